Context: an optimization exercise on an open-source flow, tuned for small area and a short achievable clock period. The choices shown serve that exercise and are no tape-out recipe. RTL that was checked went through simulation tests only; none was proved equivalent to the original. The runs stand in the order in which they began. Some may have run side by side, so a run need not build on the results above it, and the first need not be the original design. The series may have gaps, and a smaller design here may also do less where the tests do not look. The RTL of runs 1 to 8, 11 and 13 to 19 was laid out without a check of its function.

--- run.sh ---
#!/bin/bash
# synth_recipe.tcl (not shown) runs the flow's synth.tcl, then flattens the netlist and writes it again
# the make line also repeats each setting of config.mk as NAME=value (left out here)
make -C /OpenROAD-flow-scripts/flow DESIGN_CONFIG=/design/flow/config.mk WORK_HOME=/design/flow/orfs CLKGATE_MAP_FILE= SYNTH_SCRIPT=/design/flow/synth_recipe.tcl finish
--- config.mk ---
export PLATFORM = sky130hd
export DESIGN_NAME = DCT
export DESIGN_NICKNAME = DCT
export VERILOG_FILES = /design/flow/design.v
export SDC_FILE = /design/flow/constraint.sdc
export NUM_CORES = 4
export LEC_CHECK = 0
export CAP_MARGIN = 20
export CORE_MARGIN = 2
export CORE_UTILIZATION = 40
export PLACE_DENSITY = 0.6
export SLEW_MARGIN = 20
--- constraint.sdc ---
create_clock -name core_clock -period 8.0 [get_ports {CLK}]
set_input_delay 1.6000 -clock core_clock [delete_from_list [all_inputs] [get_ports {CLK}]]
set_output_delay 1.6000 -clock core_clock [all_outputs]
set_load 0.01 [all_outputs]
--- design.v ---
module DCT
#(
  parameter horizontal = 1		  
)
(
	input wire        CLK,  
	input wire        RST,  
	input wire i_stb,	
	input wire  [7:0] i_D0,
	input wire  [7:0] i_D1,
	input wire  [7:0] i_D2,
	input wire  [7:0] i_D3,
	input wire  [7:0] i_D4,
	input wire  [7:0] i_D5,
	input wire  [7:0] i_D6,
	input wire  [7:0] i_D7,
  	output wire o_stb, 
	output wire signed [15:0] o_D0,
	output wire signed [15:0] o_D1,
	output wire signed [15:0] o_D2,
	output wire signed [15:0] o_D3,
	output wire signed [15:0] o_D4,
	output wire signed [15:0] o_D5,
	output wire signed [15:0] o_D6,
	output wire signed [15:0] o_D7
  ); 
  	assign o_D0=s3_DST0;
	assign o_D1=s3_DST1;
	assign o_D2=s3_DST2;
	assign o_D3=s3_DST3;
	assign o_D4=s3_DST4;
	assign o_D5=s3_DST5;
	assign o_D6=s3_DST6;
	assign o_D7=s3_DST7;	
localparam  TRANSFORM_JPEG_IPREC_CONST_BITS   =     13																   ;
localparam  TRANSFORM_JPEG_IPREC_CONST_MULTIPLIER = (1<<TRANSFORM_JPEG_IPREC_CONST_BITS)							   ;
localparam  TRANSFORM_JPEG_IFAST_CONST_BITS       = 8																   ;
localparam  TRANSFORM_JPEG_IFAST_CONST_MULTIPLIER = (1<<TRANSFORM_JPEG_IFAST_CONST_BITS)							   ;
localparam  PASS1_BITS = 2																								;
localparam  Shift1st  = TRANSFORM_JPEG_IPREC_CONST_BITS - PASS1_BITS;												   ;
localparam  Add1st    = 1<<(Shift1st-1); 																			   ;
localparam  Shift2nd  = TRANSFORM_JPEG_IPREC_CONST_BITS + PASS1_BITS -1;										  ;
localparam  Add2nd    = 1<<(Shift2nd-1); 	
localparam Add = horizontal ? Add1st : Add2nd;
localparam Shift = horizontal ? Shift1st : Shift2nd;
localparam integer m_P_0o298631336 = 2446;  
localparam integer m_P_0o390180644 = 3196;  
localparam integer m_P_0o541196100 = 4433;  
localparam integer m_P_0o765366865 = 6270;  
localparam integer m_P_0o899976223 = 7373;  
localparam integer m_P_1o175875602 = 9633;  
localparam integer m_P_1o501321110 = 12299;  
localparam integer m_P_1o847759065 = 15137;  
localparam integer m_P_1o961570560 = 16069;  
localparam integer m_P_2o053119869 = 16819;  
localparam integer m_P_2o562915447 = 20995;  
localparam integer m_P_3o072711026 = 25172;  
  reg s1_stb;
  reg signed [31:0]  s1_D0;
  reg signed [31:0] s1_D1;
  reg signed [31:0] s1_D2;
  reg signed [31:0] s1_D3;
  reg signed [31:0] s1_D4;
  reg signed [31:0] s1_D5;
  reg signed [31:0] s1_D6;
  reg signed [31:0] s1_D7;	 
  reg signed [31:0] s1_E0;
  reg signed [31:0] s1_E1;
  reg signed [31:0] s1_E2;
  reg signed [31:0] s1_E3;
  reg signed [31:0] s1_O3;
  reg signed [31:0] s1_O2;
  reg signed [31:0] s1_O1;
  reg signed [31:0] s1_O0;	  
  always@(posedge CLK)
	  if(RST) s1_stb <= 1'b0;
	  else    s1_stb <= i_stb;
  always@(posedge CLK)begin   
	  s1_D0 <=  i_D0 ;
	  s1_D1	<=  i_D1 ;
	  s1_D2	<=  i_D2 ;
	  s1_D3	<=  i_D3 ;
	  s1_D4	<=  i_D4 ;
	  s1_D5	<=  i_D5 ;
	  s1_D6	<=  i_D6 ;
	  s1_D7	<=  i_D7 ;
	  s1_E0	<=  i_D0 + i_D7;
	  s1_E1	<=  i_D1 + i_D6;
	  s1_E2 <=  i_D2 + i_D5;
	  s1_E3	<=  i_D3 + i_D4;
	  s1_O3	<=  i_D3 - i_D4;
	  s1_O2	<=  i_D2 - i_D5;
	  s1_O1	<=  i_D1 - i_D6;
	  s1_O0	<=  i_D0 - i_D7;	  
	  end
  reg s2_stb;
  reg signed [31:0] s2_D0;
  reg signed [31:0] s2_D1;
  reg signed [31:0] s2_D2;
  reg signed [31:0] s2_D3;
  reg signed [31:0] s2_D4;
  reg signed [31:0] s2_D5;
  reg signed [31:0] s2_D6;
  reg signed [31:0] s2_D7;	 
  reg signed [31:0] s2_E0;
  reg signed [31:0] s2_E1;
  reg signed [31:0] s2_E2;
  reg signed [31:0] s2_E3;
  reg signed [31:0] s2_O3;
  reg signed [31:0] s2_O2;
  reg signed [31:0] s2_O1;
  reg signed [31:0] s2_O0;	 
  reg signed [31:0] s2_EE0;
  reg signed [31:0] s2_EO0;
  reg signed [31:0] s2_EE1;
  reg signed [31:0] s2_EO1;
  reg signed [31:0] s2_B;
  reg signed [31:0] s2_B1;
  reg signed [31:0] s2_B2;
  reg signed [31:0] s2_B3;
  reg signed [31:0] s2_B4;
  reg signed [31:0] s2_A;
  always@(posedge CLK)begin  
	  s2_D0 <=  s1_D0 ;
	  s2_D1	<=  s1_D1 ;
	  s2_D2	<=  s1_D2 ;
	  s2_D3	<=  s1_D3 ;
	  s2_D4	<=  s1_D4 ;
	  s2_D5	<=  s1_D5 ;
	  s2_D6	<=  s1_D6 ;
	  s2_D7	<=  s1_D7 ;
	  s2_E0	<=  s1_E0;
	  s2_E1	<=  s1_E1;
	  s2_E2 <=  s1_E2;
	  s2_E3	<=  s1_E3;
	  s2_O3	<=  s1_O3;
	  s2_O2	<=  s1_O2;
	  s2_O1	<=  s1_O1;
	  s2_O0	<=  s1_O0;
	  s2_EE0 <=  s1_E0 + s1_E3;
	  s2_EO0 <=  s1_E0 - s1_E3;
	  s2_EE1 <=  s1_E1 + s1_E2;
	  s2_EO1 <=  s1_E1 - s1_E2;	
	s2_B  	<=  (s1_O0 + s1_O1 + s1_O2 + s1_O3)* m_P_1o175875602;
	s2_B1	<=(s1_O3+s1_O0)*(-m_P_0o899976223);
	s2_B2	<=(s1_O2+s1_O1)*(-m_P_2o562915447);
  end
  reg s2_stb_tmp;
  reg signed [31:0] s2b_EE0;
  reg signed [31:0] s2b_EE1;
  reg signed [31:0] s2b_EO0;
  reg signed [31:0] s2b_EO1;
  reg signed [31:0] s2b_O0;
  reg signed [31:0] s2b_O1;
  reg signed [31:0] s2b_O2;
  reg signed [31:0] s2b_O3;
  reg signed [31:0] s2b_B1;
  reg signed [31:0] s2b_B2;
  always@(posedge CLK)begin  
	s2_B3<=(s2_O3+s2_O1)*(-m_P_1o961570560)+s2_B;
	s2_B4<=(s2_O2+s2_O0)*(-m_P_0o390180644)+s2_B;
	s2_A <=(s2_EO1+s2_EO0)*m_P_0o541196100;
	s2b_EE0 <= s2_EE0;
	s2b_EE1 <= s2_EE1;
	s2b_EO0 <= s2_EO0;
	s2b_EO1 <= s2_EO1;
	s2b_O0  <= s2_O0;
	s2b_O1  <= s2_O1;
	s2b_O2  <= s2_O2;
	s2b_O3  <= s2_O3;
	s2b_B1  <= s2_B1;
	s2b_B2  <= s2_B2;
  end
  reg signed [15:0] s3_DST0;
  reg signed [15:0] s3_DST1;
  reg signed [15:0] s3_DST2;
  reg signed [15:0] s3_DST3;
  reg signed [15:0] s3_DST4;
  reg signed [15:0] s3_DST5;
  reg signed [15:0] s3_DST6;
  reg signed [15:0] s3_DST7;
  reg s3_stb;  
  always@(posedge CLK)
 begin  	 
	  s3_DST0 <=  (s2b_EE0 + s2b_EE1)<< PASS1_BITS;
	  s3_DST4 <=  (s2b_EE0 - s2b_EE1)<< PASS1_BITS;
	  s3_DST2 <=  (s2_A+ (s2b_EO0 * m_P_0o765366865) + Add) >> Shift;
	  s3_DST6 <=  (s2_A +(s2b_EO1 * (-m_P_1o847759065)) + Add) >> Shift;
	  s3_DST1 <=  (((s2b_O0 * (m_P_1o501321110))+s2b_B1 + s2_B4 + Add) >> Shift);	 
	  s3_DST3 <=  (((s2b_O1 * (m_P_3o072711026))+s2b_B2 + s2_B3 + Add) >> Shift);
	  s3_DST5 <=  (((s2b_O2 * (m_P_2o053119869))+s2b_B2 + s2_B4 + Add) >> Shift);
	  s3_DST7 <=  (((s2b_O3 * (m_P_0o298631336))+s2b_B1 + s2_B3 + Add) >> Shift);		
 end	 
  reg signed [15:0] s4_DST0;
  reg signed [15:0] s4_DST1;
  reg signed [15:0] s4_DST2;
  reg signed [15:0] s4_DST3;
  reg signed [15:0] s4_DST4;
  reg signed [15:0] s4_DST5;
  reg signed [15:0] s4_DST6;
  reg signed [15:0] s4_DST7;
  always@(posedge CLK)
	  if(RST) begin
	    s2_stb     <= 1'b0;
	    s2_stb_tmp <= 1'b0;
	    s3_stb     <= 1'b0;
	  end else begin
	    s2_stb     <= s1_stb;
	    s2_stb_tmp <= s2_stb;
	    s3_stb     <= s2_stb_tmp;
	  end
  assign o_stb=s3_stb;
endmodule	
==> summary.txt, run 1 <==
status no timing/DRC/antenna violations; post-synth cell types 90; width of the die between 300 and 400 microns; Placer Congestion between 0.9 and 1; Crit path max-delay family adder cells; fin. max-slew vios 0; Max Fanout on Critical Path 6; # DRC 0; CP startpoint kind register; number of buffers created by CTS 66; list of most frequent post-synthesis cells inv_1, ha_1, fa_1; CP dominant cell by count fa_1; Worst Path Arrival 8.16 ns; fin nets 8547; RSZ-0062 raised after global routing true; antenna viol nets, final 0; area delta synth->final 11.6%; antenna violations before repair 26; fmax 131 MHz; Pre-Repair DR Iteration Count 5; Area contributors post-synth ha_1, fa_1, dfxtp_1; critical path required time 8.54 ns; wire per inst 17.3 microns; Initial Utilization 40.3%; largest net degree at the start of global routing 38; Max stage delay on crit path 0.53 ns; Hold Crit Class reg2reg; cell taking the most area after synthesis ha_1; final-report setup violation count 0; most frequent cell after synthesis inv_1; final setup margin ~0.38 ns; drt total wl 147000 microns; share of Yosys cell area claimed by the top area cell type 28.4%; clock latency on the worst-skew pair 0.66 ns; H-Tree Depth 3; Worst setup EP type register; DRT iter0 DRCs 1650; # rows 142; final hold viol count 0; Post-Syn Area per Cell 9.82 sq um; Longest Clk Path Bufs 3; # hold bufs at CTS 0; YS warnings 1; Core Box Area 150000 sq um; routed vias/inst 4.80; Place WS 0.204 ns; EDFF count, synth 0; DIE HEIGHT 393 microns; Num Clock Sinks between 500 and 600; Cell Area, Synth 60500 sq um; vias in the first global route about 42k; first-pass GRT wire length 229000 microns; fraction of layout instances using a drive strength above 1 3.59%; CTS tree built; IO Port Bufs approximately 190; vias 40.9k; Final Skew 0.0337 ns; clock-pin slew on the worst setup and hold paths 0.06 ns; fill count 14.4k; #FFs+latches synth 541; asr flop ratio synth 0%; fin crit period 7.62 ns; die area 154000 sq um; worst path bufs/invs 5; Post-DP HPWL 131000 microns; Seq/Total Area, Yosys 17.9%; Main synth FF type dfxtp_1; I/O Pins 196; overall routing resource usage between 10% and 20%; clock root buffer clkbuf_16; synthesized instance count 6160; Overflow after GRT 0; Final Cycle Share 95.3%; Worst path slowest cell fa_1; Max-cap violations 0; WS Path Type reg2reg; Max-slew headroom a little over a quarter; Slew @ Worst Pin ~1.1 ns
-- worst register-to-register path: cells and delay by family (launching register included) --
kind            cells  cell delay, ns
compound gates     12            2.73
fa+ha+maj           8            3.38
xor+xnor            2            0.22
flops               1            0.36
simple gates        3            0.37
buf+inv             5            0.43
-- layout by cell type, fill, tap and decap left out, drive strengths merged, types with 10 or more instances in the layout --
master	n
nand2b	56
clkbuf	84
a21o	97
a211oi	31
a21boi	13
o21ai	144
a31oi	19
clkdlybuf4s50	188
dfxtp	541
o31ai	10
mux2i	11
xor2	142
o211ai	12
or2	23
and3	50
a2111oi	13
or3	17
nor3	57
o21bai	81
inv	1456
fa	669
ha	1371
nand2	125
a21oi	312
o21a	44
nand3	44
xnor2	322
buf	42
nor2b	54
nor2	285
and2	15
clkinv	13
-- what timing repair did --
| action | in CTS | in global routing |
|---|---|---|
| buffers inserted | 0 | 5 |
| endpoints found under the setup margin | 0 | 18 |
| resized for setup | 0 | 34 |
-- state kept, by name, indices dropped and copies added (netlist names), 10 cells and up --
name	count
s2_A	27
s2_B	27
s2_B1	24
s2_B2	26
s2_B3	27
s2_B4	27
s2b_B1	24
s2b_B2	26
s3_DST0	10
s3_DST1	16
s3_DST2	16
s3_DST3	16
s3_DST4	11
s3_DST5	16
s3_DST6	16
s3_DST7	16
-- cell families (layout without fill, tap and decap cells) --
group | Yosys count | count (layout) | share of synthesized area, %
adder cells (fa/ha/maj) | 2040 | 2040 | 50.5
multiplexers | 15 | 15 | 0.257
buffers and inverters | 1477 | 1801 | 9.23
other | 1 | 12 | 0.00620
flip-flops | 541 | 541 | 17.9
AND/OR/NAND/NOR | 758 | 758 | 6.01
XOR/XNOR | 466 | 466 | 6.80
AO/OA/AOI/OAI | 862 | 862 | 9.29
-- final timing paths --
| path | startpoint | endpoint | slack [ns] | cells after the start |
|---|---|---|---|---|
| min | s2_B1[14] | s2b_B1[14] | 0.31 | 0 |
| max reg2reg | s1_O2[0] | s2_B2[25] | 0.38 | 30 |
| max | s1_O2[0] | s2_B2[25] | 0.38 | 30 |
| min reg2reg | s2_B1[14] | s2b_B1[14] | 0.31 | 0 |
-- per-stage QoR --
stage	instance area, sq um	setup TNS, ns	cells	hold WS [ns]	util (%)
floorplan	60500	0	6166	0.310	-
global placement	65100	0	8383	0.312	43.4
detailed placement	65100	0	8383	0.312	43.4
CTS	67400	0	8501	0.303	44.9
global route	67500	-0.00270	8506	0.323	45.0
finish	67500	0	8511	0.313	45.0
-- area by class of cell --
cell class	instances	area [sq um]	share of cell area (%)
inverters	1453	5450	8.08
well taps	2016	2520	3.74
clock inverters	34	488	0.723
flip-flops and latches	541	10800	16.1
multi-input cells	4148	44200	65.5
clock buffers	84	1810	2.68
diodes	5	12.5	0.0185
repair buffers	230	2200	3.25
-- metal layers --
metal  vias to the layer above  global-route usage (%)  routed length [microns]
met5                         -                       0                      119
met4                        22                    5.29                     3560
met3                       179                    2.80                     7290
met2                       596                    32.1                    67700
met1                     19700                    26.3                    68300
li1                      20300                       -                        -
Power of run 1 is left out: the tool's default activity adds up to more than one toggle a clock period on the data nets, which glitch-free logic cannot reach.
--- run 2: outline of the changes from run 1 ---
design.v: 213 -> 3748 lines; modules unchanged: 0
  DCT: edited, 213 -> 3748 lines, shown in part
==> module DCT as of run 2, first 110 of 3748 lines <==
module DCT #(parameter horizontal = 1) (
  input wire CLK, input wire RST, input wire i_stb,
  input wire [7:0] i_D0, i_D1, i_D2, i_D3, i_D4, i_D5, i_D6, i_D7,
  output wire o_stb,
  output wire signed [15:0] o_D0, o_D1, o_D2, o_D3, o_D4, o_D5, o_D6, o_D7
);
  wire [8:0] sum1;
  wire n_2;
  wire n_3;
  wire n_4;
  wire n_5;
  wire n_6;
  wire n_7;
  wire n_8;
  wire n_9;
  wire [8:0] sum10;
  wire [8:0] sum11;
  wire n_12;
  wire n_13;
  wire n_14;
  wire n_15;
  wire n_16;
  wire n_17;
  wire n_18;
  wire n_19;
  wire [8:0] sum20;
  wire [8:0] sum21;
  wire n_22;
  wire n_23;
  wire n_24;
  wire n_25;
  wire n_26;
  wire n_27;
  wire n_28;
  wire n_29;
  wire [8:0] sum30;
  wire [8:0] sum31;
  wire n_32;
  wire n_33;
  wire n_34;
  wire n_35;
  wire n_36;
  wire n_37;
  wire n_38;
  wire n_39;
  wire [8:0] sum40;
  wire [9:0] sum59;
  wire n_60;
  wire n_61;
  wire n_62;
  wire n_63;
  wire n_64;
  wire n_65;
  wire n_66;
  wire n_67;
  wire n_68;
  wire [9:0] sum69;
  wire [9:0] sum88;
  wire n_89;
  wire n_90;
  wire n_91;
  wire n_92;
  wire n_93;
  wire n_94;
  wire n_95;
  wire n_96;
  wire n_97;
  wire [9:0] sum98;
  wire [10:0] sum139;
  wire n_140;
  wire n_141;
  wire n_142;
  wire n_143;
  wire n_144;
  wire n_145;
  wire n_146;
  wire n_147;
  wire n_148;
  wire n_149;
  wire [10:0] sum150;
  wire [9:0] sum169;
  wire [9:0] sum179;
  wire [9:0] sum189;
  wire [10:0] sum190;
  wire n_191;
  wire n_192;
  wire n_193;
  wire n_194;
  wire n_195;
  wire n_196;
  wire n_197;
  wire n_198;
  wire n_199;
  wire [11:0] sum200;
  wire n_201;
  wire n_202;
  wire n_203;
  wire n_204;
  wire n_205;
  wire n_206;
  wire n_207;
  wire n_208;
  wire n_209;
  wire [9:0] sum210;
  wire n_220;
  wire n_231;
  wire n_242;
  wire n_244;
  wire n_246;
  wire n_248;
==> run 2 against run 1 <==
Compared with the run above:
- routed wire length shrank 43%
- critical endpoint is now r3_1357
- sequential share of layout area grew 6.8 points
- die area shrank 44%
- highest routed layer unchanged
==> summary.txt, run 2 <==
antenna viol nets, final 0; clock-pin slew on the worst setup and hold paths approximately 0.06 ns; H-Tree Depth 2; Overflow after GRT 0; # hold bufs at CTS 0; clock latency on the worst-skew pair 0.61 ns; number of buffers created by CTS 49; postcts setup bufs 0; Hold Crit Class reg2reg; width of the die slightly below 300 microns; synthesized instance count about 3.1k; fin crit period 4.55 ns; IO Port Bufs 188; EDFF count, synth 0; I/O Pins 196; area delta synth->final 11.9%; Pre-Repair DR Iteration Count 5; final hold viol count 0; Longest Clk Path Bufs 3; final std cells w/o fill 4360; worst path cell trace inv_1 > fa_1 > inv_1 > fa_1 > inv_1 > fa_1 > inv_1 > fa_1 > inv_1 > fa_1 > fa_1 > fa_1 > fa_1; Post-DP HPWL 70100 microns; WS Path Type reg2reg; Cell Area, Synth 33500 sq um; YS warnings 1; vias 20.2k; CP dominant cell by count fa_1; # DRC 0; # diodes 0; die area ~86000 sq um; routed vias/inst around 4.6; most frequent cell after synthesis inv_1; worst path bufs/invs 5; list of most frequent post-synthesis cells inv_1, fa_1, dfxtp_1; RSZ-0062 raised after global routing false; max FFs per register 4; Area contributors post-synth fa_1, dfxtp_1, ha_1; cell taking the most area after synthesis fa_1; most frequent cells in the layout inv_1, fa_1, dfxtp_1; final-report setup violation count 0; Worst path slowest cell dfxtp_1; Worst setup EP type register; DIE HEIGHT 293 microns; Core Box Area 83300 sq um; critical path required time 8.48 ns; wire per inst 19.1 microns; overall routing resource usage between 20% and 30%; fraction of layout instances using a drive strength above 1 3.38%; Worst Path Arrival 5.03 ns; most common cell after layout, fill and taps aside inv_1; first-pass GRT wire length 129000 microns; Largest Register stb; clock root buffer clkbuf_16; largest net degree at the start of global routing 15; # rows 106; fmax 220 MHz; Num Clock Sinks approximately 430; Final Skew 0.0301 ns; fin nets 4192; status no timing/DRC/antenna violations; Crit path max-delay family adder cells; post-cts repair resize count 0; Final Cycle Share 56.9%; fin. max-slew vios 0; Post-Syn Area per Cell 10.7 sq um; Initial Utilization 40.2%; setup_tns 0 ns; drt total wl roughly 83000 microns; Max Fanout on Critical Path 6; Max-slew headroom a little under a third; CP startpoint kind register; Slew @ Worst Pin 1.03 ns; DRT iter0 DRCs about 1.2k; CTS tree built; share of Yosys cell area claimed by the top area cell type 35.0%; Main synth FF type dfxtp_1; antenna violations before repair 4; post-synth cell types 69; Placer Congestion ~1.0; DP Cell Count around 4.3k; #FFs+latches synth about 430; Max-cap violations 0; Max stage delay on crit path ~0.57 ns; vias in the first global route ~22k; Seq/Total Area, Yosys between 20% and 30%; asr flop ratio synth 0%
[run 2: worst paths after layout]
kind	startpoint	to	slack (ns)	depth (start not counted)
setup reg to reg	r2_222	r3_1357	3.45	13
hold reg to reg	r2_121	r3_122	0.32	0
setup / recovery	r2_222	r3_1357	3.45	13
hold / removal	r2_121	r3_122	0.32	0
[run 2: cell type report]
type                    instances  area [sq um]
fillers                      7847         45800
inverters                     878          3300
multi-input cells            1693         20700
flip-flops and latches        427          8550
repair buffers                194          1930
well taps                    1080          1350
clock inverters                23           305
clock buffers                  65          1380
[run 2: metal layers]
metal	wire length [microns]	vias to the layer above	track usage, %
met1	36400	10100	27.0
met4	2350	2	5.41
met3	5620	134	3.99
met2	39100	569	33.0
li1	-	9452	-
met5	7	-	0
[run 2: per-stage QoR]
stage | hold slack, ns | util, % | setup slack (ns) | instance area, sq um
after detailed placement | 0.312 | 43.0 | 3.44 | 35800
after CTS | 0.323 | 45.0 | 3.44 | 37500
after global routing | 0.332 | 45.0 | 3.23 | 37500
final | 0.325 | 45.0 | 3.45 | 37500
after floorplan | 0.310 | - | 3.61 | 33500
after global placement | 0.310 | 43.0 | 3.56 | 35800
[run 2: cells by family after synthesis]
logic type	share of synthesized area (%)
and+or+nand+nor	4.87
muxes	0.0598
adders and majority gates	46.2
other	0.0112
DFF	25.5
AOI/OAI and AO/OA	6.06
xor gates and xnor gates	4.47
buffers and inverters	12.8
Power of run 2 is left out for the same reason.
--- run 3: outline of the changes from run 2 ---
design.v: 3748 -> 3671 lines; modules unchanged: 0
  DCT: edited, 3748 -> 3663 lines, shown in part
  DCT_fa: new, 4 lines
  DCT_ha: new, 4 lines
==> module DCT, changes in run 3, first 118 of 5981 lines <==
@@ -102,61 +102,61 @@
   wire n_208;
   wire n_209;
   wire [9:0] sum210;
-  wire n_220;
-  wire n_231;
-  wire n_242;
-  wire n_244;
-  wire n_246;
-  wire n_248;
-  wire n_250;
-  wire n_252;
-  wire n_254;
-  wire n_256;
-  wire n_258;
-  wire n_261;
-  wire n_263;
-  wire n_265;
-  wire n_267;
-  wire n_269;
-  wire n_271;
-  wire n_273;
-  wire n_275;
-  wire n_277;
-  wire n_279;
-  wire n_282;
-  wire n_284;
-  wire n_286;
-  wire n_288;
+  wire s_288;
+  wire c_289;
   wire n_290;
-  wire n_292;
-  wire n_294;
-  wire n_296;
-  wire n_307;
-  wire n_318;
-  wire n_319;
-  wire n_320;
+  wire s_291;
+  wire c_292;
+  wire s_293;
+  wire c_294;
+  wire s_295;
+  wire c_296;
+  wire n_297;
+  wire s_298;
+  wire c_299;
+  wire s_300;
+  wire c_301;
+  wire s_302;
+  wire c_303;
+  wire n_304;
+  wire s_305;
+  wire c_306;
+  wire s_307;
+  wire c_308;
+  wire s_309;
+  wire c_310;
+  wire n_311;
+  wire s_312;
+  wire c_313;
+  wire n_314;
+  wire s_315;
+  wire c_316;
+  wire s_317;
+  wire c_318;
+  wire s_319;
+  wire c_320;
   wire s_321;
   wire c_322;
-  wire s_323;
-  wire c_324;
-  wire s_325;
-  wire c_326;
+  wire n_323;
+  wire s_324;
+  wire c_325;
+  wire n_326;
   wire s_327;
   wire c_328;
   wire s_329;
   wire c_330;
   wire s_331;
   wire c_332;
-  wire s_333;
-  wire c_334;
-  wire s_335;
-  wire c_336;
+  wire n_333;
+  wire s_334;
+  wire c_335;
+  wire n_336;
   wire s_337;
   wire c_338;
-  wire s_339;
-  wire c_340;
-  wire s_341;
-  wire c_342;
+  wire n_339;
+  wire s_340;
+  wire c_341;
+  wire n_342;
   wire s_343;
   wire c_344;
   wire s_345;
@@ -165,16 +165,16 @@
   wire c_348;
   wire s_349;
   wire c_350;
-  wire s_351;
-  wire c_352;
-  wire s_353;
-  wire c_354;
+  wire n_351;
+  wire s_352;
+  wire c_353;
+  wire n_354;
==> module DCT_fa as of run 3 <==
module DCT_fa (input wire a, input wire b, input wire c, output wire s, output wire co);
  assign s = a ^ b ^ c;
  assign co = (a & b) | (a & c) | (b & c);
endmodule
==> module DCT_ha as of run 3 <==
module DCT_ha (input wire a, input wire b, output wire s, output wire co);
  assign s = a ^ b;
  assign co = a & b;
endmodule
--- a/config.mk
+++ b/config.mk
@@ -5,8 +5,12 @@
 export SDC_FILE = /design/flow/constraint.sdc
 export NUM_CORES = 4
 export LEC_CHECK = 0
+export ABC_CLOCK_PERIOD_IN_PS = 3500
 export CAP_MARGIN = 20
 export CORE_MARGIN = 2
 export CORE_UTILIZATION = 40
 export PLACE_DENSITY = 0.6
+export SETUP_SLACK_MARGIN = 4.5
 export SLEW_MARGIN = 20
+export SYNTH_HIERARCHICAL = 1
+export SYNTH_MINIMUM_KEEP_SIZE = 0
==> run 3 against run 2 <==
Compared with the run above:
- worst setup slack worse by 0.47 ns
- die area down 2.5%
- cell count decreased by 4.9%
- register-to-register slack worse by 0.47 ns
- first-iteration DRC count shrank 4.3%
- cell area grew 1.9%
- critical path depth grew 1
- worst hold slack got worse by 0.0013 ns
- fmax down 9.3%
- synthesized cell count is 8.9% lower
- area after synthesis down 2.5%
- sequential share of layout area is 0.27 points higher
- highest routed layer unchanged
==> summary.txt, run 3 <==
status no timing/DRC/antenna violations; die area 83900 sq um; synthesized instance count around 2.9k; WS Path Type reg2reg; post-synth cell types 65; list of most frequent post-synthesis cells fa_1, inv_1, dfxtp_1; Largest Register stb; final-report setup violation count 0; R2R setup slack 2.98 ns; clock root buffer clkbuf_16; overall routing resource usage 19.9%; final hold viol count 0; Pre-Repair DR Iteration Count 5; vias in the first global route 20.9k; antenna viol nets, final 0; CP startpoint kind register; width of the die 290 microns; most frequent cell after synthesis fa_1; asr flop ratio synth 0%; hold endpoint r3_134; Post-Syn Area per Cell around 11 sq um; largest net degree at the start of global routing 15; wire per inst 19.8 microns; fraction of layout instances using a drive strength above 1 a little over an eighth; Post-DP HPWL 64800 microns; Area contributors post-synth fa_1, dfxtp_1, ha_1; Initial Utilization approximately 40%; final hold slack 0.323 ns; fin nets 3996; Reg2Reg Depth 14; antenna violations before repair 7; share of Yosys cell area claimed by the top area cell type 36.7%; DIE HEIGHT 290 microns; Main synth FF type dfxtp_1; DP Cell Count 3953; Max-cap violations 0; Max Fanout on Critical Path 2; Slew @ Worst Pin approximately 0.63 ns; final instance area 38200 sq um; Multi-input gate area about 21000 sq um; clock-pin slew on the worst setup and hold paths 0.06 ns; fill count around 7.4k; Final Cycle Share 62.7%; I/O Pins roughly 200; Seq/Total Area, Yosys between 20% and 30%; # DRC 0; #FFs+latches synth 427; min-delay src r2_133; fin crit period 5.02 ns; area delta synth->final 17.0%; first-pass GRT wire length 124000 microns; Final Skew approximately 0.046 ns; Hold Crit Class reg2reg; EDFF count, synth 0; area post-placement about 35000 sq um; Longest Clk Path Bufs 3; vias around 20k; Worst Path Arrival ~5.6 ns; # hold bufs at CTS 0; DRT iter0 DRCs 1188; CTS tree built; Cell Area, Synth between 30000 and 40000 sq um; reg2reg end r3_593; RSZ-0062 raised after global routing true; Core Box Area 80700 sq um; Reg area a little under 9000 sq um; Num Clock Sinks approximately 430; final std cells w/o fill 4148; fmax 199 MHz; IO Port Bufs 188; max FFs per register 4; routed vias/inst between 4 and 5; Overflow after GRT 0; cell taking the most area after synthesis fa_1; fin. max-slew vios 0; Worst Hold Path Cells 0; YS warnings 7; clock latency on the worst-skew pair 0.62 ns; H-Tree Depth 2; Reg2Reg Launch Point r2_274; Placer Congestion 0.975; critical path startpoint r2_274; # rows 104; most frequent cells in the layout inv_1, fa_1, dfxtp_1; critical path required time 8.56 ns; Max-slew headroom a little under three fifths; number of buffers created by CTS 49; drt total wl ~82000 microns; Worst setup EP type register; setup_tns 0 ns; most common cell after layout, fill and taps aside inv_1
run 3: changes by cell type after synthesis, moves of 17 or more:
cell	delta
buf_2	+17
inv_1	-316
nand3_1	+24
nor3_1	+18
o21ai_0	-41
nor2_1	+27
run 3: modules after synthesis, one instance, submodules excluded:
module / cells inside / flops+latches
DCT_fa: 1 / 0
DCT: 2238 / 427
DCT_ha: 1 / 0
run 3: kinds of logic after synthesis:
family,count (synthesis),synth area share [%]
buf+inv,719,9.85
simple gates,344,5.12
mux,2,0.0651
compound gates,297,6.40
xor+xnor,177,4.75
flops,427,26.2
fa+ha+maj,883,47.6
other cells,2,0.0230
run 3: metrics by stage:
step | worst slack [ns] | utilization (%)
finish | 2.98 | 47.3
global route | 2.89 | 47.3
CTS | 2.97 | 46.5
detailed placement | 2.54 | 43.5
global placement | 2.57 | 43.5
floorplan | 3.96 | -
run 3: worst max-delay path by stage:
stage,end,slack (ns),depth (start not counted)
4_1_cts,r3_593,2.97,14
3_3_place_gp,r3_593,2.57,17
2_1_floorplan,r3_589,3.96,11
3_5_place_dp,r3_593,2.54,17
5_1_grt,r3_593,2.89,14
6_report,r3_593,2.98,14
run 3: critical path, stage by stage (launching register included):
cell and delay [ns]:
dfxtp_4 0.36, fa_1 0.50, fa_2 0.56, fa_2 0.44
fa_2 0.36, fa_2 0.36, fa_1 0.45, inv_2 0.08
ha_4 0.13, ha_4 0.12, inv_2 0.03, fa_2 0.33
fa_2 0.35, fa_2 0.37, fa_2 0.53
run 3: area by class of cell:
type / count / share of cell area [%]
Inverter: 562 / 5.53
Multi-Input combinational cell: 1713 / 55.8
Tap cell: 1060 / 3.47
Sequential cell: 427 / 23.1
Clock buffer: 62 / 3.55
Antenna cell: 1 / 0.00655
Timing Repair Buffer: 293 / 7.52
Clock inverter: 30 / 1.06
run 3: metal layers:
layer / track usage [%] / wire, microns
met5: 0 / 41
met4: 6.31 / 2650
met3: 5.53 / 6460
met2: 31.5 / 37500
met1: 26.5 / 35300
run 3: repair_timing:
item | in CTS | in global routing
buffers inserted | 37 | 65
gates resized for setup | 150 | 54
setup endpoints to repair | 48 | 43
gates cloned | 0 | 0
pin swaps | 20 | 40
Power of run 3 is left out for the same reason.
==> inputs of run 4 (changes only) <==
==> config.mk (replaced) <==
export PLATFORM = sky130hd
export DESIGN_NAME = DCT
export DESIGN_NICKNAME = DCT
export VERILOG_FILES = /design/flow/design.v
export SDC_FILE = /design/flow/constraint.sdc
export NUM_CORES = 4
export LEC_CHECK = 0
export ABC_CLOCK_PERIOD_IN_PS = 3000
export CAP_MARGIN = 20
export CORE_MARGIN = 2
export CORE_UTILIZATION = 40
export PLACE_DENSITY = 0.6
export SETUP_SLACK_MARGIN = 5
export SLEW_MARGIN = 20
export SYNTH_HIERARCHICAL = 1
export SYNTH_MINIMUM_KEEP_SIZE = 0
==> run 4 against run 3 <==
Compared with the run above:
- flip-flop and latch count unchanged
- core utilization up 1.0 points
- fmax up 0.75%
- sequential share of layout area down 0.32 points
- clock-buffer cell count up 5
- first-iteration DRC count up 6.1%
- cell count up 0.77%
- synthesized cell count unchanged
- clock skew down 0.0037 ns
- non-clock buffer count up 31
- critical path depth unchanged
- routed wire length up 2.2%
- largest cell class unchanged
==> summary.txt, run 4 <==
status no timing/DRC/antenna violations; Final Util 48.3%; fill count 7242; Placer Congestion approximately 0.9; Post-DP HPWL about 65000 microns; Pre-Repair DR Iteration Count 5; clock-pin slew on the worst setup and hold paths roughly 0.060 ns; Simple-Gate Fraction of Synth Area 5.12%; Final Cycle Share 62.3%; # DRC 0; Top Metal Used met4; DRT iter0 DRCs 1261; I/O Pins ~200; clock latency on the worst-skew pair 0.62 ns; Max stage delay on crit path around 0.55 ns; first-pass GRT wire length 129000 microns; critical path required time 8.49 ns; max FFs per register 4; drt total wl about 84000 microns; antenna viol nets, final 0; final hold viol count 0; clock root buffer clkbuf_16; Core Box Area 80700 sq um; YS warnings 7; CTS tree built; Post-Syn Area per Cell 11.5 sq um; most frequent cell after synthesis fa_1; RSZ-0062 raised after global routing true; synthesized instance count about 2.9k; width of the die 290 microns; Largest Register stb; Final Skew 0.0425 ns; Num Clock Sinks ~430; post-synthesis mux area share 0.0651%; list of most frequent post-synthesis cells fa_1, inv_1, dfxtp_1; EDFF count, synth 0; Place WS 2.82 ns; worst path cell trace fa_1 > fa_2 > fa_2 > fa_2 > fa_2 > fa_1 > inv_2 > ha_4 > ha_4 > inv_2 > fa_2 > fa_2 > fa_2 > fa_1; Main synth FF type dfxtp_1; most common cell after layout, fill and taps aside inv_1; CP dominant cell by count fa_2; Worst setup EP type register; antenna violations before repair 0; share of Yosys cell area claimed by the top area cell type 36.7%; post-synth cell types 65; xor/xnor share of the synthesized area 4.75%; Worst Path Arrival 5.47 ns; main combinational cell family by area after synthesis adder cells; #FFs+latches synth 427; IO Port Bufs approximately 190; WS Path Type reg2reg; fraction of layout instances using a drive strength above 1 between 10% and 20%; Max Fanout on Critical Path 2; Worst path slowest cell fa_2; wire length on met2 roughly 38000 microns; post-synthesis compound-gate area fraction 6.40%; Max-slew headroom 55.7%; Max-cap violations 0; fmax 201 MHz; die area 83900 sq um; most frequent cells in the layout inv_1, fa_1, dfxtp_1; routed vias/inst 4.80; DR WL met3 5240 microns; area delta synth->final 19.4%; DIE HEIGHT 290 microns; Hold Crit Class reg2reg; H-Tree Depth 2; # rows ~100; overall routing resource usage 20.6%; Crit path max-delay family adder cells; Area contributors post-synth fa_1, dfxtp_1, ha_1; final instance area a little under 40000 sq um; number of buffers created by CTS 50; cell taking the most area after synthesis fa_1; vias 20.1k; fin. max-slew vios 0; Initial Utilization 40.5%; fin nets 4028; final-report setup violation count 0; worst path bufs/invs 2; Seq/Total Area, Yosys 26.2%; setup_tns 0 ns; asr flop ratio synth 0%; Cell Area, Synth 32700 sq um; Longest Clk Path Bufs 3; area post-placement ~35000 sq um; vias in the first global route 21.3k; fin crit period roughly 5 ns; Overflow after GRT 0; final setup margin 3.02 ns; # hold bufs at CTS 0; Routed met1 length around 37000 microns; adder-cell share of the synthesized area 47.6%; wire per inst about 20 microns; Slew @ Worst Pin 0.656 ns; largest net degree at the start of global routing 15; CP startpoint kind register
[run 4: cell counts after synthesis]
No cell type changed its count.
[run 4: per-module statistics from Yosys (local to each module, per instance)]
| module | copies in the design | area (sq um) | flip-flops and latches | cells |
|---|---|---|---|---|
| DCT | 1 | 20800 | 427 | 2238 |
| DCT_fa | 557 | 20.0 | 0 | 1 |
| DCT_ha | 56 | 12.5 | 0 | 1 |
[run 4: repair_timing]
item,4_1_cts,5_1_grt
gates cloned,0,0
resized for setup,333,109
setup endpoints to repair,211,89
endpoints found under the hold margin,0,0
pin swaps,88,81
buffers inserted,108,27
[run 4: kinds of logic (layout without fill, tap and decap cells)]
| kind of cell | after synthesis | count (layout) |
|---|---|---|
| xor+xnor | 177 | 177 |
| mux | 2 | 2 |
| other cells | 2 | 12 |
| simple gates | 344 | 344 |
| fa+ha+maj | 883 | 883 |
| buf+inv | 719 | 978 |
| flops | 427 | 427 |
| compound gates | 297 | 297 |
[run 4: cell type report]
type / count / area [sq um] / share of cell area [%]
multi-input combinational: 1713 / 21800 / 56.0
tap: 1060 / 1330 / 3.40
inverter: 562 / 2120 / 5.44
clock inverter: 25 / 322 / 0.825
antenna: 2 / 5.00 / 0.0128
sequential: 427 / 8870 / 22.8
clock buffer: 67 / 1440 / 3.69
timing repair buffer: 324 / 3060 / 7.85
[run 4: final timing paths]
| path | startpoint | end | slack, ns | cells after the start |
|---|---|---|---|---|
| setup / recovery | r2_259 | r3_593 | 3.02 | 14 |
| setup reg to reg | r2_259 | r3_593 | 3.02 | 14 |
| hold / removal | r2_101 | r3_102 | 0.33 | 0 |
| hold reg to reg | r2_101 | r3_102 | 0.33 | 0 |
[run 4: stage by stage]
stage / hold WS (ns) / instances
final: 0.326 / 4180
after global routing: 0.328 / 4178
after CTS: 0.327 / 4151
after detailed placement: 0.312 / 3951
after global placement: 0.314 / 3951
after floorplan: 0.310 / 2859
[run 4: worst register-to-register path: stages, from the launching register on]
cell     delay [ns]
dfxtp_4        0.36
fa_1           0.49
fa_2           0.55
fa_2           0.44
fa_2           0.36
fa_2           0.36
fa_1           0.45
inv_2          0.08
ha_4           0.13
ha_4           0.12
inv_2          0.03
fa_2           0.33
fa_2           0.36
fa_2           0.34
fa_1           0.45
[run 4: metal layers]
layer / vias up / global-route usage, %
met5: - / 0
met4: 0 / 7.46
met3: 178 / 4.14
met2: 641 / 32.0
met1: 10100 / 28.5
li1: 9179 / -
Power of run 4 is left out for the same reason.
## Run 5: large edit since run 4, in outline
design.v: 3671 -> 7799 lines; modules unchanged: 2
  DCT: edited, 3663 -> 7791 lines, shown in part
==> module DCT, changes in run 5, first 119 of 11241 lines <==
@@ -4,439 +4,610 @@
   output wire o_stb,
   output wire signed [15:0] o_D0, o_D1, o_D2, o_D3, o_D4, o_D5, o_D6, o_D7
 );
-  wire [8:0] sum1;
-  wire n_2;
-  wire n_3;
-  wire n_4;
-  wire n_5;
-  wire n_6;
-  wire n_7;
-  wire n_8;
-  wire n_9;
-  wire [8:0] sum10;
-  wire [8:0] sum11;
-  wire n_12;
-  wire n_13;
-  wire n_14;
-  wire n_15;
-  wire n_16;
-  wire n_17;
-  wire n_18;
-  wire n_19;
-  wire [8:0] sum20;
-  wire [8:0] sum21;
-  wire n_22;
-  wire n_23;
-  wire n_24;
-  wire n_25;
-  wire n_26;
-  wire n_27;
-  wire n_28;
-  wire n_29;
-  wire [8:0] sum30;
-  wire [8:0] sum31;
-  wire n_32;
-  wire n_33;
-  wire n_34;
-  wire n_35;
-  wire n_36;
-  wire n_37;
-  wire n_38;
-  wire n_39;
-  wire [8:0] sum40;
-  wire [9:0] sum59;
+  wire s_1;
+  wire c_2;
+  wire s_3;
+  wire c_4;
+  wire s_5;
+  wire c_6;
+  wire s_7;
+  wire c_8;
+  wire s_9;
+  wire c_10;
+  wire s_11;
+  wire c_12;
+  wire s_13;
+  wire c_14;
+  wire s_15;
+  wire c_16;
+  wire w_17;
+  wire w_18;
+  wire w_19;
+  wire w_20;
+  wire w_21;
+  wire w_22;
+  wire w_23;
+  wire w_24;
+  wire w_25;
+  wire w_26;
+  wire w_27;
+  wire w_28;
+  wire w_29;
+  wire w_30;
+  wire w_31;
+  wire w_32;
+  wire w_33;
+  wire w_34;
+  wire w_35;
+  wire w_36;
+  wire w_37;
+  wire w_38;
+  wire w_39;
+  wire w_40;
+  wire w_41;
+  wire w_42;
+  wire w_43;
+  wire w_44;
+  wire w_45;
+  wire w_46;
+  wire w_47;
+  wire w_48;
+  wire w_49;
+  wire w_50;
+  wire w_51;
+  wire w_52;
+  wire n_53;
+  wire n_54;
+  wire n_55;
+  wire n_56;
+  wire n_57;
+  wire n_58;
+  wire n_59;
   wire n_60;
-  wire n_61;
-  wire n_62;
-  wire n_63;
-  wire n_64;
-  wire n_65;
-  wire n_66;
-  wire n_67;
-  wire n_68;
-  wire [9:0] sum69;
-  wire [9:0] sum88;
-  wire n_89;
-  wire n_90;
-  wire n_91;
-  wire n_92;
==> config.mk (replaced) <==
export PLATFORM = sky130hd
export DESIGN_NAME = DCT
export DESIGN_NICKNAME = DCT
export VERILOG_FILES = /design/flow/design.v
export SDC_FILE = /design/flow/constraint.sdc
export NUM_CORES = 4
export LEC_CHECK = 0
export CAP_MARGIN = 20
export CORE_MARGIN = 2
export CORE_UTILIZATION = 40
export PLACE_DENSITY = 0.6
export SLEW_MARGIN = 20
export SYNTH_HIERARCHICAL = 1
export SYNTH_MINIMUM_KEEP_SIZE = 0
==> run 5 against run 4 <==
Compared with the run above:
- register-to-register slack got worse by 0.91 ns
- critical path type unchanged
- sequential share of layout area up 4.4 points
- clock-buffer cell count grew 11
- critical path depth unchanged
- worst setup slack worse by 0.91 ns
- via count decreased by 7.2%
==> summary.txt, run 5 <==
Worst Hold Path Cells 0; postcts setup bufs 0; # DRC 0; CTS tree built; Seq/Total Area, Yosys 30.8%; fill count 7384; Post-DP HPWL about 71000 microns; critical path required time about 8.5 ns; I/O Pins just under 200; Slew @ Worst Pin 0.995 ns; Pre-Repair DR Iteration Count 5; #FFs+latches synth 506; Num Clock Sinks 506; post-synthesis compound-gate area fraction 4.70%; Post-Syn Area per Cell ~12 sq um; area delta synth->final 13.5%; # hold bufs at CTS 0; max FFs per register 4; Reg2Reg Depth 14; clock-pin slew on the worst setup and hold paths 0.06 ns; routed vias/inst 4.73; clock latency on the worst-skew pair 0.64 ns; Core Box Area 81700 sq um; Final Cycle Share approximately three quarters; H-Tree Depth 2; YS warnings 7; Final Skew 0.0507 ns; xor/xnor share of the synthesized area 4.11%; Max-cap violations 0; Placer Congestion 0.893; Largest Register stb; cell taking the most area after synthesis fa_1; setup_tns 0 ns; Hold Crit Class reg2reg; Overflow after GRT 0; # rows around 110; final hold slack 0.322 ns; drt total wl 86600 microns; number of buffers created by CTS 56; largest net degree at the start of global routing 17; IO Port Bufs 188; synthesized instance count roughly 2.7k; Worst setup EP type register; Worst Path Arrival 6.41 ns; clock root buffer clkbuf_16; DRT iter0 DRCs slightly below 900; antenna viol nets, final 0; adder-cell share of the synthesized area 48.2%; vias ~19k; vias in the first global route about 21k; Cell Area, Synth 32800 sq um; DIE HEIGHT 291 microns; post-synthesis mux area share 0%; Simple-Gate Fraction of Synth Area 4.25%; status no timing/DRC/antenna violations; EDFF count, synth 0; die area 84400 sq um; list of most frequent post-synthesis cells fa_1, dfxtp_1, inv_1; most frequent cells in the layout fa_1, dfxtp_1, inv_1; fmax 170 MHz; main combinational cell family by area after synthesis adder cells; most common cell after layout, fill and taps aside fa_1; final hold viol count 0; Initial Utilization about two fifths; Max-slew headroom 33.6%; asr flop ratio synth 0%; first-pass GRT wire length 131000 microns; final-report setup violation count 0; fin crit period a little under 6 ns; RSZ-0062 raised after global routing false; share of Yosys cell area claimed by the top area cell type between 30% and 40%; antenna violations before repair 5; fin nets approximately 3.8k; Area contributors post-synth fa_1, dfxtp_1, ha_1; overall routing resource usage 21.3%; CP startpoint kind register; fraction of layout instances using a drive strength above 1 5.06%; WS Path Type reg2reg; width of the die between 200 and 300 microns; most frequent cell after synthesis fa_1; Longest Clk Path Bufs 3; Main synth FF type dfxtp_1; Max Fanout on Critical Path 8; fin. max-slew vios 0; wire per inst 22.0 microns; R2R setup slack 2.11 ns; post-cts repair resize count 0; post-synth cell types 59
==> run 5: cell count changes in the layout (fill, tap and decap cells not counted), moves of 120 or more <==
| cell | change |
|---|---|
| dfxtp_1 | +183 |
| fa_1 | +148 |
| fa_2 | -190 |
| clkdlybuf4s50_1 | +137 |
| dlygate4sd2_1 | -131 |
| ha_1 | +120 |
==> run 5: final cells by class <==
class                   count  area [sq um]  share of cell area, %
multi-input cells        1608         20200                   54.1
well taps                1070          1340                   3.59
inverters                 434          1630                   4.37
flip-flops and latches    506         10100                   27.2
clock buffers              78          1590                   4.25
diodes                      1          2.50                0.00671
clock inverters            26           384                   1.03
repair buffers            211          2050                   5.51
==> run 5: kinds of logic after synthesis <==
family,after synthesis
AO/OA/AOI/OAI,233
AND/OR/NAND/NOR,280
flip-flops,506
adder cells (fa/ha/maj),931
other,2
XOR/XNOR,154
buffers and inverters,562
==> run 5: path summary, 6_finish.rpt <==
check / from / to
max reg2reg: r2_1511 / r3_1865
min: r2_777 / r3_778
max: r2_1511 / r3_1865
min reg2reg: r2_777 / r3_778
==> run 5: per-layer routing <==
layer  vias to the layer above  routed length [microns]  global-route usage, %
met5                         -                        0                      0
met4                         0                     2490                   5.93
met3                       137                     4940                   4.24
met2                       432                    41400                   35.9
met1                      9494                    37700                   27.8
li1                       8544                        -                      -
==> run 5: worst max-delay path, cell delays in order (launching register included) <==
cell	delay [ns]
dfxtp_1	0.82
fa_1	0.54
fa_1	0.48
fa_1	0.41
fa_1	0.50
fa_1	0.45
fa_1	0.47
inv_1	0.07
ha_1	0.14
ha_1	0.14
inv_1	0.05
fa_1	0.39
fa_1	0.43
fa_1	0.42
fa_1	0.45
==> run 5: per-module statistics from Yosys (local to each module, per instance) <==
module | times used | cells
DCT_ha | 307 | 1
DCT | 1 | 1804
DCT_fa | 557 | 1
==> run 5: through the flow <==
| stage | std cells | util, % | cell area (sq um) | setup slack [ns] |
|---|---|---|---|---|
| global route | 3933 | 45.6 | 37300 | 1.88 |
| global placement | 3829 | 43.2 | 35300 | 2.08 |
| CTS | 3933 | 45.6 | 37300 | 2.06 |
| detailed placement | 3829 | 43.2 | 35300 | 2.10 |
| floorplan | 2676 | - | 32900 | 2.63 |
| finish | 3934 | 45.6 | 37300 | 2.11 |
Power of run 5 is left out for the same reason.
==> inputs of run 6 (changes only) <==
--- a/config.mk
+++ b/config.mk
@@ -5,10 +5,12 @@
 export SDC_FILE = /design/flow/constraint.sdc
 export NUM_CORES = 4
 export LEC_CHECK = 0
+export ABC_CLOCK_PERIOD_IN_PS = 3500
 export CAP_MARGIN = 20
 export CORE_MARGIN = 2
 export CORE_UTILIZATION = 40
 export PLACE_DENSITY = 0.6
+export SETUP_SLACK_MARGIN = 4.5
 export SLEW_MARGIN = 20
 export SYNTH_HIERARCHICAL = 1
 export SYNTH_MINIMUM_KEEP_SIZE = 0
==> run 6 against run 5 <==
Compared with the run above:
- highest routed layer unchanged
- routed wire length up 4.0%
- first-iteration DRC count decreased by 3.3%
- sequential share of layout area fell by 0.43 points
- critical path depth is the same
==> summary.txt, run 6 <==
status no timing/DRC/antenna violations; fin nets approximately 3.9k; number of buffers created by CTS 58; Max stage delay on crit path 0.56 ns; list of most frequent post-synthesis cells fa_1, dfxtp_1, inv_1; Pre-Repair DR Iteration Count 5; Main synth FF type dfxtp_1; CP startpoint kind register; I/O Pins between 150 and 200; Overflow after GRT 0; # rows about 110; RSZ-0062 raised after global routing true; most frequent cell after synthesis fa_1; fmax 198 MHz; synthesized instance count 2668; most common cell after layout, fill and taps aside fa_1; overall routing resource usage 22.0%; fin. max-slew vios 0; # diodes 0; area delta synth->final 18.3%; R2R setup slack 2.95 ns; Max Fanout on Critical Path 2; YS warnings 7; asr flop ratio synth 0%; final-report setup violation count 0; Area contributors post-synth fa_1, dfxtp_1, ha_1; # DRC 0; die area 84400 sq um; worst path cell trace fa_1 > fa_2 > fa_2 > fa_1 > fa_2 > fa_1 > inv_2 > ha_4 > ha_4 > inv_2 > fa_2 > fa_2 > fa_2 > fa_2; Top Metal Used met4; #FFs+latches synth 506; DRT iter0 DRCs 863; largest net degree at the start of global routing 17; share of Yosys cell area claimed by the top area cell type 33.9%; setup_tns 0 ns; Worst Hold Path Cells 0; Reg2Reg Depth 14; Longest Clk Path Bufs 3; post-synth cell types 59; final hold viol count 0; DIE HEIGHT 291 microns; Initial Utilization 40.2%; H-Tree Depth 2; CTS tree built; CP dominant cell by count fa_2; fraction of layout instances using a drive strength above 1 between 10% and 20%; drt total wl 90000 microns; Cell Area, Synth 32800 sq um; Routed met1 length 39700 microns; Largest Register stb; wire per inst roughly 22 microns; antenna violations before repair 2; most frequent cells in the layout fa_1, inv_1, dfxtp_1; first-pass GRT wire length 136000 microns; Levels on crit path 14; Max-cap violations 0; Max-slew headroom 56.0%; clock root buffer clkbuf_16; critical path required time 8.59 ns; Final Cycle Share a little over three fifths; max FFs per register 4; Post-Syn Area per Cell 12.3 sq um; vias ~19k; WS Path Type reg2reg; width of the die 291 microns; clock latency on the worst-skew pair 0.65 ns; Worst setup EP type register; routed vias/inst 4.69; fin crit period 5.05 ns; Placer Congestion 0.913; Core Box Area 81700 sq um; IO Port Bufs 188; Worst path slowest cell fa_1; vias in the first global route 21.4k; Slew @ Worst Pin ~0.65 ns; worst path bufs/invs 2; antenna viol nets, final 0; Post-DP HPWL 70100 microns; Seq/Total Area, Yosys between 30 and 40%; clock-pin slew on the worst setup and hold paths around 0.06 ns; fill count 7282; Crit path max-delay family adder cells; Worst Path Arrival 5.64 ns; Final Skew 0.0482 ns; # hold bufs at CTS 0; Num Clock Sinks 506; cell taking the most area after synthesis fa_1; EDFF count, synth 0; Hold Crit Class reg2reg; DR WL met3 3600 microns; wire length on met2 44600 microns
[run 6: cell counts after synthesis]
Identical to the previous run, type by type.
[run 6: routing by layer]
metal  global-route usage [%]  up-vias
met5                        0        -
met1                     28.9     9661
met3                     3.29      115
met4                     5.18        0
met2                     38.3      331
li1                         -     8729
[run 6: what timing repair did]
item                                    4_1_cts  5_1_grt
buffers inserted                             73       27
gates resized for setup                     175       58
endpoints found under the setup margin       50       53
pin swaps                                    41       38
[run 6: kinds of logic after synthesis]
family                     Yosys count  share of synthesized area (%)
AOI/OAI and AO/OA                  233                           4.70
and+or+nand+nor                    280                           4.25
other                                2                         0.0229
buffers and inverters              562                           7.89
xor gates and xnor gates           154                           4.11
DFF                                506                           30.8
adders and majority gates          931                           48.2
[run 6: Yosys stat by module, one instance, submodules excluded]
module	cell area, sq um	cells inside	times used
DCT	17900	1804	1
DCT_fa	20.0	1	557
DCT_ha	12.5	1	307
[run 6: worst paths after layout]
| check | start | end |
|---|---|---|
| max reg2reg | r2_1526 | r3_1865 |
| min | r2_793 | r3_794 |
| min reg2reg | r2_793 | r3_794 |
| max | r2_1526 | r3_1865 |
[run 6: metrics by stage]
step | cells | cell area (sq um) | utilization (%) | worst slack (ns) | hold slack, ns
floorplan | 2676 | 33200 | - | 3.96 | 0.310
global placement | 3809 | 35400 | 43.4 | 2.51 | 0.315
detailed placement | 3809 | 35400 | 43.4 | 2.51 | 0.312
CTS | 3986 | 38500 | 47.1 | 2.86 | 0.326
global route | 4013 | 38900 | 47.6 | 2.83 | 0.332
finish | 4013 | 38900 | 47.6 | 2.95 | 0.320
[run 6: layout make-up]
cell class                      instances  area (sq um)  area share (%)
Tap cell                             1070          1340            3.45
Sequential cell                       506         10400            26.7
Clock inverter                         36           475            1.22
Inverter                              434          1630            4.19
Clock buffer                           68          1550            3.99
Multi-Input combinational cell       1608         20600            53.1
Timing Repair Buffer                  291          2860            7.36
[run 6: worst register-to-register path, cell delays in order (launching register included)]
cell and delay, ns:
dfxtp_4 0.35, fa_1 0.56, fa_2 0.45, fa_2 0.42
fa_1 0.49, fa_2 0.35, fa_1 0.47, inv_2 0.08
ha_4 0.13, ha_4 0.12, inv_2 0.03, fa_2 0.33
fa_2 0.34, fa_2 0.34, fa_2 0.52
Power of run 6 is left out for the same reason.
## Run 7: large edit since run 6, in outline
design.v: 7799 -> 8102 lines; modules unchanged: 2
  DCT: edited, 7791 -> 8094 lines, shown in part
==> module DCT, changes in run 7, first 111 of 10070 lines <==
@@ -1046,80 +1046,80 @@
   wire c_1152;
   wire s_1153;
   wire c_1154;
-  wire s_1155;
-  wire c_1156;
+  wire n_1155;
+  wire n_1156;
   wire s_1157;
   wire c_1158;
-  wire w_1159;
-  wire w_1160;
-  wire w_1161;
-  wire w_1162;
-  wire w_1163;
-  wire w_1164;
-  wire w_1165;
-  wire w_1166;
-  wire w_1167;
-  wire w_1168;
-  wire w_1169;
-  wire w_1170;
-  wire w_1171;
-  wire w_1172;
-  wire w_1173;
-  wire w_1174;
-  wire w_1175;
-  wire w_1176;
-  wire w_1177;
-  wire w_1178;
-  wire w_1179;
-  wire w_1180;
-  wire w_1181;
-  wire w_1182;
-  wire w_1183;
-  wire w_1184;
-  wire w_1185;
-  wire w_1186;
-  wire w_1187;
-  wire w_1188;
-  wire w_1189;
-  wire w_1190;
-  wire w_1191;
-  wire w_1192;
-  wire w_1193;
-  wire w_1194;
-  wire w_1195;
-  wire w_1196;
-  wire w_1197;
-  wire w_1198;
-  wire w_1199;
-  wire w_1200;
-  wire w_1201;
-  wire w_1202;
-  wire w_1203;
-  wire w_1204;
-  wire w_1205;
-  wire w_1206;
-  wire s_1207;
-  wire c_1208;
-  wire s_1209;
-  wire c_1210;
-  wire s_1211;
-  wire c_1212;
-  wire s_1213;
-  wire c_1214;
-  wire s_1215;
-  wire c_1216;
-  wire s_1217;
-  wire c_1218;
-  wire s_1219;
-  wire c_1220;
-  wire s_1221;
-  wire c_1222;
-  wire s_1223;
-  wire c_1224;
-  wire s_1225;
-  wire c_1226;
-  wire s_1227;
-  wire c_1228;
+  wire n_1159;
+  wire s_1160;
+  wire c_1161;
+  wire s_1162;
+  wire c_1163;
+  wire s_1164;
+  wire c_1165;
+  wire s_1166;
+  wire c_1167;
+  wire s_1168;
+  wire c_1169;
+  wire s_1170;
+  wire c_1171;
+  wire s_1172;
+  wire c_1173;
+  wire s_1174;
+  wire c_1175;
+  wire s_1176;
+  wire c_1177;
+  wire s_1178;
+  wire c_1179;
+  wire n_1180;
+  wire s_1181;
+  wire c_1182;
+  wire n_1183;
+  wire s_1184;
+  wire c_1185;
+  wire n_1186;
+  wire s_1187;
+  wire c_1188;
+  wire n_1189;
==> config.mk (replaced) <==
export PLATFORM = sky130hd
export DESIGN_NAME = DCT
export DESIGN_NICKNAME = DCT
export VERILOG_FILES = /design/flow/design.v
export SDC_FILE = /design/flow/constraint.sdc
export NUM_CORES = 4
export LEC_CHECK = 0
export ABC_CLOCK_PERIOD_IN_PS = 3000
export CAP_MARGIN = 20
export CORE_MARGIN = 2
export CORE_UTILIZATION = 40
export PLACE_DENSITY = 0.6
export SETUP_SLACK_MARGIN = 5
export SLEW_MARGIN = 20
export SYNTH_HIERARCHICAL = 1
export SYNTH_MINIMUM_KEEP_SIZE = 0
==> run 7 against run 6 <==
Compared with the run above:
- critical endpoint is now r2_1408
- cell area is 3.2% higher
- die area increased by 6.0%
- flip-flop and latch count is 23 higher
- critical path type unchanged
- worst hold slack better by 0.0054 ns
- clock skew is 0.017 ns higher
- clock-buffer cell count is 19 higher
- worst setup slack better by 1.7 ns
- highest routed layer unchanged
==> summary.txt, run 7 <==
status no timing/DRC/antenna violations; Main synth FF type dfxtp_1; fraction of layout instances using a drive strength above 1 9.08%; Core Box Area 86600 sq um; EDFF count, synth 0; Pre-Repair DR Iteration Count 5; Worst Path Arrival 3.88 ns; drt total wl 81200 microns; DRT iter0 DRCs 1063; YS warnings 7; WS Path Type reg2reg; Worst setup EP type register; area delta synth->final 15.1%; min-delay src r2_801; most frequent cells in the layout inv_1, fa_1, dfxtp_1; CP startpoint kind register; # hold bufs at CTS 0; antenna viol nets, final 0; Initial Utilization just over 40%; first-pass GRT wire length 127000 microns; H-Tree Depth 2; Area contributors post-synth fa_1, dfxtp_1, ha_1; wire per inst 18.8 microns; post-synthesis compound-gate area fraction 5.66%; Reg2Reg Launch Point r1_1131; largest net degree at the start of global routing 20; CTS tree built; asr flop ratio synth 0%; # DRC 0; routed vias/inst 4.59; Hold Crit Class reg2reg; antenna violations before repair 4; adder-cell share of the synthesized area 48.1%; vias in the first global route 21.7k; fmax slightly above 300 MHz; Placer Congestion 0.890; Final Util 46.3%; main combinational cell family by area after synthesis adder cells; clock latency on the worst-skew pair 0.66 ns; list of most frequent post-synthesis cells inv_1, fa_1, dfxtp_1; # rows 108; #FFs+latches synth 529; Cell Area, Synth 34900 sq um; Longest Clk Path Bufs 3; cell taking the most area after synthesis fa_1; DIE HEIGHT 299 microns; critical path startpoint r1_1131; width of the die about 300 microns; critical path required time roughly 8.6 ns; Max-slew headroom 51.4%; share of Yosys cell area claimed by the top area cell type 30.7%; most frequent cell after synthesis inv_1; final hold viol count 0; Max Fanout on Critical Path 3; overall routing resource usage 18.9%; clock root buffer clkbuf_16; Post-Syn Area per Cell between 10 and 15 sq um; clock-pin slew on the worst setup and hold paths ~0.060 ns; Final Skew roughly 0.066 ns; Max-cap violations 0; Num Clock Sinks 529; I/O Pins 196; vias 19.9k; max FFs per register 4; post-synthesis mux area share 0.0287%; xor/xnor share of the synthesized area 3.47%; Seq/Total Area, Yosys 30.4%; Post-DP HPWL between 60000 and 70000 microns; Largest Register stb; Final Cycle Share 41.4%; IO Port Bufs around 190; fin nets 4212; synthesized instance count 2918; post-synth cell types 61; R2R setup slack 4.69 ns; fin. max-slew vios 0; fill count roughly 7.9k; fin crit period 3.31 ns; final-report setup violation count 0; die area between 80000 and 90000 sq um; number of buffers created by CTS 60; Overflow after GRT 0; Slew @ Worst Pin 0.728 ns; setup_tns 0 ns; RSZ-0062 raised after global routing true; Simple-Gate Fraction of Synth Area under 10%
==> run 7: cell count changes after synthesis, sizes merged, moves of 6 or more <==
cell | previous run | this run
ha | 374 | 485
inv | 434 | 539
a21o | 50 | 75
dfxtp | 506 | 529
fa | 557 | 535
o21a | 15 | 25
xnor2 | 117 | 108
nand2 | 40 | 33
nor2 | 111 | 118
xor2 | 37 | 30
a31oi | 10 | 4
==> run 7: modules after synthesis, one instance, submodules excluded <==
module  copies in the design  flops+latches  area, sq um  cells inside
DCT                        1            529        18900          1964
DCT_fa                   535              0         20.0             1
DCT_ha                   419              0         12.5             1
==> run 7: final cells by class <==
class	count	area (sq um)	area share, %
multi-input combinational	1759	21700	54.2
sequential	529	10700	26.7
timing repair buffer	236	2160	5.37
inverter	539	2040	5.08
clock buffer	87	1720	4.30
tap	1155	1450	3.60
clock inverter	22	294	0.733
antenna	1	2.50	0.00624
==> run 7: layer usage <==
layer / track usage, % / vias up / share of wire, %
met4: 6.17 / 0 / 3.2
met3: 3.02 / 135 / 5.1
li1: - / 9479 / -
met1: 25.6 / 9787 / 45
met5: 0 / - / 0
met2: 31.0 / 468 / 47
==> run 7: critical path, cell delays in order, from the launching register on <==
cell and delay, ns:
dfxtp_4 0.36, ha_4 0.23, fa_1 0.49, fa_1 0.42, ha_1 0.30, a21o_1 0.18
a21o_1 0.20, a21o_1 0.20, a31o_4 0.26, a21o_1 0.21, ha_4 0.17, nor2_4 0.09
xnor2_2 0.11
==> run 7: cells by family (layout without fill, tap and decap cells) <==
logic type      Yosys count  in the layout
simple gates            273            273
flops                   529            529
mux                       1              1
compound gates          288            288
other cells               2             40
buf+inv                 667            884
xor+xnor                138            138
fa+ha+maj              1020           1020
==> run 7: final timing paths <==
path,to,cells past startpoint
worst max-delay path,r2_1408,12
worst min-delay path,r3_802,0
worst max register to register,r2_1408,12
worst min register to register,r3_802,0
==> run 7: metrics by stage <==
step / setup WS, ns / instances / hold WS, ns / instance area [sq um]
floorplan: 4.82 / 2955 / 0.310 / 35200
global placement: 4.11 / 4179 / 0.312 / 37700
detailed placement: 4.12 / 4179 / 0.314 / 37700
CTS: 4.65 / 4320 / 0.328 / 39900
global route: 4.59 / 4328 / 0.331 / 40100
finish: 4.69 / 4328 / 0.325 / 40100
==> run 7: what timing repair did <==
action,4_1_cts,5_1_grt
buffers inserted,32,7
pin swaps,15,16
setup endpoints to repair,257,75
gates resized for setup,212,39
cloned,0,0
Power of run 7 is left out for the same reason.
==> inputs of run 8 (changes only) <==
==> config.mk (replaced) <==
export PLATFORM = sky130hd
export DESIGN_NAME = DCT
export DESIGN_NICKNAME = DCT
export VERILOG_FILES = /design/flow/design.v
export SDC_FILE = /design/flow/constraint.sdc
export NUM_CORES = 4
export LEC_CHECK = 0
export ABC_CLOCK_PERIOD_IN_PS = 3500
export CAP_MARGIN = 20
export CORE_MARGIN = 2
export CORE_UTILIZATION = 40
export PLACE_DENSITY = 0.6
export SETUP_SLACK_MARGIN = 4.5
export SLEW_MARGIN = 20
export SYNTH_HIERARCHICAL = 1
export SYNTH_MINIMUM_KEEP_SIZE = 0
==> run 8 against run 7 <==
Compared with the run above:
- area after synthesis stayed put
- routed wire length is 1.1% lower
- worst hold slack hardly changed
- critical path depth is 6 lower
- worst setup slack worse by 0.13 ns
- synthesized cell count stayed put
- cell area is 0.92% lower
- critical endpoint is now r3_2294
==> summary.txt, run 8 <==
status no timing/DRC/antenna violations; fin. max-slew vios 0; antenna viol nets, final 0; Max-slew headroom between 30% and 40%; Longest Clk Path Bufs 3; clock root buffer clkbuf_16; wire per inst approximately 19 microns; Slew @ Worst Pin 0.996 ns; post-synth cell types 61; #FFs+latches synth 529; min-delay src r2_777; final-report setup violation count 0; IO Port Bufs 188; Post-DP HPWL approximately 64000 microns; EDFF count, synth 0; antenna violations before repair 5; width of the die 299 microns; Post-Syn Area per Cell 11.9 sq um; Largest Register stb; Main synth FF type dfxtp_1; Pre-Repair DR Iteration Count 4; critical path required time between 8 and 9 ns; fin crit period 3.44 ns; list of most frequent post-synthesis cells inv_1, fa_1, dfxtp_1; I/O Pins 196; overall routing resource usage 18.6%; number of buffers created by CTS 58; first-pass GRT wire length 125000 microns; setup_tns 0 ns; Num Clock Sinks 529; # rows between 100 and 150; fill count 7859; vias in the first global route 21.6k; CP startpoint kind register; Hold Crit Class reg2reg; fraction of layout instances using a drive strength above 1 5.16%; Final Cycle Share 43.0%; Reg2Reg Launch Point r2_1419; clock-pin slew on the worst setup and hold paths 0.06 ns; # DRC 0; vias 19.7k; routed vias/inst 4.59; Core Box Area 86600 sq um; Final Skew 0.0543 ns; Worst Path Arrival 3.97 ns; Worst setup EP type register; hold endpoint r3_778; DRT iter0 DRCs 932; synthesized instance count 2918; most frequent cells in the layout inv_1, fa_1, dfxtp_1; Area contributors post-synth fa_1, dfxtp_1, ha_1; WS Path Type reg2reg; clock latency on the worst-skew pair 0.67 ns; reg2reg end r3_2294; max FFs per register 4; final hold viol count 0; Max Fanout on Critical Path 9; cell taking the most area after synthesis fa_1; Max-cap violations 0; most frequent cell after synthesis inv_1; asr flop ratio synth 0%; drt total wl 80300 microns; area delta synth->final 14.0%; die area 89500 sq um; fin nets 4182; Initial Utilization 40.2%; RSZ-0062 raised after global routing false; fmax 291 MHz; CTS tree built; H-Tree Depth 2; Cell Area, Synth 34900 sq um; YS warnings 7; Reg area 10600 sq um; R2R setup slack 4.56 ns; Multi-input gate area 21500 sq um; DIE HEIGHT between 200 and 300 microns; Placer Congestion slightly below 0.9; Worst Hold Path Cells 0; largest net degree at the start of global routing 19; Reg2Reg Depth 6; # hold bufs at CTS 0; most common cell after layout, fill and taps aside inv_1; share of Yosys cell area claimed by the top area cell type 30.7%; Overflow after GRT 0; Seq/Total Area, Yosys 30.4%
## run 8: cell counts after synthesis
Identical to the previous run, type by type.
## run 8: per-layer routing
metal / up-vias / part of all wire, % / GRT usage, %
li1: 9419 / - / -
met3: 150 / 5.5 / 3.57
met4: 6 / 3.3 / 6.00
met1: 9691 / 45 / 24.6
met2: 460 / 47 / 30.9
met5: - / 0.050 / 0
## run 8: cell type report
| class | instances | area share (%) |
|---|---|---|
| diodes | 2 | 0.0126 |
| repair buffers | 208 | 5.11 |
| flip-flops and latches | 529 | 26.7 |
| multi-input cells | 1759 | 54.0 |
| clock buffers | 80 | 4.19 |
| clock inverters | 26 | 1.24 |
| well taps | 1155 | 3.64 |
| inverters | 539 | 5.09 |
## run 8: timing repair
item | CTS | global route
endpoints found under the hold margin | 0 | 0
setup buffers | 0 | 1
gates resized for setup | 1 | 18
setup endpoints to repair | 1 | 24
pin swaps | 1 | 7
## run 8: how the worst max path moves through the flow
stage | startpoint | end | depth (start not counted)
final | r2_1419 | r3_2294 | 6
after global routing | r1_1131 | r2_1409 | 11
after CTS | r2_1376 | r3_2306 | 5
after detailed placement | i_D6[0] | r1_1137 | 11
after global placement | i_D6[0] | r1_1137 | 11
after floorplan | i_D0[1] | r1_477 | 10
## run 8: critical path: stages, from the launching register on
cell and delay (ns):
dfxtp_1 0.94, fa_1 0.57, fa_1 0.50, fa_1 0.38
inv_1 0.08, fa_1 0.42, fa_1 0.45
## run 8: logic make-up (layout without fill, tap and decap cells)
kind of cell,count (synthesis),in the layout,synth area share [%]
AND/OR/NAND/NOR,273,273,3.75
multiplexers,1,1,0.0287
adder cells (fa/ha/maj),1020,1020,48.1
AO/OA/AOI/OAI,288,288,5.66
buffers and inverters,667,853,8.56
other,2,41,0.0215
flip-flops,529,529,30.4
XOR/XNOR,138,138,3.47
## run 8: modules after synthesis (local to each module, per instance)
| module | cells inside | area, sq um |
|---|---|---|
| DCT_fa | 1 | 20.0 |
| DCT_ha | 1 | 12.5 |
| DCT | 1964 | 18900 |
## run 8: through the flow
step	util [%]	instances	hold slack, ns	instance area (sq um)	setup slack (ns)
detailed placement	43.3	4189	0.312	37500	3.81
global placement	43.3	4189	0.312	37500	3.85
global route	45.9	4297	0.333	39700	4.49
finish	45.9	4298	0.325	39700	4.56
floorplan	-	2955	0.310	35000	4.59
CTS	45.8	4295	0.327	39700	4.50
Power of run 8 is left out for the same reason.
## Run 9: large edit since run 8, in outline
design.v: 8102 -> 8068 lines; modules unchanged: 2
  DCT: edited, 8094 -> 8060 lines, shown in part
==> module DCT, changes in run 9, first 111 of 9346 lines <==
@@ -1046,78 +1046,78 @@
   wire c_1152;
   wire s_1153;
   wire c_1154;
-  wire n_1155;
-  wire n_1156;
+  wire s_1155;
+  wire c_1156;
   wire s_1157;
   wire c_1158;
   wire n_1159;
   wire s_1160;
   wire c_1161;
-  wire s_1162;
-  wire c_1163;
-  wire s_1164;
-  wire c_1165;
+  wire n_1162;
+  wire s_1163;
+  wire c_1164;
+  wire n_1165;
   wire s_1166;
   wire c_1167;
-  wire s_1168;
-  wire c_1169;
-  wire s_1170;
-  wire c_1171;
+  wire n_1168;
+  wire s_1169;
+  wire c_1170;
+  wire n_1171;
   wire s_1172;
   wire c_1173;
-  wire s_1174;
-  wire c_1175;
-  wire s_1176;
-  wire c_1177;
+  wire n_1174;
+  wire s_1175;
+  wire c_1176;
+  wire n_1177;
   wire s_1178;
   wire c_1179;
   wire n_1180;
   wire s_1181;
   wire c_1182;
   wire n_1183;
-  wire s_1184;
-  wire c_1185;
-  wire n_1186;
+  wire n_1184;
+  wire s_1185;
+  wire c_1186;
   wire s_1187;
   wire c_1188;
-  wire n_1189;
-  wire s_1190;
-  wire c_1191;
-  wire n_1192;
+  wire s_1189;
+  wire c_1190;
+  wire s_1191;
+  wire c_1192;
   wire s_1193;
   wire c_1194;
-  wire n_1195;
-  wire s_1196;
-  wire c_1197;
-  wire n_1198;
+  wire s_1195;
+  wire c_1196;
+  wire s_1197;
+  wire c_1198;
   wire s_1199;
   wire c_1200;
-  wire n_1201;
-  wire s_1202;
-  wire c_1203;
-  wire s_1204;
-  wire c_1205;
-  wire s_1206;
-  wire c_1207;
-  wire s_1208;
-  wire c_1209;
-  wire s_1210;
-  wire c_1211;
-  wire s_1212;
-  wire c_1213;
-  wire s_1214;
-  wire c_1215;
-  wire s_1216;
-  wire c_1217;
-  wire s_1218;
-  wire c_1219;
-  wire s_1220;
-  wire c_1221;
-  wire s_1222;
-  wire c_1223;
-  wire s_1224;
-  wire c_1225;
-  wire n_1226;
+  wire s_1201;
+  wire c_1202;
+  wire s_1203;
+  wire c_1204;
+  wire w_1205;
+  wire w_1206;
+  wire w_1207;
+  wire w_1208;
+  wire w_1209;
+  wire w_1210;
==> config.mk (replaced) <==
export PLATFORM = sky130hd
export DESIGN_NAME = DCT
export DESIGN_NICKNAME = DCT
export VERILOG_FILES = /design/flow/design.v
export SDC_FILE = /design/flow/constraint.sdc
export NUM_CORES = 4
export LEC_CHECK = 0
export ABC_CLOCK_PERIOD_IN_PS = 3000
export CAP_MARGIN = 20
export CORE_MARGIN = 2
export CORE_UTILIZATION = 40
export PLACE_DENSITY = 0.6
export SETUP_SLACK_MARGIN = 5
export SLEW_MARGIN = 20
export SYNTH_HIERARCHICAL = 1
export SYNTH_MINIMUM_KEEP_SIZE = 0
==> run 9 against run 8 <==
Compared with the run above:
- critical path depth down 1
- core utilization increased by 1.4 points
- die area decreased by 0.68%
- clock-buffer cell count decreased by 9
- cell count is 0.81% higher
- worst hold slack worse by 0.0012 ns
- sequential share of layout area increased by 0.090 points
- fmax is 10% higher
- critical path type unchanged
==> summary.txt, run 9 <==
Cell Area, Synth about 35000 sq um; Worst setup EP type register; Overflow after GRT 0; area delta synth->final 16.5%; setup_tns 0 ns; Seq/Total Area, Yosys 30.7%; Longest Clk Path Bufs 3; #FFs+latches synth 531; WS Path Type reg2reg; # hold bufs at CTS 0; final-report setup violation count 0; vias 20.2k; YS warnings 7; Max-slew headroom 48.0%; overall routing resource usage 19.2%; fraction of layout instances using a drive strength above 1 10.9%; Max Fanout on Critical Path 5; Reg2Reg Launch Point r2_1376; H-Tree Depth 2; final hold viol count 0; most frequent cell after synthesis inv_1; Area contributors post-synth fa_1, dfxtp_1, ha_1; most common cell after layout, fill and taps aside fa_1; most frequent cells in the layout fa_1, inv_1, dfxtp_1; EDFF count, synth 0; Hold Crit Class reg2reg; Worst Path Arrival 3.61 ns; Worst path slowest cell fa_1; Initial Utilization about two fifths; fmax 320 MHz; RSZ-0062 raised after global routing true; width of the die between 200 and 300 microns; critical path required time 8.49 ns; clock latency on the worst-skew pair 0.66 ns; critical path startpoint r2_1376; clock root buffer clkbuf_16; # rows around 110; DRT iter0 DRCs 1048; Max stage delay on crit path 0.55 ns; status no timing/DRC/antenna violations; die area roughly 89000 sq um; I/O Pins around 200; Placer Congestion 0.882; largest net degree at the start of global routing 19; max FFs per register 4; CP startpoint kind register; wire per inst 19.0 microns; synthesized instance count ~2.9k; clock-pin slew on the worst setup and hold paths 0.06 ns; DIE HEIGHT 298 microns; vias in the first global route 22.2k; R2R setup slack 4.88 ns; Core Box Area about 85000 sq um; drt total wl 82300 microns; Final Skew around 0.054 ns; Largest Register stb; Pre-Repair DR Iteration Count 5; Main synth FF type dfxtp_1; fin nets ~4.2k; post-synth cell types 56; asr flop ratio synth 0%; number of buffers created by CTS 61; min-delay src r2_781; Num Clock Sinks 531; Post-Syn Area per Cell 12.0 sq um; Max-cap violations 0; final setup margin 4.88 ns; CTS tree built; fin crit period 3.12 ns; # DRC 0; list of most frequent post-synthesis cells inv_1, fa_1, dfxtp_1; antenna violations before repair 9; CP dominant cell by count fa_2; share of Yosys cell area claimed by the top area cell type about 31%; Place WS just over 4 ns; fin. max-slew vios 0; Slew @ Worst Pin between 0.7 and 0.8 ns; Final Cycle Share between 30 and 40%; worst path cell trace fa_1 > fa_1 > fa_2 > fa_2 > fa_2; first-pass GRT wire length 129000 microns; routed vias/inst ~4.7; IO Port Bufs 188; Post-DP HPWL between 60000 and 70000 microns; antenna viol nets, final 0; fill count ~7.9k; cell taking the most area after synthesis fa_1; # diodes 0
[run 9: layer usage]
| metal | global-route usage, % | share of wire, % |
|---|---|---|
| met1 | 25.4 | 43 |
| met2 | 32.0 | 47 |
| met3 | 3.41 | 6.5 |
| met4 | 6.16 | 3.6 |
| met5 | 0 | 0 |
[run 9: through the flow]
stage	utilization, %	std cells	hold WS, ns	instance area [sq um]
finish	47.2	4333	0.324	40300
global route	47.2	4333	0.330	40300
CTS	46.7	4291	0.323	39900
detailed placement	43.7	4144	0.313	37400
global placement	43.7	4144	0.311	37400
floorplan	-	2934	0.310	35000
[run 9: kinds of logic after synthesis]
logic type,count (synthesis),synth area share (%)
xor+xnor,140,3.54
compound gates,281,5.35
buf+inv,667,8.62
fa+ha+maj,1006,48.0
flops,531,30.7
other cells,2,0.0217
simple gates,270,3.77
[run 9: modules after synthesis (local to each module, per instance)]
module / cells inside / cell area, sq um / flip-flops and latches / copies in the design
DCT_fa: 1 / 20.0 / 0 / 537
DCT: 1957 / 18800 / 531 / 1
DCT_ha: 1 / 12.5 / 0 / 403
[run 9: worst max-delay path: cells and delay by family, from the launching register on]
family	cells	cell delay (ns)
adder cells (fa/ha/maj)	5	2.48
flip-flops	1	0.46
[run 9: final timing paths]
kind | depth (start not counted) | endpoint
setup / recovery | 5 | r3_1717
hold / removal | 0 | r3_782
setup reg to reg | 5 | r3_1717
hold reg to reg | 0 | r3_782
[run 9: timing repair]
action / CTS / global route
gates resized for setup: 231 / 53
setup endpoints to repair: 249 / 73
buffers inserted: 40 / 42
pin swaps: 10 / 20
hold endpoints to repair: 0 / 0
[run 9: cell type report]
type / count / area, sq um / share of cell area (%)
Sequential cell: 531 / 10800 / 26.8
Clock buffer: 71 / 1650 / 4.10
Timing Repair Buffer: 276 / 2460 / 6.09
Tap cell: 1144 / 1430 / 3.55
Multi-Input combinational cell: 1736 / 21400 / 53.2
Inverter: 539 / 2050 / 5.07
Clock inverter: 36 / 509 / 1.26
Power of run 9 is left out for the same reason.
==> inputs of run 10 (changes only) <==
--- a/config.mk
+++ b/config.mk
@@ -8,8 +8,8 @@
 export ABC_CLOCK_PERIOD_IN_PS = 3000
 export CAP_MARGIN = 20
 export CORE_MARGIN = 2
-export CORE_UTILIZATION = 40
-export PLACE_DENSITY = 0.6
+export CORE_UTILIZATION = 55
+export PLACE_DENSITY = 0.75
 export SETUP_SLACK_MARGIN = 5
 export SLEW_MARGIN = 20
 export SYNTH_HIERARCHICAL = 1
==> run 10 against run 9 <==
Compared with the run above:
- cell count decreased by 6.6%
- area after synthesis unchanged
- flip-flop and latch count unchanged
- critical endpoint is now r3_2813
==> summary.txt, run 10 <==
status no timing/DRC/antenna violations; fmax approximately 320 MHz; Worst Path Arrival roughly 3.7 ns; Max Fanout on Critical Path 6; EDFF count, synth 0; RSZ-0062 raised after global routing true; Final Cycle Share 39.4%; drt total wl 86200 microns; most frequent cell after synthesis inv_1; antenna violations before repair 5; Hold Crit Class reg2reg; worst path bufs/invs 1; overall routing resource usage 27.3%; # DRC 0; largest net degree at the start of global routing 19; vias 21.2k; Final Skew about 0.068 ns; vias in the first global route 23.6k; Cell Area, Synth 34600 sq um; WS Path Type reg2reg; worst path cell trace buf_6 > fa_2 > fa_2 > fa_2 > fa_2 > fa_2; CTS tree built; fraction of layout instances using a drive strength above 1 12.2%; fill count 4652; # rows 91; Slew @ Worst Pin 0.785 ns; synthesized instance count 2897; Max-slew headroom a little under half; most common cell after layout, fill and taps aside inv_1; fin crit period 3.16 ns; critical path required time 8.53 ns; H-Tree Depth 2; DIE HEIGHT 255 microns; fin nets 4232; most frequent cells in the layout inv_1, fa_1, dfxtp_1; fin. max-slew vios 0; Overflow after GRT 0; Main synth FF type dfxtp_1; area delta synth->final 16.0%; routed vias/inst 5.25; final hold viol count 0; CP dominant cell by count fa_2; clock root buffer clkbuf_16; asr flop ratio synth 0%; IO Port Bufs 188; cell taking the most area after synthesis fa_1; # hold bufs at CTS 0; YS warnings 7; Longest Clk Path Bufs 3; setup_tns 0 ns; antenna viol nets, final 0; #FFs+latches synth between 500 and 600; final-report setup violation count 0; Crit path max-delay family adder cells; Initial Utilization 55.9%; Area contributors post-synth fa_1, dfxtp_1, ha_1; post-synth cell types 56; Seq/Total Area, Yosys 30.7%; die area around 65000 sq um; Largest Register stb; Core Box Area 61900 sq um; clock-pin slew on the worst setup and hold paths roughly 0.06 ns; Num Clock Sinks 531; list of most frequent post-synthesis cells inv_1, fa_1, dfxtp_1; width of the die 255 microns; Pre-Repair DR Iteration Count 5; Max stage delay on crit path 0.58 ns; number of buffers created by CTS 57; share of Yosys cell area claimed by the top area cell type 31.1%; Max-cap violations 0; CP startpoint kind register; max FFs per register 4; Post-DP HPWL 64200 microns; Worst path slowest cell fa_2; I/O Pins 196; clock latency on the worst-skew pair roughly 0.66 ns; Post-Syn Area per Cell 12.0 sq um; wire per inst 21.3 microns; Worst setup EP type register; DRT iter0 DRCs roughly 1.3k; Placer Congestion 0.925; first-pass GRT wire length 132000 microns
-- run 10: cell counts after synthesis --
Identical to the previous run, type by type.
-- run 10: per-layer routing --
layer | track usage, % | part of all wire (%)
met1 | 34.8 | 40
met2 | 45.2 | 48
met3 | 5.84 | 7.2
met4 | 11.9 | 4.9
met5 | 0 | 0
-- run 10: area by class of cell --
| class | instances | area, sq um | share of cell area [%] |
|---|---|---|---|
| inverters | 539 | 2050 | 5.09 |
| well taps | 837 | 1050 | 2.61 |
| flip-flops and latches | 531 | 10800 | 26.9 |
| multi-input cells | 1736 | 21500 | 53.7 |
| repair buffers | 294 | 2550 | 6.35 |
| diodes | 2 | 5.00 | 0.0125 |
| clock inverters | 37 | 594 | 1.48 |
| clock buffers | 70 | 1560 | 3.87 |
-- run 10: timing repair --
item	CTS	global route
endpoints found under the setup margin	249	81
resized for setup	251	81
buffers inserted	57	46
pin swaps	23	35
-- run 10: through the flow --
stage | hold WS, ns | cells | worst slack [ns] | instance area, sq um | utilization (%)
2_1_floorplan | 0.310 | 2934 | 4.82 | 35000 | -
3_5_place_dp | 0.312 | 3834 | 3.93 | 36900 | 59.6
4_1_cts | 0.322 | 3998 | 4.89 | 39600 | 64.0
5_1_grt | 0.333 | 4045 | 4.81 | 40100 | 64.8
3_3_place_gp | 0.312 | 3834 | 3.96 | 36900 | 59.6
6_report | 0.324 | 4046 | 4.84 | 40200 | 64.8
-- run 10: cell families (layout without fill, tap and decap cells) --
logic type | after synthesis | count (layout) | synth area share, %
and+or+nand+nor | 270 | 270 | 3.77
other | 2 | 41 | 0.0217
buffers and inverters | 667 | 940 | 8.62
xor gates and xnor gates | 140 | 140 | 3.54
DFF | 531 | 531 | 30.7
adders and majority gates | 1006 | 1006 | 48.0
AOI/OAI and AO/OA | 281 | 281 | 5.35
-- run 10: worst paths after layout --
path | startpoint | end | slack, ns | depth (start not counted)
setup / recovery | r2_1376 | r3_2813 | 4.84 | 6
hold / removal | r2_783 | r3_784 | 0.32 | 0
setup reg to reg | r2_1376 | r3_2813 | 4.84 | 6
hold reg to reg | r2_783 | r3_784 | 0.32 | 0
-- run 10: per-module statistics from Yosys, one instance, submodules excluded --
module	area, sq um	flip-flops and latches	times used
DCT	18800	531	1
DCT_fa	20.0	0	537
DCT_ha	12.5	0	403
Power of run 10 is left out for the same reason.
==> run 11: too many edits to list; what changed since run 10 <==
design.v: 8068 -> 8202 lines; modules unchanged: 2
  DCT: edited, 8060 -> 8194 lines, shown in part
==> module DCT, changes in run 11, first 111 of 8559 lines <==
@@ -1480,85 +1480,72 @@
   wire s_1663;
   wire c_1664;
   wire n_1665;
-  wire s_1666;
-  wire c_1667;
-  wire n_1668;
   wire s_1669;
   wire c_1670;
   wire n_1671;
-  wire s_1672;
-  wire c_1673;
-  wire n_1674;
   wire s_1675;
   wire c_1676;
   wire n_1677;
-  wire s_1678;
-  wire c_1679;
-  wire n_1680;
   wire s_1681;
   wire c_1682;
   wire n_1683;
-  wire s_1684;
-  wire c_1685;
-  wire n_1686;
   wire s_1687;
   wire c_1688;
   wire n_1689;
-  wire s_1690;
-  wire c_1691;
-  wire n_1692;
   wire s_1693;
   wire c_1694;
   wire n_1695;
-  wire s_1696;
-  wire c_1697;
-  wire s_1698;
-  wire c_1699;
-  wire s_1700;
-  wire c_1701;
-  wire s_1702;
-  wire c_1703;
-  wire n_1710;
-  wire n_1712;
-  wire n_1714;
-  wire n_1716;
-  wire n_1718;
-  wire n_1720;
+  wire s_1699;
+  wire c_1700;
+  wire n_1701;
+  wire s_1705;
+  wire c_1706;
+  wire n_1707;
+  wire s_1711;
+  wire c_1712;
+  wire n_1713;
+  wire s_1717;
+  wire c_1718;
+  wire n_1719;
+  wire s_1720;
+  wire c_1721;
   wire n_1722;
-  wire n_1724;
-  wire n_1726;
-  wire n_1728;
-  wire n_1730;
-  wire n_1732;
-  wire n_1734;
-  wire n_1736;
-  wire n_1738;
-  wire n_1740;
-  wire n_1742;
-  wire n_1744;
-  wire n_1746;
+  wire s_1723;
+  wire c_1724;
+  wire s_1725;
+  wire c_1726;
+  wire s_1727;
+  wire c_1728;
+  wire s_1729;
+  wire c_1730;
+  wire n_1741;
+  wire n_1743;
+  wire n_1745;
+  wire n_1747;
   wire n_1748;
+  wire n_1749;
   wire n_1750;
+  wire n_1751;
   wire n_1752;
-  wire s_1764;
-  wire c_1765;
-  wire s_1766;
-  wire c_1767;
-  wire s_1768;
-  wire c_1769;
-  wire s_1770;
-  wire c_1771;
-  wire s_1772;
-  wire c_1773;
-  wire w_1774;
-  wire w_1775;
-  wire w_1776;
-  wire w_1777;
-  wire w_1778;
-  wire w_1779;
-  wire w_1780;
-  wire w_1781;
-  wire w_1782;
--- a/config.mk
+++ b/config.mk
@@ -8,8 +8,8 @@
 export ABC_CLOCK_PERIOD_IN_PS = 3000
 export CAP_MARGIN = 20
 export CORE_MARGIN = 2
-export CORE_UTILIZATION = 55
-export PLACE_DENSITY = 0.75
+export CORE_UTILIZATION = 40
+export PLACE_DENSITY = 0.6
 export SETUP_SLACK_MARGIN = 5
 export SLEW_MARGIN = 20
 export SYNTH_HIERARCHICAL = 1
==> run 11 against run 10 <==
Compared with the run above:
- core utilization down 18 points
- non-clock buffer count down 62
- cell count up 8.2%
- register-to-register slack better by 0.16 ns
- area after synthesis up 3.1%
- clock skew down 0.046 ns
==> summary.txt, run 11 <==
status no timing/DRC/antenna violations; Placer Congestion 0.878; IO Port Bufs roughly 190; vias in the first global route between 20k and 25k; Longest Clk Path Bufs 3; DRT iter0 DRCs 928; Multi-input gate area roughly 21000 sq um; antenna viol nets, final 0; Post-DP HPWL approximately 66000 microns; Core Box Area 88400 sq um; YS warnings 7; post-synth cell types 56; Hold Crit Class reg2reg; Overflow after GRT 0; fill count 8127; most frequent cell after synthesis dfxtp_1; CTS tree built; most frequent cells in the layout dfxtp_1, inv_1, fa_1; die area 91600 sq um; clock-pin slew on the worst setup and hold paths approximately 0.060 ns; first-pass GRT wire length 129000 microns; #FFs+latches synth 589; antenna violations before repair 2; drt total wl 83200 microns; Slew @ Worst Pin approximately 0.9 ns; Seq/Total Area, Yosys roughly a third; fin nets 4228; # DRC 0; number of buffers created by CTS 71; Max stage delay on crit path approximately 0.56 ns; H-Tree Depth 3; critical path required time around 8.6 ns; largest net degree at the start of global routing 15; cell taking the most area after synthesis dfxtp_1; final hold viol count 0; vias between 20k and 25k; asr flop ratio synth 0%; routed vias/inst ~4.6; EDFF count, synth 0; # rows 109; worst path bufs/invs 0; wire per inst between 15 and 20 microns; I/O Pins a little under 200; fmax 334 MHz; Area contributors post-synth dfxtp_1, fa_1, ha_1; Final Skew between 0.02 and 0.025 ns; setup_tns 0 ns; list of most frequent post-synthesis cells dfxtp_1, inv_1, fa_1; Post-Syn Area per Cell 12.1 sq um; synthesized instance count 2942; fin. max-slew vios 0; # hold bufs at CTS 0; final-report setup violation count 0; Worst setup EP type register; CP startpoint kind register; Pre-Repair DR Iteration Count 5; Largest Register stb; Max-cap violations 0; Worst path slowest cell fa_1; DIE HEIGHT 303 microns; Reg area between 10000 and 15000 sq um; Cell Area, Synth approximately 36000 sq um; area delta synth->final 16.0%; share of Yosys cell area claimed by the top area cell type 33.0%; Crit path max-delay family adder cells; WS Path Type reg2reg; clock latency on the worst-skew pair 0.63 ns; Initial Utilization 40.4%; overall routing resource usage 19.2%; Max-slew headroom 40.7%; Worst Path Arrival 3.55 ns; RSZ-0062 raised after global routing true; worst path cell trace fa_1 > fa_1 > ha_1 > o21a_1 > o21ai_2 > a21boi_1 > o21ai_1 > a21boi_2 > o21ai_2 > nand2b_1 > ha_1 > nor2_2 > xnor2_1; fin crit period 2.99 ns; width of the die 303 microns; clock root buffer clkbuf_16; max FFs per register 4; Max Fanout on Critical Path 2; most common cell after layout, fill and taps aside dfxtp_1; fraction of layout instances using a drive strength above 1 9.63%; Main synth FF type dfxtp_1; Num Clock Sinks 589; Final Cycle Share 37.4%
==> run 11: cell types whose count changed after synthesis, moves of 6 or more <==
| cell | previous run | this run |
|---|---|---|
| a21oi_1 | 70 | 77 |
| o21a_1 | 22 | 16 |
| o21ai_0 | 55 | 45 |
| xnor2_1 | 115 | 109 |
| or3_1 | 3 | 9 |
| dfxtp_1 | 531 | 589 |
| nor3_1 | 16 | 10 |
| o21bai_1 | 6 | 12 |
| nand2b_1 | 30 | 19 |
==> run 11: final timing paths <==
kind                start  endpoint  slack [ns]  cells past startpoint
hold reg to reg    r2_793    r3_794        0.33                      0
setup reg to reg  r1_1054   r2_1386        5.01                     13
hold / removal     r2_793    r3_794        0.33                      0
setup / recovery  r1_1054   r2_1386        5.01                     13
==> run 11: through the flow <==
step                hold slack (ns)  cell area (sq um)  cells  setup slack, ns  util [%]
global route                  0.328              41400   4375             4.85      46.8
floorplan                     0.310              36000   2979             4.82         -
detailed placement            0.312              38600   4223             3.79      43.6
finish                        0.325              41400   4376             5.01      46.8
global placement              0.310              38600   4223             3.79      43.6
CTS                           0.326              41200   4366             4.93      46.6
==> run 11: per-layer routing <==
layer	GRT usage [%]	up-vias	wire [microns]
met1	25.0	9915	36100
met4	5.86	2	2130
met5	0	-	11
li1	-	9538	-
met2	32.1	509	39800
met3	4.00	126	5160
==> run 11: layout make-up <==
class                           instances  area share, %
Inverter                              542           5.04
Clock buffer                           86           4.58
Sequential cell                       589           28.6
Tap cell                             1165           3.52
Clock inverter                         41           1.57
Timing Repair Buffer                  232           4.80
Multi-Input combinational cell       1720           51.9
Antenna cell                            1        0.00605
==> run 11: logic make-up after synthesis <==
kind of cell	synth area share [%]
buf+inv	8.40
xor+xnor	3.34
other cells	0.0210
compound gates	5.09
flops	33.0
fa+ha+maj	46.5
simple gates	3.56
==> run 11: timing repair <==
| item | 4_1_cts | 5_1_grt |
|---|---|---|
| pin swaps | 23 | 36 |
| resized for setup | 212 | 71 |
| endpoints found under the setup margin | 209 | 49 |
| buffers inserted | 16 | 9 |
==> run 11: modules after synthesis (local to each module, per instance) <==
| module | cell area (sq um) | flip-flops and latches | cells |
|---|---|---|---|
| DCT | 19900 | 589 | 2002 |
| DCT_ha | 12.5 | 0 | 1 |
| DCT_fa | 20.0 | 0 | 1 |
Power of run 11 is left out for the same reason.
==> inputs of run 12 (changes only) <==
==> design.v: back to that of run 9 <==
==> flow/run.sh (new file) <==
#!/bin/bash
# Own layout flow: the standard layout (standard.sh, standard synthesis unchanged),
# with a tighter setup-repair target and plain buffers on the ports.
# Knobs are set in flow/knobs.txt (one make assignment per line).
set -euo pipefail
here=$(pwd)
python3 - "$here" <<'PY'
import sys, shlex
here = sys.argv[1]
s = open(here + '/standard.sh').read()
knobs = [l.strip() for l in open(here + '/flow/knobs.txt') if l.strip() and not l.startswith('#')]
extra = ' '.join(shlex.quote(k) for k in knobs)
s = s.replace('"${@:-finish}"', extra + ' "${@:-finish}"')
open(here + '/standard_own.sh', 'w').write(s)
PY
bash standard_own.sh > "$here/flow_make.log" 2>&1
==> flow/knobs.txt (new file) <==
SETUP_SLACK_MARGIN=5.3
BUFFER_PORTS_ARGS=-buffer_cell sky130_fd_sc_hd__buf_2
==> standard.sh (new file) <==
#!/bin/bash
# synth_recipe.tcl (not shown) runs the flow's synth.tcl, then flattens the netlist and writes it again
# the make line also repeats each setting of config.mk as NAME=value (left out here)
make -C /OpenROAD-flow-scripts/flow DESIGN_CONFIG=/design/flow/config.mk WORK_HOME=/design/flow/orfs CLKGATE_MAP_FILE= SYNTH_SCRIPT=/design/flow/synth_recipe.tcl "${@:-finish}"
removed: run.sh
==> run 12 against run 11 <==
Compared with the run above:
- first-iteration DRC count is 17% higher
- synthesized cell count is 1.5% lower
- critical path depth is 8 lower
- worst hold slack hardly changed
- critical endpoint is now r3_2813
- cell area is 0.59% higher
- routed wire length is 1.9% higher
- clock-buffer cell count is 10 lower
==> summary.txt, run 12 <==
CP startpoint kind register; #FFs+latches synth 531; status no timing/DRC/antenna violations; worst path cell trace fa_1 > fa_1 > fa_1 > fa_1 > fa_2; area post-placement roughly 37000 sq um; Seq/Total Area, Yosys 30.7%; main combinational cell family by area after synthesis adder cells; clock latency on the worst-skew pair 0.67 ns; Max-cap violations 0; most frequent cell after synthesis inv_1; # hold bufs at CTS 0; Area contributors post-synth fa_1, dfxtp_1, ha_1; final-report setup violation count 0; DP Cell Count 4143; overall routing resource usage 19.5%; fin. max-slew vios 0; list of most frequent post-synthesis cells inv_1, fa_1, dfxtp_1; largest net degree at the start of global routing 20; clock-pin slew on the worst setup and hold paths about 0.060 ns; # rows 107; synthesized instance count 2897; final instance area 41600 sq um; worst path bufs/invs 0; DR WL met3 5520 microns; fmax 323 MHz; Pre-Repair DR Iteration Count 5; Max-slew headroom 58.0%; clock root buffer clkbuf_16; I/O Pins 196; YS warnings 7; adder-cell share of the synthesized area between 40% and 50%; fin nets 4291; Final Skew 0.0700 ns; vias in the first global route 22.4k; asr flop ratio synth 0%; # DRC 0; post-synthesis compound-gate area fraction under 10%; Initial Utilization 40.5%; Max stage delay on crit path 0.57 ns; Crit path max-delay family adder cells; wire per inst 19.2 microns; width of the die 298 microns; Reg area 11000 sq um; IO Port Bufs 188; share of Yosys cell area claimed by the top area cell type 31.1%; Post-DP HPWL between 60000 and 70000 microns; Placer Congestion 0.877; RSZ-0062 raised after global routing true; Cell Area, Synth 34600 sq um; Overflow after GRT 0; die area 88900 sq um; CTS tree built; Main synth FF type dfxtp_1; Largest Register stb; most frequent cells in the layout inv_1, ha_1, fa_1; antenna violations before repair 4; fill count 7625; CP dominant cell by count fa_1; Slew @ Worst Pin 0.626 ns; Top Metal Used met5; critical path required time 8.51 ns; most common cell after layout, fill and taps aside inv_1; final hold viol count 0; EDFF count, synth 0; vias 20.5k; wire length on met2 40200 microns; WS Path Type reg2reg; Final Cycle Share 38.7%; fraction of layout instances using a drive strength above 1 about a quarter; post-synth cell types 56; cell taking the most area after synthesis fa_1; area delta synth->final 20.2%; Simple-Gate Fraction of Synth Area ~3.8%; number of buffers created by CTS 59; DIE HEIGHT about 300 microns; Post-Syn Area per Cell between 10 and 15 sq um; Routed met1 length 35600 microns; Worst setup EP type register; post-synthesis mux area share 0%; Hold Crit Class reg2reg; xor/xnor share of the synthesized area 3.54%; Worst Path Arrival 3.61 ns; max FFs per register 4; DRT iter0 DRCs 1082; Core Box Area ~85000 sq um; Longest Clk Path Bufs 3; Num Clock Sinks 531; Max Fanout on Critical Path 6; Multi-input gate area between 20000 and 25000 sq um; final std cells w/o fill between 4k and 5k; drt total wl about 85000 microns; setup_tns 0 ns; Worst path slowest cell fa_1; fin crit period 3.10 ns; first-pass GRT wire length between 100000 and 150000 microns; H-Tree Depth 2; antenna viol nets, final 0; routed vias/inst between 4 and 5; final hold slack 0.325 ns
==> run 12: cell count changes in the layout (fill, tap and decap cells not counted), moves of 82 or more <==
cell and delta:
fa_2 +120, buf_2 +99, dlygate4sd2_1 -132, dfxtp_1 -170
buf_4 +82, fa_1 -120, buf_6 +99
==> run 12: area by class of cell <==
cell class	instances	share of cell area [%]
clock inverter	30	0.824
clock buffer	76	3.97
sequential	531	26.4
timing repair buffer	351	7.10
tap	1144	3.44
inverter	539	4.96
multi-input combinational	1736	53.3
antenna	1	0.00601
==> run 12: worst register-to-register path: cells and delay by family (launching register included) <==
| kind | cells | cell delay, ns |
|---|---|---|
| flip-flops | 1 | 0.46 |
| adder cells (fa/ha/maj) | 5 | 2.47 |
==> run 12: repair_timing <==
item	CTS	global route
pin swaps	91	110
hold endpoints to repair	0	0
endpoints found under the setup margin	256	231
setup buffers	114	44
cloned	0	0
resized for setup	342	174
==> run 12: worst paths after layout <==
check / startpoint / to / slack (ns) / cells past startpoint
worst max-delay path: r2_1376 / r3_2813 / 4.90 / 5
worst min-delay path: r2_801 / r3_802 / 0.33 / 0
worst max register to register: r2_1376 / r3_2813 / 4.90 / 5
worst min register to register: r2_801 / r3_802 / 0.33 / 0
==> run 12: routing by layer <==
metal,vias to the layer above,global-route usage (%)
met5,-,0
met4,2,7.14
met3,188,3.54
met2,555,32.7
met1,10200,25.3
li1,9610,-
==> run 12: cell families after synthesis <==
kind of cell | Yosys count
AOI/OAI and AO/OA | 281
xor gates and xnor gates | 140
adders and majority gates | 1006
buffers and inverters | 667
DFF | 531
other | 2
and+or+nand+nor | 270
==> run 12: stage by stage <==
step                setup WS (ns)  utilization, %
floorplan                    4.82               -
detailed placement           4.47            42.8
CTS                          4.92            47.5
global route                 4.87            48.7
global placement             4.49            42.8
finish                       4.90            48.7
==> run 12: modules after synthesis (local to each module, per instance) <==
| module | cells | times used | area, sq um | flip-flops and latches |
|---|---|---|---|---|
| DCT_fa | 1 | 537 | 20.0 | 0 |
| DCT | 1957 | 1 | 18800 | 531 |
| DCT_ha | 1 | 403 | 12.5 | 0 |
Power of run 12 is left out for the same reason.
==> inputs of run 13 (changes only) <==
==> design.v: back to that of run 11 <==
==> flow/knobs.txt (replaced) <==
SETUP_SLACK_MARGIN=5.2
BUFFER_PORTS_ARGS=-buffer_cell sky130_fd_sc_hd__buf_2
==> run 13 against run 12 <==
Compared with the run above:
- cell area down 1.1%
- worst setup slack better by 0.10 ns
- sequential share of layout area grew 2.5 points
- synthesized cell count grew 1.6%
- worst hold slack got worse by 0.0053 ns
- first-iteration DRC count fell by 8.6%
- register-to-register slack improved by 0.10 ns
- clock-buffer cell count up 13
- critical path type unchanged
- largest cell class unchanged
==> summary.txt, run 13 <==
status no timing/DRC/antenna violations; Max-cap violations 0; list of most frequent post-synthesis cells dfxtp_1, inv_1, fa_1; DIE HEIGHT 303 microns; critical path startpoint r1_1054; Longest Clk Path Bufs 3; Worst Setup EP r2_1387; Reg2Reg Depth 13; Largest Register stb; fin nets 4239; RSZ-0062 raised after global routing true; #FFs+latches synth just under 600; Post-Syn Area per Cell approximately 12 sq um; Post-DP HPWL 65300 microns; most frequent cell after synthesis dfxtp_1; R2R setup slack about 5.0 ns; Pre-Repair DR Iteration Count 7; vias in the first global route 21.8k; Worst Path Arrival ~3.5 ns; Worst setup EP type register; width of the die 303 microns; YS warnings 7; routed vias/inst 4.63; fraction of layout instances using a drive strength above 1 ~17%; number of buffers created by CTS 68; wire per inst approximately 19 microns; clock root buffer clkbuf_16; Area contributors post-synth dfxtp_1, fa_1, ha_1; max FFs per register 4; overall routing resource usage a little under a fifth; clock latency on the worst-skew pair 0.61 ns; setup_tns 0 ns; cell taking the most area after synthesis dfxtp_1; # rows ~110; # DRC 0; Initial Utilization 40.4%; critical path required time approximately 8.5 ns; final hold viol count 0; first-pass GRT wire length between 100000 and 150000 microns; vias 20.3k; reg2reg end r2_1387; Max-slew headroom 45.3%; most common cell after layout, fill and taps aside fa_1; fmax 334 MHz; asr flop ratio synth 0%; post-synth cell types 56; Final Skew ~0.021 ns; # hold bufs at CTS 0; antenna viol nets, final 0; Slew @ Worst Pin 0.820 ns; drt total wl 83500 microns; EDFF count, synth 0; fin. max-slew vios 0; WS Path Type reg2reg; CP startpoint kind register; largest net degree at the start of global routing 15; Max Fanout on Critical Path 2; area delta synth->final 15.3%; final-report setup violation count 0; Overflow after GRT 0; share of Yosys cell area claimed by the top area cell type about a third; clock-pin slew on the worst setup and hold paths roughly 0.06 ns; Num Clock Sinks around 590; DRT iter0 DRCs 989; Cell Area, Synth 35700 sq um; IO Port Bufs 188; Core Box Area 88400 sq um; Final Cycle Share between 30 and 40%; Main synth FF type dfxtp_1; Placer Congestion 0.880; Hold Crit Class reg2reg; die area 91600 sq um; CTS tree built; antenna violations before repair 9; synthesized instance count 2942; Seq/Total Area, Yosys 33.0%; fin crit period 2.99 ns; I/O Pins 196; most frequent cells in the layout fa_1, inv_1, dfxtp_1; H-Tree Depth 3; Reg2Reg Launch Point r1_1054
[run 13: changes by cell type in the layout (fill, tap and decap cells not counted), moves of 12 or more]
cell,change
buf_2,+67
buf_4,-69
buf_6,-88
dfxtp_1,+139
dfxtp_2,-21
dfxtp_4,-60
fa_1,+120
fa_2,-120
ha_4,-12
inv_1,+30
inv_2,-20
[run 13: timing repair]
action | CTS | global route
pin swaps | 78 | 74
setup endpoints to repair | 165 | 71
gates resized for setup | 146 | 85
buffers inserted | 26 | 17
[run 13: worst min-delay path by stage]
stage               endpoint  startpoint  depth (start not counted)  slack [ns]
floorplan             r3_774      r2_773                          0        0.31
global placement      r3_780      r2_779                          0        0.31
detailed placement    r3_776      r2_775                          0        0.31
CTS                   r3_788      r2_787                          0        0.32
global route          r3_782      r2_781                          0        0.33
finish                r3_788      r2_787                          0        0.32
[run 13: per-module statistics from Yosys, one instance, submodules excluded]
| module | cell area (sq um) | cells | flops+latches | copies in the design |
|---|---|---|---|---|
| DCT_fa | 20.0 | 1 | 0 | 537 |
| DCT_ha | 12.5 | 1 | 0 | 403 |
| DCT | 19900 | 2002 | 589 | 1 |
[run 13: worst max-delay path, stage by stage (launching register included)]
cell and delay (ns):
dfxtp_2 0.33, fa_1 0.55, fa_1 0.43, ha_1 0.31, o21a_1 0.14, o21ai_2 0.06
a21boi_1 0.18, o21ai_2 0.09, a21boi_2 0.17, o21ai_2 0.08, buf_4 0.14, buf_6 0.11
a21oi_4 0.15, xor2_1 0.18
[run 13: kinds of logic after synthesis]
| kind of cell | after synthesis | share of synthesized area, % |
|---|---|---|
| xor+xnor | 136 | 3.34 |
| compound gates | 277 | 5.09 |
| simple gates | 263 | 3.56 |
| flops | 589 | 33.0 |
| fa+ha+maj | 1005 | 46.5 |
| buf+inv | 670 | 8.40 |
| other cells | 2 | 0.0210 |
[run 13: final cells by class]
class | instances | area [sq um]
Multi-Input combinational cell | 1720 | 21700
Antenna cell | 3 | 7.51
Tap cell | 1165 | 1460
Fill cell | 8026 | 47200
Clock inverter | 35 | 480
Inverter | 542 | 2090
Clock buffer | 89 | 1950
Timing Repair Buffer | 246 | 1520
Sequential cell | 589 | 11900
[run 13: stage by stage]
stage | instance area, sq um | std cells | setup slack [ns] | utilization (%) | hold slack [ns]
after floorplan | 36000 | 2979 | 4.82 | - | 0.310
after global placement | 37600 | 4219 | 4.28 | 42.5 | 0.311
after detailed placement | 37600 | 4219 | 4.26 | 42.5 | 0.312
after CTS | 40700 | 4369 | 5.00 | 46.0 | 0.318
after global routing | 41200 | 4389 | 4.83 | 46.6 | 0.332
final | 41200 | 4389 | 5.01 | 46.6 | 0.320
[run 13: metal layers]
metal	global-route usage (%)	vias up	wire (microns)
met3	4.08	154	5280
li1	-	9546	-
met1	24.7	10100	35900
met5	0	-	76
met4	6.73	12	2680
met2	31.6	470	39600
Power of run 13 is left out for the same reason.
==> inputs of run 14 (changes only) <==
==> flow/knobs.txt (replaced) <==
SETUP_SLACK_MARGIN=5.0
BUFFER_PORTS_ARGS=-buffer_cell sky130_fd_sc_hd__buf_2
==> run 14 against run 13 <==
Compared with the run above:
- worst hold slack worse by 0.0042 ns
- flip-flop and latch count unchanged
- first-iteration DRC count up 7.3%
- fmax up 0.69%
- register-to-register slack better by 0.02 ns
- highest routed layer unchanged
==> summary.txt, run 14 <==
I/O Pins 196; vias in the first global route 22.2k; CP dominant cell by count fa_1; Seq/Total Area, Yosys 33.0%; # diodes 0; YS warnings 7; CTS tree built; EDFF count, synth 0; reg2reg end r3_1740; final hold viol count 0; Multi-input gate area 21400 sq um; Place WS 4.26 ns; clock-pin slew on the worst setup and hold paths 0.06 ns; final instance area approximately 40000 sq um; post-synth cell types 56; max FFs per register 4; Max Fanout on Critical Path 7; final setup margin 5.03 ns; fin nets roughly 4.2k; vias 20.2k; IO Port Bufs 188; Max stage delay on crit path about 0.9 ns; overall routing resource usage 19.0%; Final Cycle Share 37.1%; critical path required time 8.50 ns; Initial Utilization 40.4%; final-report setup violation count 0; # rows around 110; Slew @ Worst Pin 0.916 ns; worst path cell trace fa_1 > fa_1 > fa_1 > fa_1; WS Path Type reg2reg; fill count 8175; Placer Congestion about 0.87; drt total wl 82600 microns; fin. max-slew vios 0; Reg2Reg Depth 4; R2R setup slack between 5 and 6 ns; fraction of layout instances using a drive strength above 1 13.6%; status no timing/DRC/antenna violations; # DRC 0; antenna viol nets, final 0; Area contributors post-synth dfxtp_1, fa_1, ha_1; share of Yosys cell area claimed by the top area cell type 33.0%; Reg area 11800 sq um; Pre-Repair DR Iteration Count 6; routed vias/inst 4.63; Core Box Area 88400 sq um; largest net degree at the start of global routing 14; Main synth FF type dfxtp_1; CP startpoint kind register; number of buffers created by CTS a little under 70; Reg2Reg Launch Point r2_1380; Final Skew 0.0217 ns; Post-DP HPWL approximately 65000 microns; Worst Setup EP r3_1740; first-pass GRT wire length 129000 microns; Crit path max-delay family adder cells; width of the die 303 microns; DRT iter0 DRCs 1061; area post-placement ~38000 sq um; cell taking the most area after synthesis dfxtp_1; RSZ-0062 raised after global routing true; most frequent cell after synthesis dfxtp_1; most common cell after layout, fill and taps aside dfxtp_1; #FFs+latches synth just under 600; Worst setup EP type register; Overflow after GRT 0; die area 91600 sq um; clock root buffer clkbuf_16; antenna violations before repair 9; Largest Register stb; Longest Clk Path Bufs 3; Levels on crit path 4; asr flop ratio synth 0%; fmax 337 MHz; Num Clock Sinks around 590; Worst path slowest cell dfxtp_1; Worst Path Arrival 3.47 ns; fin crit period 2.97 ns; Hold Crit Class reg2reg; area delta synth->final 12.6%; Max-cap violations 0; clock latency on the worst-skew pair around 0.63 ns; DIE HEIGHT 303 microns; Cell Area, Synth 35700 sq um; most frequent cells in the layout dfxtp_1, inv_1, fa_1; Max-slew headroom 38.9%; wire per inst approximately 19 microns; list of most frequent post-synthesis cells dfxtp_1, inv_1, fa_1; worst path bufs/invs 0; Post-Syn Area per Cell roughly 12 sq um; setup_tns 0 ns; critical path startpoint r2_1380; synthesized instance count 2942; H-Tree Depth 3
==> run 14: cell counts after synthesis <==
Identical to the previous run, type by type.
==> run 14: cells by family after synthesis <==
| logic type | share of synthesized area [%] |
|---|---|
| xor+xnor | 3.34 |
| simple gates | 3.56 |
| other cells | 0.0210 |
| fa+ha+maj | 46.5 |
| buf+inv | 8.40 |
| compound gates | 5.09 |
| flops | 33.0 |
==> run 14: final cells by class <==
type / count / share of cell area [%]
well taps: 1165 / 3.63
clock buffers: 92 / 4.74
multi-input cells: 1720 / 53.1
clock inverters: 32 / 1.02
repair buffers: 213 / 2.81
flip-flops and latches: 589 / 29.5
inverters: 542 / 5.20
==> run 14: metal layers <==
layer	part of all wire (%)	vias to the layer above	track usage [%]
met5	0.099	-	0
met4	2.8	16	6.05
met3	5.7	156	3.50
met2	48	476	31.9
met1	44	10000	25.0
li1	-	9505	-
==> run 14: worst min-delay path by stage <==
| stage | startpoint | end | slack (ns) | cells past startpoint |
|---|---|---|---|---|
| floorplan | r2_773 | r3_774 | 0.31 | 0 |
| global placement | r2_789 | r3_790 | 0.31 | 0 |
| detailed placement | r2_803 | r3_804 | 0.31 | 0 |
| CTS | r2_787 | r3_788 | 0.32 | 0 |
| global route | r2_787 | r3_788 | 0.31 | 0 |
| finish | r2_787 | r3_788 | 0.32 | 0 |
==> run 14: per-stage QoR <==
step | util (%) | hold WS, ns | cells
6_report | 45.5 | 0.316 | 4353
5_1_grt | 45.5 | 0.313 | 4353
4_1_cts | 45.2 | 0.316 | 4346
3_5_place_dp | 42.5 | 0.312 | 4221
3_3_place_gp | 42.5 | 0.311 | 4221
2_1_floorplan | - | 0.310 | 2979
==> run 14: per-module statistics from Yosys (local to each module, per instance) <==
module	flops+latches	cells	cell area, sq um
DCT	589	2002	19900
DCT_fa	0	1	20.0
DCT_ha	0	1	12.5
==> run 14: timing repair <==
item	4_1_cts	5_1_grt
resized for setup	27	41
endpoints found under the setup margin	78	48
cloned	0	0
hold buffers	0	0
setup buffers	1	7
pin swaps	3	16
Power of run 14 is left out for the same reason.
==> inputs of run 15 (changes only) <==
==> flow/knobs.txt (replaced) <==
SETUP_SLACK_MARGIN=5.2
BUFFER_PORTS_ARGS=-buffer_cell sky130_fd_sc_hd__buf_2
--- a/config.mk
+++ b/config.mk
@@ -5,7 +5,7 @@
 export SDC_FILE = /design/flow/constraint.sdc
 export NUM_CORES = 4
 export LEC_CHECK = 0
-export ABC_CLOCK_PERIOD_IN_PS = 3000
+export ABC_CLOCK_PERIOD_IN_PS = 1500
 export CAP_MARGIN = 20
 export CORE_MARGIN = 2
 export CORE_UTILIZATION = 40
==> run 15 against run 14 <==
Compared with the run above:
- synthesized cell count unchanged
- flip-flop and latch count unchanged
- die area unchanged
- largest cell class unchanged
- cell area increased by 2.4%
- first-iteration DRC count decreased by 6.8%
- global-route usage about the same
- register-to-register slack got worse by 0.02 ns
- critical endpoint is now r2_1387
- worst setup slack got worse by 0.020 ns
- cell count increased by 0.83%
- core utilization increased by 1.1 points
- non-clock buffer count increased by 33
- worst hold slack improved by 0.0042 ns
==> summary.txt, run 15 <==
Main synth FF type dfxtp_1; antenna viol nets, final 0; Post-DP HPWL approximately 65000 microns; area delta synth->final 15.3%; wire per inst roughly 19 microns; IO Port Bufs 188; Post-Syn Area per Cell 12.1 sq um; fin. max-slew vios 0; asr flop ratio synth 0%; drt total wl 83500 microns; clock-pin slew on the worst setup and hold paths 0.06 ns; Worst Path Arrival 3.51 ns; main combinational cell family by area after synthesis adder cells; area post-placement 37600 sq um; overall routing resource usage 19.1%; DIE HEIGHT 303 microns; YS warnings 7; Final Cycle Share 37.4%; final instance area 41200 sq um; Hold Crit Class reg2reg; # DRC 0; critical path required time 8.52 ns; CP dominant cell by count o21ai_2; Core Box Area roughly 88000 sq um; post-synthesis mux area share 0%; Area contributors post-synth dfxtp_1, fa_1, ha_1; Initial Utilization 40.4%; Largest Register stb; number of buffers created by CTS 68; fin nets 4239; most common cell after layout, fill and taps aside fa_1; fill count 8026; antenna violations before repair 9; Final Util 46.6%; post-synthesis compound-gate area fraction 5.09%; share of Yosys cell area claimed by the top area cell type 33.0%; fraction of layout instances using a drive strength above 1 17.3%; H-Tree Depth 3; post-synth cell types 56; fmax 334 MHz; routed vias/inst between 4 and 5; fin crit period 2.99 ns; Multi-input gate area 21700 sq um; WS Path Type reg2reg; Max stage delay on crit path 0.55 ns; clock root buffer clkbuf_16; RSZ-0062 raised after global routing true; # rows 109; I/O Pins between 150 and 200; final setup margin around 5.0 ns; EDFF count, synth 0; CP startpoint kind register; Pre-Repair DR Iteration Count 7; xor/xnor share of the synthesized area 3.34%; Worst path slowest cell fa_1; Max-cap violations 0; Seq/Total Area, Yosys 33.0%; vias in the first global route 21.8k; Longest Clk Path Bufs 3; largest net degree at the start of global routing 15; met2 Track Usage GR a little under a third; GRT met3 Usage 4.08%; most frequent cell after synthesis dfxtp_1; cell taking the most area after synthesis dfxtp_1; Worst setup EP type register; status no timing/DRC/antenna violations; Max-slew headroom between 40% and 50%; #FFs+latches synth 589; Final Skew ~0.021 ns; Placer Congestion 0.880; Cell Area, Synth roughly 36000 sq um; first-pass GRT wire length 129000 microns; adder-cell share of the synthesized area 46.5%; GR peak layer met2; Num Clock Sinks approximately 590; Slew @ Worst Pin ~0.8 ns; list of most frequent post-synthesis cells dfxtp_1, inv_1, fa_1; clock latency on the worst-skew pair 0.61 ns; final-report setup violation count 0; width of the die 303 microns; final hold viol count 0; vias between 20k and 25k; worst path cell trace fa_1 > fa_1 > ha_1 > o21a_1 > o21ai_2 > a21boi_1 > o21ai_2 > a21boi_2 > o21ai_2 > buf_4 > buf_6 > a21oi_4 > xor2_1; Place WS 4.26 ns; Overflow after GRT 0; CTS tree built; setup_tns 0 ns; die area 91600 sq um; Simple-Gate Fraction of Synth Area under 10%; max FFs per register 4; DRT iter0 DRCs 989; synthesized instance count 2942; Max Fanout on Critical Path 2; GR Util met1 24.7%; Reg area 11900 sq um; most frequent cells in the layout fa_1, inv_1, dfxtp_1
## run 15: cell count changes in the layout (fill, tap and decap cells not counted), sizes merged
cell and delta:
clkinvlp -2, clkinv +1, buf +33, diode +3, clkbuf -3, bufinv +6
inv -2
## run 15: area by class of cell
cell class,count,area share [%]
timing repair buffer,246,3.70
inverter,542,5.07
tap,1165,3.54
clock buffer,89,4.75
multi-input combinational,1720,52.8
sequential,589,28.9
antenna,3,0.0182
clock inverter,35,1.17
## run 15: kinds of logic (layout without fill, tap and decap cells)
group / after synthesis / after routing
adder cells (fa/ha/maj): 1005 / 1005
buffers and inverters: 670 / 912
flip-flops: 589 / 589
AO/OA/AOI/OAI: 277 / 277
AND/OR/NAND/NOR: 263 / 263
XOR/XNOR: 136 / 136
other: 2 / 42
## run 15: worst max-delay path: cells and delay by family (launching register included)
family                   cells  cell delay, ns
adder cells (fa/ha/maj)      3            1.29
AO/OA/AOI/OAI                7            0.87
flip-flops                   1            0.33
XOR/XNOR                     1            0.18
buffers and inverters        2            0.25
## run 15: per-stage QoR
step	instances	hold WS [ns]
finish	4389	0.320
floorplan	2979	0.310
CTS	4369	0.318
detailed placement	4219	0.312
global route	4389	0.332
global placement	4219	0.311
## run 15: final timing paths
kind / slack [ns] / endpoint / from / cells after the start
worst max register to register: 5.01 / r2_1387 / r1_1054 / 13
worst min register to register: 0.32 / r3_788 / r2_787 / 0
worst max-delay path: 5.01 / r2_1387 / r1_1054 / 13
worst min-delay path: 0.32 / r3_788 / r2_787 / 0
## run 15: timing repair
| action | 4_1_cts | 5_1_grt |
|---|---|---|
| buffers inserted | 26 | 17 |
| hold buffers | 0 | 0 |
| pin swaps | 78 | 74 |
| resized for setup | 146 | 85 |
| setup endpoints to repair | 165 | 71 |
## run 15: modules after synthesis, one instance, submodules excluded
module  cell area, sq um  flip-flops and latches  cells
DCT_fa              20.0                       0      1
DCT                19900                     589   2002
DCT_ha              12.5                       0      1
## run 15: routing by layer
layer,share of wire (%),up-vias
met4,3.2,12
li1,-,9546
met5,0.091,-
met3,6.3,154
met1,43,10100
met2,47,470
Power of run 15 is left out for the same reason.
==> inputs of run 16 (changes only) <==
==> run.sh (new file) <==
#!/bin/bash
# synth_recipe.tcl (not shown) runs the flow's synth.tcl, then flattens the netlist and writes it again
# the make line also repeats each setting of config.mk as NAME=value (left out here)
make -C /OpenROAD-flow-scripts/flow DESIGN_CONFIG=/design/flow/config.mk WORK_HOME=/design/flow/orfs CLKGATE_MAP_FILE= SYNTH_SCRIPT=/design/flow/synth_recipe.tcl finish
--- a/config.mk
+++ b/config.mk
@@ -5,10 +5,11 @@
 export SDC_FILE = /design/flow/constraint.sdc
 export NUM_CORES = 4
 export LEC_CHECK = 0
-export ABC_CLOCK_PERIOD_IN_PS = 1500
+export ABC_CLOCK_PERIOD_IN_PS = 3000
 export CAP_MARGIN = 20
 export CORE_MARGIN = 2
 export CORE_UTILIZATION = 40
+export CTS_BUF_LIST = sky130_fd_sc_hd__clkbuf_4 sky130_fd_sc_hd__clkbuf_8
 export PLACE_DENSITY = 0.6
 export SETUP_SLACK_MARGIN = 5
 export SLEW_MARGIN = 20
removed: flow/run.sh
removed: flow/knobs.txt
removed: standard.sh
==> run 16 against run 15 <==
Compared with the run above:
- fmax shrank 1.2%
- register-to-register slack lost 0.03 ns
- largest cell class unchanged
- cell count grew 1.0%
==> summary.txt, run 16 <==
fin crit period 3.03 ns; fill count 8080; area post-placement 38600 sq um; largest net degree at the start of global routing 15; Main synth FF type dfxtp_1; I/O Pins around 200; RSZ-0062 raised after global routing true; H-Tree Depth 3; most frequent cells in the layout dfxtp_1, inv_1, fa_1; Final Cycle Share 37.8%; final hold viol count 0; final instance area 41400 sq um; Crit path max-delay family adder cells; Placer Congestion around 0.9; Reg2Reg Launch Point r1_1131; EDFF count, synth 0; Largest Register stb; CP startpoint kind register; CTS tree built; antenna viol nets, final 0; Worst setup EP type register; antenna violations before repair 2; first-pass GRT wire length about 130000 microns; post-synth cell types 56; Worst Path Arrival 3.68 ns; list of most frequent post-synthesis cells dfxtp_1, inv_1, fa_1; fmax 330 MHz; area delta synth->final 16.0%; asr flop ratio synth 0%; #FFs+latches synth a little under 600; WS Path Type reg2reg; Longest Clk Path Bufs 3; Max-slew headroom ~40%; hold endpoint r3_780; Max Fanout on Critical Path 3; Worst path slowest cell fa_1; routed vias/inst 4.57; # hold bufs at CTS 0; Cell Area, Synth approximately 36000 sq um; max FFs per register 4; vias 20.3k; setup_tns 0 ns; DRT iter0 DRCs around 860; critical path required time a little under 9 ns; share of Yosys cell area claimed by the top area cell type 33.0%; Overflow after GRT 0; wire per inst 18.8 microns; Core Box Area around 90000 sq um; Area contributors post-synth dfxtp_1, fa_1, ha_1; clock root buffer clkbuf_8; # rows approximately 110; # DRC 0; Worst Hold Path Cells 0; Num Clock Sinks 589; DIE HEIGHT between 300 and 400 microns; worst path cell trace fa_1 > fa_1 > ha_4 > o21a_1 > o21ai_2 > a21boi_1 > o21ai_1 > a21boi_2 > o21ai_2 > buf_4 > buf_6 > a21oi_4 > xor2_1; cell taking the most area after synthesis dfxtp_1; die area roughly 90000 sq um; Initial Utilization around 40%; width of the die 303 microns; fin. max-slew vios 0; synthesized instance count 2942; clock latency on the worst-skew pair 0.74 ns; most frequent cell after synthesis dfxtp_1; reg2reg end r2_1387; YS warnings 7; min-delay src r2_779; vias in the first global route 22.4k; final-report setup violation count 0; Seq/Total Area, Yosys 33.0%; IO Port Bufs ~190; Slew @ Worst Pin 0.910 ns; Reg2Reg Depth 13; Max-cap violations 0; R2R setup slack 4.97 ns; most common cell after layout, fill and taps aside dfxtp_1; status no timing/DRC/antenna violations; number of buffers created by CTS 104; fraction of layout instances using a drive strength above 1 12.0%; overall routing resource usage 19.2%; drt total wl ~83000 microns; worst path bufs/invs 2; Final Skew approximately 0.039 ns; Pre-Repair DR Iteration Count 5; Max stage delay on crit path about 0.56 ns; Hold Crit Class reg2reg; Post-DP HPWL 65900 microns; fin nets roughly 4.3k; clock-pin slew on the worst setup and hold paths 0.06 ns; Post-Syn Area per Cell 12.1 sq um
-- run 16: worst max path at each step --
stage / startpoint / depth (start not counted) / slack [ns] / to
2_1_floorplan: i_D0[1] / 10 / 4.82 / r1_477
3_3_place_gp: i_D7[0] / 12 / 3.79 / r1_983
3_5_place_dp: i_D7[0] / 12 / 3.79 / r1_983
4_1_cts: r1_1054 / 13 / 4.92 / r2_1386
5_1_grt: r1_1131 / 13 / 4.85 / r2_1386
6_report: r1_1131 / 13 / 4.97 / r2_1387
-- run 16: repair_timing --
action | 4_1_cts | 5_1_grt
buffers inserted | 6 | 8
endpoints found under the setup margin | 201 | 64
cloned | 0 | 0
pin swaps | 9 | 28
resized for setup | 263 | 77
endpoints found under the hold margin | 0 | 0
-- run 16: per-module statistics from Yosys, one instance, submodules excluded --
module / copies in the design / flip-flops and latches / area, sq um / cells inside
DCT: 1 / 589 / 19900 / 2002
DCT_fa: 537 / 0 / 20.0 / 1
DCT_ha: 403 / 0 / 12.5 / 1
-- run 16: layout make-up --
| cell class | count | area [sq um] | share of cell area [%] |
|---|---|---|---|
| antenna | 1 | 2.50 | 0.00604 |
| clock inverter | 41 | 518 | 1.25 |
| clock buffer | 154 | 1980 | 4.77 |
| timing repair buffer | 221 | 2030 | 4.91 |
| sequential | 589 | 11800 | 28.6 |
| inverter | 542 | 2080 | 5.04 |
| tap | 1165 | 1460 | 3.52 |
| multi-input combinational | 1720 | 21500 | 51.9 |
-- run 16: per-stage QoR --
step                      util (%)  instances  setup slack (ns)  hold WS [ns]
after CTS                     46.5       4424              4.92         0.327
after global routing          46.8       4433              4.85         0.329
final                         46.8       4433              4.97         0.326
after floorplan                  -       2979              4.82         0.310
after detailed placement      43.6       4223              3.79         0.312
after global placement        43.6       4223              3.79         0.310
-- run 16: layer usage --
| layer | vias to the layer above | global-route usage [%] | wire length [microns] |
|---|---|---|---|
| met5 | - | 0 | 0 |
| met3 | 150 | 4.53 | 5350 |
| met1 | 9985 | 24.7 | 36000 |
| met2 | 519 | 31.8 | 39400 |
| li1 | 9601 | - | - |
| met4 | 0 | 6.59 | 2390 |
-- run 16: cell families after synthesis --
family / Yosys count / synth area share, %
XOR/XNOR: 136 / 3.34
flip-flops: 589 / 33.0
AO/OA/AOI/OAI: 277 / 5.09
AND/OR/NAND/NOR: 263 / 3.56
adder cells (fa/ha/maj): 1005 / 46.5
buffers and inverters: 670 / 8.40
other: 2 / 0.0210
Power of run 16 is left out for the same reason.
--- run 17: outline of the changes from run 16 ---
design.v: 8202 -> 8378 lines; modules unchanged: 2
  DCT: edited, 8194 -> 8370 lines, shown in part
==> module DCT, changes in run 17, first 111 of 8405 lines <==
@@ -1567,46 +1567,46 @@
   wire c_1802;
   wire s_1803;
   wire c_1804;
-  wire s_1805;
-  wire c_1806;
-  wire s_1807;
-  wire c_1808;
+  wire w_1805;
+  wire s_1806;
+  wire c_1807;
+  wire w_1808;
   wire s_1809;
   wire c_1810;
-  wire s_1811;
-  wire c_1812;
-  wire s_1813;
-  wire c_1814;
+  wire w_1811;
+  wire s_1812;
+  wire c_1813;
+  wire w_1814;
   wire s_1815;
   wire c_1816;
-  wire s_1817;
-  wire c_1818;
-  wire s_1819;
-  wire c_1820;
+  wire w_1817;
+  wire s_1818;
+  wire c_1819;
+  wire w_1820;
   wire s_1821;
   wire c_1822;
-  wire s_1823;
-  wire c_1824;
-  wire s_1825;
-  wire c_1826;
+  wire w_1823;
+  wire s_1824;
+  wire c_1825;
+  wire w_1826;
   wire s_1827;
   wire c_1828;
-  wire s_1829;
-  wire c_1830;
-  wire s_1831;
-  wire c_1832;
+  wire w_1829;
+  wire s_1830;
+  wire c_1831;
+  wire w_1832;
   wire s_1833;
   wire c_1834;
-  wire w_1835;
-  wire w_1836;
-  wire w_1837;
-  wire w_1838;
-  wire w_1839;
-  wire w_1840;
-  wire w_1841;
-  wire w_1842;
-  wire w_1843;
-  wire w_1844;
+  wire s_1835;
+  wire c_1836;
+  wire s_1837;
+  wire c_1838;
+  wire s_1839;
+  wire c_1840;
+  wire s_1841;
+  wire c_1842;
+  wire s_1843;
+  wire c_1844;
   wire w_1845;
   wire w_1846;
   wire w_1847;
@@ -1732,109 +1732,109 @@
   wire w_1967;
   wire w_1968;
   wire w_1969;
-  wire n_1970;
-  wire n_1971;
-  wire s_1972;
-  wire c_1973;
-  wire s_1974;
-  wire c_1975;
-  wire s_1976;
-  wire c_1977;
-  wire s_1978;
-  wire c_1979;
+  wire w_1970;
+  wire w_1971;
+  wire w_1972;
+  wire w_1973;
+  wire w_1974;
+  wire w_1975;
+  wire w_1976;
+  wire w_1977;
+  wire w_1978;
+  wire w_1979;
   wire s_1980;
   wire c_1981;
-  wire n_1982;
-  wire s_1983;
-  wire c_1984;
+  wire s_1982;
+  wire c_1983;
+  wire n_1984;
   wire n_1985;
   wire s_1986;
--- a/config.mk
+++ b/config.mk
@@ -9,7 +9,6 @@
 export CAP_MARGIN = 20
 export CORE_MARGIN = 2
 export CORE_UTILIZATION = 40
-export CTS_BUF_LIST = sky130_fd_sc_hd__clkbuf_4 sky130_fd_sc_hd__clkbuf_8
 export PLACE_DENSITY = 0.6
 export SETUP_SLACK_MARGIN = 5
 export SLEW_MARGIN = 20
==> run 17 against run 16 <==
Compared with the run above:
- core utilization shrank 0.63 points
- die area down 0.92%
- worst setup slack worse by 0.045 ns
- cell area decreased by 1.8%
- worst hold slack lost 0.0021 ns
- clock-buffer cell count shrank 60
- global-route usage fell by 0.43 points
- largest cell class unchanged
- sequential share of layout area is 0.61 points higher
- routed wire length decreased by 2.1%
- via count fell by 3.7%
- critical endpoint is now r2_1386
==> summary.txt, run 17 <==
status no timing/DRC/antenna violations; worst path cell trace fa_1 > fa_1 > ha_1 > o21a_1 > o21ai_2 > a21boi_1 > o21a_1 > o21a_1 > o21ai_2 > nand2b_1 > ha_2 > nor2_2 > xnor2_1; Post-DP HPWL roughly 63000 microns; width of the die 301 microns; list of most frequent post-synthesis cells dfxtp_1, fa_1, ha_1; clock latency on the worst-skew pair 0.63 ns; Cell Area, Synth 35300 sq um; asr flop ratio synth 0%; DIE HEIGHT around 300 microns; Max-cap violations 0; Place WS 3.88 ns; vias between 15k and 20k; fin nets between 4k and 5k; most common cell after layout, fill and taps aside dfxtp_1; # DRC 0; CTS tree built; EDFF count, synth 0; fin crit period 3.07 ns; I/O Pins 196; Levels on crit path 13; Reg2Reg Launch Point r1_1054; Area contributors post-synth dfxtp_1, fa_1, ha_1; critical path required time 8.54 ns; Worst path slowest cell fa_1; fmax 326 MHz; most frequent cells in the layout dfxtp_1, fa_1, ha_1; WS Path Type reg2reg; fraction of layout instances using a drive strength above 1 9.10%; final hold slack roughly 0.32 ns; final setup margin 4.93 ns; Main synth FF type dfxtp_1; most frequent cell after synthesis dfxtp_1; max FFs per register 4; CP startpoint kind register; IO Port Bufs 188; fill count between 8k and 9k; first-pass GRT wire length 126000 microns; Worst Setup EP r2_1386; #FFs+latches synth roughly 600; Max Fanout on Critical Path 3; Largest Register stb; Hold Crit Class reg2reg; DRT iter0 DRCs around 1.1k; final instance area 40600 sq um; number of buffers created by CTS 71; overall routing resource usage 18.8%; R2R setup slack 4.93 ns; setup_tns 0 ns; Worst Path Arrival 3.61 ns; Placer Congestion 0.881; antenna violations before repair 1; Final Skew 0.0303 ns; Slew @ Worst Pin 0.938 ns; Reg2Reg Depth 13; clock root buffer clkbuf_16; die area approximately 91000 sq um; final hold viol count 0; area post-placement 38200 sq um; Max stage delay on crit path 0.54 ns; Seq/Total Area, Yosys 33.5%; Final Cycle Share 38.4%; YS warnings 7; Crit path max-delay family adder cells; Worst setup EP type register; area delta synth->final 15.0%; largest net degree at the start of global routing 14; Core Box Area 88000 sq um; RSZ-0062 raised after global routing true; Pre-Repair DR Iteration Count 5; wire per inst between 15 and 20 microns; worst path bufs/invs 0; critical path startpoint r1_1054; synthesized instance count 2806; clock-pin slew on the worst setup and hold paths 0.06 ns; fin. max-slew vios 0; drt total wl 81500 microns; Longest Clk Path Bufs 3; Initial Utilization around 40%; # hold bufs at CTS 0; share of Yosys cell area claimed by the top area cell type 33.5%; Max-slew headroom 37.4%; final-report setup violation count 0; Num Clock Sinks approximately 600; H-Tree Depth 3; routed vias/inst 4.62; antenna viol nets, final 0; Overflow after GRT 0; CP dominant cell by count o21a_1; cell taking the most area after synthesis dfxtp_1; reg2reg end r2_1386; # rows 109; Post-Syn Area per Cell 12.6 sq um; vias in the first global route 21.1k; post-synth cell types 66
[run 17: changes by cell type after synthesis, moves of 5 or more]
cell      delta
a21boi_0     -8
a21o_1       -8
a21oi_1     -10
inv_1      -159
mux2i_1     +15
nand2b_1     +6
nand4_1      -6
nor2_1       +7
nor2b_1      +8
o21a_1       +5
o21ai_1      +8
o21bai_1     -5
or3_1        -8
xor2_1       +8
[run 17: final cells by class]
| cell class | count | area [sq um] | area share (%) |
|---|---|---|---|
| Clock buffer | 94 | 1970 | 4.85 |
| Clock inverter | 29 | 358 | 0.880 |
| Timing Repair Buffer | 223 | 1930 | 4.75 |
| Sequential cell | 591 | 11900 | 29.2 |
| Tap cell | 1165 | 1460 | 3.59 |
| Antenna cell | 1 | 2.50 | 0.00616 |
| Inverter | 383 | 1490 | 3.66 |
| Multi-Input combinational cell | 1735 | 21600 | 53.1 |
[run 17: how the worst min path moves through the flow]
stage	start	end	slack, ns	depth (start not counted)
after detailed placement	r2_787	r3_788	0.31	0
after floorplan	r2_773	r3_774	0.31	0
after CTS	r2_797	r3_798	0.32	0
after global placement	r2_793	r3_794	0.31	0
after global routing	r2_797	r3_798	0.32	0
final	r2_801	r3_802	0.32	0
[run 17: layer usage]
layer,vias to the layer above,part of all wire (%),track usage (%)
met3,130,5.3,3.43
met2,432,46,30.7
met5,-,0.013,0
met1,9689,45,25.2
li1,9260,-,-
met4,2,3.3,6.15
[run 17: Yosys stat by module (local to each module, per instance)]
module  flops+latches  times used
DCT               591           1
DCT_ha              0         409
DCT_fa              0         533
[run 17: worst reg2reg max path, cell delays in order, from the launching register on]
cell	delay, ns
dfxtp_4	0.36
fa_1	0.55
fa_1	0.43
ha_1	0.31
o21a_1	0.12
o21ai_2	0.14
a21boi_1	0.09
o21a_1	0.19
o21a_1	0.20
o21ai_2	0.15
nand2b_1	0.09
ha_2	0.17
nor2_2	0.08
xnor2_1	0.12
[run 17: kinds of logic (layout without fill, tap and decap cells)]
kind of cell	after synthesis	count (layout)	synth area share (%)
adders and majority gates	1002	1002	46.8
DFF	591	591	33.5
buffers and inverters	511	729	6.79
and+or+nand+nor	273	273	3.75
AOI/OAI and AO/OA	267	267	5.09
xor gates and xnor gates	141	141	3.49
muxes	19	19	0.595
other	2	34	0.0212
[run 17: what timing repair did]
| item | 4_1_cts | 5_1_grt |
|---|---|---|
| endpoints found under the setup margin | 216 | 33 |
| cloned | 0 | 0 |
| pin swaps | 22 | 25 |
| resized for setup | 187 | 56 |
| buffers inserted | 13 | 5 |
[run 17: metrics by stage]
stage	cells	util [%]
after floorplan	2837	-
after global placement	4079	43.4
after detailed placement	4079	43.4
after CTS	4215	46.1
after global routing	4220	46.2
final	4221	46.2
Power of run 17 is left out for the same reason.
==> inputs of run 18 (changes only) <==
==> flow/run.sh (new file) <==
#!/bin/bash
# Own layout flow: the standard layout (standard.sh, standard synthesis unchanged),
# with a tighter setup-repair target and plain buffers on the ports.
# Knobs are set in flow/knobs.txt (one make assignment per line).
set -euo pipefail
here=$(pwd)
python3 - "$here" <<'PY'
import sys, shlex
here = sys.argv[1]
s = open(here + '/standard.sh').read()
knobs = [l.strip() for l in open(here + '/flow/knobs.txt') if l.strip() and not l.startswith('#')]
extra = ' '.join(shlex.quote(k) for k in knobs)
s = s.replace('"${@:-finish}"', extra + ' "${@:-finish}"')
open(here + '/standard_own.sh', 'w').write(s)
PY
bash standard_own.sh > "$here/flow_make.log" 2>&1
==> flow/knobs.txt (new file) <==
SETUP_SLACK_MARGIN=5.0
BUFFER_PORTS_ARGS=-buffer_cell sky130_fd_sc_hd__buf_2
==> standard.sh (new file) <==
#!/bin/bash
# synth_recipe.tcl (not shown) runs the flow's synth.tcl, then flattens the netlist and writes it again
# the make line also repeats each setting of config.mk as NAME=value (left out here)
make -C /OpenROAD-flow-scripts/flow DESIGN_CONFIG=/design/flow/config.mk WORK_HOME=/design/flow/orfs CLKGATE_MAP_FILE= SYNTH_SCRIPT=/design/flow/synth_recipe.tcl "${@:-finish}"
removed: run.sh
==> run 18 against run 17 <==
Compared with the run above:
- synthesized cell count is the same
- first-iteration DRC count shrank 17%
- clock skew shrank 0.0088 ns
- worst hold slack lost 0.00060 ns
- core utilization shrank 1.0 points
- largest cell class unchanged
- via count grew 0.46%
- worst setup slack lost 0.013 ns
- still clean
==> summary.txt, run 18 <==
clock-pin slew on the worst setup and hold paths 0.06 ns; Overflow after GRT 0; fill count 8027; fraction of layout instances using a drive strength above 1 14.1%; area delta synth->final 12.4%; Placer Congestion 0.887; drt total wl 81000 microns; asr flop ratio synth 0%; number of buffers created by CTS 69; WS Path Type reg2reg; CTS tree built; cell taking the most area after synthesis dfxtp_1; Worst setup EP type register; final std cells w/o fill 4210; Final Cycle Share around 39%; adder-cell share of the synthesized area 46.8%; DP Cell Count 4080; #FFs+latches synth 591; status no timing/DRC/antenna violations; Post-DP HPWL 62900 microns; Cell Area, Synth between 30000 and 40000 sq um; max FFs per register 4; min-delay src r2_805; I/O Pins 196; overall routing resource usage 18.6%; Simple-Gate Fraction of Synth Area 3.75%; die area between 90000 and 100000 sq um; antenna viol nets, final 0; share of Yosys cell area claimed by the top area cell type 33.5%; most frequent cell after synthesis dfxtp_1; Max Fanout on Critical Path 3; fin. max-slew vios 0; DRT iter0 DRCs 880; Worst Hold Path Cells 0; setup_tns 0 ns; synthesized instance count around 2.8k; Worst Path Arrival 3.63 ns; Largest Register stb; xor/xnor share of the synthesized area 3.49%; Max-cap violations 0; hold endpoint r3_806; # DRC 0; critical path required time about 8.6 ns; clock root buffer clkbuf_16; RSZ-0062 raised after global routing true; Final Skew around 0.022 ns; Max-slew headroom approximately a third; most common cell after layout, fill and taps aside dfxtp_1; list of most frequent post-synthesis cells dfxtp_1, fa_1, ha_1; YS warnings 7; largest net degree at the start of global routing 14; CP startpoint kind register; EDFF count, synth 0; post-synth cell types 66; Initial Utilization 40.2%; Seq/Total Area, Yosys between 30% and 40%; post-synthesis compound-gate area fraction 5.09%; fin nets 4061; reg2reg end r2_1386; main combinational cell family by area after synthesis adder cells; R2R setup slack roughly 5 ns; Slew @ Worst Pin a little under 1 ns; routed vias/inst approximately 4.7; fin crit period 3.08 ns; H-Tree Depth 3; vias 19.6k; IO Port Bufs 188; vias in the first global route between 20k and 25k; fmax 324 MHz; Reg2Reg Depth 13; final setup margin 4.92 ns; post-synthesis mux area share less than 1%; final hold viol count 0; Core Box Area about 88000 sq um; most frequent cells in the layout dfxtp_1, fa_1, ha_1; antenna violations before repair 6; wire per inst roughly 19 microns; # rows 109; clock latency on the worst-skew pair 0.63 ns; Area contributors post-synth dfxtp_1, fa_1, ha_1; Hold Crit Class reg2reg; first-pass GRT wire length 125000 microns; Reg2Reg Launch Point r1_977; Place WS roughly 4.4 ns; width of the die ~300 microns; final-report setup violation count 0; Post-Syn Area per Cell 12.6 sq um; DIE HEIGHT 301 microns; Pre-Repair DR Iteration Count 5; Main synth FF type dfxtp_1; Longest Clk Path Bufs 3; # diodes 0; Num Clock Sinks roughly 590
## run 18: cell types whose count changed in the layout (fill, tap and decap cells not counted), sizes merged
cell | previous run | this run
diode | 1 | 0
inv | 389 | 387
dlygate4sd2 | 130 | 0
clkinvlp | 5 | 3
dlymetal6s2s | 1 | 0
clkdlybuf4s50 | 42 | 0
clkbuf | 102 | 89
clkdlybuf4s15 | 4 | 0
bufinv | 5 | 3
buf | 38 | 212
clkinv | 13 | 25
## run 18: worst max-delay path: stages, from the launching register on
cell and delay, ns:
dfxtp_4 0.35, fa_1 0.55, fa_1 0.42, ha_1 0.30
o21a_1 0.12, o21ai_2 0.13, a21boi_1 0.09, o21a_1 0.18
o21a_1 0.20, o21ai_2 0.16, nand2b_1 0.08, ha_1 0.18
nor2_1 0.12, xnor2_1 0.13
## run 18: cell type report
| cell class | count | area, sq um | area share [%] |
|---|---|---|---|
| clock buffers | 89 | 1920 | 4.84 |
| clock inverters | 35 | 394 | 0.992 |
| inverters | 383 | 1490 | 3.74 |
| multi-input cells | 1735 | 21500 | 54.0 |
| flip-flops and latches | 591 | 11900 | 29.9 |
| well taps | 1165 | 1460 | 3.67 |
| repair buffers | 212 | 1130 | 2.84 |
## run 18: layer usage
metal	wire, microns	vias up	track usage, %
met5	49	-	0
met4	2270	8	5.83
met3	4610	129	3.48
met2	37900	473	30.4
met1	36200	9772	25.0
li1	-	9220	-
## run 18: per-module statistics from Yosys (local to each module, per instance)
module	area, sq um	flip-flops and latches	cells	times used
DCT	19600	591	1864	1
DCT_fa	20.0	0	1	533
DCT_ha	12.5	0	1	409
## run 18: worst max path at each step
stage	start	to	depth (start not counted)
floorplan	i_D0[1]	r1_477	10
global placement	i_D6[0]	r1_1137	12
detailed placement	i_D6[0]	r1_1137	12
CTS	r1_1054	r2_1386	13
global route	r1_977	r2_1386	13
finish	r1_977	r2_1386	13
## run 18: what timing repair did
| action | 4_1_cts | 5_1_grt |
|---|---|---|
| pin swaps | 3 | 10 |
| resized for setup | 24 | 25 |
| hold buffers | 0 | 0 |
| setup buffers | 3 | 3 |
| endpoints found under the setup margin | 62 | 34 |
## run 18: metrics by stage
step	utilization, %	cell area [sq um]	hold slack, ns
finish	45.2	39700	0.323
global route	45.2	39700	0.329
CTS	45.0	39600	0.326
detailed placement	42.4	37300	0.312
global placement	42.4	37300	0.312
floorplan	-	35700	0.310
## run 18: cell families after synthesis
kind of cell,Yosys count
and+or+nand+nor,273
other,2
DFF,591
xor gates and xnor gates,141
buffers and inverters,511
adders and majority gates,1002
AOI/OAI and AO/OA,267
muxes,19
Power of run 18 is left out for the same reason.
==> run 19: too many edits to list; what changed since run 18 <==
design.v: 8378 -> 8422 lines; modules unchanged: 2
  DCT: edited, 8370 -> 8414 lines, shown in part
==> module DCT, changes in run 19, first 111 of 8144 lines <==
@@ -1278,19 +1278,19 @@
   wire c_1461;
   wire s_1462;
   wire c_1463;
-  wire s_1464;
-  wire c_1465;
-  wire s_1466;
-  wire c_1467;
-  wire s_1468;
-  wire c_1469;
-  wire s_1470;
-  wire c_1471;
+  wire w_1464;
+  wire s_1465;
+  wire c_1466;
+  wire s_1467;
+  wire c_1468;
+  wire s_1469;
+  wire c_1470;
+  wire w_1471;
   wire s_1472;
   wire c_1473;
-  wire n_1474;
-  wire s_1475;
-  wire c_1476;
+  wire s_1474;
+  wire c_1475;
+  wire n_1476;
   wire s_1477;
   wire c_1478;
   wire s_1479;
@@ -1299,77 +1299,77 @@
   wire c_1482;
   wire s_1483;
   wire c_1484;
-  wire s_1485;
-  wire c_1486;
-  wire n_1487;
+  wire w_1485;
+  wire s_1486;
+  wire c_1487;
   wire s_1488;
   wire c_1489;
-  wire s_1490;
-  wire c_1491;
-  wire s_1492;
-  wire c_1493;
-  wire s_1494;
-  wire c_1495;
-  wire s_1496;
-  wire c_1497;
-  wire s_1498;
-  wire c_1499;
-  wire s_1500;
-  wire c_1501;
-  wire n_1502;
+  wire n_1490;
+  wire s_1491;
+  wire c_1492;
+  wire s_1493;
+  wire c_1494;
+  wire s_1495;
+  wire c_1496;
+  wire s_1497;
+  wire c_1498;
+  wire s_1499;
+  wire c_1500;
+  wire s_1501;
+  wire c_1502;
   wire s_1503;
   wire c_1504;
-  wire s_1505;
-  wire c_1506;
-  wire s_1507;
-  wire c_1508;
-  wire s_1509;
-  wire c_1510;
-  wire s_1511;
-  wire c_1512;
-  wire s_1513;
-  wire c_1514;
-  wire n_1515;
-  wire s_1516;
-  wire c_1517;
-  wire s_1518;
-  wire c_1519;
-  wire n_1520;
-  wire s_1521;
-  wire c_1522;
-  wire s_1523;
-  wire c_1524;
-  wire s_1525;
-  wire c_1526;
-  wire s_1527;
-  wire c_1528;
-  wire s_1529;
-  wire c_1530;
-  wire s_1531;
-  wire c_1532;
-  wire s_1533;
-  wire c_1534;
-  wire s_1535;
-  wire c_1536;
-  wire s_1537;
-  wire c_1538;
-  wire s_1539;
-  wire c_1540;
-  wire s_1541;
-  wire c_1542;
+  wire n_1505;
+  wire s_1506;
==> run 19 against run 18 <==
Compared with the run above:
- flip-flop and latch count unchanged
- sequential share of layout area increased by 0.28 points
- via count shrank 1.9%
- cell count fell by 0.81%
- highest routed layer unchanged
- still clean
- core utilization up 0.15 points
- largest cell class unchanged
==> summary.txt, run 19 <==
Crit path max-delay family adder cells; # DRC 0; final hold viol count 0; Max stage delay on crit path 0.54 ns; vias 19.2k; Initial Utilization between 40 and 50%; share of Yosys cell area claimed by the top area cell type 33.7%; synthesized instance count 2818; clock root buffer clkbuf_16; first-pass GRT wire length about 120000 microns; DIE HEIGHT roughly 300 microns; drt total wl 80000 microns; DP Cell Count approximately 4.1k; wire per inst between 15 and 20 microns; # diodes 0; WS Path Type reg2reg; clock-pin slew on the worst setup and hold paths 0.06 ns; post-synth cell types 59; Reg2Reg Launch Point r1_1054; final-report setup violation count 0; H-Tree Depth 3; Worst path slowest cell fa_1; max FFs per register 4; fmax 337 MHz; final setup margin about 5.0 ns; worst path cell trace fa_1 > fa_1 > ha_4 > o21a_1 > o21ai_2 > a21boi_1 > o21a_1 > o21a_1 > o21ai_2 > nand2b_1 > ha_1 > nor2_2 > xnor2_1; YS warnings 7; final hold slack 0.320 ns; most frequent cells in the layout dfxtp_1, fa_1, ha_1; setup_tns 0 ns; clock latency on the worst-skew pair 0.65 ns; Reg area 11900 sq um; Final Skew 0.0404 ns; fin crit period slightly below 3 ns; fill count 7876; antenna viol nets, final 0; CP startpoint kind register; Slew @ Worst Pin a little under 0.9 ns; status no timing/DRC/antenna violations; routed vias/inst about 4.6; postcts setup bufs 0; largest net degree at the start of global routing 15; Core Box Area just under 90000 sq um; area delta synth->final 12.1%; Multi-input gate area 21100 sq um; Largest Register stb; worst path bufs/invs 0; antenna violations before repair 4; critical path startpoint r1_1054; IO Port Bufs approximately 190; Cell Area, Synth 35100 sq um; Max-cap violations 0; Worst Path Arrival 3.53 ns; # rows 108; width of the die 300 microns; CTS tree built; Max Fanout on Critical Path 3; Num Clock Sinks 591; Seq/Total Area, Yosys 33.7%; min-delay src r2_799; die area 90200 sq um; number of buffers created by CTS 70; fin nets roughly 4k; Main synth FF type dfxtp_1; Pre-Repair DR Iteration Count 5; fraction of layout instances using a drive strength above 1 14.3%; RSZ-0062 raised after global routing true; list of most frequent post-synthesis cells dfxtp_1, fa_1, ha_1; #FFs+latches synth 591; final std cells w/o fill 4176; fin. max-slew vios 0; Overflow after GRT 0; CP dominant cell by count o21a_1; Placer Congestion between 0.8 and 0.9; Max-slew headroom 40.7%; Hold Crit Class reg2reg; Place WS 4.52 ns; Worst setup EP type register; DRT iter0 DRCs 859; EDFF count, synth 0; I/O Pins 196; Post-DP HPWL a little over 60000 microns; Area contributors post-synth dfxtp_1, fa_1, ha_1; cell taking the most area after synthesis dfxtp_1; most frequent cell after synthesis dfxtp_1; overall routing resource usage 18.6%; Post-Syn Area per Cell approximately 12 sq um; most common cell after layout, fill and taps aside dfxtp_1; critical path required time 8.56 ns; Final Cycle Share 37.1%; Longest Clk Path Bufs 3; asr flop ratio synth 0%; vias in the first global route 21.0k
## run 19: timing repair
item                                   CTS  global route
endpoints found under the hold margin    0             0
pin swaps                                1             3
hold buffers                             0             0
setup endpoints to repair               80            19
resized for setup                       32            14
## run 19: layout make-up
type | instances | area share [%]
clock buffer | 90 | 4.89
sequential | 591 | 30.2
timing repair buffer | 202 | 2.67
multi-input combinational | 1709 | 53.6
inverter | 394 | 3.88
tap | 1155 | 3.67
clock inverter | 35 | 1.16
## run 19: routing by layer
metal | global-route usage (%) | share of wire (%) | vias up | routed length (microns)
li1 | - | - | 9170 | -
met1 | 24.8 | 45 | 9459 | 36000
met2 | 29.8 | 46 | 479 | 36700
met3 | 4.42 | 6.3 | 123 | 5040
met4 | 5.76 | 2.6 | 4 | 2120
met5 | 0 | 0.030 | - | 24
## run 19: through the flow
stage | util, % | area (sq um)
floorplan | - | 35400
global placement | 42.5 | 36900
detailed placement | 42.5 | 36900
CTS | 45.3 | 39300
global route | 45.3 | 39400
finish | 45.3 | 39400
## run 19: modules after synthesis (local to each module, per instance)
module  cell area [sq um]  cells  flip-flops and latches  copies in the design
DCT                 19600   1890                     591                     1
DCT_ha               12.5      1                       0                   407
DCT_fa               20.0      1                       0                   521
## run 19: path summary, 6_finish.rpt
| path | to | slack [ns] | depth (start not counted) |
|---|---|---|---|
| worst max-delay path | r2_1386 | 5.03 | 13 |
| worst min-delay path | r3_800 | 0.32 | 0 |
| worst min register to register | r3_800 | 0.32 | 0 |
| worst max register to register | r2_1386 | 5.03 | 13 |
## run 19: cells by family after synthesis
logic type,Yosys count,synth area share [%]
fa+ha+maj,987,46.3
flops,591,33.7
buf+inv,524,6.97
simple gates,289,3.92
compound gates,261,4.95
xor+xnor,149,3.71
mux,16,0.463
other cells,1,0.0107
Power of run 19 is left out for the same reason.
--- run 20: outline of the changes from run 19 ---
design.v: 8422 -> 7977 lines; modules unchanged: 2
  DCT: edited, 8414 -> 7966 lines, shown in part
  DCT_ao: new, 3 lines
==> module DCT, changes in run 20, first 125 of 15272 lines <==
@@ -44,42 +44,42 @@
   wire w_38;
   wire w_39;
   wire w_40;
-  wire w_41;
-  wire w_42;
-  wire w_43;
-  wire w_44;
-  wire w_45;
-  wire w_46;
-  wire w_47;
-  wire w_48;
-  wire w_49;
-  wire w_50;
-  wire w_51;
-  wire w_52;
-  wire n_53;
-  wire n_54;
-  wire n_55;
-  wire n_56;
-  wire n_57;
-  wire n_58;
-  wire n_59;
-  wire n_60;
+  wire n_41;
+  wire n_42;
+  wire n_43;
+  wire n_44;
+  wire n_45;
+  wire n_46;
+  wire n_47;
+  wire n_48;
+  wire s_49;
+  wire c_50;
+  wire s_51;
+  wire c_52;
+  wire s_53;
+  wire c_54;
+  wire s_55;
+  wire c_56;
+  wire s_57;
+  wire c_58;
+  wire s_59;
+  wire c_60;
   wire s_61;
   wire c_62;
   wire s_63;
   wire c_64;
-  wire s_65;
-  wire c_66;
-  wire s_67;
-  wire c_68;
-  wire s_69;
-  wire c_70;
-  wire s_71;
-  wire c_72;
-  wire s_73;
-  wire c_74;
-  wire s_75;
-  wire c_76;
+  wire w_65;
+  wire w_66;
+  wire w_67;
+  wire w_68;
+  wire w_69;
+  wire w_70;
+  wire w_71;
+  wire w_72;
+  wire w_73;
+  wire w_74;
+  wire w_75;
+  wire w_76;
   wire w_77;
   wire w_78;
   wire w_79;
@@ -87,7 +87,7 @@
   wire w_81;
   wire w_82;
   wire w_83;
-  wire w_84;
+  wire n_84;
   wire w_85;
   wire w_86;
   wire w_87;
@@ -95,24 +95,24 @@
   wire w_89;
   wire w_90;
   wire w_91;
-  wire w_92;
-  wire w_93;
-  wire w_94;
-  wire w_95;
-  wire w_96;
-  wire w_97;
-  wire w_98;
-  wire w_99;
-  wire w_100;
-  wire w_101;
-  wire w_102;
-  wire w_103;
-  wire w_104;
-  wire w_105;
-  wire w_106;
-  wire w_107;
-  wire w_108;
-  wire n_109;
+  wire n_92;
+  wire s_93;
+  wire c_94;
+  wire s_95;
+  wire c_96;
+  wire s_97;
+  wire c_98;
+  wire s_99;
+  wire c_100;
+  wire s_101;
+  wire c_102;
+  wire s_103;
+  wire c_104;
+  wire s_105;
+  wire c_106;
+  wire s_107;
+  wire c_108;
+  wire w_109;
   wire w_110;
==> module DCT_ao as of run 20 <==
module DCT_ao (input wire g, input wire p, input wire c, output wire o);
  assign o = g | (p & c);
endmodule
==> flow/knobs.txt (replaced) <==
SETUP_SLACK_MARGIN=5.25
BUFFER_PORTS_ARGS=-buffer_cell sky130_fd_sc_hd__buf_2
==> run 20 against run 19 <==
Compared with the run above:
- register-to-register slack better by 0.15 ns
- global-route usage up 0.36 points
- worst setup slack better by 0.15 ns
- core utilization up 0.65 points
- highest routed layer unchanged
==> summary.txt, run 20 <==
# DRC 0; DIE HEIGHT 304 microns; asr flop ratio synth 0%; number of buffers created by CTS 69; drt total wl 84100 microns; Placer Congestion ~0.86; #FFs+latches synth approximately 590; antenna viol nets, final 0; fmax roughly 350 MHz; Worst setup EP type register; Core Box Area 88600 sq um; Max stage delay on crit path between 0.5 and 0.6 ns; H-Tree Depth 3; Largest Register stb; Post-DP HPWL 65200 microns; CP startpoint kind register; worst path bufs/invs 1; Max-slew headroom 40.5%; fraction of layout instances using a drive strength above 1 16.3%; final setup margin 5.18 ns; Overflow after GRT 0; largest net degree at the start of global routing 16; setup_tns 0 ns; list of most frequent post-synthesis cells dfxtp_1, fa_1, ha_1; Seq/Total Area, Yosys 33.0%; routed vias/inst ~4.7; Final Cycle Share between 30% and 40%; Post-Syn Area per Cell ~12 sq um; final hold slack roughly 0.32 ns; most common cell after layout, fill and taps aside fa_1; IO Port Bufs 188; most frequent cells in the layout fa_1, dfxtp_1, ha_1; clock root buffer clkbuf_16; overall routing resource usage between 10% and 20%; clock-pin slew on the worst setup and hold paths 0.06 ns; Worst path slowest cell fa_1; vias 20.3k; final std cells w/o fill 4293; Place WS 4.71 ns; YS warnings 7; cell taking the most area after synthesis dfxtp_1; Hold Crit Class reg2reg; Cell Area, Synth 35900 sq um; Num Clock Sinks a little under 600; antenna violations before repair 5; fin crit period 2.82 ns; width of the die 304 microns; post-synth cell types 55; most frequent cell after synthesis dfxtp_1; Main synth FF type dfxtp_1; DRT iter0 DRCs 1022; max FFs per register 4; wire per inst 19.6 microns; Slew @ Worst Pin 0.891 ns; fin nets 4080; clock latency on the worst-skew pair 0.64 ns; synthesized instance count 2902; final hold viol count 0; Longest Clk Path Bufs 3; CTS tree built; worst path cell trace fa_1 > ha_4 > nor2_4 > a2111oi_4 > nor3_2 > buf_4 > o211ai_4 > a21oi_2 > o21ai_2 > or4b_1 > o311ai_1; Max Fanout on Critical Path 3; Crit path max-delay family compound AO/OA/AOI/OAI gates; fin. max-slew vios 0; DP Cell Count between 4k and 5k; # rows 109; vias in the first global route approximately 22k; area delta synth->final 13.5%; Max-cap violations 0; critical path required time 8.53 ns; Area contributors post-synth dfxtp_1, fa_1, ha_1; EDFF count, synth 0; RSZ-0062 raised after global routing true; fill count 8137; die area between 90000 and 100000 sq um; Initial Utilization 40.5%; Pre-Repair DR Iteration Count 5; share of Yosys cell area claimed by the top area cell type 33.0%; status no timing/DRC/antenna violations; final-report setup violation count 0; Final Skew 0.0245 ns; WS Path Type reg2reg; I/O Pins 196; Worst Path Arrival 3.34 ns; first-pass GRT wire length 131000 microns
## run 20: timing repair
item / CTS / global route
resized for setup: 110 / 83
endpoints found under the setup margin: 168 / 69
setup buffers: 6 / 8
hold buffers: 0 / 0
pin swaps: 15 / 20
hold endpoints to repair: 0 / 0
## run 20: cells by family after synthesis
| group | count (synthesis) | synth area share (%) |
|---|---|---|
| flops | 591 | 33.0 |
| fa+ha+maj | 939 | 43.6 |
| mux | 14 | 0.408 |
| xor+xnor | 202 | 4.93 |
| compound gates | 378 | 7.36 |
| simple gates | 255 | 3.93 |
| other cells | 1 | 0.0104 |
| buf+inv | 522 | 6.80 |
## run 20: worst paths after layout
kind / startpoint / endpoint / slack [ns] / cells past startpoint
max: r3_1441 / r4_4359 / 5.18 / 11
min: r2_629 / r3_630 / 0.32 / 0
max reg2reg: r3_1441 / r4_4359 / 5.18 / 11
min reg2reg: r2_629 / r3_630 / 0.32 / 0
## run 20: per-stage QoR
stage	util (%)	instance area [sq um]
2_1_floorplan	-	36000
3_3_place_gp	42.4	37600
3_5_place_dp	42.4	37600
4_1_cts	45.5	40300
5_1_grt	46.0	40700
6_report	46.0	40800
## run 20: metal layers
layer	part of all wire (%)	vias to the layer above	GRT usage (%)
met3	5.8	154	3.93
met1	43	10100	24.0
met2	48	491	31.7
met4	3.4	2	7.25
met5	0.015	-	0
li1	-	9567	-
## run 20: final cells by class
cell class / instances / area (sq um) / share of cell area [%]
Inverter: 394 / 1490 / 3.66
Tap cell: 1165 / 1460 / 3.58
Timing Repair Buffer: 223 / 1280 / 3.15
Sequential cell: 591 / 12000 / 29.4
Antenna cell: 2 / 5.00 / 0.0123
Clock inverter: 33 / 469 / 1.15
Clock buffer: 90 / 1900 / 4.65
Multi-Input combinational cell: 1795 / 22200 / 54.4
## run 20: Yosys stat by module (local to each module, per instance)
module,flops+latches,times used,cells
DCT_ha,0,407,1
DCT_ao,0,210,1
DCT,591,1,1764
DCT_fa,0,521,1
Power of run 20 is left out for the same reason.
==> inputs of run 21 (changes only) <==
==> flow/knobs.txt (replaced) <==
SETUP_SLACK_MARGIN=5.4
BUFFER_PORTS_ARGS=-buffer_cell sky130_fd_sc_hd__buf_2
==> run 21 against run 20 <==
Compared with the run above:
- core utilization is 2.1 points higher
- critical path type unchanged
- first-iteration DRC count grew 20%
- cell count rose by 1.6%
- clock skew about the same
- register-to-register slack better by 0.08 ns
- synthesized cell count is the same
- fmax increased by 2.9%
==> summary.txt, run 21 <==
status no timing/DRC/antenna violations; Max-cap violations 0; max FFs per register 4; width of the die between 300 and 400 microns; Final Cycle Share 34.2%; fill count 7872; DIE HEIGHT 304 microns; post-synth cell types 55; CTS tree built; Post-Syn Area per Cell 12.4 sq um; # DRC 0; antenna violations before repair 3; most frequent cell after synthesis dfxtp_1; Slew @ Worst Pin 0.740 ns; list of most frequent post-synthesis cells dfxtp_1, fa_1, ha_1; Seq/Total Area, Yosys 33.0%; Worst path slowest cell fa_1; fin nets a little over 4k; vias 20.6k; fraction of layout instances using a drive strength above 1 22.9%; vias in the first global route roughly 22k; most frequent cells in the layout fa_1, dfxtp_1, inv_1; first-pass GRT wire length 131000 microns; main combinational cell family by area after synthesis adder cells; Max stage delay on crit path 0.58 ns; GR Util met1 25.6%; Reg2Reg Launch Point r3_1441; Initial Utilization 40.5%; DRT iter0 DRCs 1225; Pre-Repair DR Iteration Count 4; met2 Track Usage GR 30.0%; # rows 109; # diodes 0; Crit path max-delay family compound AO/OA/AOI/OAI gates; Overflow after GRT 0; WS Path Type reg2reg; Hold Crit Class reg2reg; Reg2Reg Depth 11; Max Fanout on Critical Path 3; Main synth FF type dfxtp_1; EDFF count, synth 0; final-report setup violation count 0; GR peak layer met2; asr flop ratio synth 0%; CP startpoint kind register; drt total wl between 80000 and 90000 microns; wire per inst about 19 microns; fmax 365 MHz; area delta synth->final 18.7%; adder-cell share of the synthesized area between 40% and 50%; overall routing resource usage 18.7%; number of buffers created by CTS 68; worst path cell trace fa_1 > ha_4 > inv_2 > a211oi_4 > a2111oi_4 > nor3_2 > o211ai_2 > a21oi_2 > o21ai_2 > or4b_1 > o311ai_1; hold endpoint r3_642; reg2reg end r4_4359; Area contributors post-synth dfxtp_1, fa_1, ha_1; Max-slew headroom just over 50%; DP Cell Count 4145; Worst Hold Path Cells 0; Worst setup EP type register; share of Yosys cell area claimed by the top area cell type 33.0%; clock root buffer clkbuf_16; Placer Congestion slightly above 0.9; routed vias/inst approximately 4.7; post-synthesis mux area share less than 1%; Largest Register stb; GRT met3 Usage 3.62%; xor/xnor share of the synthesized area 4.93%; antenna viol nets, final 0; Worst Path Arrival 3.25 ns; die area 92200 sq um; H-Tree Depth 3; YS warnings 7; RSZ-0062 raised after global routing true; final hold viol count 0; I/O Pins between 150 and 200; worst path bufs/invs 1; final std cells w/o fill 4361; critical path required time ~8.5 ns; clock latency on the worst-skew pair between 0.6 and 0.7 ns; clock-pin slew on the worst setup and hold paths 0.06 ns; Final Skew 0.0247 ns; min-delay src r2_641; setup_tns 0 ns; Post-DP HPWL 65200 microns; #FFs+latches synth 591; post-synthesis compound-gate area fraction 7.36%; Cell Area, Synth 35900 sq um; fin. max-slew vios 0; Longest Clk Path Bufs 3; cell taking the most area after synthesis dfxtp_1; Core Box Area 88600 sq um; largest net degree at the start of global routing 16; Simple-Gate Fraction of Synth Area just under 4%; Num Clock Sinks 591; IO Port Bufs between 150 and 200; fin crit period between 2 and 3 ns; R2R setup slack 5.26 ns; most common cell after layout, fill and taps aside fa_1; synthesized instance count approximately 2.9k
-- run 21: stage by stage --
| stage | worst slack, ns | instance area (sq um) | hold WS (ns) | utilization (%) |
|---|---|---|---|---|
| 2_1_floorplan | 5.27 | 36400 | 0.310 | - |
| 3_3_place_gp | 4.95 | 37900 | 0.312 | 42.8 |
| 3_5_place_dp | 4.89 | 37900 | 0.312 | 42.8 |
| 4_1_cts | 5.24 | 41400 | 0.327 | 46.7 |
| 5_1_grt | 5.13 | 42600 | 0.327 | 48.1 |
| 6_report | 5.26 | 42600 | 0.323 | 48.1 |
-- run 21: kinds of logic (layout without fill, tap and decap cells) --
| family | after synthesis | after routing |
|---|---|---|
| buffers and inverters | 522 | 810 |
| multiplexers | 14 | 14 |
| flip-flops | 591 | 591 |
| other | 1 | 7 |
| adder cells (fa/ha/maj) | 939 | 939 |
| AO/OA/AOI/OAI | 378 | 378 |
| AND/OR/NAND/NOR | 255 | 255 |
| XOR/XNOR | 202 | 202 |
-- run 21: cell type report --
| type | instances | area [sq um] | area share [%] |
|---|---|---|---|
| Multi-Input combinational cell | 1795 | 22700 | 53.2 |
| Sequential cell | 591 | 12200 | 28.6 |
| Timing Repair Buffer | 296 | 2440 | 5.72 |
| Clock buffer | 86 | 1900 | 4.46 |
| Inverter | 394 | 1540 | 3.60 |
| Tap cell | 1165 | 1460 | 3.42 |
| Clock inverter | 34 | 419 | 0.983 |
-- run 21: per-module statistics from Yosys (local to each module, per instance) --
module | cells inside | flip-flops and latches | copies in the design | cell area (sq um)
DCT | 1764 | 591 | 1 | 18800
DCT_ao | 1 | 0 | 210 | 7.51
DCT_fa | 1 | 0 | 521 | 20.0
DCT_ha | 1 | 0 | 407 | 12.5
-- run 21: how the worst max path moves through the flow --
stage	startpoint	end	slack, ns	depth (start not counted)
2_1_floorplan	i_D5[0]	r1_816	5.27	6
3_3_place_gp	r2_1153	r3_2646	4.95	6
3_5_place_dp	r2_1153	r3_2646	4.89	6
4_1_cts	r3_1441	r4_4359	5.24	11
5_1_grt	r3_1441	r4_4359	5.13	11
6_report	r3_1441	r4_4359	5.26	11
-- run 21: layer usage --
metal	vias up	routed length [microns]	part of all wire (%)
li1	9679	-	-
met1	10200	38200	45
met3	154	5270	6.2
met5	-	41	0.048
met2	580	38800	46
met4	6	2500	2.9
-- run 21: worst register-to-register path, stage by stage (launching register included) --
cell,delay [ns]
dfxtp_2,0.32
fa_1,0.58
ha_4,0.22
inv_2,0.06
a211oi_4,0.05
a2111oi_4,0.29
nor3_2,0.11
o211ai_2,0.21
a21oi_2,0.09
o21ai_2,0.16
or4b_1,0.45
o311ai_1,0.10
-- run 21: timing repair --
item / CTS / global route
endpoints found under the setup margin: 305 / 200
pin swaps: 49 / 53
gates resized for setup: 280 / 166
buffers inserted: 31 / 65
hold endpoints to repair: 0 / 0
hold buffers: 0 / 0
Power of run 21 is left out for the same reason.
==> inputs of run 22 (changes only) <==
==> flow/knobs.txt (replaced) <==
SETUP_SLACK_MARGIN=5.1
BUFFER_PORTS_ARGS=-buffer_cell sky130_fd_sc_hd__buf_2
==> run 22 against run 21 <==
Compared with the run above:
- highest routed layer unchanged
- clock-buffer cell count up 8
- register-to-register slack got worse by 0.11 ns
- cell count shrank 1.8%
==> summary.txt, run 22 <==
fin crit period 2.85 ns; final instance area 40100 sq um; Final Skew 0.0167 ns; R2R setup slack 5.15 ns; antenna viol nets, final 0; overall routing resource usage 18.8%; Overflow after GRT 0; Worst setup EP type register; Reg2Reg Launch Point r2_1178; most frequent cells in the layout dfxtp_1, fa_1, ha_1; H-Tree Depth 3; list of most frequent post-synthesis cells dfxtp_1, fa_1, ha_1; wire per inst between 15 and 20 microns; CP startpoint kind register; Main synth FF type dfxtp_1; status no timing/DRC/antenna violations; area delta synth->final 11.8%; min-delay src r2_631; most common cell after layout, fill and taps aside dfxtp_1; final-report setup violation count 0; die area 92200 sq um; post-synth cell types 55; Post-DP HPWL 65000 microns; synthesized instance count 2902; clock-pin slew on the worst setup and hold paths 0.06 ns; # rows 109; IO Port Bufs 188; fmax approximately 350 MHz; critical path required time 8.50 ns; Reg2Reg Depth 4; max FFs per register 4; reg2reg end r3_3260; antenna violations before repair 4; Final Util 45.3%; area post-placement roughly 38000 sq um; YS warnings 7; EDFF count, synth 0; Num Clock Sinks 591; drt total wl 83600 microns; Pre-Repair DR Iteration Count 5; Final Cycle Share 35.6%; Cell Area, Synth 35900 sq um; largest net degree at the start of global routing 14; fin nets 4065; #FFs+latches synth ~590; Area contributors post-synth dfxtp_1, fa_1, ha_1; Initial Utilization between 40% and 50%; final hold viol count 0; Max Fanout on Critical Path 6; fin. max-slew vios 0; first-pass GRT wire length 130000 microns; GR peak layer met2; number of buffers created by CTS 69; Post-Syn Area per Cell around 12 sq um; DIE HEIGHT 304 microns; most frequent cell after synthesis dfxtp_1; clock latency on the worst-skew pair 0.62 ns; Seq/Total Area, Yosys about a third; share of Yosys cell area claimed by the top area cell type roughly 33%; Worst Path Arrival 3.35 ns; clock root buffer clkbuf_16; GR Util met1 25.0%; vias 20.1k; DRT iter0 DRCs 1045; CTS tree built; width of the die a little over 300 microns; routed vias/inst about 4.7; Max-cap violations 0; vias in the first global route 21.9k; Placer Congestion ~0.88; cell taking the most area after synthesis dfxtp_1; Slew @ Worst Pin 1.00 ns; Worst Hold Path Cells 0; hold endpoint r3_632; # DRC 0; fraction of layout instances using a drive strength above 1 13.5%; setup_tns 0 ns; I/O Pins 196; Hold Crit Class reg2reg; Core Box Area 88600 sq um; GRT met3 Usage 3.34%; WS Path Type reg2reg; asr flop ratio synth 0%; Max-slew headroom approximately a third; RSZ-0062 raised after global routing true; met2 Track Usage GR 30.8%; Longest Clk Path Bufs 3; Largest Register stb
[run 22: Yosys stat by module, one instance, submodules excluded]
module | copies in the design | cells | area (sq um)
DCT_fa | 521 | 1 | 20.0
DCT_ha | 407 | 1 | 12.5
DCT_ao | 210 | 1 | 7.51
DCT | 1 | 1764 | 18800
[run 22: area by class of cell]
class,count,area (sq um)
clock buffer,94,1960
multi-input combinational,1795,21800
tap,1165,1460
fill,8098,48500
sequential,591,11900
inverter,394,1480
antenna,3,7.51
timing repair buffer,208,1090
clock inverter,32,432
[run 22: kinds of logic after synthesis]
logic type               after synthesis  synth area share, %
adder cells (fa/ha/maj)              939                 43.6
XOR/XNOR                             202                 4.93
multiplexers                          14                0.408
AND/OR/NAND/NOR                      255                 3.93
AO/OA/AOI/OAI                        378                 7.36
buffers and inverters                522                 6.80
other                                  1               0.0104
flip-flops                           591                 33.0
[run 22: what timing repair did]
action / 4_1_cts / 5_1_grt
setup buffers: 0 / 2
hold buffers: 0 / 0
endpoints found under the setup margin: 93 / 33
pin swaps: 3 / 10
gates resized for setup: 39 / 35
[run 22: worst max path at each step]
stage / from / endpoint / slack, ns / cells after the start
5_1_grt: r3_1439 / r4_4359 / 5.00 / 10
3_3_place_gp: r3_1439 / r4_4359 / 4.74 / 11
6_report: r2_1178 / r3_3260 / 5.15 / 4
3_5_place_dp: r3_1439 / r4_4359 / 4.66 / 11
4_1_cts: r3_1439 / r4_4359 / 5.04 / 11
2_1_floorplan: i_D5[0] / r1_816 / 5.14 / 6
[run 22: per-stage QoR]
stage / instances / worst slack [ns] / hold slack, ns
3_5_place_dp: 4151 / 4.66 / 0.312
6_report: 4282 / 5.15 / 0.322
3_3_place_gp: 4151 / 4.74 / 0.311
5_1_grt: 4279 / 5.00 / 0.330
4_1_cts: 4277 / 5.04 / 0.323
2_1_floorplan: 2908 / 5.14 / 0.310
[run 22: critical path: stages, from the launching register on]
cell and delay, ns:
dfxtp_1 0.77, fa_1 0.55, fa_1 0.47, fa_1 0.52, fa_1 0.42
[run 22: metal layers]
layer / share of wire, % / routed length (microns)
met1: 44 / 37000
met2: 47 / 39100
met3: 5.8 / 4860
met4: 3.2 / 2670
met5: 0.013 / 11
Power of run 22 is left out for the same reason.
## Run 23: large edit since run 22, in outline
design.v: 7977 -> 8389 lines; modules unchanged: 3
  DCT: edited, 7966 -> 8378 lines, shown in part
==> module DCT, changes in run 23, first 125 of 15237 lines <==
@@ -44,42 +44,42 @@
   wire w_38;
   wire w_39;
   wire w_40;
-  wire n_41;
-  wire n_42;
-  wire n_43;
-  wire n_44;
-  wire n_45;
-  wire n_46;
-  wire n_47;
-  wire n_48;
-  wire s_49;
-  wire c_50;
-  wire s_51;
-  wire c_52;
-  wire s_53;
-  wire c_54;
-  wire s_55;
-  wire c_56;
-  wire s_57;
-  wire c_58;
-  wire s_59;
-  wire c_60;
+  wire w_41;
+  wire w_42;
+  wire w_43;
+  wire w_44;
+  wire w_45;
+  wire w_46;
+  wire w_47;
+  wire w_48;
+  wire w_49;
+  wire w_50;
+  wire w_51;
+  wire w_52;
+  wire n_53;
+  wire n_54;
+  wire n_55;
+  wire n_56;
+  wire n_57;
+  wire n_58;
+  wire n_59;
+  wire n_60;
   wire s_61;
   wire c_62;
   wire s_63;
   wire c_64;
-  wire w_65;
-  wire w_66;
-  wire w_67;
-  wire w_68;
-  wire w_69;
-  wire w_70;
-  wire w_71;
-  wire w_72;
-  wire w_73;
-  wire w_74;
-  wire w_75;
-  wire w_76;
+  wire s_65;
+  wire c_66;
+  wire s_67;
+  wire c_68;
+  wire s_69;
+  wire c_70;
+  wire s_71;
+  wire c_72;
+  wire s_73;
+  wire c_74;
+  wire s_75;
+  wire c_76;
   wire w_77;
   wire w_78;
   wire w_79;
@@ -87,7 +87,7 @@
   wire w_81;
   wire w_82;
   wire w_83;
-  wire n_84;
+  wire w_84;
   wire w_85;
   wire w_86;
   wire w_87;
@@ -95,24 +95,24 @@
   wire w_89;
   wire w_90;
   wire w_91;
-  wire n_92;
-  wire s_93;
-  wire c_94;
-  wire s_95;
-  wire c_96;
-  wire s_97;
-  wire c_98;
-  wire s_99;
-  wire c_100;
-  wire s_101;
-  wire c_102;
-  wire s_103;
-  wire c_104;
-  wire s_105;
-  wire c_106;
-  wire s_107;
-  wire c_108;
-  wire w_109;
+  wire w_92;
+  wire w_93;
+  wire w_94;
+  wire w_95;
+  wire w_96;
+  wire w_97;
+  wire w_98;
+  wire w_99;
+  wire w_100;
+  wire w_101;
+  wire w_102;
+  wire w_103;
+  wire w_104;
+  wire w_105;
+  wire w_106;
+  wire w_107;
+  wire w_108;
+  wire n_109;
   wire w_110;
==> flow/knobs.txt (replaced) <==
SETUP_SLACK_MARGIN=5.15
BUFFER_PORTS_ARGS=-buffer_cell sky130_fd_sc_hd__buf_2
==> run 23 against run 22 <==
Compared with the run above:
- still clean on timing, DRC and antenna
- first-iteration DRC count rose by 1.8%
- cell area fell by 0.29%
- worst setup slack improved by 0.022 ns
- core utilization rose by 0.71 points
- area after synthesis fell by 1.9%
- largest cell class unchanged
==> summary.txt, run 23 <==
final hold viol count 0; fin crit period 2.82 ns; asr flop ratio synth 0%; Cell Area, Synth 35200 sq um; clock root buffer clkbuf_16; drt total wl 81200 microns; final hold slack 0.324 ns; area delta synth->final 13.6%; fraction of layout instances using a drive strength above 1 between 10% and 20%; I/O Pins 196; Longest Clk Path Bufs 3; wire per inst just under 20 microns; Post-Syn Area per Cell 12.5 sq um; antenna viol nets, final 0; Area contributors post-synth dfxtp_1, fa_1, ha_1; H-Tree Depth 3; Place WS 4.50 ns; critical path required time 8.49 ns; Largest Register stb; DRT iter0 DRCs 1064; most frequent cell after synthesis dfxtp_1; final-report setup violation count 0; # diodes 0; Final Skew 0.0205 ns; width of the die 301 microns; # hold bufs at CTS 0; clock-pin slew on the worst setup and hold paths roughly 0.060 ns; overall routing resource usage 18.8%; routed vias/inst ~4.7; antenna violations before repair 2; setup_tns 0 ns; first-pass GRT wire length roughly 130000 microns; YS warnings 7; fmax 354 MHz; Slew @ Worst Pin 0.962 ns; most common cell after layout, fill and taps aside dfxtp_1; CTS tree built; RSZ-0062 raised after global routing true; clock latency on the worst-skew pair 0.63 ns; cell taking the most area after synthesis dfxtp_1; Placer Congestion 0.912; status no timing/DRC/antenna violations; Worst path slowest cell dfxtp_1; #FFs+latches synth a little under 600; Post-DP HPWL 62800 microns; # rows 108; IO Port Bufs 188; Max-slew headroom 35.8%; vias a little under 20k; list of most frequent post-synthesis cells dfxtp_1, fa_1, ha_1; WS Path Type reg2reg; Final Util 46.0%; fin. max-slew vios 0; Main synth FF type dfxtp_1; Overflow after GRT 0; # DRC 0; post-synth cell types 68; most frequent cells in the layout dfxtp_1, fa_1, ha_1; fill count between 7k and 8k; largest net degree at the start of global routing 14; die area 90400 sq um; Final Cycle Share 35.3%; Seq/Total Area, Yosys 33.6%; synthesized instance count roughly 2.8k; worst path cell trace fa_1 > fa_1 > fa_1 > fa_1; EDFF count, synth 0; Core Box Area 87000 sq um; CP startpoint kind register; Max stage delay on crit path 0.77 ns; number of buffers created by CTS 71; final setup margin about 5.2 ns; Num Clock Sinks 591; Worst setup EP type register; share of Yosys cell area claimed by the top area cell type between 30% and 40%; Worst Path Arrival 3.32 ns; vias in the first global route 21.1k; Max-cap violations 0; Pre-Repair DR Iteration Count 5; Hold Crit Class reg2reg; Initial Utilization 40.5%; DIE HEIGHT 301 microns; CP dominant cell by count fa_1; max FFs per register 4; fin nets 4034; Max Fanout on Critical Path 6
-- run 23: changes by cell type in the layout (fill, tap and decap cells not counted), sizes merged, moves of 18 or more --
cell   delta
and2     -68
xor2    -111
nor2     +69
xnor2    +62
a21oi    +20
nand2    +18
a21o    -173
ha       +45
-- run 23: worst max-delay path, delay by kind of cell, from the launching register on --
family / cells / cell delay (ns)
fa+ha+maj: 4 / 1.93
flops: 1 / 0.77
-- run 23: cell families after synthesis --
| group | share of synthesized area, % |
|---|---|
| flops | 33.6 |
| mux | 0.458 |
| simple gates | 3.99 |
| compound gates | 5.12 |
| fa+ha+maj | 46.1 |
| xor+xnor | 3.81 |
| other cells | 0.0106 |
| buf+inv | 6.95 |
-- run 23: routing by layer --
metal | global-route usage, % | up-vias | share of wire, %
met5 | 0 | - | 0
met4 | 6.46 | 0 | 3.2
met3 | 4.55 | 142 | 6.7
met2 | 29.7 | 502 | 45
met1 | 25.1 | 9671 | 45
li1 | - | 9203 | -
-- run 23: repair_timing --
item,in CTS,in global routing
resized for setup,56,97
pin swaps,2,56
hold endpoints to repair,0,0
buffers inserted,3,10
setup endpoints to repair,131,57
-- run 23: worst paths after layout --
path | slack [ns] | to | from | cells past startpoint
hold / removal | 0.32 | r3_800 | r2_799 | 0
hold reg to reg | 0.32 | r3_800 | r2_799 | 0
setup reg to reg | 5.18 | r3_3466 | r2_1384 | 4
setup / recovery | 5.18 | r3_3466 | r2_1384 | 4
-- run 23: metrics by stage --
| step | cells | area (sq um) |
|---|---|---|
| floorplan | 2828 | 35500 |
| global placement | 4052 | 37000 |
| detailed placement | 4052 | 37000 |
| CTS | 4179 | 39600 |
| global route | 4189 | 40000 |
| finish | 4189 | 40000 |
-- run 23: final cells by class --
type,instances,area [sq um],share of cell area [%]
Multi-Input combinational cell,1715,21400,53.4
Sequential cell,591,11900,29.8
Clock buffer,90,1960,4.90
Inverter,391,1520,3.80
Tap cell,1155,1450,3.61
Timing Repair Buffer,213,1210,3.04
Clock inverter,34,566,1.41
-- run 23: per-module statistics from Yosys (local to each module, per instance) --
module | area [sq um] | cells inside | times used
DCT_ao | 7.51 | 1 | 16
DCT | 19600 | 1878 | 1
DCT_ha | 12.5 | 1 | 407
DCT_fa | 20.0 | 1 | 521
Power of run 23 is left out for the same reason.
==> inputs of run 24 (changes only) <==
==> design.v: back to that of run 20 <==
==> flow/knobs.txt (replaced) <==
SETUP_SLACK_MARGIN=5.1
BUFFER_PORTS_ARGS=-buffer_cell sky130_fd_sc_hd__buf_2
--- a/config.mk
+++ b/config.mk
@@ -9,6 +9,8 @@
 export CAP_MARGIN = 20
 export CORE_MARGIN = 2
 export CORE_UTILIZATION = 40
+export CTS_CLUSTER_DIAMETER = 90
+export CTS_CLUSTER_SIZE = 24
 export PLACE_DENSITY = 0.6
 export SETUP_SLACK_MARGIN = 5
 export SLEW_MARGIN = 20
==> run 24 against run 23 <==
Compared with the run above:
- non-clock buffer count shrank 6
- routed wire length grew 1.2%
- sequential share of layout area grew 0.84 points
- register-to-register slack lost 0.03 ns
- cell area shrank 3.0%
- die area grew 1.9%
- synthesized cell count grew 2.8%
- clock skew grew 0.012 ns
- flip-flop and latch count is the same
- core utilization shrank 2.2 points
- still clean on timing, DRC and antenna
==> summary.txt, run 24 <==
status no timing/DRC/antenna violations; Reg2Reg Depth 11; Slew @ Worst Pin 0.970 ns; YS warnings 7; IO Port Bufs about 190; worst path cell trace fa_1 > ha_1 > inv_1 > a211oi_4 > a2111oi_4 > nor3_4 > o211ai_2 > a21oi_2 > o21ai_2 > or4b_1 > o311ai_2; clock root buffer clkbuf_16; Overflow after GRT 0; Worst path slowest cell fa_1; DP Cell Count 4151; final-report setup violation count 0; first-pass GRT wire length 128000 microns; Initial Utilization 40.5%; overall routing resource usage 18.4%; #FFs+latches synth 591; post-synth cell types 55; drt total wl 82300 microns; clock-pin slew on the worst setup and hold paths 0.09 ns; fraction of layout instances using a drive strength above 1 a little under an eighth; final hold slack 0.332 ns; Max-cap violations 0; CP startpoint kind register; setup_tns 0 ns; antenna violations before repair 4; critical path startpoint r3_1439; I/O Pins 196; width of the die 304 microns; fin. max-slew vios 0; Max stage delay on crit path around 0.47 ns; largest net degree at the start of global routing 25; most frequent cell after synthesis dfxtp_1; share of Yosys cell area claimed by the top area cell type between 30% and 40%; antenna viol nets, final 0; Longest Clk Path Bufs 3; wire per inst 19.5 microns; WS Path Type reg2reg; max FFs per register 4; Post-DP HPWL 65000 microns; fin crit period about 2.9 ns; fin nets 4029; Hold Crit Class reg2reg; Main synth FF type dfxtp_1; Core Box Area 88600 sq um; Max-slew headroom a little over a third; RSZ-0062 raised after global routing true; Final Cycle Share a little over a third; # DRC 0; min-delay src r2_631; Max Fanout on Critical Path 3; CTS tree built; final std cells w/o fill 4208; Crit path max-delay family compound AO/OA/AOI/OAI gates; most common cell after layout, fill and taps aside dfxtp_1; DRT iter0 DRCs 1116; clock latency on the worst-skew pair 0.59 ns; routed vias/inst between 4 and 5; synthesized instance count 2902; list of most frequent post-synthesis cells dfxtp_1, fa_1, ha_1; Area contributors post-synth dfxtp_1, fa_1, ha_1; H-Tree Depth 2; worst path bufs/invs 1; vias in the first global route 21.4k; number of buffers created by CTS 34; Worst Path Arrival between 3 and 4 ns; Seq/Total Area, Yosys 33.0%; Final Skew 0.0327 ns; vias 19.9k; area delta synth->final 8.04%; Largest Register stb; Post-Syn Area per Cell 12.4 sq um; Levels on crit path 11; Place WS 4.66 ns; Cell Area, Synth about 36000 sq um; # rows 109; fmax 350 MHz; EDFF count, synth 0; asr flop ratio synth 0%; Pre-Repair DR Iteration Count 5; final hold viol count 0; final setup margin roughly 5.1 ns; cell taking the most area after synthesis dfxtp_1; most frequent cells in the layout dfxtp_1, fa_1, ha_1; Worst setup EP type register; Worst Hold Path Cells 0; critical path required time 8.48 ns; Num Clock Sinks between 500 and 600; Placer Congestion 0.885; DIE HEIGHT between 300 and 400 microns; die area 92200 sq um; Reg2Reg Launch Point r3_1439
==> run 24: final timing paths <==
kind / endpoint / slack, ns
hold / removal: r3_632 / 0.33
setup / recovery: r4_4359 / 5.14
setup reg to reg: r4_4359 / 5.14
hold reg to reg: r3_632 / 0.33
==> run 24: modules after synthesis (local to each module, per instance) <==
module	copies in the design	area, sq um	flip-flops and latches	cells
DCT	1	18800	591	1764
DCT_fa	521	20.0	0	1
DCT_ao	210	7.51	0	1
DCT_ha	407	12.5	0	1
==> run 24: metrics by stage <==
step	instance area (sq um)	utilization, %
global placement	37500	42.3
floorplan	35900	-
finish	38800	43.8
detailed placement	37500	42.3
global route	38800	43.8
CTS	38600	43.6
==> run 24: kinds of logic (layout without fill, tap and decap cells) <==
| family | Yosys count | in the layout | synth area share [%] |
|---|---|---|---|
| mux | 14 | 14 | 0.408 |
| simple gates | 255 | 255 | 3.93 |
| compound gates | 378 | 378 | 7.36 |
| flops | 591 | 591 | 33.0 |
| fa+ha+maj | 939 | 939 | 43.6 |
| buf+inv | 522 | 653 | 6.80 |
| other cells | 1 | 11 | 0.0104 |
| xor+xnor | 202 | 202 | 4.93 |
==> run 24: repair_timing <==
| action | CTS | global route |
|---|---|---|
| endpoints found under the hold margin | 0 | 0 |
| resized for setup | 39 | 35 |
| pin swaps | 3 | 5 |
| setup endpoints to repair | 99 | 35 |
| setup buffers | 0 | 1 |
| hold buffers | 0 | 0 |
==> run 24: routing by layer <==
layer / vias up / track usage (%) / share of wire, %
li1: 9414 / - / -
met2: 424 / 30.6 / 47
met5: - / 0 / 0.013
met3: 109 / 2.66 / 5.2
met4: 2 / 4.84 / 2.8
met1: 9974 / 25.2 / 45
==> run 24: cell type report <==
type,instances,area [sq um]
fillers,8212,49900
multi-input cells,1795,21800
flip-flops and latches,591,11900
inverters,394,1480
well taps,1165,1460
repair buffers,207,1080
clock buffers,37,882
clock inverters,15,189
diodes,4,10.0
Power of run 24 is left out for the same reason.
==> inputs of run 25 (changes only) <==
==> design.v: back to that of run 23 <==
==> flow/knobs.txt (replaced) <==
SETUP_SLACK_MARGIN=5.15
BUFFER_PORTS_ARGS=-buffer_cell sky130_fd_sc_hd__buf_2
==> run 25 against run 24 <==
Compared with the run above:
- still clean
- critical path depth did not move
- cell count fell by 2.1%
- worst hold slack lost 0.0038 ns
- non-clock buffer count up 7
- synthesized cell count down 2.8%
- flip-flop and latch count unchanged
- sequential share of layout area rose by 0.21 points
- clock skew fell by 0.0021 ns
- area after synthesis down 1.9%
- critical endpoint is now r1_486
- largest cell class unchanged
==> summary.txt, run 25 <==
Place WS 4.50 ns; Reg2Reg Depth 7; antenna viol nets, final 0; Reg2Reg Launch Point r2_1359; critical path startpoint i_D4[1]; wire per inst a little under 20 microns; Worst setup EP type register; Final Util 44.4%; fmax roughly 350 MHz; max FFs per register 4; clock latency on the worst-skew pair 0.59 ns; status no timing/DRC/antenna violations; Core Box Area 87000 sq um; Max Fanout on Critical Path 2; drt total wl 79900 microns; final hold viol count 0; first-pass GRT wire length between 100000 and 150000 microns; asr flop ratio synth 0%; routed vias/inst 4.68; Post-Syn Area per Cell 12.5 sq um; EDFF count, synth 0; Max-cap violations 0; largest net degree at the start of global routing 25; fraction of layout instances using a drive strength above 1 15.3%; fin nets approximately 4k; post-synth cell types just under 70; # diodes 0; DRT iter0 DRCs 1024; Worst Hold Path Cells 0; synthesized instance count 2822; Final Cycle Share 35.6%; # hold bufs at CTS 0; most common cell after layout, fill and taps aside fa_1; Final Skew 0.0306 ns; Largest Register stb; setup_tns 0 ns; YS warnings 7; Initial Utilization about two fifths; cell taking the most area after synthesis dfxtp_1; Cell Area, Synth 35200 sq um; final hold slack 0.328 ns; fin. max-slew vios 0; final-report setup violation count 0; Placer Congestion a little over 0.9; critical path required time 8.47 ns; vias in the first global route 20.8k; Num Clock Sinks roughly 590; Slew @ Worst Pin between 0.9 and 1 ns; RSZ-0062 raised after global routing true; most frequent cell after synthesis dfxtp_1; clock-pin slew on the worst setup and hold paths about 0.090 ns; number of buffers created by CTS 35; # rows 108; overall routing resource usage ~18%; CP startpoint kind primary input; IO Port Bufs 188; width of the die 301 microns; vias 19.3k; H-Tree Depth 2; WS Path Type in2reg; #FFs+latches synth 591; # DRC 0; Seq/Total Area, Yosys 33.6%; Area contributors post-synth dfxtp_1, fa_1, ha_1; Worst Path Arrival 3.32 ns; Post-DP HPWL 62800 microns; final setup margin 5.15 ns; Pre-Repair DR Iteration Count 5; list of most frequent post-synthesis cells dfxtp_1, fa_1, ha_1; antenna violations before repair 2; Main synth FF type dfxtp_1; Hold Crit Class reg2reg; area delta synth->final 9.79%; DIE HEIGHT 301 microns; most frequent cells in the layout fa_1, dfxtp_1, ha_1; die area 90400 sq um; clock root buffer clkbuf_16; share of Yosys cell area claimed by the top area cell type 33.6%; I/O Pins 196; Longest Clk Path Bufs 3; fin crit period 2.85 ns; Max-slew headroom 33.5%; min-delay src r2_787; Overflow after GRT 0; CTS tree built
[run 25: cell types whose count changed in the layout (fill, tap and decap cells not counted), sizes merged, moves of 11 or more]
cell | previous run | this run
xnor2 | 45 | 107
and2 | 74 | 6
and3 | 18 | 7
a21o | 240 | 67
xor2 | 157 | 46
o21ai | 39 | 51
ha | 418 | 463
nor2 | 49 | 118
a21oi | 54 | 74
nand2 | 28 | 46
o21a | 6 | 17
[run 25: area by class of cell]
type                    instances  area [sq um]
inverters                     391          1520
well taps                    1155          1450
clock buffers                  37           903
flip-flops and latches        591         11900
fillers                      8147         48400
repair buffers                214          1250
multi-input cells            1715         21400
clock inverters                17           230
[run 25: stage by stage]
step | instances | cell area, sq um
floorplan | 2828 | 35500
global placement | 4052 | 37000
detailed placement | 4052 | 37000
CTS | 4110 | 38200
global route | 4120 | 38700
finish | 4120 | 38700
[run 25: path summary, 6_finish.rpt]
check	slack, ns	endpoint
max reg2reg	5.19	r3_2277
min	0.33	r3_788
min reg2reg	0.33	r3_788
max	5.15	r1_486
[run 25: critical path: stages]
cell,delay [ns]
buf_8,0.10
ha_4,0.23
a21o_1,0.16
a21o_1,0.20
a21o_1,0.19
a21oi_2,0.20
nor2b_2,0.07
o21ai_1,0.11
nand2b_1,0.07
ha_2,0.16
or2_4,0.23
[run 25: what timing repair did]
action | CTS | global route
endpoints found under the setup margin | 133 | 65
endpoints found under the hold margin | 0 | 0
gates cloned | 0 | 0
setup buffers | 4 | 10
resized for setup | 60 | 106
pin swaps | 4 | 64
[run 25: kinds of logic after synthesis]
kind of cell | after synthesis | synth area share, %
AOI/OAI and AO/OA | 268 | 5.12
DFF | 591 | 33.6
xor gates and xnor gates | 153 | 3.81
muxes | 16 | 0.458
buffers and inverters | 522 | 6.95
other | 1 | 0.0106
adders and majority gates | 984 | 46.1
and+or+nand+nor | 287 | 3.99
[run 25: per-layer routing]
metal / GRT usage [%] / share of wire (%) / vias up
met5: 0 / 0 / -
li1: - / - / 9103
met2: 29.4 / 45 / 466
met4: 5.59 / 3.3 / 0
met1: 24.9 / 45 / 9583
met3: 4.08 / 6.2 / 149
[run 25: per-module statistics from Yosys, one instance, submodules excluded]
module | copies in the design | cells inside | flops+latches
DCT_fa | 521 | 1 | 0
DCT_ha | 407 | 1 | 0
DCT_ao | 16 | 1 | 0
DCT | 1 | 1878 | 591
Power of run 25 is left out for the same reason.
==> inputs of run 26 (changes only) <==
--- a/config.mk
+++ b/config.mk
@@ -9,8 +9,8 @@
 export CAP_MARGIN = 20
 export CORE_MARGIN = 2
 export CORE_UTILIZATION = 40
-export CTS_CLUSTER_DIAMETER = 90
-export CTS_CLUSTER_SIZE = 24
+export CTS_CLUSTER_DIAMETER = 110
+export CTS_CLUSTER_SIZE = 32
 export PLACE_DENSITY = 0.6
 export SETUP_SLACK_MARGIN = 5
 export SLEW_MARGIN = 20
==> run 26 against run 25 <==
Compared with the run above:
- worst hold slack improved by 0.0044 ns
- area after synthesis stayed put
- still clean on timing, DRC and antenna
- global-route usage decreased by 0.094 points
==> summary.txt, run 26 <==
post-synth cell types 68; status no timing/DRC/antenna violations; Post-Syn Area per Cell 12.5 sq um; Seq/Total Area, Yosys 33.6%; reg2reg end r3_3466; Final Cycle Share 35.1%; RSZ-0062 raised after global routing true; # DRC 0; setup_tns 0 ns; Largest Register stb; clock root buffer clkbuf_16; die area ~90000 sq um; Final Skew 0.0394 ns; Reg area about 12000 sq um; Worst Hold Path Cells 0; CP dominant cell by count fa_1; fin. max-slew vios 0; cell taking the most area after synthesis dfxtp_1; Initial Utilization 40.5%; I/O Pins 196; list of most frequent post-synthesis cells dfxtp_1, fa_1, ha_1; overall routing resource usage 18.3%; H-Tree Depth 1; final-report setup violation count 0; DRT iter0 DRCs around 1.0k; #FFs+latches synth 591; R2R setup slack a little over 5 ns; routed vias/inst 4.66; final hold slack 0.332 ns; Max stage delay on crit path 0.79 ns; fin crit period 2.81 ns; first-pass GRT wire length 123000 microns; most frequent cells in the layout fa_1, dfxtp_1, ha_1; synthesized instance count 2822; critical path required time 8.51 ns; clock-pin slew on the worst setup and hold paths between 0.1 and 0.15 ns; Num Clock Sinks 591; fmax 356 MHz; Overflow after GRT 0; Placer Congestion between 0.9 and 1; DIE HEIGHT 301 microns; min-delay src r2_795; antenna violations before repair 3; YS warnings 7; Slew @ Worst Pin between 0.9 and 1 ns; EDFF count, synth 0; fraction of layout instances using a drive strength above 1 14.8%; hold endpoint r3_796; most common cell after layout, fill and taps aside fa_1; share of Yosys cell area claimed by the top area cell type 33.6%; clock latency on the worst-skew pair 0.63 ns; CP startpoint kind register; Main synth FF type dfxtp_1; Worst path slowest cell dfxtp_1; Reg2Reg Depth 4; Area contributors post-synth dfxtp_1, fa_1, ha_1; # hold bufs at CTS 0; Longest Clk Path Bufs 3; wire per inst a little under 20 microns; vias in the first global route approximately 21k; width of the die 301 microns; area delta synth->final 8.86%; most frequent cell after synthesis dfxtp_1; Max Fanout on Critical Path 6; Max-cap violations 0; asr flop ratio synth 0%; Post-DP HPWL 62800 microns; WS Path Type reg2reg; Max-slew headroom 36.9%; antenna viol nets, final 0; max FFs per register 4; Hold Crit Class reg2reg; Reg2Reg Launch Point r2_1384; Pre-Repair DR Iteration Count 5; IO Port Bufs 188; Core Box Area 87000 sq um; Cell Area, Synth roughly 35000 sq um; # rows 108; worst path cell trace fa_1 > fa_1 > fa_1 > fa_1; fill count roughly 8.2k; fin nets 3987; final hold viol count 0; Worst Path Arrival 3.32 ns; vias 19.1k; number of buffers created by CTS 27; CTS tree built; largest net degree at the start of global routing 33; Worst setup EP type register; drt total wl 79800 microns; Multi-input gate area 21400 sq um
-- run 26: worst max path at each step --
stage          startpoint       to  slack (ns)  depth (start not counted)
2_1_floorplan     i_D0[1]   r1_477        4.82                         10
6_report          r2_1384  r3_3466        5.19                          4
4_1_cts           r2_1359  r3_2277        5.11                          6
5_1_grt           r2_1359  r3_2277        5.11                          7
3_5_place_dp      i_D7[0]   r1_983        4.50                         12
3_3_place_gp      i_D7[0]   r1_983        4.53                         12
-- run 26: final cells by class --
type	count	area share [%]
Timing Repair Buffer	210	2.98
Clock buffer	29	1.81
Tap cell	1155	3.77
Clock inverter	13	0.588
Sequential cell	591	31.1
Inverter	391	3.97
Multi-Input combinational cell	1715	55.8
Antenna cell	1	0.00653
-- run 26: metrics by stage --
stage | cells | util, % | instance area, sq um | worst slack, ns
floorplan | 2828 | - | 35500 | 4.82
global placement | 4052 | 42.5 | 37000 | 4.53
detailed placement | 4052 | 42.5 | 37000 | 4.50
CTS | 4098 | 43.7 | 38000 | 5.11
global route | 4104 | 44.0 | 38300 | 5.11
finish | 4105 | 44.1 | 38300 | 5.19
-- run 26: critical path, delay by kind of cell (launching register included) --
| family | cells | cell delay [ns] |
|---|---|---|
| fa+ha+maj | 4 | 1.92 |
| flops | 1 | 0.79 |
-- run 26: cell families (layout without fill, tap and decap cells) --
family	Yosys count	count (layout)	synth area share [%]
flip-flops	591	591	33.6
buffers and inverters	522	643	6.95
multiplexers	16	16	0.458
other	1	8	0.0106
XOR/XNOR	153	153	3.81
adder cells (fa/ha/maj)	984	984	46.1
AND/OR/NAND/NOR	287	287	3.99
AO/OA/AOI/OAI	268	268	5.12
-- run 26: routing by layer --
metal  GRT usage, %  vias to the layer above  routed length [microns]
li1               -                     9063                        -
met1           24.8                     9472                    35500
met2           29.6                      486                    36500
met3           3.84                      128                     5350
met4           5.15                        0                     2450
met5              0                        -                        0
-- run 26: per-module statistics from Yosys, one instance, submodules excluded --
module  flip-flops and latches  cells
DCT_ha                       0      1
DCT_ao                       0      1
DCT                        591   1878
DCT_fa                       0      1
-- run 26: what timing repair did --
| item | CTS | global route |
|---|---|---|
| setup buffers | 4 | 6 |
| resized for setup | 62 | 78 |
| pin swaps | 4 | 34 |
| endpoints found under the setup margin | 138 | 58 |
Power of run 26 is left out for the same reason.
==> inputs of run 27 (changes only) <==
--- a/config.mk
+++ b/config.mk
@@ -9,8 +9,8 @@
 export CAP_MARGIN = 20
 export CORE_MARGIN = 2
 export CORE_UTILIZATION = 40
-export CTS_CLUSTER_DIAMETER = 110
-export CTS_CLUSTER_SIZE = 32
+export CTS_CLUSTER_DIAMETER = 100
+export CTS_CLUSTER_SIZE = 28
 export PLACE_DENSITY = 0.6
 export SETUP_SLACK_MARGIN = 5
 export SLEW_MARGIN = 20
==> run 27 against run 26 <==
Compared with the run above:
- still clean
- synthesized cell count stayed put
- routed wire length rose by 0.73%
- cell area is 0.96% higher
- die area stayed put
- cell count is 0.51% higher
- sequential share of layout area is 0.29 points lower
- non-clock buffer count rose by 5
- clock-buffer cell count rose by 8
- critical path depth rose by 1
- largest cell class unchanged
- highest routed layer unchanged
==> summary.txt, run 27 <==
clock-pin slew on the worst setup and hold paths 0.10 ns; DRT iter0 DRCs approximately 1.1k; GR Util met1 between 20% and 30%; CP startpoint kind register; wire per inst 19.5 microns; Reg2Reg Depth 5; fraction of layout instances using a drive strength above 1 between 15 and 20%; Place WS 4.50 ns; met2 Track Usage GR 29.6%; Worst Path Arrival 3.31 ns; GRT met3 Usage 3.62%; Longest Clk Path Bufs 3; vias a little under 20k; drt total wl approximately 80000 microns; share of Yosys cell area claimed by the top area cell type 33.6%; Max-cap violations 0; Slew @ Worst Pin approximately 0.96 ns; Final Skew between 0.02 and 0.03 ns; Final Cycle Share 35.5%; area post-placement 37000 sq um; EDFF count, synth 0; number of buffers created by CTS 34; final setup margin 5.16 ns; fin nets ~4k; Overflow after GRT 0; Cell Area, Synth 35200 sq um; RSZ-0062 raised after global routing true; Seq/Total Area, Yosys between 30% and 40%; GR peak layer met2; R2R setup slack roughly 5.2 ns; Pre-Repair DR Iteration Count 5; Post-DP HPWL around 63000 microns; # hold bufs at CTS 0; vias in the first global route 20.8k; Multi-input gate area 21400 sq um; antenna violations before repair 2; #FFs+latches synth 591; largest net degree at the start of global routing 29; most frequent cell after synthesis dfxtp_1; setup_tns 0 ns; Num Clock Sinks about 590; list of most frequent post-synthesis cells dfxtp_1, fa_1, ha_1; clock latency on the worst-skew pair ~0.59 ns; reg2reg end r3_2904; YS warnings 7; die area 90400 sq um; routed vias/inst around 4.7; first-pass GRT wire length ~120000 microns; Final Util 44.5%; Post-Syn Area per Cell 12.5 sq um; Max Fanout on Critical Path 9; final instance area 38700 sq um; fin crit period around 2.8 ns; final hold viol count 0; post-synth cell types just under 70; fin. max-slew vios 0; cell taking the most area after synthesis dfxtp_1; critical path startpoint r2_1371; width of the die roughly 300 microns; hold endpoint r3_800; Max-slew headroom 36.1%; min-delay src r2_799; Hold Crit Class reg2reg; fmax 352 MHz; critical path required time 8.47 ns; fill count 8143; I/O Pins 196; Largest Register stb; Main synth FF type dfxtp_1; IO Port Bufs 188; DIE HEIGHT 301 microns; Reg area 11900 sq um; status no timing/DRC/antenna violations; H-Tree Depth 2; asr flop ratio synth 0%; CTS tree built; antenna viol nets, final 0; area delta synth->final 9.90%; Worst Hold Path Cells 0; overall routing resource usage between 10% and 20%; Placer Congestion ~0.91; most frequent cells in the layout fa_1, dfxtp_1, ha_1; Reg2Reg Launch Point r2_1371; synthesized instance count ~2.8k; max FFs per register 4; Core Box Area between 80000 and 90000 sq um; Area contributors post-synth dfxtp_1, fa_1, ha_1; final-report setup violation count 0; Initial Utilization ~40%; # DRC 0; WS Path Type reg2reg; Worst setup EP type register; # rows 108; clock root buffer clkbuf_16
-- run 27: critical path: stages, from the launching register on --
cell and delay [ns]:
dfxtp_1 0.86, ha_1 0.37, inv_1 0.09, fa_1 0.43
fa_1 0.55, fa_1 0.41
-- run 27: layout make-up --
cell class,instances,area share (%)
multi-input cells,1715,55.3
flip-flops and latches,591,30.8
inverters,391,3.93
well taps,1155,3.73
repair buffers,215,3.20
clock buffers,37,2.28
clock inverters,20,0.676
diodes,2,0.0129
-- run 27: how the worst max path moves through the flow --
stage | slack, ns | to
after detailed placement | 4.50 | r1_983
after CTS | 5.13 | r3_2277
after global placement | 4.53 | r1_983
after global routing | 5.11 | r4_4637
final | 5.16 | r3_2904
after floorplan | 4.82 | r1_477
-- run 27: cell families after synthesis --
logic type	share of synthesized area [%]
xor+xnor	3.81
mux	0.458
compound gates	5.12
flops	33.6
other cells	0.0106
buf+inv	6.95
simple gates	3.99
fa+ha+maj	46.1
-- run 27: what timing repair did --
item / in CTS / in global routing
buffers inserted: 4 / 11
pin swaps: 4 / 65
resized for setup: 58 / 104
setup endpoints to repair: 133 / 58
-- run 27: through the flow --
step | hold slack, ns | instances
after global routing | 0.338 | 4124
after global placement | 0.312 | 4052
final | 0.335 | 4126
after floorplan | 0.310 | 2828
after detailed placement | 0.312 | 4052
after CTS | 0.334 | 4113
-- run 27: per-layer routing --
metal | vias to the layer above | wire [microns]
li1 | 9098 | -
met1 | 9558 | 36500
met2 | 435 | 36700
met3 | 120 | 4650
met4 | 0 | 2650
met5 | - | 0
-- run 27: Yosys stat by module, one instance, submodules excluded --
| module | flops+latches | cells inside | times used | area [sq um] |
|---|---|---|---|---|
| DCT_fa | 0 | 1 | 521 | 20.0 |
| DCT_ao | 0 | 1 | 16 | 7.51 |
| DCT | 591 | 1878 | 1 | 19600 |
| DCT_ha | 0 | 1 | 407 | 12.5 |
Power of run 27 is left out for the same reason.
==> inputs of run 28 (changes only) <==
==> flow/knobs.txt (replaced) <==
SETUP_SLACK_MARGIN=5.2
BUFFER_PORTS_ARGS=-buffer_cell sky130_fd_sc_hd__buf_1
--- a/config.mk
+++ b/config.mk
@@ -9,8 +9,8 @@
 export CAP_MARGIN = 20
 export CORE_MARGIN = 2
 export CORE_UTILIZATION = 40
-export CTS_CLUSTER_DIAMETER = 100
-export CTS_CLUSTER_SIZE = 28
+export CTS_CLUSTER_DIAMETER = 90
+export CTS_CLUSTER_SIZE = 24
 export PLACE_DENSITY = 0.6
 export SETUP_SLACK_MARGIN = 5
 export SLEW_MARGIN = 20
==> run 28 against run 27 <==
Compared with the run above:
- still clean on timing, DRC and antenna
- worst hold slack got worse by 0.0027 ns
- clock-buffer cell count up 2
- core utilization is 0.13 points higher
- synthesized cell count unchanged
- fmax increased by 0.98%
- area after synthesis stayed put
- cell count grew 0.17%
- clock skew decreased by 0.0060 ns
- worst setup slack improved by 0.028 ns
- critical path depth rose by 7
==> summary.txt, run 28 <==
Main synth FF type dfxtp_1; fin. max-slew vios 0; Post-Syn Area per Cell 12.5 sq um; fin crit period 2.81 ns; Core Box Area 87000 sq um; I/O Pins between 150 and 200; CP startpoint kind primary input; clock-pin slew on the worst setup and hold paths 0.09 ns; Cell Area, Synth 35200 sq um; number of buffers created by CTS 35; Overflow after GRT 0; overall routing resource usage 18.5%; list of most frequent post-synthesis cells dfxtp_1, fa_1, ha_1; share of Yosys cell area claimed by the top area cell type 33.6%; clock latency on the worst-skew pair 0.59 ns; area delta synth->final 10.2%; Worst path slowest cell ha_4; synthesized instance count about 2.8k; DIE HEIGHT 301 microns; Worst setup EP type register; Final Skew 0.0228 ns; drt total wl 80200 microns; die area 90400 sq um; vias in the first global route roughly 21k; Seq/Total Area, Yosys roughly 34%; final hold viol count 0; max FFs per register 4; most frequent cells in the layout fa_1, dfxtp_1, ha_1; # DRC 0; setup_tns 0 ns; Longest Clk Path Bufs 3; GR Util met1 25.2%; DRT iter0 DRCs 903; # hold bufs at CTS 0; Max Fanout on Critical Path 3; CP dominant cell by count ha_4; EDFF count, synth 0; Max stage delay on crit path between 0.2 and 0.3 ns; Max-cap violations 0; most frequent cell after synthesis dfxtp_1; status no timing/DRC/antenna violations; Final Cycle Share 35.2%; WS Path Type in2reg; YS warnings 7; Pre-Repair DR Iteration Count 5; met2 Track Usage GR 30.4%; GRT met3 Usage 3.16%; CTS tree built; vias 19.3k; critical path required time ~8.5 ns; wire per inst 19.4 microns; post-synth cell types 68; H-Tree Depth 2; fraction of layout instances using a drive strength above 1 10.2%; antenna viol nets, final 0; Post-DP HPWL approximately 63000 microns; Worst Path Arrival 3.33 ns; antenna violations before repair 2; fill count 8101; most common cell after layout, fill and taps aside fa_1; Area contributors post-synth dfxtp_1, fa_1, ha_1; Largest Register stb; final-report setup violation count 0; #FFs+latches synth about 590; worst path cell trace buf_12 > inv_12 > ha_4 > or2_4 > a21oi_4 > o21bai_4 > a21o_1 > a21oi_2 > nor2b_2 > o21ai_1 > nand2b_1 > ha_4; Slew @ Worst Pin a little under 1 ns; Initial Utilization between 40% and 50%; Num Clock Sinks 591; largest net degree at the start of global routing 25; Placer Congestion 0.909; cell taking the most area after synthesis dfxtp_1; fmax 355 MHz; RSZ-0062 raised after global routing true; routed vias/inst 4.68; fin nets 4009; GR peak layer met2; clock root buffer clkbuf_16; first-pass GRT wire length between 100000 and 150000 microns; Max-slew headroom 35.0%; IO Port Bufs 188; Hold Crit Class reg2reg; width of the die 301 microns; # rows 108; asr flop ratio synth 0%
-- run 28: cell count changes in the layout (fill, tap and decap cells not counted), moves of 6 or more --
cell | before | now
buf_2 | 177 | 2
buf_1 | 0 | 169
buf_4 | 25 | 35
dfxtp_4 | 6 | 16
dfxtp_1 | 521 | 514
bufinv_16 | 0 | 6
-- run 28: cells by family after synthesis --
family,count (synthesis),share of synthesized area (%)
xor+xnor,153,3.81
buf+inv,522,6.95
compound gates,268,5.12
other cells,1,0.0106
simple gates,287,3.99
fa+ha+maj,984,46.1
mux,16,0.458
flops,591,33.6
-- run 28: cell type report --
| type | instances | area [sq um] | area share, % |
|---|---|---|---|
| timing repair buffer | 224 | 1150 | 2.95 |
| inverter | 391 | 1520 | 3.92 |
| clock inverter | 16 | 307 | 0.790 |
| sequential | 591 | 12000 | 30.8 |
| antenna | 2 | 5.00 | 0.0129 |
| multi-input combinational | 1715 | 21500 | 55.3 |
| clock buffer | 39 | 943 | 2.43 |
| tap | 1155 | 1450 | 3.72 |
-- run 28: routing by layer --
| metal | share of wire [%] | vias up |
|---|---|---|
| li1 | - | 9128 |
| met1 | 45 | 9609 |
| met2 | 46 | 470 |
| met3 | 5.6 | 117 |
| met4 | 2.8 | 0 |
| met5 | 0 | - |
-- run 28: path summary, 6_finish.rpt --
kind | from | to | slack (ns) | depth (start not counted)
worst max-delay path | i_D5[0] | r1_974 | 5.19 | 12
worst max register to register | r2_1379 | r3_2900 | 5.24 | 4
worst min-delay path | r2_787 | r3_788 | 0.33 | 0
worst min register to register | r2_787 | r3_788 | 0.33 | 0
-- run 28: modules after synthesis, one instance, submodules excluded --
| module | flops+latches | times used |
|---|---|---|
| DCT_ha | 0 | 407 |
| DCT | 591 | 1 |
| DCT_ao | 0 | 16 |
| DCT_fa | 0 | 521 |
-- run 28: stage by stage --
step | utilization [%] | setup WS (ns) | instance area, sq um | cells | hold WS (ns)
2_1_floorplan | - | 4.82 | 35500 | 2828 | 0.310
6_report | 44.6 | 5.19 | 38800 | 4133 | 0.332
5_1_grt | 44.6 | 5.11 | 38800 | 4131 | 0.345
3_5_place_dp | 42.2 | 4.37 | 36700 | 4053 | 0.312
3_3_place_gp | 42.2 | 4.39 | 36700 | 4053 | 0.313
4_1_cts | 43.9 | 5.15 | 38200 | 4117 | 0.334
-- run 28: repair_timing --
action	4_1_cts	5_1_grt
setup endpoints to repair	165	67
hold endpoints to repair	0	0
gates resized for setup	99	126
pin swaps	14	75
buffers inserted	9	14
-- run 28: critical path, delay by kind of cell --
kind | cells | cell delay, ns
AO/OA/AOI/OAI | 5 | 0.70
adder cells (fa/ha/maj) | 2 | 0.45
AND/OR/NAND/NOR | 3 | 0.42
buffers and inverters | 2 | 0.15
Power of run 28 is left out for the same reason.
--- run 29: outline of the changes from run 28 ---
design.v: 8389 -> 8189 lines; modules unchanged: 3
  DCT: edited, 8378 -> 8178 lines, shown in part
==> module DCT, changes in run 29, first 125 of 15042 lines <==
@@ -44,42 +44,42 @@
   wire w_38;
   wire w_39;
   wire w_40;
-  wire w_41;
-  wire w_42;
-  wire w_43;
-  wire w_44;
-  wire w_45;
-  wire w_46;
-  wire w_47;
-  wire w_48;
-  wire w_49;
-  wire w_50;
-  wire w_51;
-  wire w_52;
-  wire n_53;
-  wire n_54;
-  wire n_55;
-  wire n_56;
-  wire n_57;
-  wire n_58;
-  wire n_59;
-  wire n_60;
+  wire n_41;
+  wire n_42;
+  wire n_43;
+  wire n_44;
+  wire n_45;
+  wire n_46;
+  wire n_47;
+  wire n_48;
+  wire s_49;
+  wire c_50;
+  wire s_51;
+  wire c_52;
+  wire s_53;
+  wire c_54;
+  wire s_55;
+  wire c_56;
+  wire s_57;
+  wire c_58;
+  wire s_59;
+  wire c_60;
   wire s_61;
   wire c_62;
   wire s_63;
   wire c_64;
-  wire s_65;
-  wire c_66;
-  wire s_67;
-  wire c_68;
-  wire s_69;
-  wire c_70;
-  wire s_71;
-  wire c_72;
-  wire s_73;
-  wire c_74;
-  wire s_75;
-  wire c_76;
+  wire w_65;
+  wire w_66;
+  wire w_67;
+  wire w_68;
+  wire w_69;
+  wire w_70;
+  wire w_71;
+  wire w_72;
+  wire w_73;
+  wire w_74;
+  wire w_75;
+  wire w_76;
   wire w_77;
   wire w_78;
   wire w_79;
@@ -87,7 +87,7 @@
   wire w_81;
   wire w_82;
   wire w_83;
-  wire w_84;
+  wire n_84;
   wire w_85;
   wire w_86;
   wire w_87;
@@ -95,24 +95,24 @@
   wire w_89;
   wire w_90;
   wire w_91;
-  wire w_92;
-  wire w_93;
-  wire w_94;
-  wire w_95;
-  wire w_96;
-  wire w_97;
-  wire w_98;
-  wire w_99;
-  wire w_100;
-  wire w_101;
-  wire w_102;
-  wire w_103;
-  wire w_104;
-  wire w_105;
-  wire w_106;
-  wire w_107;
-  wire w_108;
-  wire n_109;
+  wire n_92;
+  wire s_93;
+  wire c_94;
+  wire s_95;
+  wire c_96;
+  wire s_97;
+  wire c_98;
+  wire s_99;
+  wire c_100;
+  wire s_101;
+  wire c_102;
+  wire s_103;
+  wire c_104;
+  wire s_105;
+  wire c_106;
+  wire s_107;
+  wire c_108;
+  wire w_109;
   wire w_110;
==> flow/knobs.txt (replaced) <==
SETUP_SLACK_MARGIN=5.3
BUFFER_PORTS_ARGS=-buffer_cell sky130_fd_sc_hd__buf_1
==> run 29 against run 28 <==
Compared with the run above:
- still clean on timing, DRC and antenna
- clock skew up 0.013 ns
- routed wire length grew 1.5%
- fmax up 4.1%
- non-clock buffer count is 12 higher
- core utilization up 0.37 points
- first-iteration DRC count grew 3.1%
- sequential share of layout area decreased by 0.37 points
- register-to-register slack gained 0.10 ns
- critical endpoint is now o_D2[12]
- highest routed layer is now met5
==> summary.txt, run 29 <==
DP Cell Count approximately 4k; Area contributors post-synth dfxtp_1, fa_1, ha_1; Reg2Reg Depth 7; Pre-Repair DR Iteration Count 4; R2R setup slack ~5.3 ns; share of Yosys cell area claimed by the top area cell type 33.3%; routed vias/inst 4.68; # rows between 100 and 150; Num Clock Sinks 591; final-report setup violation count 0; most frequent cell after synthesis dfxtp_1; synthesized instance count 2861; Max stage delay on crit path 0.40 ns; final setup margin ~5.3 ns; Placer Congestion 0.941; Post-DP HPWL around 64000 microns; DRT iter0 DRCs just over 900; fin. max-slew vios 0; clock latency on the worst-skew pair 0.60 ns; Max-slew headroom approximately 43%; largest net degree at the start of global routing 25; fraction of layout instances using a drive strength above 1 13.9%; # DRC 0; number of buffers created by CTS 36; first-pass GRT wire length 126000 microns; fin nets approximately 4.0k; overall routing resource usage 18.5%; max FFs per register 4; Place WS 4.74 ns; fmax approximately 370 MHz; most frequent cells in the layout fa_1, dfxtp_1, ha_1; post-synth cell types 55; Hold Crit Class reg2reg; final std cells w/o fill 4199; Final Cycle Share between 30% and 40%; Max-cap violations 0; Seq/Total Area, Yosys around 33%; status no timing/DRC/antenna violations; Initial Utilization 40.3%; Slew @ Worst Pin 0.861 ns; hold endpoint r3_704; worst path cell trace buf_6; Overflow after GRT 0; worst path bufs/invs 1; die area 91100 sq um; area delta synth->final 11.6%; Crit path max-delay family flip-flops; clock root buffer clkbuf_16; DIE HEIGHT 302 microns; fin crit period 2.70 ns; list of most frequent post-synthesis cells dfxtp_1, fa_1, ha_1; vias 19.7k; YS warnings 7; asr flop ratio synth 0%; RSZ-0062 raised after global routing true; Worst Path Arrival around 1.1 ns; Post-Syn Area per Cell 12.4 sq um; I/O Pins 196; Worst path slowest cell dfxtp_4; vias in the first global route approximately 21k; CP startpoint kind register; min-delay src r2_703; critical path required time 6.40 ns; Core Box Area 88100 sq um; Max Fanout on Critical Path 4; drt total wl 81500 microns; cell taking the most area after synthesis dfxtp_1; reg2reg end r3_1627; final hold slack 0.327 ns; # hold bufs at CTS 0; wire per inst 19.4 microns; IO Port Bufs between 150 and 200; Largest Register stb; final hold viol count 0; Main synth FF type dfxtp_1; Worst setup EP type output pin; width of the die ~300 microns; WS Path Type reg2out; most common cell after layout, fill and taps aside fa_1; Reg2Reg Launch Point r2_1257; Final Skew 0.0358 ns; Worst Hold Path Cells 0; Longest Clk Path Bufs 3; #FFs+latches synth 591; antenna violations before repair 6; clock-pin slew on the worst setup and hold paths 0.09 ns; antenna viol nets, final 0; Cell Area, Synth 35500 sq um; H-Tree Depth 2; CTS tree built; setup_tns 0 ns; EDFF count, synth 0
## run 29: per-module statistics from Yosys (local to each module, per instance)
module,copies in the design,area (sq um),flip-flops and latches
DCT,1,19100,591
DCT_ao,112,7.51,0
DCT_fa,521,20.0,0
DCT_ha,407,12.5,0
## run 29: worst max path at each step
stage                 start  endpoint  slack [ns]  depth (start not counted)
detailed placement  i_D6[0]   r1_1037        4.74                          7
finish              r4_4479  o_D2[12]        5.30                          1
global placement    i_D6[0]   r1_1038        4.77                          8
CTS                 r3_3287   r4_4542        5.25                         11
floorplan           i_D6[0]   r1_1037        5.27                          6
global route        r3_2147   r4_4491        5.20                         10
## run 29: area by class of cell
class | count | area [sq um]
antenna | 2 | 5.00
clock buffer | 40 | 936
clock inverter | 20 | 263
fill | 8144 | 48500
inverter | 391 | 1530
multi-input combinational | 1754 | 21900
sequential | 591 | 12100
tap | 1165 | 1460
timing repair buffer | 236 | 1480
## run 29: logic make-up after synthesis
| kind of cell | after synthesis | share of synthesized area [%] |
|---|---|---|
| buf+inv | 522 | 6.88 |
| compound gates | 322 | 6.18 |
| other cells | 1 | 0.0106 |
| simple gates | 269 | 3.85 |
| xor+xnor | 181 | 4.47 |
| flops | 591 | 33.3 |
| mux | 15 | 0.426 |
| fa+ha+maj | 960 | 44.9 |
## run 29: through the flow
step,instance area [sq um],util [%]
3_3_place_gp,37100,42.1
2_1_floorplan,35800,-
6_report,39600,45.0
4_1_cts,38900,44.2
3_5_place_dp,37100,42.1
5_1_grt,39600,45.0
## run 29: what timing repair did
item,CTS,global route
resized for setup,245,136
pin swaps,11,24
endpoints found under the setup margin,238,135
setup buffers,8,24
## run 29: layer usage
layer | vias to the layer above | track usage [%] | part of all wire [%]
met2 | 415 | 30.4 | 46
met4 | 8 | 4.43 | 2.5
met1 | 9818 | 24.9 | 45
met5 | - | 0 | 0.052
met3 | 109 | 4.34 | 6.2
li1 | 9315 | - | -
Power of run 29 is left out for the same reason.
==> inputs of run 30 (changes only) <==
==> flow/knobs.txt (replaced) <==
SETUP_SLACK_MARGIN=5.35
BUFFER_PORTS_ARGS=-buffer_cell sky130_fd_sc_hd__buf_1
==> run 30 against run 29 <==
Compared with the run above:
- still clean
- synthesized cell count stayed put
- worst hold slack improved by 0.0031 ns
- worst setup slack improved by 0.023 ns
- clock skew decreased by 0.0014 ns
- routed wire length up 2.0%
- non-clock buffer count is 44 higher
- global-route usage grew 0.34 points
- flip-flop and latch count unchanged
- fmax is 0.85% higher
- core utilization is 1.1 points higher
- critical path type unchanged
- highest routed layer unchanged
==> summary.txt, run 30 <==
Worst Hold Path Cells 0; most frequent cells in the layout fa_1, dfxtp_1, ha_1; clock-pin slew on the worst setup and hold paths 0.09 ns; GR peak layer met2; GRT met3 Usage about 4.3%; Largest Register stb; I/O Pins a little under 200; Crit path max-delay family flip-flops; min-delay src r2_703; CTS tree built; Reg2Reg Launch Point r1_955; fin. max-slew vios 0; final-report setup violation count 0; WS Path Type reg2out; Seq/Total Area, Yosys 33.3%; share of Yosys cell area claimed by the top area cell type 33.3%; # rows 109; worst path cell trace buf_6; #FFs+latches synth 591; Core Box Area 88100 sq um; Num Clock Sinks 591; Max Fanout on Critical Path 4; most common cell after layout, fill and taps aside fa_1; list of most frequent post-synthesis cells dfxtp_1, fa_1, ha_1; DIE HEIGHT approximately 300 microns; RSZ-0062 raised after global routing true; fmax approximately 370 MHz; Worst setup EP type output pin; hold endpoint r3_704; YS warnings 7; Post-DP HPWL 64400 microns; fraction of layout instances using a drive strength above 1 around 18%; Main synth FF type dfxtp_1; overall routing resource usage 18.9%; Final Cycle Share between 30% and 40%; width of the die between 300 and 400 microns; Worst path slowest cell dfxtp_4; die area 91100 sq um; cell taking the most area after synthesis dfxtp_1; Initial Utilization 40.3%; fin nets 4080; Placer Congestion 0.913; vias in the first global route 21.7k; Max stage delay on crit path 0.39 ns; most frequent cell after synthesis dfxtp_1; final hold viol count 0; CP startpoint kind register; GR Util met1 25.5%; Reg2Reg Depth 8; clock root buffer clkbuf_16; Levels on crit path 1; critical path required time 6.40 ns; Hold Crit Class reg2reg; synthesized instance count 2861; R2R setup slack 5.32 ns; max FFs per register 4; # hold bufs at CTS 0; status no timing/DRC/antenna violations; setup_tns 0 ns; antenna violations before repair 8; Longest Clk Path Bufs 3; routed vias/inst between 4 and 5; DRT iter0 DRCs 1052; Max-slew headroom between 40% and 50%; drt total wl 83100 microns; Overflow after GRT 0; antenna viol nets, final 0; number of buffers created by CTS 35; post-synth cell types 55; area delta synth->final 14.3%; met2 Track Usage GR a little under a third; vias 20.0k; # DRC 0; reg2reg end r2_1268; wire per inst 19.6 microns; worst path bufs/invs 1; Slew @ Worst Pin 0.791 ns; Area contributors post-synth dfxtp_1, fa_1, ha_1; Worst Path Arrival 1.08 ns; largest net degree at the start of global routing 25; clock latency on the worst-skew pair 0.59 ns; Final Skew 0.0345 ns; Pre-Repair DR Iteration Count 5; Cell Area, Synth about 35000 sq um; H-Tree Depth 2; fin crit period 2.68 ns; Max-cap violations 0; EDFF count, synth 0; IO Port Bufs 188; asr flop ratio synth 0%; Post-Syn Area per Cell 12.4 sq um; first-pass GRT wire length 129000 microns
run 30: how the worst max path moves through the flow:
| stage | startpoint | endpoint | slack [ns] |
|---|---|---|---|
| 3_5_place_dp | i_D4[0] | r1_960 | 4.75 |
| 5_1_grt | r3_2145 | r4_4491 | 5.21 |
| 4_1_cts | r4_4529 | o_D6[15] | 5.28 |
| 3_3_place_gp | i_D4[0] | r1_960 | 4.75 |
| 6_report | r4_4479 | o_D2[13] | 5.32 |
| 2_1_floorplan | i_D6[0] | r1_1037 | 5.27 |
run 30: cell families after synthesis:
logic type / after synthesis / synth area share [%]
adder cells (fa/ha/maj): 960 / 44.9
flip-flops: 591 / 33.3
buffers and inverters: 522 / 6.88
AO/OA/AOI/OAI: 322 / 6.18
AND/OR/NAND/NOR: 269 / 3.85
XOR/XNOR: 181 / 4.47
multiplexers: 15 / 0.426
other: 1 / 0.0106
run 30: metal layers:
metal / share of wire (%) / wire, microns / vias up
li1: - / - / 9399
met4: 2.6 / 2150 / 6
met5: 0.041 / 34 / -
met3: 6.4 / 5320 / 122
met2: 46 / 38300 / 466
met1: 45 / 37200 / 10000
run 30: area by class of cell:
| type | instances | area (sq um) |
|---|---|---|
| antenna | 1 | 2.50 |
| clock buffer | 40 | 936 |
| clock inverter | 15 | 196 |
| fill | 8048 | 47500 |
| inverter | 391 | 1530 |
| multi-input combinational | 1754 | 22100 |
| sequential | 591 | 12200 |
| tap | 1165 | 1460 |
| timing repair buffer | 280 | 2160 |
run 30: worst register-to-register path: stages, from the launching register on:
cell and delay (ns):
dfxtp_4 0.38, fa_1 0.56, fa_1 0.45, ha_4 0.24, a21o_1 0.17, a21o_1 0.20, a21o_1 0.23, a21o_1 0.20
xor2_1 0.13
run 30: timing repair:
action	in CTS	in global routing
endpoints found under the setup margin	303	187
pin swaps	30	55
resized for setup	369	158
buffers inserted	19	56
run 30: Yosys stat by module (local to each module, per instance):
module | flip-flops and latches | cells inside
DCT | 591 | 1821
DCT_ao | 0 | 1
DCT_fa | 0 | 1
DCT_ha | 0 | 1
run 30: per-stage QoR:
step           hold slack, ns  cell area, sq um  util, %  std cells  worst slack, ns
3_5_place_dp            0.314             37300     42.3       4106             4.75
5_1_grt                 0.327             40600     46.1       4236             5.21
2_1_floorplan           0.310             35900        -       2867             5.27
3_3_place_gp            0.311             37300     42.3       4106             4.75
4_1_cts                 0.330             39500     44.9       4180             5.28
6_report                0.330             40600     46.1       4237             5.32
Power of run 30 is left out for the same reason.
==> inputs of run 31 (changes only) <==
==> flow/knobs.txt (replaced) <==
SETUP_SLACK_MARGIN=5.3
BUFFER_PORTS_ARGS=-buffer_cell sky130_fd_sc_hd__buf_1
--- a/config.mk
+++ b/config.mk
@@ -8,10 +8,10 @@
 export ABC_CLOCK_PERIOD_IN_PS = 3000
 export CAP_MARGIN = 20
 export CORE_MARGIN = 2
-export CORE_UTILIZATION = 40
+export CORE_UTILIZATION = 60
 export CTS_CLUSTER_DIAMETER = 90
 export CTS_CLUSTER_SIZE = 24
-export PLACE_DENSITY = 0.6
+export PLACE_DENSITY = 0.72
 export SETUP_SLACK_MARGIN = 5
 export SLEW_MARGIN = 20
 export SYNTH_HIERARCHICAL = 1
==> run 31 against run 30 <==
Compared with the run above:
- still clean on timing, DRC and antenna
- die area shrank 33%
- flip-flop and latch count is the same
- sequential share of layout area grew 1.2 points
- critical endpoint is now o_D7[13]
==> summary.txt, run 31 <==
# diodes 0; Placer Congestion approximately 0.96; fin. max-slew vios 0; CTS tree built; final hold viol count 0; H-Tree Depth 1; Main synth FF type dfxtp_1; RSZ-0062 raised after global routing true; YS warnings 7; fraction of layout instances using a drive strength above 1 14.8%; number of buffers created by CTS 30; synthesized instance count 2861; setup_tns 0 ns; critical path required time 6.40 ns; cell taking the most area after synthesis dfxtp_1; antenna violations before repair 1; fin crit period 2.71 ns; final instance area 38900 sq um; DP Cell Count 3703; Initial Utilization ~60%; Overflow after GRT 0; vias 20.3k; routed vias/inst 5.38; clock root buffer clkbuf_16; first-pass GRT wire length 124000 microns; max FFs per register 4; worst path bufs/invs 1; #FFs+latches synth between 500 and 600; Max Fanout on Critical Path 4; status no timing/DRC/antenna violations; clock latency on the worst-skew pair 0.62 ns; Seq/Total Area, Yosys between 30 and 40%; Area contributors post-synth dfxtp_1, fa_1, ha_1; width of the die 247 microns; WS Path Type reg2out; worst path cell trace buf_6; # hold bufs at CTS 0; antenna viol nets, final 0; DRT iter0 DRCs 1271; area post-placement 36500 sq um; Final Cycle Share 33.9%; EDFF count, synth 0; clock-pin slew on the worst setup and hold paths roughly 0.090 ns; share of Yosys cell area claimed by the top area cell type 33.3%; most common cell after layout, fill and taps aside fa_1; Worst Path Arrival 1.11 ns; IO Port Bufs between 150 and 200; Post-DP HPWL a little over 60000 microns; I/O Pins 196; Levels on crit path 1; post-synth cell types 55; Worst path slowest cell dfxtp_4; drt total wl 79700 microns; Hold Crit Class reg2reg; final std cells w/o fill roughly 3.8k; Worst Hold Path Cells 0; Longest Clk Path Bufs 3; DIE HEIGHT 247 microns; Max stage delay on crit path 0.39 ns; vias in the first global route 22.4k; final-report setup violation count 0; Max-cap violations 0; # DRC 0; Max-slew headroom 49.6%; Final Skew between 0.015 and 0.02 ns; Core Box Area 58800 sq um; Cell Area, Synth 35500 sq um; most frequent cell after synthesis dfxtp_1; overall routing resource usage 27.1%; Largest Register stb; area delta synth->final 9.71%; Slew @ Worst Pin approximately 0.75 ns; wire per inst between 20 and 25 microns; die area 61100 sq um; Num Clock Sinks 591; fin nets 4020; largest net degree at the start of global routing 25; Crit path max-delay family flip-flops; Reg2Reg Depth 10; Post-Syn Area per Cell roughly 12 sq um; list of most frequent post-synthesis cells dfxtp_1, fa_1, ha_1; Worst setup EP type output pin; asr flop ratio synth 0%; fill count 4353; Pre-Repair DR Iteration Count 4; most frequent cells in the layout fa_1, dfxtp_1, ha_1; CP startpoint kind register; fmax 369 MHz; # rows 89
==> run 31: changes by cell type in the layout (fill, tap and decap cells not counted), sizes merged <==
cell | previous run | this run
clkinv | 3 | 2
inv | 399 | 392
bufinv | 1 | 0
buf | 279 | 221
diode | 1 | 0
clkbuf | 41 | 37
==> run 31: repair_timing <==
| item | CTS | global route |
|---|---|---|
| buffers inserted | 6 | 25 |
| pin swaps | 8 | 40 |
| gates resized for setup | 302 | 165 |
| setup endpoints to repair | 278 | 138 |
| hold endpoints to repair | 0 | 0 |
==> run 31: routing by layer <==
layer / GRT usage [%] / wire length (microns) / vias to the layer above
met2: 44.8 / 38200 / 577
met1: 36.3 / 33500 / 10300
met3: 5.19 / 5320 / 146
met5: 0 / 0 / -
li1: - / - / 9255
met4: 8.51 / 2670 / 0
==> run 31: final timing paths <==
check               start        to  slack [ns]
setup / recovery  r4_4542  o_D7[13]        5.29
hold / removal     r2_689    r3_690        0.33
setup reg to reg  r3_2165   r4_4491        5.30
hold reg to reg    r2_689    r3_690        0.33
==> run 31: layout make-up <==
| class | instances | area, sq um | area share [%] |
|---|---|---|---|
| well taps | 773 | 967 | 2.48 |
| multi-input cells | 1754 | 21900 | 56.3 |
| clock buffers | 33 | 793 | 2.04 |
| repair buffers | 225 | 1560 | 4.00 |
| inverters | 391 | 1530 | 3.92 |
| clock inverters | 6 | 65.1 | 0.167 |
| flip-flops and latches | 591 | 12100 | 31.1 |
==> run 31: metrics by stage <==
stage	hold WS, ns	setup WS, ns	util (%)
final	0.329	5.29	66.2
after global routing	0.340	5.16	66.2
after CTS	0.333	5.25	64.9
after detailed placement	0.313	4.75	62.1
after global placement	0.312	4.78	62.1
after floorplan	0.310	5.27	-
==> run 31: modules after synthesis (local to each module, per instance) <==
module	copies in the design	cells
DCT_fa	521	1
DCT	1	1821
DCT_ao	112	1
DCT_ha	407	1
==> run 31: kinds of logic after synthesis <==
group           after synthesis  share of synthesized area, %
fa+ha+maj                   960                          44.9
flops                       591                          33.3
buf+inv                     522                          6.88
compound gates              322                          6.18
simple gates                269                          3.85
xor+xnor                    181                          4.47
mux                          15                         0.426
other cells                   1                        0.0106
Power of run 31 is left out for the same reason.
==> inputs of run 32 (changes only) <==
==> flow/knobs.txt (replaced) <==
SETUP_SLACK_MARGIN=5.25
BUFFER_PORTS_ARGS=-buffer_cell sky130_fd_sc_hd__buf_1
--- a/config.mk
+++ b/config.mk
@@ -8,10 +8,10 @@
 export ABC_CLOCK_PERIOD_IN_PS = 3000
 export CAP_MARGIN = 20
 export CORE_MARGIN = 2
-export CORE_UTILIZATION = 60
+export CORE_UTILIZATION = 40
 export CTS_CLUSTER_DIAMETER = 90
 export CTS_CLUSTER_SIZE = 24
-export PLACE_DENSITY = 0.72
+export PLACE_DENSITY = 0.6
 export SETUP_SLACK_MARGIN = 5
 export SLEW_MARGIN = 20
 export SYNTH_HIERARCHICAL = 1
==> run 32 against run 31 <==
Compared with the run above:
- fmax about the same
- sequential share of layout area is 0.15 points lower
- cell count grew 11%
- still clean on timing, DRC and antenna
- clock skew increased by 0.011 ns
- highest routed layer is now met5
==> summary.txt, run 32 <==
synthesized instance count 2861; area delta synth->final 9.02%; clock latency on the worst-skew pair 0.60 ns; Levels on crit path 4; fin nets roughly 4.0k; CTS tree built; final hold viol count 0; Num Clock Sinks 591; Max Fanout on Critical Path 4; vias in the first global route approximately 21k; met2 Track Usage GR 30.6%; largest net degree at the start of global routing 25; fmax roughly 370 MHz; Cell Area, Synth 35500 sq um; Slew @ Worst Pin 0.947 ns; cell taking the most area after synthesis dfxtp_1; R2R setup slack 5.29 ns; Pre-Repair DR Iteration Count 5; share of Yosys cell area claimed by the top area cell type 33.3%; #FFs+latches synth 591; Overflow after GRT 0; Main synth FF type dfxtp_1; GR peak layer met2; asr flop ratio synth 0%; Placer Congestion 0.924; list of most frequent post-synthesis cells dfxtp_1, fa_1, ha_1; setup_tns 0 ns; Longest Clk Path Bufs 3; WS Path Type reg2reg; Worst setup EP type register; status no timing/DRC/antenna violations; worst path bufs/invs 0; fin. max-slew vios 0; overall routing resource usage 18.5%; Core Box Area 88100 sq um; I/O Pins just under 200; min-delay src r2_711; number of buffers created by CTS 35; Worst path slowest cell dfxtp_1; Final Util 43.9%; critical path required time 8.47 ns; die area 91100 sq um; fin crit period 2.71 ns; Max stage delay on crit path 0.67 ns; CP dominant cell by count fa_1; antenna viol nets, final 0; vias around 20k; reg2reg end r3_2800; Final Cycle Share 33.8%; Worst Hold Path Cells 0; Hold Crit Class reg2reg; DIE HEIGHT 302 microns; Post-DP HPWL 64400 microns; Initial Utilization 40.3%; final-report setup violation count 0; post-synth cell types 55; fill count 8339; Max-cap violations 0; Final Skew 0.0271 ns; worst path cell trace fa_1 > fa_1 > fa_1 > fa_1; # rows 109; antenna violations before repair 8; EDFF count, synth 0; Worst Path Arrival about 3.2 ns; routed vias/inst ~4.7; width of the die a little over 300 microns; DRT iter0 DRCs about 1.0k; most frequent cells in the layout fa_1, dfxtp_1, ha_1; GRT met3 Usage 4.24%; final hold slack 0.329 ns; Largest Register stb; Post-Syn Area per Cell 12.4 sq um; CP startpoint kind register; Area contributors post-synth dfxtp_1, fa_1, ha_1; drt total wl 81400 microns; most common cell after layout, fill and taps aside fa_1; clock-pin slew on the worst setup and hold paths 0.10 ns; YS warnings 7; wire per inst 19.5 microns; area post-placement around 37000 sq um; first-pass GRT wire length 125000 microns; # DRC 0; most frequent cell after synthesis dfxtp_1; Reg2Reg Launch Point r2_1297; hold endpoint r3_712; IO Port Bufs ~190; Crit path max-delay family adder cells; Max-slew headroom between 30% and 40%; Reg2Reg Depth 4; fraction of layout instances using a drive strength above 1 9.53%; GR Util met1 between 20% and 30%; RSZ-0062 raised after global routing true; max FFs per register 4; clock root buffer clkbuf_16; Seq/Total Area, Yosys 33.3%; final instance area 38700 sq um; H-Tree Depth 2
## run 32: cell counts after synthesis
Identical to the previous run, type by type.
## run 32: final cells by class
class / count / area [sq um] / share of cell area, %
flip-flops and latches: 591 / 12000 / 31.0
clock buffers: 37 / 893 / 2.31
clock inverters: 14 / 179 / 0.462
repair buffers: 225 / 1050 / 2.73
multi-input cells: 1754 / 21600 / 55.9
well taps: 1165 / 1460 / 3.77
inverters: 391 / 1480 / 3.82
diodes: 2 / 5.00 / 0.0129
## run 32: cells by family after synthesis
| logic type | count (synthesis) | share of synthesized area, % |
|---|---|---|
| other | 1 | 0.0106 |
| buffers and inverters | 522 | 6.88 |
| AND/OR/NAND/NOR | 269 | 3.85 |
| flip-flops | 591 | 33.3 |
| AO/OA/AOI/OAI | 322 | 6.18 |
| adder cells (fa/ha/maj) | 960 | 44.9 |
| XOR/XNOR | 181 | 4.47 |
| multiplexers | 15 | 0.426 |
## run 32: routing by layer
metal | part of all wire [%] | vias to the layer above
met3 | 6.6 | 114
li1 | - | 9273
met4 | 2.4 | 6
met5 | 0.043 | -
met1 | 44 | 9721
met2 | 47 | 488
## run 32: per-module statistics from Yosys, one instance, submodules excluded
module	cells	area [sq um]
DCT	1821	19100
DCT_fa	1	20.0
DCT_ha	1	12.5
DCT_ao	1	7.51
## run 32: metrics by stage
step	instances	setup WS, ns
after CTS	4164	5.25
after floorplan	2867	5.26
after global placement	4106	4.86
final	4179	5.29
after detailed placement	4106	4.85
after global routing	4178	5.12
## run 32: worst max path at each step
stage | to | from
5_1_grt | r4_4528 | r3_4222
4_1_cts | r2_1269 | r1_881
3_3_place_gp | r3_1627 | r2_1257
3_5_place_dp | r3_2177 | r2_1259
6_report | r3_2800 | r2_1297
2_1_floorplan | r1_883 | i_D7[0]
## run 32: repair_timing
item	CTS	global route
gates resized for setup	129	80
pin swaps	10	12
hold buffers	0	0
endpoints found under the setup margin	191	71
buffers inserted	7	13
Power of run 32 is left out for the same reason.
==> inputs of run 33 (changes only) <==
--- a/config.mk
+++ b/config.mk
@@ -6,13 +6,13 @@
 export NUM_CORES = 4
 export LEC_CHECK = 0
 export ABC_CLOCK_PERIOD_IN_PS = 3000
-export CAP_MARGIN = 20
+export CAP_MARGIN = 5
 export CORE_MARGIN = 2
 export CORE_UTILIZATION = 40
 export CTS_CLUSTER_DIAMETER = 90
 export CTS_CLUSTER_SIZE = 24
 export PLACE_DENSITY = 0.6
 export SETUP_SLACK_MARGIN = 5
-export SLEW_MARGIN = 20
+export SLEW_MARGIN = 5
 export SYNTH_HIERARCHICAL = 1
 export SYNTH_MINIMUM_KEEP_SIZE = 0
==> run 33 against run 32 <==
Compared with the run above:
- still clean
- register-to-register slack about the same
- global-route usage unchanged
- non-clock buffer count unchanged
- clock skew unchanged
- area after synthesis unchanged
- clock-buffer cell count unchanged
- routed wire length unchanged
- critical path type unchanged
==> summary.txt, run 33 <==
CTS tree built; asr flop ratio synth 0%; Final Cycle Share 33.8%; Main synth FF type dfxtp_1; IO Port Bufs around 190; Final Skew ~0.027 ns; fin crit period 2.71 ns; Pre-Repair DR Iteration Count 5; list of most frequent post-synthesis cells dfxtp_1, fa_1, ha_1; fin nets 4025; Reg2Reg Depth 4; fmax roughly 370 MHz; area delta synth->final 9.02%; antenna violations before repair 8; fin. max-slew vios 0; H-Tree Depth 2; Multi-input gate area roughly 22000 sq um; # DRC 0; drt total wl 81400 microns; wire length on met2 38300 microns; number of buffers created by CTS 35; die area 91100 sq um; Post-DP HPWL 64400 microns; clock-pin slew on the worst setup and hold paths 0.10 ns; overall routing resource usage 18.5%; Final Util between 40 and 50%; post-synth cell types 55; Num Clock Sinks 591; clock latency on the worst-skew pair 0.60 ns; Crit path max-delay family adder cells; Core Box Area 88100 sq um; Max-cap violations 0; Placer Congestion 0.924; clock root buffer clkbuf_16; vias 19.6k; most frequent cells in the layout fa_1, dfxtp_1, ha_1; max FFs per register 4; final hold viol count 0; CP startpoint kind register; final-report setup violation count 0; worst path cell trace fa_1 > fa_1 > fa_1 > fa_1; DRT iter0 DRCs 1048; Cell Area, Synth 35500 sq um; CP dominant cell by count fa_1; #FFs+latches synth 591; Seq/Total Area, Yosys 33.3%; fraction of layout instances using a drive strength above 1 approximately a tenth; Area contributors post-synth dfxtp_1, fa_1, ha_1; DIE HEIGHT 302 microns; hold endpoint r3_712; Hold Crit Class reg2reg; Max Fanout on Critical Path 4; antenna viol nets, final 0; R2R setup slack ~5.3 ns; wire per inst 19.5 microns; largest net degree at the start of global routing 25; Routed met1 length 35800 microns; setup_tns 0 ns; final hold slack between 0.3 and 0.4 ns; WS Path Type reg2reg; routed vias/inst 4.69; Overflow after GRT 0; worst path bufs/invs 0; first-pass GRT wire length 125000 microns; Top Metal Used met5; status no timing/DRC/antenna violations; RSZ-0062 raised after global routing true; fill count 8339; Worst setup EP type register; Max-slew headroom a little under two fifths; most common cell after layout, fill and taps aside fa_1; DR WL met3 between 5000 and 6000 microns; Worst Hold Path Cells 0; # rows 109; Worst path slowest cell dfxtp_1; Largest Register stb; I/O Pins between 150 and 200; reg2reg end r3_2800; # hold bufs at CTS 0; Post-Syn Area per Cell 12.4 sq um; width of the die 302 microns; cell taking the most area after synthesis dfxtp_1; synthesized instance count roughly 2.9k; YS warnings 7; Worst Path Arrival 3.18 ns; Reg2Reg Launch Point r2_1297; Initial Utilization 40.3%; EDFF count, synth 0; share of Yosys cell area claimed by the top area cell type 33.3%; Slew @ Worst Pin between 0.9 and 1 ns; Reg area 12000 sq um; min-delay src r2_711; critical path required time between 8 and 9 ns; vias in the first global route 21.1k; Longest Clk Path Bufs 3; Max stage delay on crit path 0.67 ns; most frequent cell after synthesis dfxtp_1
[run 33: cell counts after synthesis]
No cell type changed its count.
[run 33: repair_timing]
item	in CTS	in global routing
gates resized for setup	129	80
buffers inserted	7	13
endpoints found under the hold margin	0	0
pin swaps	10	12
setup endpoints to repair	191	71
[run 33: metal layers]
| metal | up-vias | GRT usage (%) |
|---|---|---|
| met5 | - | 0 |
| met4 | 6 | 4.55 |
| met3 | 114 | 4.24 |
| met2 | 488 | 30.6 |
| met1 | 9721 | 24.6 |
| li1 | 9273 | - |
[run 33: how the worst max path moves through the flow]
stage,startpoint,to,cells past startpoint,slack [ns]
floorplan,i_D7[0],r1_883,6,5.26
detailed placement,r2_1259,r3_2177,6,4.85
global route,r3_4222,r4_4528,11,5.12
finish,r2_1297,r3_2800,4,5.29
global placement,r2_1257,r3_1627,6,4.86
CTS,r1_881,r2_1269,8,5.25
[run 33: final cells by class]
| type | instances | share of cell area (%) |
|---|---|---|
| clock buffer | 37 | 2.31 |
| clock inverter | 14 | 0.462 |
| timing repair buffer | 225 | 2.73 |
| sequential | 591 | 31.0 |
| inverter | 391 | 3.82 |
| antenna | 2 | 0.0129 |
| tap | 1165 | 3.77 |
| multi-input combinational | 1754 | 55.9 |
[run 33: stage by stage]
step,area (sq um),std cells,setup slack (ns)
global route,38700,4178,5.12
global placement,36900,4106,4.86
detailed placement,36900,4106,4.85
finish,38700,4179,5.29
CTS,38300,4164,5.25
floorplan,35600,2867,5.26
[run 33: logic make-up (layout without fill, tap and decap cells)]
logic type	Yosys count	in the layout	synth area share [%]
AND/OR/NAND/NOR	269	269	3.85
other	1	9	0.0106
buffers and inverters	522	667	6.88
XOR/XNOR	181	181	4.47
adder cells (fa/ha/maj)	960	960	44.9
AO/OA/AOI/OAI	322	322	6.18
flip-flops	591	591	33.3
multiplexers	15	15	0.426
[run 33: worst reg2reg max path: cells and delay by family (launching register included)]
family / cells / cell delay [ns]
adder cells (fa/ha/maj): 4 / 1.91
flip-flops: 1 / 0.67
[run 33: Yosys stat by module, one instance, submodules excluded]
module	copies in the design	cells inside
DCT	1	1821
DCT_fa	521	1
DCT_ha	407	1
DCT_ao	112	1
Power of run 33 is left out for the same reason.
==> inputs of run 34 (changes only) <==
--- a/config.mk
+++ b/config.mk
@@ -6,13 +6,13 @@
 export NUM_CORES = 4
 export LEC_CHECK = 0
 export ABC_CLOCK_PERIOD_IN_PS = 3000
-export CAP_MARGIN = 5
+export CAP_MARGIN = 20
 export CORE_MARGIN = 2
-export CORE_UTILIZATION = 40
+export CORE_UTILIZATION = 45
 export CTS_CLUSTER_DIAMETER = 90
 export CTS_CLUSTER_SIZE = 24
-export PLACE_DENSITY = 0.6
+export PLACE_DENSITY = 0.7
 export SETUP_SLACK_MARGIN = 5
-export SLEW_MARGIN = 5
+export SLEW_MARGIN = 20
 export SYNTH_HIERARCHICAL = 1
 export SYNTH_MINIMUM_KEEP_SIZE = 0
==> run 34 against run 33 <==
Compared with the run above:
- highest routed layer unchanged
- core utilization up 5.6 points
- via count increased by 1.5%
- worst setup slack worse by 0.022 ns
- still clean
- non-clock buffer count unchanged
- flip-flop and latch count unchanged
- register-to-register slack about the same
==> summary.txt, run 34 <==
Final Skew roughly 0.044 ns; antenna viol nets, final 0; Seq/Total Area, Yosys ~33%; hold endpoint r3_694; DIE HEIGHT 285 microns; # hold bufs at CTS 0; Placer Congestion around 0.94; RSZ-0062 raised after global routing true; worst path cell trace buf_6; final-report setup violation count 0; clock-pin slew on the worst setup and hold paths ~0.090 ns; Longest Clk Path Bufs 3; H-Tree Depth 1; max FFs per register 4; Core Box Area about 78000 sq um; status no timing/DRC/antenna violations; EDFF count, synth 0; wire per inst 19.6 microns; Simple-Gate Fraction of Synth Area 3.85%; Overflow after GRT 0; area delta synth->final 8.47%; clock latency on the worst-skew pair about 0.64 ns; Hold Crit Class reg2reg; Slew @ Worst Pin ~0.85 ns; adder-cell share of the synthesized area 44.9%; Num Clock Sinks 591; Post-Syn Area per Cell about 12 sq um; Reg area roughly 12000 sq um; Reg2Reg Launch Point r3_3328; Worst setup EP type output pin; routed vias/inst 4.92; CTS tree built; Initial Utilization 45.7%; xor/xnor share of the synthesized area 4.47%; list of most frequent post-synthesis cells dfxtp_1, fa_1, ha_1; die area 81100 sq um; drt total wl 79200 microns; most frequent cell after synthesis dfxtp_1; overall routing resource usage between 10% and 20%; post-synthesis compound-gate area fraction 6.18%; Worst path slowest cell dfxtp_4; asr flop ratio synth 0%; fmax about 370 MHz; share of Yosys cell area claimed by the top area cell type between 30 and 40%; most common cell after layout, fill and taps aside fa_1; CP startpoint kind register; Final Cycle Share 34.1%; Max-slew headroom 43.2%; YS warnings 7; post-synth cell types 55; Max Fanout on Critical Path 4; Crit path max-delay family flip-flops; WS Path Type reg2out; Max stage delay on crit path 0.39 ns; fill count 6811; # DRC 0; Worst Path Arrival 1.13 ns; critical path required time about 6.4 ns; Main synth FF type dfxtp_1; Worst Hold Path Cells 0; reg2reg end r4_4542; largest net degree at the start of global routing 25; R2R setup slack around 5.3 ns; clock root buffer clkbuf_16; first-pass GRT wire length between 100000 and 150000 microns; Pre-Repair DR Iteration Count 5; min-delay src r2_693; IO Port Bufs 188; Max-cap violations 0; cell taking the most area after synthesis dfxtp_1; fin nets 4020; final hold viol count 0; synthesized instance count 2861; Reg2Reg Depth 10; fraction of layout instances using a drive strength above 1 11.4%; vias in the first global route 21.5k; Multi-input gate area roughly 22000 sq um; Post-DP HPWL 62800 microns; most frequent cells in the layout fa_1, dfxtp_1, ha_1; vias 19.9k; Cell Area, Synth between 30000 and 40000 sq um; worst path bufs/invs 1; fin. max-slew vios 0; DRT iter0 DRCs 1072; number of buffers created by CTS 30; Largest Register stb; #FFs+latches synth 591; post-synthesis mux area share 0.427%; I/O Pins roughly 200; Area contributors post-synth dfxtp_1, fa_1, ha_1; setup_tns 0 ns; final std cells w/o fill 4043; width of the die 285 microns; # rows 102; antenna violations before repair 3; DP Cell Count 3973; main combinational cell family by area after synthesis adder cells; fin crit period 2.73 ns
## run 34: changes by cell type in the layout (fill, tap and decap cells not counted), moves of 3 or more
cell       change
buf_4          +3
inv_6          -4
clkbuf_16      -5
buf_6         +15
dfxtp_1       -21
buf_1         -46
dfxtp_4        +8
dfxtp_2       +13
buf_2         +26
## run 34: kinds of logic after synthesis
kind of cell	Yosys count
fa+ha+maj	960
compound gates	322
xor+xnor	181
other cells	1
mux	15
flops	591
buf+inv	522
simple gates	269
## run 34: routing by layer
metal	track usage, %	share of wire (%)	up-vias
met3	3.38	6.1	127
li1	-	-	9257
met1	26.5	43	9983
met2	33.4	47	530
met4	5.91	3.1	4
met5	0	0.032	-
## run 34: cell type report
type / instances / area share, %
inverter: 391 / 3.83
multi-input combinational: 1754 / 56.2
timing repair buffer: 225 / 3.15
antenna: 1 / 0.00650
clock buffer: 32 / 1.97
clock inverter: 9 / 0.231
sequential: 591 / 31.3
tap: 1040 / 3.38
## run 34: worst max path at each step
stage | startpoint | endpoint | slack [ns] | cells after the start
after floorplan | i_D7[0] | r1_883 | 5.26 | 6
after global placement | r3_3287 | r4_4542 | 4.92 | 10
after detailed placement | r3_3287 | r4_4542 | 4.84 | 10
after CTS | r3_3287 | r4_4542 | 5.18 | 11
after global routing | r3_2151 | r4_4491 | 5.14 | 9
final | r4_4479 | o_D2[12] | 5.27 | 1
## run 34: modules after synthesis (local to each module, per instance)
module	times used	flip-flops and latches
DCT_ao	112	0
DCT	1	591
DCT_ha	407	0
DCT_fa	521	0
## run 34: per-stage QoR
step                      util [%]  instance area [sq um]  setup slack (ns)  hold slack, ns
after global routing          49.5                  38500              5.14           0.338
final                         49.5                  38500              5.27           0.329
after floorplan                  -                  35600              5.26           0.310
after CTS                     48.8                  37900              5.18           0.337
after global placement        47.2                  36700              4.92           0.312
after detailed placement      47.2                  36700              4.84           0.314
## run 34: what timing repair did
action / 4_1_cts / 5_1_grt
gates resized for setup: 190 / 116
pin swaps: 7 / 31
buffers inserted: 7 / 21
setup endpoints to repair: 224 / 99
Power of run 34 is left out for the same reason.
==> inputs of run 35 (changes only) <==
--- a/config.mk
+++ b/config.mk
@@ -8,10 +8,11 @@
 export ABC_CLOCK_PERIOD_IN_PS = 3000
 export CAP_MARGIN = 20
 export CORE_MARGIN = 2
-export CORE_UTILIZATION = 45
+export CORE_UTILIZATION = 40
 export CTS_CLUSTER_DIAMETER = 90
 export CTS_CLUSTER_SIZE = 24
-export PLACE_DENSITY = 0.7
+export GPL_ROUTABILITY_DRIVEN = 0
+export PLACE_DENSITY = 0.6
 export SETUP_SLACK_MARGIN = 5
 export SLEW_MARGIN = 20
 export SYNTH_HIERARCHICAL = 1
==> run 35 against run 34 <==
Compared with the run above:
- flip-flop and latch count did not move
- worst hold slack barely moved
- worst setup slack improved by 0.022 ns
- via count fell by 1.5%
- die area rose by 12%
- fmax rose by 0.82%
- largest cell class unchanged
- still clean on timing, DRC and antenna
- global-route usage fell by 1.4 points
==> summary.txt, run 35 <==
die area between 90000 and 100000 sq um; # rows 109; Main synth FF type dfxtp_1; fmax 369 MHz; Simple-Gate Fraction of Synth Area roughly 3.8%; xor/xnor share of the synthesized area between 4 and 5%; routed vias/inst 4.69; Reg2Reg Depth 4; Slew @ Worst Pin 0.947 ns; Overflow after GRT 0; Final Cycle Share 33.8%; drt total wl 81400 microns; max FFs per register 4; Max-slew headroom a little under two fifths; synthesized instance count 2861; # DRC 0; antenna violations before repair 8; post-synthesis compound-gate area fraction 6.18%; Max Fanout on Critical Path 4; cell taking the most area after synthesis dfxtp_1; Worst setup EP type register; Initial Utilization 40.3%; EDFF count, synth 0; number of buffers created by CTS 35; reg2reg end r3_2800; most frequent cells in the layout fa_1, dfxtp_1, ha_1; main combinational cell family by area after synthesis adder cells; antenna viol nets, final 0; clock latency on the worst-skew pair 0.60 ns; DIE HEIGHT a little over 300 microns; Pre-Repair DR Iteration Count 5; Num Clock Sinks 591; # hold bufs at CTS 0; WS Path Type reg2reg; post-synth cell types 55; min-delay src r2_711; H-Tree Depth 2; adder-cell share of the synthesized area 44.9%; Worst Hold Path Cells 0; first-pass GRT wire length 125000 microns; YS warnings 7; final-report setup violation count 0; status no timing/DRC/antenna violations; width of the die 302 microns; IO Port Bufs 188; post-synthesis mux area share 0.427%; most common cell after layout, fill and taps aside fa_1; list of most frequent post-synthesis cells dfxtp_1, fa_1, ha_1; final hold slack 0.329 ns; final hold viol count 0; setup_tns 0 ns; fin. max-slew vios 0; Cell Area, Synth 35500 sq um; Final Skew 0.0271 ns; critical path required time 8.47 ns; Reg2Reg Launch Point r2_1297; RSZ-0062 raised after global routing true; area delta synth->final 9.02%; R2R setup slack ~5.3 ns; Largest Register stb; clock root buffer clkbuf_16; fin crit period 2.71 ns; clock-pin slew on the worst setup and hold paths about 0.1 ns; overall routing resource usage between 15 and 20%; #FFs+latches synth 591; fraction of layout instances using a drive strength above 1 9.53%; Post-Syn Area per Cell 12.4 sq um; I/O Pins ~200; CP startpoint kind register; asr flop ratio synth 0%; Hold Crit Class reg2reg; most frequent cell after synthesis dfxtp_1; share of Yosys cell area claimed by the top area cell type 33.3%; Max-cap violations 0; fin nets 4025; largest net degree at the start of global routing 25; vias in the first global route 21.1k; Core Box Area 88100 sq um; Seq/Total Area, Yosys 33.3%; Worst Path Arrival 3.18 ns; DRT iter0 DRCs 1048; hold endpoint r3_712; vias 19.6k; Post-DP HPWL 64400 microns; Longest Clk Path Bufs 3; Area contributors post-synth dfxtp_1, fa_1, ha_1; wire per inst approximately 19 microns; CTS tree built
## run 35: cell counts after synthesis
No cell type changed its count.
## run 35: stage by stage
stage	cells	worst slack, ns	area (sq um)	util [%]
floorplan	2867	5.26	35600	-
global placement	4106	4.86	36900	41.9
detailed placement	4106	4.85	36900	41.9
CTS	4164	5.25	38300	43.5
global route	4178	5.12	38700	43.9
finish	4179	5.29	38700	43.9
## run 35: cells by family (layout without fill, tap and decap cells)
family / after synthesis / count (layout)
AO/OA/AOI/OAI: 322 / 322
XOR/XNOR: 181 / 181
adder cells (fa/ha/maj): 960 / 960
buffers and inverters: 522 / 667
flip-flops: 591 / 591
multiplexers: 15 / 15
other: 1 / 9
AND/OR/NAND/NOR: 269 / 269
## run 35: final cells by class
type / instances / area [sq um]
Antenna cell: 2 / 5.00
Clock buffer: 37 / 893
Clock inverter: 14 / 179
Fill cell: 8339 / 49400
Inverter: 391 / 1480
Multi-Input combinational cell: 1754 / 21600
Sequential cell: 591 / 12000
Tap cell: 1165 / 1460
Timing Repair Buffer: 225 / 1050
## run 35: per-layer routing
| layer | part of all wire (%) | GRT usage, % | up-vias |
|---|---|---|---|
| met5 | 0.043 | 0 | - |
| met4 | 2.4 | 4.55 | 6 |
| met3 | 6.6 | 4.24 | 114 |
| met1 | 44 | 24.6 | 9721 |
| met2 | 47 | 30.6 | 488 |
| li1 | - | - | 9273 |
## run 35: critical path, stage by stage, from the launching register on
cell     delay (ns)
dfxtp_1        0.67
fa_1           0.51
fa_1           0.42
fa_1           0.57
fa_1           0.40
## run 35: Yosys stat by module, one instance, submodules excluded
module	cells inside	cell area, sq um	times used
DCT	1821	19100	1
DCT_fa	1	20.0	521
DCT_ha	1	12.5	407
DCT_ao	1	7.51	112
## run 35: timing repair
action                                  in CTS  in global routing
endpoints found under the setup margin     191                 71
endpoints found under the hold margin        0                  0
pin swaps                                   10                 12
setup buffers                                7                 13
gates resized for setup                    129                 80
## run 35: worst max path at each step
| stage | startpoint | to | depth (start not counted) |
|---|---|---|---|
| after global routing | r3_4222 | r4_4528 | 11 |
| after detailed placement | r2_1259 | r3_2177 | 6 |
| final | r2_1297 | r3_2800 | 4 |
| after CTS | r1_881 | r2_1269 | 8 |
| after global placement | r2_1257 | r3_1627 | 6 |
| after floorplan | i_D7[0] | r1_883 | 6 |
Power of run 35 is left out for the same reason.

==> separate check: timing with driven ports <==
No port has a modelled driver above. Below, the same layouts with a new extraction and two added sets of constraints. Step 1 (the two cells are an assumption about what drives the block):
set clk [get_ports {CLK}]
set_driving_cell -lib_cell sky130_fd_sc_hd__clkbuf_16 $clk
set_driving_cell -lib_cell sky130_fd_sc_hd__buf_2 [delete_from_list [all_inputs] $clk]
Step 2 times the ports against the registers' clock, not the clock port: input delays grow and output delays shrink by t, the midpoint of the rising clock arrivals with the driver on. Three values: no drivers, after step 1, after step 2; two values: the first two.
run | shift t [ns] | slack for setup (ns) | worst register clock-pin slew, ns | pins driven straight from the clock port
run 1 | 0.724 | 0.379 / 0.379 / 0.379 | 0.07 / 0.07 | 1
run 2 | 0.657 | 3.451 / 3.451 / 3.451 | 0.07 / 0.07 | 1
run 3 | 0.655 | 2.982 / 2.982 / 2.982 | 0.07 / 0.07 | 1
run 4 | 0.666 | 3.019 / 3.019 / 3.019 | 0.06 / 0.06 | 1
run 5 | 0.679 | 2.112 / 2.112 / 2.112 | 0.07 / 0.07 | 1
run 6 | 0.689 | 2.955 / 2.955 / 2.955 | 0.07 / 0.07 | 1
run 7 | 0.694 | 4.687 / 4.687 / 4.400 | 0.06 / 0.06 | 1
run 8 | 0.701 | 4.560 / 4.560 / 3.950 | 0.07 / 0.07 | 1
run 9 | 0.696 | 4.879 / 4.879 / 4.386 | 0.06 / 0.06 | 1
run 10 | 0.682 | 4.845 / 4.845 / 4.372 | 0.07 / 0.07 | 1
run 11 | 0.685 | 5.008 / 5.008 / 4.403 | 0.07 / 0.07 | 1
run 12 | 0.700 | 4.904 / 4.904 / 4.611 | 0.07 / 0.07 | 1
run 13 | 0.670 | 5.008 / 5.008 / 4.436 | 0.07 / 0.07 | 1
run 14 | 0.683 | 5.028 / 5.028 / 4.394 | 0.06 / 0.06 | 1
run 15 | 0.670 | 5.008 / 5.008 / 4.436 | 0.07 / 0.07 | 1
run 16 | 0.778 | 4.973 / 4.973 / 4.296 | 0.07 / 0.07 | 1
run 17 | 0.676 | 4.928 / 4.928 / 4.448 | 0.06 / 0.06 | 1
run 18 | 0.683 | 4.916 / 4.916 / 4.481 | 0.06 / 0.06 | 1
run 19 | 0.692 | 5.032 / 5.032 / 4.397 | 0.07 / 0.07 | 1
run 20 | 0.687 | 5.181 / 5.181 / 4.947 | 0.07 / 0.07 | 1
run 21 | 0.674 | 5.261 / 5.223 / 4.972 | 0.07 / 0.07 | 1
run 22 | 0.684 | 5.154 / 5.154 / 4.842 | 0.06 / 0.06 | 1
run 23 | 0.680 | 5.176 / 5.176 / 4.521 | 0.06 / 0.06 | 1
run 24 | 0.634 | 5.143 / 5.143 / 4.861 | 0.10 / 0.10 | 1
run 25 | 0.639 | 5.152 / 5.155 / 4.516 | 0.10 / 0.10 | 1
run 26 | 0.671 | 5.193 / 5.170 / 4.499 | 0.12 / 0.12 | 1
run 27 | 0.643 | 5.158 / 5.155 / 4.532 | 0.11 / 0.11 | 1
run 28 | 0.643 | 5.186 / 5.169 / 4.525 | 0.10 / 0.10 | 1
run 29 | 0.645 | 5.297 / 5.235 / 4.761 | 0.10 / 0.10 | 1
run 30 | 0.644 | 5.320 / 5.248 / 4.740 | 0.10 / 0.10 | 1
run 31 | 0.668 | 5.291 / 5.230 / 4.780 | 0.10 / 0.10 | 1
run 32 | 0.649 | 5.292 / 5.238 / 4.892 | 0.10 / 0.10 | 1
run 33 | 0.649 | 5.292 / 5.238 / 4.892 | 0.10 / 0.10 | 1
run 34 | 0.674 | 5.270 / 5.209 / 4.902 | 0.11 / 0.11 | 1
run 35 | 0.649 | 5.292 / 5.238 / 4.892 | 0.10 / 0.10 | 1
After both steps every run listed still meets setup and hold. The setup slack of run 26, which loses most, moves by -0.023 ns with the drivers and by -0.694 ns with both steps.
